Background: an optimization exercise with open tools, aiming at small area. Do not read the settings as production practice.
In this exercise RTL edits were held to simulation tests only and were not proved equivalent to the original.
Order is by start time. A run may have started before the one above it ended, and the first run may already hold edits.
The series may have gaps, and a smaller design here may also do less where the tests do not look.
No activity file was given, so power comes from the tool's default toggle rates.

`config.mk`:
```
export PLATFORM = sky130hd
export DESIGN_NAME = LCD_WATCH
export DESIGN_NICKNAME = LCD_WATCH
export VERILOG_FILES = /design/flow/design.v
export SDC_FILE = /design/flow/constraint.sdc
export NUM_CORES = 4
export LEC_CHECK = 0
export CAP_MARGIN = 20
export CORE_MARGIN = 2
export CORE_UTILIZATION = 40
export SLEW_MARGIN = 20
```
`constraint.sdc`:
```
create_clock -name core_clock -period 10.0 [get_ports {CLK}]
set_input_delay 2.0000 -clock core_clock [delete_from_list [all_inputs] [get_ports {CLK}]]
set_output_delay 2.0000 -clock core_clock [all_outputs]
set_load 0.01 [all_outputs]
```
`design.v`:
```
module ARALM (RESETN,CLK,
HOUR,MIN,U,D,COUNT,SW_A,M_A10,M_A1,H_A10,H_A1,ALR_ONOFF,s,OPTION);
input [3:0]OPTION;
input RESETN,CLK;
input SW_A,U,D;
input [3:0]COUNT;
input [6:0]HOUR,MIN;
output [3:0]M_A10,M_A1,H_A10,H_A1;
output ALR_ONOFF;
output s;
wire RESETN,CLK;
wire [6:0]HOUR_A,MIN_A;
wire U,D;
wire [3:0]COUNT;
wire [3:0]OPTION;
reg SW_A_EN,SW_A_LAST,ALR_ONOFF;
reg s;
parameter ON = 1 , OFF = 0;
always @(posedge CLK) 
begin
	SW_A_LAST <= SW_A;
	SW_A_EN <= SW_A & ~SW_A_LAST;
end
always @(negedge RESETN or posedge CLK)
begin
	if(RESETN==1'b0)
		begin
			ALR_ONOFF <= OFF;
		end
	else
		begin
			if(ALR_ONOFF == OFF)  
				begin
					if(SW_A_EN == 1)   
						begin 
							ALR_ONOFF <= ON;  
 						end
					else
						ALR_ONOFF <= OFF; 
				end
			else                   
				begin
					if(SW_A_EN == 1)    
						ALR_ONOFF <= OFF;     
					else
						ALR_ONOFF <= ON;     
				end
		end
end
always @(negedge RESETN or posedge CLK)
begin
	if(RESETN==1'b0)
		 s<=0;
	else
		begin
			if (ALR_ONOFF == ON)        
				begin
					if( (HOUR_A	== HOUR) && (MIN_A == MIN) )    
						begin
							s<=1;                    
						end
					else  
						 s<=0;                    
				end
			else                             
				begin
					s<=0;                     
				end
		end
end
ALARM_SET ALR_SET(RESETN,CLK,HOUR_A,MIN_A,U,D,COUNT,OPTION);
WT_SEP_SM M_A_SEP(MIN_A,M_A10,M_A1);  
WT_SEP_H H_A_SEP(HOUR_A,H_A10,H_A1);  
endmodule
module ALARM_SET (RESETN,CLK,HOUR_A,MIN_A,U,D,COUNT,OPTION);
input RESETN,CLK;
input U,D;
input [3:0]COUNT;
input [3:0]OPTION;
output [6:0]HOUR_A,MIN_A;
reg U_EN ,D_EN,U_LAST,D_LAST;
reg[6:0] HOUR_A,MIN_A;
always @(posedge CLK) 
begin
	U_LAST <= U;
	U_EN <= U & ~U_LAST;
	D_LAST <= D;
	D_EN <= D & ~D_LAST;
end
always @(negedge RESETN or posedge CLK )
begin
   if(RESETN==1'b0)
		begin
			HOUR_A <= 0;
			MIN_A <= 0;
		end
   else
		begin		
				if( (U_EN&&COUNT==4'b0010)&&OPTION==4'b0001 ) 
						begin
							if(HOUR_A >= 24) 
								HOUR_A<=0;
							else
								HOUR_A <= HOUR_A + 1; 			
							end
				else if( (D_EN&&COUNT==4'b0010)&&OPTION==4'b0001 )
						begin
							if(HOUR_A == 0)
								HOUR_A <= 23;
							else
								HOUR_A <= HOUR_A - 1;   
						end
				else if( (U_EN&&COUNT==4'b0001)&&OPTION==4'b0001 ) 
						begin
							if(MIN_A >= 59) 
								MIN_A<=0;
							else
								MIN_A <= MIN_A + 1; 			
							end
				else if((D_EN&&COUNT==4'b0001)&&OPTION==4'b0001)
						begin
							if(MIN_A == 0)
								MIN_A <= 59;
							else
								MIN_A <= MIN_A - 1;  
						end
				else
					begin
						HOUR_A <= HOUR_A;
						MIN_A <= MIN_A;
					end
		end				
end
endmodule
module LCD_WATCH_ampm(HOUR,HOUR_AMPM10,HOUR_AMPM1);
input [6:0]HOUR;
output [3:0]HOUR_AMPM10,HOUR_AMPM1;
reg[3:0] HOUR_AMPM10,HOUR_AMPM1;
wire[3:0] H10,H1;
always @(*)
begin
			if( ( (H10==1)&&(H1>=3) ) || ( (H10==2)&&(H1>=2) )  )   
				begin
					HOUR_AMPM10 = H10-1;
					HOUR_AMPM1 = H1-2; 
				end
			else if( (H10==2)&& (H1==0) )   
				begin
					HOUR_AMPM10 = 0;
					HOUR_AMPM1 = 8; 				
				end
			else if( (H10==2)&& (H1==1) )    
				begin
					HOUR_AMPM10 = 0;
					HOUR_AMPM1 = 9; 				
				end			
			else        
				begin
					HOUR_AMPM10 = H10;
					HOUR_AMPM1 = H1; 				
				end
end	
 WT_SEP_H H_SEP(HOUR,H10,H1);  
endmodule
module calender(
RESETN,CLK,HOUR,MIN,SEC,CNT1,U,D,COUNT,y10,y1,m10,m1,d10,d1,OPTION);
input [3:0]OPTION;
input RESETN,CLK;
input [6:0]HOUR,MIN,SEC;
input U,D;
input [3:0]COUNT;
input [9:0]CNT1;
output [3:0]y10,y1,m10,m1,d10,d1;
reg U_EN ,D_EN,U_LAST,D_LAST ;
reg[6:0] YEAR,MONTH,DAY;
wire[3:0]d1,d10,m1,m10,y1,y10;
always @(posedge CLK) 
begin
	U_LAST <= U;
	U_EN <= U & ~U_LAST;
	D_LAST <= D;
	D_EN <= D & ~D_LAST;
end
always @(negedge RESETN or posedge CLK)
begin
   if(RESETN==1'b0)
      DAY <= 15;
   else
      begin
           if( ((CNT1 == 999) && (SEC == 59)&& (MIN==59)&&(HOUR == 23)) || ((U_EN&&COUNT==4'b0001)&&OPTION==4'b0011) )  
              begin
							if(MONTH == 2)
								begin
									if(DAY==28)
											DAY<=1;
										else
											DAY <= DAY + 1;  
								end
							else if(MONTH == 4 || MONTH == 6 || MONTH == 9 || MONTH == 11 )
								begin		
										if(DAY==30)
											DAY<=1;
										else
											DAY <= DAY + 1;  
								end
							else
								begin		
										if(DAY==31)
											DAY<=1;
										else
											DAY <= DAY + 1;  
								end
					end
			  else if( (D_EN&&COUNT==4'b0001)&&OPTION==4'b0011 )
				  begin
							if(MONTH == 3)
								begin
									if(DAY==1)
											DAY<=28;
										else
											DAY <= DAY - 1;  
								end
							else if(MONTH == 5 || MONTH == 7 || MONTH == 10 || MONTH == 12 )
								begin		
										if(DAY==1)
											DAY<=30;
										else
											DAY <= DAY - 1;  
								end
							else
								begin		
										if(DAY==1)
											DAY<=31;
										else
											DAY <= DAY - 1;  
								end
				  end
			  else
					DAY <=DAY;
      end
end
always @(negedge RESETN or posedge CLK)
begin
   if(RESETN==1'b0)
      MONTH <= 12;
   else
      begin
           if( ( (CNT1 == 999) && (SEC == 59)&& (MIN==59)&&(HOUR == 23) && DAY == 31) ||  ( (U_EN&&COUNT==4'b0010)&&OPTION==4'b0011)  )  
              begin    
						if(MONTH==12)
							MONTH<=1;
						else
							MONTH <= MONTH + 1; 
					end
			  else if((D_EN&&COUNT==4'b0010)&&OPTION==4'b0011)
				  begin
						if(MONTH == 1)
							MONTH <=12;
						else
							MONTH <= MONTH -1;
				  end
				else
					MONTH <=MONTH;
      end
end
always @(negedge RESETN or posedge CLK )
begin
   if(RESETN==1'b0)
      YEAR <= 20;
   else
      begin
           if( ((CNT1 == 999) && (SEC == 59)&& (MIN==59)&&(HOUR == 23)&& DAY == 31 && MONTH==12) || ((U_EN&&COUNT==4'b0011)&&OPTION==4'b0011) )  
              begin    
						if(YEAR==99)
							YEAR<=1;
						else
							YEAR <= YEAR + 1; 
					end
				else if((D_EN&&COUNT==4'b0011)&&OPTION==4'b0011)
					begin
						if(YEAR==1)
							YEAR <= 99;
						else
							YEAR <= YEAR - 1;
					end
				else
					YEAR <= YEAR;
      end
end
WT_SEP_Y Y_SEP(YEAR,y10,y1); 
WT_SEP_M M_SEP(MONTH,m10,m1);
WT_SEP_D D_SEP(DAY,d10,d1);
endmodule
module WT_SEP_D(
NUMBER,A,B);
input [6:0] NUMBER;
output [3:0]A,B;
reg [3:0]A,B;
always @(NUMBER)
begin
	if(NUMBER <=9)
		begin
			A=0;
			B=NUMBER[3:0];
		end
	else if(NUMBER <=19)
		begin
			A=1;
			B=NUMBER -10;
		end
	else if(NUMBER <=29)
		begin
			A=2;
			B=NUMBER -20;
		end
	else if(NUMBER <=39)
		begin
			A=3;
			B=NUMBER -30;
		end
	else 
		begin
			A=0;
			B=0;
		end
end
endmodule
module WT_SEP_M(
NUMBER,A,B);
input [6:0] NUMBER;
output [3:0]A,B;
reg [3:0]A,B;
always @(NUMBER)
begin
	if(NUMBER <=9)
		begin
			A=0;
			B=NUMBER[3:0];
		end
	else if(NUMBER <=19)
		begin
			A=1;
			B=NUMBER -10;
		end
	else 
		begin
			A=0;
			B=0;
		end
end
endmodule
module WT_SEP_Y(
NUMBER,A,B);
input [6:0] NUMBER;
output [3:0]A,B;
reg [3:0]A,B;
always @(NUMBER)
begin
	if(NUMBER <=9)
		begin
			A=0;
			B=NUMBER[3:0];
		end
	else if(NUMBER <=19)
		begin
			A=1;
			B=NUMBER -10;
		end
	else if(NUMBER <=29)
		begin
			A=2;
			B=NUMBER -20;
		end
	else if(NUMBER <=39)
		begin
			A=3;
			B=NUMBER -30;
		end		
	else if(NUMBER <=49)
		begin
			A=4;
			B=NUMBER -40;
		end		
	else if(NUMBER <=59)
		begin
			A=5;
			B=NUMBER -50;
		end		
	else if(NUMBER <=69)
		begin
			A=6;
			B=NUMBER -60;
		end		
	else if(NUMBER <=79)
		begin
			A=7;
			B=NUMBER -70;
		end		
	else if(NUMBER <=89)
		begin
			A=8;
			B=NUMBER -80;
		end		
	else if(NUMBER <=99)
		begin
			A=9;
			B=NUMBER -90;
		end		
	else 
		begin
			A=0;
			B=0;
		end
end
endmodule
module COUNTDOWN(COUNT1,COUNT_DOWN,CLK,RESETN);
input CLK,RESETN;
input [31:0]COUNT1;
output [2:0]COUNT_DOWN;
reg [2:0]COUNT_DOWN;
always @(negedge RESETN or posedge CLK)
begin 
	if(RESETN ==1'b0)
		COUNT_DOWN <= 0;
	else
		 begin
						if( COUNT1>0 && COUNT1 <999)  
									COUNT_DOWN <= 3'b101; 		 
						else if( COUNT1>=1000 && COUNT1 <1999)  
									COUNT_DOWN <= 3'b100; 	 
						else if( COUNT1>=2000 && COUNT1 <2999)  
										COUNT_DOWN <= 3'b011;  
						else if( COUNT1>=3000 && COUNT1 <3999)  
										COUNT_DOWN <= 3'b010; 			 
						else if( COUNT1>=4000 && COUNT1 <4999)  
										COUNT_DOWN <= 3'b001;		 
						else 
									COUNT_DOWN <= 0;
		end
end
endmodule
module COUNTDOWN_game2(COUNT1,COUNT_DOWN,CLK,RESETN);
input CLK,RESETN;
input [31:0]COUNT1;
output [2:0]COUNT_DOWN;
reg [2:0]COUNT_DOWN;
always @(negedge RESETN or posedge CLK)
begin 
	if(RESETN ==1'b0)
		COUNT_DOWN <= 0;
	else
		 begin
						if( COUNT1>0 && COUNT1 <999)  
									COUNT_DOWN <= 3'b011; 		 
						else if( COUNT1>=1000 && COUNT1 <1999)  
									COUNT_DOWN <= 3'b010; 	 
						else if( COUNT1>=2000 && COUNT1 <2999)  
										COUNT_DOWN <= 3'b001;  
						else 
									COUNT_DOWN <= 0;
		end
end
endmodule
module game_2player(RESETN,CLK,P_1,P_2,
COUNT,COUNT_DOWN,P1_100,P1_10,P1_1,P2_100,P2_10,P2_1,
LOCATION,OPTION,SCREEN,P_1_2); 
input RESETN,CLK;
input [1:0]P_1,P_2,P_1_2;
input [3:0]COUNT;
input [3:0]OPTION;
output [2:0]COUNT_DOWN;
output [3:0] P1_100,P1_10,P1_1,P2_100,P2_10,P2_1;
output [2:0]LOCATION;
output [2:0]SCREEN;
reg [6:0]P_1_COUNT,P_2_COUNT;
reg [2:0]LOCATION;
reg [2:0] SCREEN ;
reg [31:0]COUNT1,COUNT2;
wire [1:0]P_1,P_2;
wire [1:0]P_1_EN,P_2_EN  ;
wire [3:0] P1_100,P1_10,P1_1,P2_100,P2_10,P2_1;
wire [7:0]SUB_COUNT ;
wire CLK,RESETN;
wire [2:0]COUNT_DOWN; 
assign SUB_COUNT = P_1_COUNT - P_2_COUNT + 127;
always @(negedge RESETN or posedge CLK)
begin
	if(RESETN == 1'b0) 
		P_1_COUNT <= 0;
	else
		begin
			if( COUNT1 == 0)
				P_1_COUNT <= 0;
			else if( P_1_EN[0] || P_1_EN[1] )
				P_1_COUNT <= P_1_COUNT + 1 ;
			else   
				P_1_COUNT <= P_1_COUNT;
		end
end
always @(negedge RESETN or posedge CLK)
begin
	if(RESETN == 1'b0) 
		P_2_COUNT <= 0;
	else
		begin
			if( COUNT1 == 0)
				P_2_COUNT <= 0;
			else if( P_2_EN[0] || P_2_EN[1] )
				P_2_COUNT <= P_2_COUNT + 1 ;
			else   
				P_2_COUNT <= P_2_COUNT;
		end
end
always @(negedge RESETN or posedge CLK)
begin	
	if(RESETN==1'b0)
		begin			
			COUNT1 <= 0;
			COUNT2 <= 0;
			SCREEN <= 3'b001;
			LOCATION <= 3'b011;
		end
	else if(OPTION != 4'b0111)	     
		begin			
			COUNT1 <= 0;
			SCREEN <= 3'b001;
			LOCATION <= 3'b011;
		end
	else 
		begin
			if(SCREEN == 3'b100)  
				begin
					if( P_1[1] && P_1[0] && P_1_2[1] && P_1_2[0] )  
					begin
						COUNT1 <= 0;     
						SCREEN <= 3'b001;  
						LOCATION <= 3'b011;  
					end
				end
			else if( SCREEN == 3'b001 )  
				begin
						if(COUNT2 <= 3000)   
							COUNT2 <= COUNT2 +1 ;
						else  
							begin
								COUNT2 <= 0;  
								SCREEN <= 3'b010; 
								LOCATION <= 3'b011;   
							end								
				end
			else if( SCREEN == 3'b010 )         
				begin
					COUNT1 <= 1;
					if(P_1_COUNT == 7'b0111111 || P_2_COUNT == 7'b0111111 )   
						begin
							LOCATION <= 3'b011;     
							SCREEN <= 3'b100;		  
							COUNT1<= 0;
						end
					else
						begin
							if( SUB_COUNT < 120 || SUB_COUNT > 134  )    
 								begin
									LOCATION <= 3'b011;                    
									SCREEN <= 3'b100;       
								end
							else if( SUB_COUNT == 120)
									LOCATION <= 3'b000;		
							else if( SUB_COUNT == 122 || SUB_COUNT == 121)
									LOCATION <= 3'b000;					
							else if( SUB_COUNT == 124 || SUB_COUNT == 123)
									LOCATION <= 3'b001;					
							else if( SUB_COUNT == 126 || SUB_COUNT == 125)
									LOCATION <= 3'b010;					
							else if( SUB_COUNT == 0 )	
									LOCATION <= 3'b011;					
							else if( SUB_COUNT == 128 || SUB_COUNT == 129)
									LOCATION <= 3'b100;					
							else if( SUB_COUNT == 130 || SUB_COUNT == 131)
									LOCATION <= 3'b101;					
							else if( SUB_COUNT == 132 || SUB_COUNT == 133)
									LOCATION <= 3'b110;	
							else if( SUB_COUNT == 134)
								LOCATION <= 3'b110;
							else 
									LOCATION <= 3'b011;
					end
				end
			else  
				begin
					COUNT1 <= 0;
					SCREEN <= 3'b001;
					LOCATION <= 3'b011;
				end
		end
end
COUNTDOWN_game2 COUNTDOWN(COUNT2,COUNT_DOWN,CLK,RESETN);
oneshot p_1_0_ENABLE(CLK,P_1[0],P_1_EN[0]);
oneshot p_1_1_ENABLE(CLK,P_1[1],P_1_EN[1]);
oneshot p_2_0_ENABLE(CLK,P_2[0],P_2_EN[0]);
oneshot p_2_1_ENABLE(CLK,P_2[1],P_2_EN[1]);
WT_SEP_PLAYER P1(P_1_COUNT,P1_100,P1_10,P1_1);
WT_SEP_PLAYER P2(P_2_COUNT,P2_100,P2_10,P2_1);
endmodule
module game1_1player(RESETN,CLK,
P_1,STATE_GAME,STATE3,G10,G1,P10,P1,LEVEL,COUNT1,COUNT2,COUNT_DOWN,P_1_2);  
input RESETN,CLK;
input [1:0]P_1,P_1_2;
input [3:0]STATE_GAME;  
output [3:0] G10,G1,P10,P1;
output [2:0]STATE3;
output [3:0] LEVEL; 
output [31:0]COUNT1,COUNT2;
output [3:0]COUNT_DOWN;
wire [3:0]COUNT_DOWN;
wire [2:0]STATE3 ; 
wire[3:0] G10,G1,P10,P1;
wire [7:0] DATA;
wire CLK,RESETN;
reg [6:0] LEVEL_COUNT;
reg LEVEL_CLEAR;
reg ALL_CLEAR;
reg LEVEL_FAIL;
reg [1:0]P_1_EN ,P_1_LAST;
reg [6:0]P_1_COUNT;
reg [3:0] LEVEL;
reg [31:0]COUNT1;
reg [31:0]COUNT2;
assign STATE3 = {ALL_CLEAR,LEVEL_FAIL,LEVEL_CLEAR};        
always @(*)
begin
	if(LEVEL <= 5)
	LEVEL_COUNT = 10*LEVEL;
	else
	LEVEL_COUNT = 0;
end
always @(posedge CLK) 
begin
	P_1_LAST[1] <= P_1[1];
	P_1_EN[1] <= P_1[1] & ~P_1_LAST[1];
	P_1_LAST[0] <= P_1[0];
	P_1_EN[0] <= P_1[0] & ~P_1_LAST[0];
end
always @(negedge RESETN or posedge CLK)
begin
	if(RESETN == 1'b0) 
		P_1_COUNT <= 0;
	else
		begin
			if( COUNT1 == 0)
				P_1_COUNT <= 0;
			else if( P_1_EN[0] || P_1_EN[1] ) 
				P_1_COUNT <= P_1_COUNT + 1 ;
			else   
				P_1_COUNT <= P_1_COUNT;
		end
end
always @(negedge RESETN or posedge CLK)
begin	
	if(RESETN==1'b0)
		begin			
			LEVEL_CLEAR <= 1;      
			LEVEL_FAIL <= 0;             
			COUNT1 <= 0;
			COUNT2 <= 0;
			LEVEL <= 1;	          
			ALL_CLEAR <= 0;
		end
	else if(STATE_GAME != 4'b0110)	   
		begin			 
			LEVEL_CLEAR <= 1;             
			LEVEL_FAIL <= 0;
			COUNT1 <= 0;
			LEVEL <= 1;	
			ALL_CLEAR <= 0;
		end
	else                           
		begin
			if(ALL_CLEAR ==1)         
				begin
					if(P_1[1] && P_1[0]&&P_1_2[0]&&P_1_2[1])	 
					begin
						ALL_CLEAR  <= 0; 
						LEVEL_CLEAR <= 1;          
					end
					else 
						begin
							ALL_CLEAR  <= 1; 
							LEVEL_CLEAR <= 0;
							LEVEL_FAIL <= 0;
						end
				end
			else 
			begin
				if(LEVEL_FAIL == 1)             
					begin
						if(P_1[1] && P_1[0]&&P_1_2[0]&&P_1_2[1])             
							begin
								LEVEL_FAIL <= 0;					
								LEVEL_CLEAR <= 1;         	  
							end
					end
				else   
					begin
						if( (LEVEL_CLEAR==1) && (COUNT2 <= 3000) )  
								COUNT2 <= COUNT2 +1 ;
						else if( (LEVEL_CLEAR==1) && (COUNT2 > 3000)  )  
											begin
												COUNT2 <= 0;
												LEVEL_CLEAR <= 0;
											end
						else	   
							begin
										if(LEVEL <=5)    
										begin
														if( (COUNT1 <= 5000) && ( LEVEL_COUNT >  P_1_COUNT ) )   
															begin
																LEVEL_CLEAR <= 0;  
																LEVEL_FAIL <= 0;
																LEVEL <= LEVEL;                               
 																COUNT1 <= COUNT1 + 1;   
															end
														else if( (COUNT1 <= 5000)  && ( LEVEL_COUNT  <=  P_1_COUNT ) )      
															begin
																if(LEVEL == 5)
																	LEVEL_CLEAR <= 0;     
																else
																	LEVEL_CLEAR <= 1; 
																LEVEL_FAIL <= 0;
																LEVEL <= LEVEL + 1;      
																COUNT1 <= 0;   
															end
														else 
															begin  
																LEVEL_CLEAR <= 0;
																LEVEL_FAIL <= 1;          
																LEVEL <= 1 ; 
																COUNT1 <= 0;    
															end
										end
										else    
											begin
												LEVEL <= 1;
												LEVEL_CLEAR <= 0;
												LEVEL_FAIL <= 0;
												COUNT1 <= 0;
												ALL_CLEAR <= 1;
											end
							end	
			end
		end
	end
end
COUNTDOWN count_down(COUNT1,COUNT_DOWN[2:0],CLK,RESETN);
assign COUNT_DOWN[3] = 1'b0;
WT_SEP_Y count_G_SEP(LEVEL_COUNT,G10,G1); 
WT_SEP_Y count_p_SEP(P_1_COUNT,P10,P1);
endmodule
module WT_SEP_PLAYER(
NUMBER,C,A,B);
input [6:0] NUMBER;
output [3:0]A,B,C;
reg [3:0]A,B,C;
always @(NUMBER)
begin
	if(NUMBER <=9)
		begin
			C=0;
			A=0;
			B=NUMBER[3:0];		
		end
	else if(NUMBER <=19)
		begin
			C=0;
			A=1;
			B=NUMBER -10;
		end
	else if(NUMBER <=29)
		begin
			C=0;
			A=2;
			B=NUMBER -20;
		end	
	else if(NUMBER <=39)
		begin
			C=0;
			A=3;
			B=NUMBER -30;
		end
	else if(NUMBER <=49)
		begin
			C=0;
			A=4;
			B=NUMBER -40;
		end
	else if(NUMBER <=59)
		begin
			C=0;
			A=5;
			B=NUMBER -50;
		end
	else if(NUMBER <=69)
		begin
			C=0;
			A=6;
			B=NUMBER -60;
		end
	else if(NUMBER <=79)
		begin
			C=0;
			A=7;
			B=NUMBER -70;
		end
	else if(NUMBER <=89)
		begin
			C=0;
			A=8;
			B=NUMBER -80;
		end
	else if(NUMBER <=99)
		begin
			C=0;
			A=9;
			B=NUMBER -90;
		end
	else if(NUMBER <=109)
		begin
			C=1;
			A=0;
			B=NUMBER -100;
		end
	else if(NUMBER <=119)
		begin
			C=1;
			A=1;
			B=NUMBER -110;
		end
	else if(NUMBER <=129)
		begin
			C=1;
			A=2;
			B=NUMBER -120;
		end
	else 
		begin
			C=0;
			A=0;
			B=0;
		end
end
endmodule
module WT_SEP_H(
NUMBER,A,B);
input [6:0] NUMBER;
output [3:0]A,B;
reg [3:0]A,B;
always @(NUMBER)
begin
	if(NUMBER <=9)
		begin
			A=0;
			B=NUMBER[3:0];
		end
	else if(NUMBER <=19)
		begin
			A=1;
			B=NUMBER -10;
		end
	else if(NUMBER <=23)
		begin
			A=2;
			B=NUMBER -20;
		end
	else 
		begin
			A=0;
			B=0;
		end
end
endmodule
module STOP_WATCH(RESETN,CLK,MIN_S10,MIN_S1,SEC_S10,SEC_S1,SW_S);
input RESETN,CLK;
input SW_S;
output [3:0]MIN_S10,MIN_S1,SEC_S10,SEC_S1;
reg [6:0]MIN_S,SEC_S;
reg [1:0]S;
wire [3:0]MIN_S10,MIN_S1,SEC_S10,SEC_S1;
wire SW_S;
wire [1:0]SW_S_MODE;
wire RESETN,CLK;
integer CNT;
always @(negedge RESETN or posedge CLK)
begin
   if(~RESETN)
      CNT <= 0;
   else
      begin
			if(SW_S_MODE == 2'b00)     
				CNT <= 0;
			else if(SW_S_MODE == 2'b01) 
				begin
					if(CNT>=999)  
						CNT <= 0;
					else
						CNT <= CNT+1;
				end
			else if(SW_S_MODE == 2'b10) 
				CNT <= CNT ;    
			else 
				CNT <= 0;       
      end
end
always @ (negedge RESETN or posedge CLK)
begin
	if(~RESETN)
		begin
			SEC_S <= 0;
		end
	else
		begin
			if(SW_S_MODE == 2'b00)        
					SEC_S <= 0;							
			else if(SW_S_MODE == 2'b01)    
				begin
					if( CNT==999 )  
					begin
						if(SEC_S >= 59)  
							SEC_S<=0;
					else
						SEC_S <= SEC_S + 1;  
					end
				end
			else if(SW_S_MODE == 2'b10)     
					SEC_S <= SEC_S;     
			else
				SEC_S <= 0; 
		end
end
always @(negedge RESETN or posedge CLK)
begin
   if(~RESETN)
      MIN_S<=0;
   else
		begin
			if(SW_S_MODE == 2'b00)        
					MIN_S <= 0;							
			else if(SW_S_MODE == 2'b01)    
				begin
					if( (CNT == 999) && (SEC_S == 59) )  
					begin
						if(MIN_S >= 59)  
							MIN_S<=0;
					else
						MIN_S <= MIN_S + 1;  
					end
				end				
			else if(SW_S_MODE == 2'b10)     
				begin
					MIN_S <= MIN_S;     
				end
			else
				MIN_S  <= 0; 
		end
end
SW_TRANSFER sw(RESETN,CLK,SW_S,SW_S_MODE);
WT_SEP_SM S_S_SEP(SEC_S,SEC_S10,SEC_S1); 
WT_SEP_SM S_M_SEP(MIN_S,MIN_S10,MIN_S1); 
endmodule
module oneshot(CLK,SW,SW_EN);
input SW,CLK;
output SW_EN;
reg SW_LAST,SW_EN;
always @(posedge CLK)
begin
	SW_LAST <= SW;
	SW_EN <= SW & ~SW_LAST;
end
endmodule
module SW_TRANSFER(RESETN,CLK,SW_S,SW_S_MODE);
input RESETN,CLK;
input SW_S;
output [1:0]SW_S_MODE;
reg [1:0]SW_S_MODE;
integer CLK_COUNT;
always @(negedge RESETN or posedge CLK)
begin
	if(~RESETN)
		begin
			SW_S_MODE <= 0;
		end
	else
		begin
			if(CLK_COUNT >= 1500)   
				begin
					SW_S_MODE <=2'b00;        
				end
			else if ( (CLK_COUNT > 0) && (CLK_COUNT<1500) )	 
				begin
					if(SW_S_MODE == 2'b00)    
							SW_S_MODE <= 2'b01;       
					else if(SW_S_MODE == 2'b01)    
							SW_S_MODE <= 2'b10;        
					else if (SW_S_MODE == 2'b10)    
						   SW_S_MODE <= 2'b01;       
					else 
						SW_S_MODE <= 2'b00;
				end
			else
				SW_S_MODE <= SW_S_MODE;       
		end
end	
always @(negedge RESETN or posedge CLK)
begin
		if(~RESETN)
			begin
				CLK_COUNT <=  0; 
			end
		else 
			begin
				if(SW_S == 1)
					CLK_COUNT <= CLK_COUNT + 1;      
				else
					CLK_COUNT <= 0;                   
			end	
end
endmodule
module TIEMR( 
RESETN,CLK,U,D,COUNT,SW_T,S_T10,S_T1,M_T10,M_T1,S,OPTION);
input [3:0]OPTION;
input RESETN,CLK;
input SW_T,U,D;
input [3:0]COUNT;
output [3:0]S_T10,S_T1,M_T10,M_T1;
output S;
wire U,D,SW_T;
wire [3:0]COUNT;
wire SW_T_EN,U_EN ,D_EN;
wire RESETN,CLK;
wire TIMER_ONOFF;
reg [6:0]MIN_A,SEC_A;
reg S;
integer CNT1;
parameter ON =1 , OFF = 0;
always @(negedge RESETN or posedge CLK)
begin
	if(RESETN==1'b0)
		 S<=0;
	else
		begin
			if (TIMER_ONOFF == ON)        
				begin
					if( (MIN_A	== 0) && (SEC_A == 0) )     
						begin
							S<=1;                    
						end
					else  
						 S<=0;                    
				end
			else                             
				begin
					S<=0;                     
				end
		end
end
always @(negedge RESETN or posedge CLK )
begin
   if(RESETN==1'b0)
		begin
			SEC_A <= 0;
			MIN_A <= 0;
			CNT1 <= 0;
		end
   else
		begin		
				if(TIMER_ONOFF == OFF)
					begin
						if( (U_EN&&COUNT==4'b0001)&&OPTION==4'b0010 ) 
								begin
									if(SEC_A >= 60 ) 
										SEC_A<=0;
									else
										SEC_A <= SEC_A + 1; 			
									end
						else if( (D_EN&&COUNT==4'b0001)&&OPTION==4'b0010 )
								begin
									if(SEC_A == 0)
										SEC_A <= 59;
									else
										SEC_A <= SEC_A - 1;   
								end
						else if( (U_EN&&COUNT==4'b0010)&&OPTION==4'b0010 )  
								begin
									if(MIN_A >= 59) 
										MIN_A<=0;
									else
										MIN_A <= MIN_A + 1; 			
									end
						else if((D_EN&&COUNT==4'b0010)&&OPTION==4'b0010)
								begin
									if(MIN_A == 0)
										MIN_A <= 59;
									else
										MIN_A <= MIN_A - 1;  
								end
						else
							begin
								SEC_A <= SEC_A;
								MIN_A <= MIN_A;
							end
				end
			else             
				begin
						if(CNT1 < 999)       
							CNT1 <= CNT1 + 1;     
						else                   
							begin
								if(MIN_A != 0 )        
									begin
										if(SEC_A != 0)          
												begin
													SEC_A <= SEC_A -1; 	 
													MIN_A <= MIN_A ; 		
													CNT1 <= 0;            
												end
											else                  
												begin   
													SEC_A <=59;         
													MIN_A <=MIN_A -1;   
													CNT1 <= 0;      
												end
									end
								else       
									begin
											if(SEC_A != 0)          
													begin
														SEC_A <= SEC_A -1; 	 
														MIN_A <= MIN_A ; 		
														CNT1 <= 0;            
													end
												else                  
													begin   
														SEC_A <=0;         
														MIN_A <=0;   
														CNT1 <= 0;      
													end
									end
							end				
				end			
		end				
end
oneshot U_ENABLE(CLK,U,U_EN);
oneshot D_ENABLE(CLK,D,D_EN);
oneshot SW_T_ENABLE(CLK,SW_T,SW_T_EN);
TIMER_ONOFF ONOFF(RESETN,CLK,TIMER_ONOFF,SW_T_EN);
WT_SEP_SM T_S_SEP(SEC_A,S_T10,S_T1);  
WT_SEP_SM T_M_SEP(MIN_A,M_T10,M_T1);  
endmodule
module TIMER_ONOFF(RESETN,CLK,TIMER_ONOFF,SW_T_EN);
input RESETN,CLK,SW_T_EN;
output TIMER_ONOFF;
reg TIMER_ONOFF;
parameter ON =1 , OFF = 0;
always @(negedge RESETN or posedge CLK)
begin
	if(RESETN==1'b0)
		begin
			TIMER_ONOFF <= OFF;
		end
	else
		begin
			if(TIMER_ONOFF == OFF)
				begin
					if(SW_T_EN == 1)
						begin
							TIMER_ONOFF <= ON;
						end
					else
						TIMER_ONOFF <= OFF;
				end
			else 
				begin
					if(SW_T_EN == 1)
						TIMER_ONOFF <= OFF;
					else
						TIMER_ONOFF <= ON;
				end
		end
end
endmodule
module WORLD_TIME(
RESETN,CLK,HOUR,HOUR_W10,HOUR_W1,W_SELECT,W_COUNT);
input RESETN,CLK;
input [6:0]HOUR;
input W_SELECT;
output [3:0]HOUR_W10,HOUR_W1;
output [2:0]W_COUNT;
wire W_SELECT;
wire [3:0]HOUR_W10,HOUR_W1;
wire CLK;
wire [6:0]HOUR_W;
wire [6:0]HOUR;
wire W_EN ;
reg [2:0]W_COUNT;
always @(negedge RESETN or posedge CLK)
begin
	if (RESETN==1'b0)
			W_COUNT <= 0;
	else
		begin
			if(W_EN==1)
				begin	
					if(W_COUNT >= 3'b011)  
						W_COUNT <= 0;
					else
						W_COUNT <= W_COUNT + 1;
				end
			else
				W_COUNT <= W_COUNT ;
		end 
end
HOUR_W_TRANSFER W_HOUR(HOUR_W,HOUR,W_COUNT);
oneshot W_ENABLE(CLK,W_SELECT,W_EN);
WT_SEP_H H_SEP(HOUR_W,HOUR_W10,HOUR_W1);  
endmodule
module up_down (RESETN,CLK,COUNT_U,COUNT_D, COUNT);
input RESETN,CLK,COUNT_U,COUNT_D; 
output [3:0]COUNT;
reg [3:0]COUNT;
wire U_EN,D_EN;
oneshot COUNT_U_ENABLE(CLK,COUNT_U,U_EN);
oneshot COUNT_D_ENABLE(CLK,COUNT_D,D_EN);
always @(negedge RESETN or posedge CLK)
begin
	if(RESETN==1'b0)
		COUNT <= 4'b0000;
	else
	if(U_EN && ~D_EN)  
		begin
			if(COUNT == 4'b0011) 
					COUNT<= 4'b0000;
			else
				COUNT <= COUNT + 1;
		end
	else if(~U_EN && D_EN) 
		begin
			if(COUNT == 4'b0000) 
					COUNT<= 4'b0011;
			else
				COUNT <= COUNT - 1;
		end
	else
		COUNT <= COUNT ;
end
endmodule
module HOUR_W_TRANSFER(HOUR_W,HOUR,W_COUNT);
input [6:0]HOUR;
input [2:0]W_COUNT;
output [6:0]HOUR_W ;
reg [6:0]HOUR_W ;
always @(*)
begin
	if(W_COUNT == 0)  
		begin
			if(HOUR < 22)          
				HOUR_W = HOUR + 2;     
			else if(HOUR == 23)       
				HOUR_W = 1;
			else                   
				HOUR_W =0;
		end	
	else if(W_COUNT == 3'b001) 
		begin
			if(HOUR >= 1 )   
				HOUR_W = HOUR - 1;
			else     
				HOUR_W = 23;
		end
	else if(W_COUNT == 3'b010) 
		begin
			if(HOUR >= 14 )   
				HOUR_W = HOUR - 14;
			else                  
				HOUR_W = HOUR + 10;
		end
	else  
		begin		
				if(HOUR >= 9 )   
				HOUR_W = HOUR - 9;
			else                  
			HOUR_W = HOUR + 15;
		end
end
endmodule
module WT_DECODER(BCD,BUFF);
input [3:0]BCD;
output [7:0]BUFF;
reg[7:0]BUFF;
always @(BCD)
begin 
	 case(BCD)
		4'b0000: BUFF =8'b00110000;
		4'b0001: BUFF =8'b00110001;
		4'b0010: BUFF =8'b00110010;
		4'b0011: BUFF =8'b00110011;
		4'b0100: BUFF =8'b00110100;
		4'b0101: BUFF =8'b00110101;
		4'b0110: BUFF =8'b00110110;
		4'b0111: BUFF =8'b00110111;
		4'b1000: BUFF =8'b00111000;
		4'b1001: BUFF =8'b00111001;
		4'b1011: BUFF =8'b01000111;          
		4'b1100: BUFF =8'b01001111;        
		4'b1101: BUFF =8'b00111010;        
		4'b1110: BUFF =8'b00100000;        
		default: BUFF =8'b00100000;		 
		endcase
	end
endmodule
module WT_SEP_SM(
NUMBER,A,B);
input [6:0] NUMBER;
output [3:0]A,B;
reg [3:0]A,B;
always @(NUMBER)
begin
	if(NUMBER <=9)
		begin
			A=0;
			B=NUMBER[3:0];
		end
	else if(NUMBER <=19)
		begin
			A=1;
			B=NUMBER -10;
		end
	else if(NUMBER <=29)
		begin
			A=2;
			B=NUMBER -20;
		end
	else if(NUMBER <=39)
		begin
			A=3;
			B=NUMBER -30;
		end		
	else if(NUMBER <=49)
		begin
			A=4;
			B=NUMBER -40;
		end		
	else if(NUMBER <=59)
		begin
			A=5;
			B=NUMBER -50;
		end		
	else 
		begin
			A=0;
			B=0;
		end
end
endmodule
module LCD_WATCH(
RESETN,CLK,LCD_E,LCD_RS,LCD_RW,LCD_DATA,
COUNT_U,COUNT_D,COUNT,U,D,
OPTION,SW_A,ALARM,TIMER_END,ALR_ONOFF,SW_T,W_SELECT,P_1,P_1_2,P_2,SW_S);
input RESETN,CLK;
input COUNT_U,COUNT_D,U,D;
input [3:0]OPTION;
input SW_A,SW_T,SW_S;
input W_SELECT;
input [1:0]P_1;
input [1:0]P_1_2,P_2;
output LCD_E,LCD_RS,LCD_RW;
output [7:0] LCD_DATA;
output [3:0] COUNT;
output ALARM,TIMER_END;
output ALR_ONOFF;
wire CLK_100HZ_EN;
wire LCD_E;
wire [7:0]DATA;
wire [7:0]DATAG;
wire[3:0] H10,H1,M10,M1,S10,S1; 
wire[3:0] H_A10,H_A1,M_A10,M_A1;      
wire[3:0] M_T10,M_T1,S_T10,S_T1;      
wire[3:0] HOUR_W10,HOUR_W1;          
wire[3:0] MIN_S10,MIN_S1,SEC_S10,SEC_S1;   
wire [3:0]y10,y1,m10,m1,d10,d1; 
wire RESETN,CLK;
wire COUNT_U,COUNT_D,U,D;
wire [3:0] COUNT;
wire s;
assign s = 1'b0;
wire [6:0] HOUR_A,MIN_A;
wire [6:0] MIN_T,SEC_T;
wire W_SELECT;
wire [2:0]W_COUNT;
wire [3:0] HOUR_AMPM10,HOUR_AMPM1;
wire [1:0]P_1;
wire [1:0]P_1_2,P_2;
wire [3:0]OPTION;
wire [2:0]STATE3;
wire [3:0]G10,G1,P10,P1;
wire [3:0]LEVEL;
wire [31:0]COUNT1,COUNT2;
wire [3:0]COUNT_DOWN;
wire A,T;
wire [2:0]COUNT_DOWN_2;
wire [3:0]P1_100,P1_10,P1_1,P2_100,P2_10,P2_1;
wire [2:0]LOCATION;
wire [2:0]SCREEN;
wire SW_A,SW_T,SW_S;
reg [9:0] CNT1;
reg LCD_RS,LCD_RW;
reg [7:0] LCD_DATA;
reg [2:0] STATE;
reg CLK_100HZ;
reg [6:0] HOUR,MIN,SEC;
reg [3:0] NUM;
reg [3:0] NUMG;
reg U_EN ,D_EN,U_LAST,D_LAST;
reg [7:0] DATA1;
parameter DELAY =3'b000,
          FUNCTION_SET =3'b001,
          ENTRY_MODE =3'b010,
          DISP_ONOFF =3'b011,
          LINE1 =3'b100,
          LINE2 =3'b101;
integer CNT2;
integer CNT_100HZ;
always @(posedge CLK) 
begin
	U_LAST <= U;
	U_EN <= U & ~U_LAST;
	D_LAST <= D;
	D_EN <= D & ~D_LAST;
end
always @(negedge RESETN or posedge CLK)
begin
   if(~RESETN)
      CNT1 <= 0;
   else
      begin
         if(CNT1>=999)  
            CNT1 <= 0;
         else
            CNT1 <= CNT1+1;
      end
end
always @(negedge RESETN or posedge CLK)
begin
   if(~RESETN)
      SEC <= 0;
   else
      begin
         if( CNT1==999 || ( (U_EN&&COUNT==4'b0001)&&OPTION==4'b0000)   )  
            begin
               if(SEC >= 59)  
                  SEC<=0;
               else
                  SEC <= SEC + 1;  
            end
			else if( (D_EN&&COUNT==4'b0001)&&OPTION==4'b0000 ) 
					begin
						if(SEC == 0)
							SEC <= 59;
						else
							SEC <= SEC - 1;    
					end
			else
				SEC <= SEC;
      end
end
always @(negedge RESETN or posedge CLK)
begin
   if(~RESETN)
      MIN<=0;
   else 
      begin
         if( ((CNT1 == 999) && (SEC == 59))||((U_EN&&COUNT==4'b0010)&&OPTION==4'b0000 )) 
            begin
               if(MIN >=59)  
                  MIN <=0;
               else
                  MIN <=MIN + 1;  
            end
			else if(  (D_EN && COUNT==4'b0010)&&OPTION==4'b0000 ) 
				begin
					if(MIN == 0)
							MIN <= 59;
					else						
							MIN<=MIN- 1;    
				end	
			else
				MIN <=MIN;
      end
end
always @(negedge RESETN or posedge CLK)
begin
   if(~RESETN)
      HOUR<=0;
   else 
      begin
         if( ((CNT1 == 999) && (SEC == 59)&& (MIN==59)) || ((U_EN&&COUNT==4'b0011)&&OPTION==4'b0000)    )  
            begin
               if(HOUR >=24)  
                  HOUR <=0;
               else
                  HOUR <=HOUR + 1;  
            end
			else if( (D_EN&&COUNT==4'b0011)&&OPTION==4'b0000 ) 
				begin
					if(HOUR == 0)
							HOUR <= 23;
					else						
							HOUR <= HOUR- 1;    
				end	
			else	
				HOUR <= HOUR;
      end
end
always @ (negedge RESETN or posedge CLK)
begin
   if (RESETN == 1'b0)
   begin
      CNT_100HZ<=0;
      CLK_100HZ<=1'b0;
   end
   else if( CNT_100HZ >=4)
   begin
      CNT_100HZ<=0;
      CLK_100HZ<= ~CLK_100HZ;
   end
   else
      CNT_100HZ <= CNT_100HZ+1;
end
always @(negedge RESETN or posedge CLK)
begin
   if(RESETN ==1'b0)
         STATE <= DELAY;
   else if(CLK_100HZ_EN)
      begin
         case(STATE)
            DELAY:
               if(CNT2==70) STATE <= FUNCTION_SET;   
            FUNCTION_SET:
               if(CNT2==30) STATE <= DISP_ONOFF;
            DISP_ONOFF:
               if(CNT2==30) STATE <= ENTRY_MODE;
            ENTRY_MODE:
               if(CNT2==30) STATE <= LINE1;    
            LINE1:      
               if(CNT2==20) STATE <= LINE2;     
            LINE2:       
               if(CNT2==20) STATE <= LINE1;
            default : STATE <= DELAY;
         endcase
      end
end
always @(negedge RESETN or posedge CLK)
begin
   if(RESETN ==1'b0)
      CNT2 <= 0;
   else if(CLK_100HZ_EN)
      begin
         case(STATE)
         DELAY :
            if(CNT2 >=70) CNT2 <=0;
            else CNT2 <= CNT2 +1;
         FUNCTION_SET:
            if(CNT2 >=30) CNT2 <=0;
            else CNT2 <= CNT2 +1;
         DISP_ONOFF:
            if(CNT2 >=30) CNT2 <=0;
            else CNT2 <= CNT2 +1;
         ENTRY_MODE:
            if(CNT2 >=30) CNT2 <=0;
            else CNT2 <= CNT2 +1;               
         LINE1:
            if(CNT2 >=20) CNT2 <=0;
            else CNT2 <= CNT2 +1;   
         LINE2:
            if(CNT2 >=20) CNT2 <=0;
            else CNT2 <= CNT2 +1;   
         default : CNT2 <= 0;
         endcase
      end
   end
always @(*)
begin
	DATA1 = 8'b00100000;
	NUM = 10;
	if(OPTION ==4'b0000)
		begin
			if(STATE == LINE1)
				case(CNT2)
					2:	DATA1 = 8'b01001100;  
					3: DATA1 = 8'b01000011;  
					4: DATA1 = 8'b01000100;  
					5: DATA1 = 8'b01011111;  
					6: DATA1 = 8'b01010111;  
					7: DATA1 = 8'b01000001;  
					8: DATA1 = 8'b01010100;  
					9: DATA1 = 8'b01000011; 
					10:DATA1 = 8'b01001000; 
					default: DATA1 = 8'b00100000;
				endcase
			else if(STATE == LINE2)
				case(CNT2)
					4: NUM =H10;
					5: NUM =H1;
					6: NUM = 13;
					7: NUM =M10;
					8: NUM =M1;
					9: NUM = 13;
					10: NUM =S10;
					11: NUM =S1;
					16: if(A==1)
							NUM =1;
						 else
							NUM = 0;
					default NUM=10;
				endcase
			else
				begin
					NUM =0;
					DATA1 = 8'b00100000;
				end
		end
	else if(OPTION ==4'b0001)
		begin
			if(STATE == LINE1)
					case(CNT2)
						2:	DATA1 = 8'b01001100;  
                  3: DATA1 = 8'b01000011;  
                  4: DATA1 = 8'b01000100;  
                  5: DATA1 = 8'b01011111;  
                  6: DATA1 = 8'b01000001;  
                  7: DATA1 = 8'b01001100;  
                  8: DATA1 = 8'b01000001;  
                  9: DATA1 = 8'b01010010; 
                  10:DATA1 = 8'b01001101; 
                  default: DATA1 = 8'b00100000;
					endcase
			else if(STATE == LINE2)
					case(CNT2)
						4: NUM =H_A10;
						5: NUM =H_A1;
						6: NUM = 13;
						7: NUM =M_A10;
						8: NUM =M_A1;
						default NUM=10;
					endcase
				else
					begin
						NUM =0;
						DATA1 = 8'b00100000;
					end		
		end
	else if(OPTION ==4'b0010)
		begin
			if(STATE == LINE1)
					case(CNT2)
						2:	DATA1 = 8'b01001100;  
                  3: DATA1 = 8'b01000011;  
                  4: DATA1 = 8'b01000100;  
                  5: DATA1 = 8'b01011111;  
                  6: DATA1 = 8'b01010100;  
                  7: DATA1 = 8'b01001001;   
                  8: DATA1 = 8'b01001101;  
                  9: DATA1 = 8'b01000101; 
                  10:DATA1 = 8'b01010010; 
                  default: DATA1 = 8'b00100000;
					endcase
			else if(STATE == LINE2)
					case(CNT2)
						4: NUM =M_T10;
						5: NUM =M_T1;	
						6: NUM = 13;	
						7: NUM =S_T10;
						8: NUM =S_T1;
						default NUM=10;
					endcase		
				else
					begin
						NUM =0;
						DATA1 = 8'b00100000;
					end		
		end
	else if(OPTION ==4'b0011)
		begin
			if(STATE == LINE1)
					case(CNT2)
						2:	DATA1 = 8'b01001100;  
                  3: DATA1 = 8'b01000011;  
                  4: DATA1 = 8'b01000100;  
                  5: DATA1 = 8'b01011111;  
                  6: DATA1 = 8'b01000011;  
                  7: DATA1 = 8'b01000001;  
                  8: DATA1 = 8'b01001100;  
                  9: DATA1 = 8'b01000101; 
                  10:DATA1 = 8'b01001110; 
                  11:DATA1 = 8'b01000100; 
                  12:DATA1 = 8'b01000101; 
                  13:DATA1 = 8'b01010010; 
                  default: DATA1 = 8'b00100000;
					endcase
			else if(STATE == LINE2)
					case(CNT2)
						2: NUM =2;
						3: NUM =0;
						4: NUM =y10;
						5: NUM =y1;
						7: NUM =m10;
						8: NUM =m1;
						10: NUM =d10;
						11: NUM =d1;
						default NUM=10;
					endcase		
				else
					begin
						NUM =0;
						DATA1 = 8'b00100000;
					end		
		end
	else if(OPTION ==4'b0100)
		begin
			if(STATE == LINE1)
					case(CNT2)
                  2:
                     begin
								if(W_COUNT == 0)
									DATA1 = 8'b01010011;            
								else if(W_COUNT == 1)
									DATA1 = 8'b01000010;            
								else if(W_COUNT == 2)
									DATA1 = 8'b01001110;             
								else 
									DATA1 = 8'b01001100;             
                     end
                  3:
                     begin
								if(W_COUNT == 0)
									DATA1 = 8'b01011001;            
								else if(W_COUNT == 1)
									DATA1 = 8'b01000101;            
								else if(W_COUNT == 2)
									DATA1 = 8'b01000101;            
								else 
									DATA1 = 8'b01001111;            
                     end
                  4:
                     begin
								if(W_COUNT == 0)
									DATA1 = 8'b01000100;            
								else if(W_COUNT == 1)
									DATA1 = 8'b01001001;            
								else if(W_COUNT == 2)
									DATA1 = 8'b01010111;            
								else 
									DATA1 = 8'b01001110;             
                     end
                  5:
                     begin
								if(W_COUNT == 0)
									DATA1 = 8'b01001110;      		  
								else if(W_COUNT == 1)
									DATA1 = 8'b01001010;            
								else if(W_COUNT == 2)
									DATA1 = 8'b01011001;            
								else 
									DATA1 = 8'b01000100;      		  
                     end
                  6:
                     begin
								if(W_COUNT == 0)
									DATA1 = 8'b01000101;           
								else if(W_COUNT == 1)
									DATA1 = 8'b01001001;        	 
								else if(W_COUNT == 2)
									DATA1 = 8'b01001111;         	 
								else
									DATA1 = 8'b01001111;            
                     end
                  7:
                     begin
								if(W_COUNT == 0)
									DATA1 = 8'b01011001;				  
								else if(W_COUNT == 1)
									DATA1 = 8'b01001110;             
								else if(W_COUNT == 2)
									DATA1 = 8'b01010010;         	 
								else 
									DATA1 = 8'b01001110;               
                     end
                  8:
                     begin    
								if(W_COUNT == 0)								
									DATA1 = 8'b00100000;           
								else if(W_COUNT == 1)
									DATA1 = 8'b01000111;     		  
								else if(W_COUNT == 2)
									DATA1 = 8'b01001011;            
								else 
									DATA1 = 8'b00100000;             
                     end
                  default: DATA1 = 8'b00100000;
					endcase
			else if(STATE == LINE2)
					case(CNT2)
						4: NUM =HOUR_W10;
						5: NUM =HOUR_W1;
						6: NUM = 13;
						7: NUM =M10;
						8: NUM =M1;
						9: NUM = 13;
						10: NUM =S10;
						11: NUM =S1;
						default NUM=10;
					endcase		
				else
					begin
						NUM =0;
						DATA1 = 8'b00100000;
					end		
		end
		else if(OPTION ==4'b0101)
		begin
				if(STATE == LINE1)
					case(CNT2)
						2:	DATA1 = 8'b01001100;  
                  3: DATA1 = 8'b01000011;  
                  4: DATA1 = 8'b01000100;  
                  5: DATA1 = 8'b01011111;  
                  6: DATA1 = 8'b01010111;  
                  7: DATA1 = 8'b01000001;  
                  8: DATA1 = 8'b01010100;  
                  9: DATA1 = 8'b01000011; 
                  10:DATA1 = 8'b01001000; 
                  12:	if(HOUR >=12)
									DATA1 = 8'b01010000;  
								else
									DATA1 = 8'b01000001;  
                  13:DATA1 = 8'b01001101;  
                  default: DATA1 = 8'b00100000;
					endcase
				else if(STATE == LINE2)
					case(CNT2)
						4: NUM =HOUR_AMPM10;
						5: NUM =HOUR_AMPM1;
						6: NUM = 13;
						7: NUM =M10;
						8: NUM =M1;
						9: NUM = 13;
						10: NUM =S10;
						11: NUM =S1;
						16: if(s==1)
								NUM =1;
							 else
								NUM = 0;
						default NUM=10;
					endcase
				else
					begin
						NUM =0;
						DATA1 = 8'b00100000;
					end
		end
		else if(OPTION ==4'b0110)
		begin
				if(STATE == LINE1)
					case(CNT2)
						2:	if(STATE3 == 3'b000)
							DATA1 = 8'b01001100;          
							else if(STATE3 == 3'b001)
							DATA1 = 8'b01010010;			   
							else 
							DATA1 = 8'b00100000;
						3: if(STATE3 == 3'b000)
							DATA1 = 8'b01000101;          
							else if(STATE3 == 3'b001)
							DATA1 = 8'b01000101;			   
							else if(STATE3 == 3'b100)
							DATA1 = 8'b01000011;		 
							else 
							DATA1 = 8'b00100000;
                  4: 
							if(STATE3 == 3'b000)
							DATA1 = 8'b01010110;          
							else if(STATE3 == 3'b001)		   
							DATA1 = 8'b01000001;
							else if(STATE3 == 3'b100)  
							DATA1 = 8'b01001100;
							else 
							DATA1 = 8'b00100000;
				    	5: if(STATE3 == 3'b000)
							DATA1 = 8'b01000101;          
							else if(STATE3 == 3'b001)        
							DATA1 = 8'b01000100;
							else if(STATE3 == 3'b100)
							DATA1 = 8'b01000101;   
							else 
							DATA1 = 8'b00100000;
					   6: if(STATE3 == 3'b000)
							DATA1 = 8'b01001100;          
							else if(STATE3 == 3'b001)		   
							DATA1 = 8'b01011001;
							else if(STATE3 == 3'b100)
							DATA1 = 8'b01000001;   
							else 
							DATA1 = 8'b00100000;
                  7: 	if(STATE3 == 3'b010)
								DATA1 = 8'b01000110;       
								else if(STATE3 == 3'b100)
								DATA1 = 8'b01010010;  
								else 
								DATA1 = 8'b00100000;     
                  8: 	if(STATE3 == 3'b000)
                        DATA1 = DATAG ;       
								else if(STATE3 == 3'b001)
								DATA1 = DATAG;      
								else if(STATE3 == 3'b010)
								DATA1 = 8'b01000001;      
								else 
								DATA1 = 8'b00100000;
                  9:    if(STATE3 == 3'b010)
								DATA1 = 8'b01001001;     
								else if(STATE3 == 3'b100)
								DATA1 = 8'b01010010;  
								else 
								DATA1 = 8'b00100000;     
                  10:	if(STATE3 == 3'b000)
                        DATA1 = 8'b01010100;     
								else if(STATE3 == 3'b010)
								DATA1 = 8'b01001100;     
								else if(STATE3 == 3'b100)
								DATA1 = 8'b01000101;  
								else 
								DATA1 = 8'b00100000;
						11:	
								if(STATE3 == 3'b000)
                        DATA1 = 8'b01001001;    
								else if(STATE3 == 3'b100)
								DATA1 = 8'b01010000;     
								else 
								DATA1 = 8'b00100000;
						12:	if(STATE3 == 3'b000)
                        DATA1 = 8'b01001101;          
								else if(STATE3 == 3'b100)
								DATA1 = 8'b01001100;     
								else 
								DATA1 = 8'b00100000;
						13:	if(STATE3 == 3'b000)
                        DATA1 = 8'b01000101;       
								else if(STATE3 == 3'b100)
								DATA1 = 8'b01000001;     
								else 
								DATA1 = 8'b00100000; 
						14:	if(STATE3 == 3'b000)
								DATA1 = DATAG;	
								else if(STATE3 == 3'b100)
								DATA1 = 8'b01011001;     
								else 
								DATA1 = 8'b00100000;
						15:	if(STATE3 == 3'b100)
								DATA1 = 8'b00111111;  
								else 
								DATA1 = 8'b00100000;
                  default: DATA1 = 8'b00100000;
					endcase
				else if(STATE == LINE2)
					case(CNT2)
                  1:		if(STATE3 == 3'b000)
                        NUM=11;   
								else 
								NUM=10; 
						2:
								if(STATE3 == 3'b000)
								NUM = 12;        
								else 
								NUM=10; 
						4:		if(STATE3 == 3'b000)
                        NUM = G10;
								else 
								NUM = 10;
						5:		if(STATE3 == 3'b000)
                        NUM = G1;
								else 
								NUM = 10;
						10:	if(STATE3 == 3'b000)
                        NUM = P10;         
								else 
								NUM=10;
						11:	if(STATE3 == 3'b000)
                        NUM = P1;         
								else 
								NUM=10;							
						default NUM=10;
					endcase
				else
					begin
						NUM =0;
						DATA1 = 8'b00100000;
					end					
			end
	else if(OPTION ==4'b0111)
		begin
				if(STATE == LINE1)
					case(CNT2)
						2:	if(SCREEN == 3'b010)
							DATA1 = 8'b00110001;         
							else 
							DATA1 = 8'b00100000;
						3: if(SCREEN == 3'b001)
                     DATA1 = 8'b01010010;			   
							else if(SCREEN == 3'b010)
							DATA1 = 8'b01010000;			   
							else if(SCREEN == 3'b100)
							DATA1 = 8'b01000111;         
							else 
							DATA1 = 8'b00100000;
                  4: if(SCREEN == 3'b001)
                     DATA1 = 8'b01000101;			   
							else if(SCREEN == 3'b100)
							DATA1 = 8'b01000001;          
							else 
							DATA1 = 8'b00100000;
				    	5: if(SCREEN == 3'b001)
                     DATA1 = 8'b01000001;		   
							else if(SCREEN == 3'b010)
							DATA1 = 8'b01111100;        
							else if(SCREEN == 3'b100)
							DATA1 = 8'b01001101;          
							else 
							DATA1 = 8'b00100000;
					   6: if(SCREEN == 3'b001)
                     DATA1 = 8'b01000100;         
							else if(SCREEN == 3'b010)
							begin
								if(LOCATION == 3'b000)
										DATA1 = 8'b10111011;       
								else
										DATA1 = 8'b00100000;
							end
							else if(SCREEN == 3'b100)
							DATA1 = 8'b01000101;          
							else  
							DATA1 = 8'b00100000;
                  7: 	if(SCREEN == 3'b001)
                        DATA1 = 8'b01011001;          
								else if(SCREEN == 3'b010)
							   begin
									if(LOCATION == 3'b001)
											DATA1 = 8'b10111011;       
									else
											DATA1 = 8'b00100000;
								end
								else if(SCREEN == 3'b100)
								DATA1 = 8'b00100000;
								else 
								DATA1 = 8'b00100000;     
                  8: 	if(SCREEN == 3'b010)
								begin
									if(LOCATION == 3'b010)
											DATA1 = 8'b10111011;       
									else
											DATA1 = 8'b00100000;
								end
								else if(SCREEN == 3'b100)
								DATA1 = 8'b01001111;          
								else 
								DATA1 = 8'b00100000;
                  9:  	if(SCREEN == 3'b001)
									begin
										if(COUNT_DOWN_2==3'b011)
										DATA1 = 8'b00110011;         
										else if(COUNT_DOWN_2==3'b010)
										DATA1 = 8'b00110010;			 
										else if(COUNT_DOWN_2==3'b001)	
										DATA1 = 8'b00110001;		    
										else 
										DATA1 = 8'b00100000;
									end						
								else if(SCREEN == 3'b010)
								begin
									if(LOCATION == 3'b011)
											DATA1 = 8'b01111100;       
									else
											DATA1 = 8'b00100000;
								end
								else if(SCREEN == 3'b100)
								DATA1 = 8'b01010110;             
								else 
								DATA1 = 8'b00100000;     
                  10:	if(SCREEN == 3'b010)
								begin
									if(LOCATION == 3'b100)
											DATA1 = 8'b10111100;       
									else
											DATA1 = 8'b00100000;
								end
								else if(SCREEN == 3'b100)
								DATA1 = 8'b01000101;           
								else 
								DATA1 = 8'b00100000;
						11:	if(SCREEN == 3'b010)
								begin
									if(LOCATION == 3'b101)
											DATA1 = 8'b10111100;       
									else
											DATA1 = 8'b00100000;
								end
								else if(SCREEN == 3'b100)
								DATA1 = 8'b01010010;           
								else 
								DATA1 = 8'b00100000;
						12:	if(SCREEN == 3'b010)
								begin
									if(LOCATION == 3'b110)
											DATA1 = 8'b10111100;       
									else
											DATA1 = 8'b00100000;
								end
								else 
								DATA1 = 8'b00100000;
						13:	if(SCREEN == 3'b010)
								DATA1 = 8'b01111100;         
								else 
								DATA1 = 8'b00100000;
						15: 	if(SCREEN == 3'b010)
								DATA1 = 8'b00110010;         
								else
								DATA1 = 8'b00100000;
						16: 	if(SCREEN == 3'b010)
								DATA1 = 8'b01010000;			   
								else
								DATA1 = 8'b00100000;
                  default: DATA1 = 8'b00100000;
					endcase
				else if(STATE == LINE2)
					case(CNT2) 
						2:		if(SCREEN == 3'b010)
								NUM = P1_100; 
								else
								NUM = 10;
						3:   if(SCREEN == 3'b010)
								NUM = P1_10; 
								else
								NUM = 10; 
						4:		if(SCREEN == 3'b010)
								NUM = P1_1; 
								else
								NUM = 10;
						14:	if(SCREEN == 3'b010)
								NUM = P2_100; 
								else
								NUM = 10;
						15:	if(SCREEN == 3'b010)
								NUM = P2_10; 
								else
								NUM = 10;
						16:	if(SCREEN == 3'b010)
								NUM = P2_1; 
								else
								NUM = 10;
						default NUM=10;
					endcase
				else
					begin
						NUM =0;
						DATA1 = 8'b00100000;
					end				
		end	
		else if(OPTION ==4'b1000)
		begin
			if(STATE == LINE1)
					case(CNT2)
						1: DATA1 = 8'b01010011;	 
						2:	DATA1 = 8'b01010100;  
                  3: DATA1 = 8'b01001111;  
                  4: DATA1 = 8'b01010000;  
                  5: DATA1 = 8'b01011111;  
                  6: DATA1 = 8'b01010111;  
                  7: DATA1 = 8'b01000001;  
                  8: DATA1 = 8'b01010100;  
                  9: DATA1 = 8'b01000011; 
                  10:DATA1 = 8'b01001000; 
                  default: DATA1 = 8'b00100000;
					endcase
			else if(STATE == LINE2)
					case(CNT2)
						4: NUM =MIN_S10;
						5: NUM =MIN_S1;
						6: NUM =13;
						7: NUM =SEC_S10;
						8: NUM =SEC_S1;
						default NUM=10;
					endcase
				else
					begin
						NUM =0;
						DATA1 = 8'b00100000;
					end		
		end	
end
always @(*)
begin
	NUMG = 0;
	if (STATE == LINE1)  
		case(CNT2)
			8: 
				if(STATE3 == 3'b000)
					NUMG =LEVEL;
				else if(STATE3 == 3'b001)
					begin
						if( COUNT2 && COUNT2 <999)  
									NUMG = 3; 		 
						else if( COUNT2>=1000 && COUNT2 <1999)  
									NUMG = 2; 	 
						else if( COUNT2>=2000 && COUNT2 <2999)  
									NUMG = 1;  
						else
							NUMG = 0;
					end  
			14: if(STATE3 == 3'b000)
					NUMG =COUNT_DOWN;
			default NUMG=0;
		endcase	
end
always @(negedge RESETN or posedge CLK)
begin
   if(RESETN ==1'b0)
      begin
         LCD_RS <=1'b1;
         LCD_RW <=1'b1;
         LCD_DATA <=8'b00000000;
      end
   else if(CLK_100HZ_EN)
      begin
         case(STATE)
            FUNCTION_SET :
               begin
                  LCD_RS <= 1'b0;
                  LCD_RW <= 1'b0;
                  LCD_DATA <= 8'b00111100;
               end   
            DISP_ONOFF :
               begin
                  LCD_RS <= 1'b0;
                  LCD_RW <= 1'b0;
                  LCD_DATA <= 8'b00001100;
               end      
            ENTRY_MODE :
               begin
                  LCD_RS <= 1'b0;
                  LCD_RW <= 1'b0;
                  LCD_DATA <= 8'b00000110;
               end
            LINE1 :   
               begin
                  LCD_RW <= 1'b0;
                  case(CNT2)
                  0:
                     begin
                        LCD_RS <= 1'b0;
                        LCD_DATA <= 8'b10000000;
                     end
                  1:
                     begin
                        LCD_RS <= 1'b1;
                        LCD_DATA <= DATA1;
                     end
                  2:
                     begin
                        LCD_RS <= 1'b1;
                        LCD_DATA <= DATA1;
                     end
                  3:
                     begin
                        LCD_RS <= 1'b1;
                        LCD_DATA <= DATA1;
                     end
                  4:
                     begin
                        LCD_RS <= 1'b1;
                        LCD_DATA <= DATA1;
                     end
                  5:
                     begin
                        LCD_RS <= 1'b1;
                        LCD_DATA <= DATA1;
                     end
                  6:
                     begin
                        LCD_RS <= 1'b1;
                        LCD_DATA <= DATA1;
                     end
                  7:
                     begin
                        LCD_RS <= 1'b1;
                        LCD_DATA <= DATA1;
                     end
                  8:
                     begin
                        LCD_RS <= 1'b1;
                        LCD_DATA <= DATA1;
                     end
                  9:
                     begin
                        LCD_RS <= 1'b1;
                        LCD_DATA <= DATA1;
                     end
                  10:
                     begin
                        LCD_RS <= 1'b1;
                        LCD_DATA <= DATA1;
                     end
                  11:
                     begin
                        LCD_RS <= 1'b1;
                        LCD_DATA <= DATA1;
                     end
                  12:
                     begin
                        LCD_RS <= 1'b1;
                        LCD_DATA <= DATA1;
                     end
                  13:
                     begin
                        LCD_RS <= 1'b1;
                        LCD_DATA <= DATA1;
                     end
                  14:
                     begin
                        LCD_RS <= 1'b1;
                        LCD_DATA <= DATA1;
                     end
                  15:
                     begin
                        LCD_RS <= 1'b1;
                        LCD_DATA <= DATA1;
                     end
                  16:
                     begin
                        LCD_RS <= 1'b1;
                        LCD_DATA <= DATA1;
                     end
                  default:
                     begin
                        LCD_RS <=1'b1;
                        LCD_DATA <=8'b00100000;
                     end
                  endcase
               end
               LINE2 :   
               begin
                  LCD_RW <= 1'b0;
                  case(CNT2)
                  0:
                     begin
                        LCD_RS <= 1'b0;
                        LCD_DATA <= 8'b11000000;
                     end
                  1:
                     begin
                        LCD_RS <= 1'b1;
                        LCD_DATA <= DATA;
                     end
                  2:
                     begin
                        LCD_RS <= 1'b1;
                        LCD_DATA <= DATA;                    
                        end
                  3:
                     begin
                        LCD_RS <= 1'b1;
                        LCD_DATA <= DATA;
                     end
                  4:
                     begin
                        LCD_RS <= 1'b1;                  
                        LCD_DATA <= DATA;
                     end
                  5:
                     begin
                        LCD_RS <= 1'b1;   
                        LCD_DATA <= DATA;
                     end
                  6:
                     begin
                        LCD_RS <= 1'b1;
                        LCD_DATA <= DATA;  
                     end
                  7:
                     begin
                        LCD_RS <= 1'b1;                 
                        LCD_DATA <= DATA;
                     end
                  8:
                     begin
                        LCD_RS <= 1'b1;                  
                        LCD_DATA <= DATA;
                     end
                  9:
                     begin
                        LCD_RS <= 1'b1;
                        LCD_DATA <= 8'b00100000; 
                     end
                  10:
                     begin
                        LCD_RS <= 1'b1;                
                        LCD_DATA <= DATA;
                     end
                  11:
                     begin
                        LCD_RS <= 1'b1;                 
                        LCD_DATA <= DATA;
                     end
                  12:
                     begin
                        LCD_RS <= 1'b1;
                        LCD_DATA <= DATA;
                     end
                  13:
                     begin
                        LCD_RS <= 1'b1;
                        LCD_DATA <= DATA;
                     end
                  14:
                     begin
                        LCD_RS <= 1'b1;
                        LCD_DATA <= DATA;
                     end
                  15:
                     begin
                        LCD_RS <= 1'b1;
                        LCD_DATA <= DATA;
                     end
                  16:
                     begin
                        LCD_RS <= 1'b1;
                        LCD_DATA <= DATA;
                     end
                  default:
                     begin
                        LCD_RS <=1'b1;
                        LCD_DATA <=8'b00100000;
                     end
                  endcase
            end
         default :
            begin   
               LCD_RS <=1'b1;
               LCD_RW <=1'b1;
               LCD_DATA <=8'b00000000;
            end      
         endcase
      end
end
assign LCD_E = CLK_100HZ;
assign CLK_100HZ_EN = (CNT_100HZ >= 4) && (CLK_100HZ == 1'b0);
assign ALARM = A;
assign TIMER_END = T;
WT_SEP_SM S_SEP(SEC,S10,S1);  
WT_SEP_SM M_SEP(MIN,M10,M1);  
WT_SEP_H H_SEP(HOUR,H10,H1);  
up_down option(RESETN,CLK,COUNT_U,COUNT_D, COUNT);
WT_DECODER S_DECODE(NUM,DATA);
WT_DECODER S_1_DECODE(NUMG,DATAG);
ARALM option1(RESETN,CLK,HOUR,MIN,U,D,COUNT,SW_A,M_A10,M_A1,H_A10,H_A1,ALR_ONOFF,A,OPTION);
TIEMR option2(RESETN,CLK,U,D,COUNT,SW_T,S_T10,S_T1,M_T10,M_T1,T,OPTION);
calender option3(RESETN,CLK,HOUR,MIN,SEC,CNT1,U,D,COUNT,y10,y1,m10,m1,d10,d1,OPTION);
WORLD_TIME option4(RESETN,CLK,HOUR,HOUR_W10,HOUR_W1,W_SELECT,W_COUNT);
LCD_WATCH_ampm option5(HOUR,HOUR_AMPM10,HOUR_AMPM1);
game1_1player option6(RESETN,CLK,P_1,OPTION,STATE3,G10,G1,P10,P1,LEVEL,COUNT1,COUNT2,COUNT_DOWN,P_1_2);
game_2player option7(RESETN,CLK,P_1_2,P_2,COUNT,COUNT_DOWN_2,P1_100,P1_10,P1_1,P2_100,P2_10,P2_1,LOCATION,OPTION,SCREEN,P_1); 
STOP_WATCH option8(RESETN,CLK,MIN_S10,MIN_S1,SEC_S10,SEC_S1,SW_S);
endmodule
```
`run.sh`:
```
#!/bin/bash
# synth_recipe.tcl (not shown) runs the flow's synth.tcl, then flattens the netlist and writes it again
# the make line also repeats each setting of config.mk as NAME=value (left out here)
make -C /OpenROAD-flow-scripts/flow DESIGN_CONFIG=/design/flow/config.mk WORK_HOME=/design/flow/orfs CLKGATE_MAP_FILE= SYNTH_SCRIPT=/design/flow/synth_recipe.tcl finish
```
==> metrics.yaml, run 1 <==
global_route:
  grt_max_degree: 125
  antenna_found_initial: 6
  grt_remaining_overflow: 0
  grt_usage_pct: 27.2
  grt_pass1_wl_mm: 215
  grt_pass1_vias: 36300
routing:
  dr.pass1.iters: 7
  num_vias: 39400
  drtAntennaViolNets: 0
  initialDrtViolationCount: 4254
  viasPerCell: 6.35
  avgRoutedWirePerCell_um: 22.2
  drc_errors: 0
  wl_mm: 138
timing:
  fin_crit_sh_pct: 60.3
  fmax_mhz: 166
  rsz0062_at_grt: "no"
  fin_crit_ns: 6.03
  hold_violations: 0
  timing.setup.tns_ns: 0
  relSlewSlack_pct: 20.3
  fin_skew_ns: 0.0248
  slew_viol_final: 0
  worstMarginPinSlew_ns: 1.16
  whs_ns: 0.378
  finalSetupViolCount: 0
power:
  p_leak_nw: 17.1
  peakVddDrop_mv: 0.151
  powerDensity_mw_per_mm2: 163
final_layout:
  drive_gt1_share_pct: 5.91
  instances_no_fill: 6203
  design_area_mm2: 0.0419
  multi_input_area_mm2: 0.0259
  fin_nets: 5147
  layout_commonest_cell: "nand2_1"
  seq_area_mm2: 0.0110
  final_cell_mix: "nand2_1, nor2_1, dfrtp_1, o21ai_0, a21oi_1"
  syn2layout_area_growth_pct: 8.67
  fillers: 9727
placed_design:
  place_area_mm2: 0.0400
  hpwl_mm: 101
  placed_cells: 6101
  io_buffers: 37
  gp_congestion: 1.11
critical_path:
  r2r_end: "LCD_DATA[2]$_DFFE_PN0P_"
  cp_max_fo: 12
  crit_family: "simple AND/OR/NAND/NOR gates"
  r2r_slack_ns: 3.97
  cp_cell_sequence: "nor4_1 > nand3_1 > nor2_1 > buf_4 > o221ai_1 > a2111oi_0 > a21oi_1 > o41ai_2 > nor2_1 > mux2_4 > o21a_1"
  r2r_start: "CNT2[8]$_DFFE_PN0P_"
  cp_common_cell: "nor2_1"
  crit_buf_inv: 1
  reg2regPathDepth: 11
  arrival_ns: 6.58
  crit_path_end_kind: "flop"
  critPathRequiredTime_ns: 10.55
  worstSetupPathType: "reg2reg"
  critPathLaunchType: "flop"
  slowest_stage: "a2111oi_0"
  critical-path-max-stage-delay_ns: 1.02
synthesis:
  synth-compound-area-share_pct: 27.0
  ys_seq_area_share_pct: 28.5
  synth-edff-count: 0
  muxShareOfSynthArea_pct: 0.659
  yosys.area_share.simple_pct: 26.8
  ys.flop_type: "dfrtp_1"
  synth_area_per_cell_um2: 7.68
  synth_fa_ha_area_share_pct: 7.66
  synthXorXnorAreaFrac_pct: 4.88
  syn_inst: 5021
  synth-seq-cells: 443
  yosys.cell_types.count: 104
  ys_async_sr_fraction_pct: 94.1
  synth_top_family_by_area: "compound AO/OA/AOI/OAI gates"
  syn-cell-area_mm2: 0.0386
  yosysWarnings: 24
floorplan:
  rows: 113
  core-area_mm2: 0.0953
  die-area_mm2: 0.0989
  die_y_um: 314
  fp.dieW_um: 314
  boundaryPins: 38
  initial_core_util_pct: 40.5
status:
  outcome: "timing/DRC/antenna clean"
clock_tree:
  root_buffer: "clkbuf_16"
  cts_setup_buffers: 0
  clk_pin_slew_worst_paths_ns: 0.07
  clk_latency_ns: 0.66
  htreeDepth: 2
  clk_path_buf_depth: 3
  cts_hold_buf: 0
  cts_sinks: 443
  post_cts_resized: 0
  cts_inserted_buffers: 54
  cts_tree: "done"
min_path:
  min-delay-start: "option3.D_LAST$_DFF_P_"
  min_to: "option3.D_EN$_DFF_P_"
  hold_path_depth: 1
  hp-class: "reg2reg"
job:
  max_cap_violations: 0
==> state kept, by name, summed over array words and instances (netlist names), 8 cells and up <==
signal and cells:
CNT1 10, CNT2 32, CNT_100HZ 32, LCD_DATA 8, option2.CNT1 32, option6.COUNT1 32, option6.COUNT2 32, option7.COUNT2 32
option8.CNT 32, option8.sw.CLK_COUNT 32
==> worst max path at each step <==
stage | from | endpoint | slack (ns) | depth (start not counted)
after floorplan | OPTION[0] | LCD_DATA[2]$_DFFE_PN0P_ | 5.32 | 12
after global placement | OPTION[0] | LCD_DATA[2]$_DFFE_PN0P_ | 4.22 | 11
after detailed placement | OPTION[0] | LCD_DATA[2]$_DFFE_PN0P_ | 4.09 | 11
after CTS | HOUR[3]$_DFFE_PN0P_ | LCD_DATA[2]$_DFFE_PN0P_ | 4.32 | 18
after global routing | HOUR[3]$_DFFE_PN0P_ | LCD_DATA[2]$_DFFE_PN0P_ | 3.93 | 18
final | CNT2[8]$_DFFE_PN0P_ | LCD_DATA[2]$_DFFE_PN0P_ | 3.97 | 11
==> layout make-up <==
cell class / instances / area share, %
Clock buffer: 74 / 3.72
Antenna cell: 1 / 0.00597
Timing Repair Buffer: 100 / 2.05
Inverter: 173 / 1.55
Tap cell: 1265 / 3.78
Sequential cell: 443 / 26.2
Multi-Input combinational cell: 4121 / 61.9
Clock inverter: 26 / 0.851
==> stage by stage <==
stage          worst slack (ns)  total power (W)  util, %
2_1_floorplan              5.32          0.00396        -
3_3_place_gp               4.22          0.00466     41.9
3_5_place_dp               4.09          0.00466     41.9
4_1_cts                    4.32          0.00684     43.9
5_1_grt                    3.93          0.00726     44.0
6_report                   3.97          0.00684     44.0
==> synth_stat cells (51+ instances only) <==
cell type | n | share of area [%]
dfrtp_1 | 402 | 26
nor4_1 | 76 | 1.2
nand3_1 | 225 | 2.9
o21ai_0 | 388 | 5.0
a21o_1 | 51 | 0.99
nor2_1 | 504 | 4.9
a21oi_1 | 299 | 3.9
ha_1 | 232 | 7.5
and3_1 | 94 | 1.5
o31ai_1 | 70 | 1.4
nor2b_1 | 54 | 0.88
nand4_1 | 97 | 1.6
a31oi_1 | 120 | 1.9
xnor2_1 | 110 | 2.5
and2_1 | 90 | 1.5
or3_1 | 59 | 0.96
nand2_1 | 513 | 5.0
inv_1 | 169 | 1.6
clkbuf_1 | 252 | 2.5
a211oi_1 | 59 | 1.1
nor3_1 | 166 | 2.2
xor2_1 | 105 | 2.4
nand2b_1 | 55 | 0.89
==> per-layer routing <==
| metal | routed length, um | part of all wire [%] | global-route usage (%) |
|---|---|---|---|
| met1 | 60700 | 44 | 38.2 |
| met5 | 59 | 0.043 | 0 |
| met3 | 11400 | 8.3 | 4.58 |
| met4 | 6270 | 4.6 | 11.4 |
| met2 | 59300 | 43 | 41.1 |
==> logic make-up (layout without fill, tap and decap cells) <==
logic type      Yosys count  after routing
simple gates           2095           2095
xor+xnor                215            215
mux                      23             23
fa+ha+maj               235            235
compound gates         1553           1553
flops                   443            443
other cells               0              1
buf+inv                 457            373
==> power breakdown <==
group | internal [W] | switching (W) | leakage, nW
Combinational | 0.000916 | 0.00152 | 10.4
Clock | 0.00127 | 0.000853 | 0.936
Sequential | 0.00192 | 0.000346 | 5.80
Total | 0.00412 | 0.00272 | 17.1
==> run 2: changes to the inputs <==
==> design.v (replaced) <==
module LCD_WATCH(
RESETN,CLK,LCD_E,LCD_RS,LCD_RW,LCD_DATA,
COUNT_U,COUNT_D,COUNT,U,D,
OPTION,SW_A,ALARM,TIMER_END,ALR_ONOFF,SW_T,W_SELECT,P_1,P_1_2,P_2,SW_S);
input RESETN,CLK;
input COUNT_U,COUNT_D,U,D;
input [3:0]OPTION;
input SW_A,SW_T,SW_S;
input W_SELECT;
input [1:0]P_1;
input [1:0]P_1_2,P_2;
output LCD_E,LCD_RS,LCD_RW;
output [7:0] LCD_DATA;
output [3:0] COUNT;
output ALARM,TIMER_END;
output ALR_ONOFF;
reg LCD_RS,LCD_RW;
reg [7:0] LCD_DATA;
reg u_l, u_e, d_l, d_e, cu_l, cu_e, cd_l, cd_e;
reg a_l, a_e, t_l, t_e, w_l, w_e;
reg [1:0] p1_l, p12_l, p2_l;
reg g1_inc, g2a_inc, g2b_inc;
always @(posedge CLK)
begin
	u_l <= U;        u_e <= U & ~u_l;
	d_l <= D;        d_e <= D & ~d_l;
	cu_l <= COUNT_U; cu_e <= COUNT_U & ~cu_l;
	cd_l <= COUNT_D; cd_e <= COUNT_D & ~cd_l;
	a_l <= SW_A;     a_e <= SW_A & ~a_l;
	t_l <= SW_T;     t_e <= SW_T & ~t_l;
	w_l <= W_SELECT; w_e <= W_SELECT & ~w_l;
	p1_l <= P_1;     g1_inc  <= |(P_1 & ~p1_l);
	p12_l <= P_1_2;  g2a_inc <= |(P_1_2 & ~p12_l);
	p2_l <= P_2;     g2b_inc <= |(P_2 & ~p2_l);
end
wire o0 = (OPTION == 4'd0);
wire o1 = (OPTION == 4'd1);
wire o2 = (OPTION == 4'd2);
wire o3 = (OPTION == 4'd3);
wire o6 = (OPTION == 4'd6);
wire o7 = (OPTION == 4'd7);
reg [1:0] cnt;
assign COUNT = {2'b00, cnt};
always @(negedge RESETN or posedge CLK)
	if (!RESETN) cnt <= 2'd0;
	else if (cu_e & ~cd_e) cnt <= cnt + 2'd1;
	else if (~cu_e & cd_e) cnt <= cnt - 2'd1;
wire cs1 = (cnt == 2'd1);
wire cs2 = (cnt == 2'd2);
wire cs3 = (cnt == 2'd3);
reg [9:0] ms;
reg [5:0] sec, min;
reg [4:0] hour;
wire tick = (ms == 10'd999);
wire sec59 = (sec == 6'd59);
wire min59 = (min == 6'd59);
always @(negedge RESETN or posedge CLK)
	if (!RESETN) ms <= 10'd0;
	else if (tick) ms <= 10'd0;
	else ms <= ms + 10'd1;
wire s_up = tick | (u_e & cs1 & o0);
wire s_dn = d_e & cs1 & o0;
wire m_up = (tick & sec59) | (u_e & cs2 & o0);
wire m_dn = d_e & cs2 & o0;
wire h_up = (tick & sec59 & min59) | (u_e & cs3 & o0);
wire h_dn = d_e & cs3 & o0;
always @(negedge RESETN or posedge CLK)
	if (!RESETN) begin sec <= 0; min <= 0; hour <= 0; end
	else begin
		if (s_up) sec <= sec59 ? 6'd0 : sec + 6'd1;
		else if (s_dn) sec <= (sec == 0) ? 6'd59 : sec - 6'd1;
		if (m_up) min <= min59 ? 6'd0 : min + 6'd1;
		else if (m_dn) min <= (min == 0) ? 6'd59 : min - 6'd1;
		if (h_up) hour <= (hour == 5'd24) ? 5'd0 : hour + 5'd1;
		else if (h_dn) hour <= (hour == 0) ? 5'd23 : hour - 5'd1;
	end
reg alr_on, alr_s;
reg [4:0] hour_a;
reg [5:0] min_a;
assign ALR_ONOFF = alr_on;
assign ALARM = alr_s;
always @(negedge RESETN or posedge CLK)
	if (!RESETN) begin alr_on <= 0; alr_s <= 0; hour_a <= 0; min_a <= 0; end
	else begin
		alr_on <= alr_on ^ a_e;
		alr_s <= alr_on & (hour_a == hour) & (min_a == min);
		if (o1) begin
			if (u_e & cs2) hour_a <= (hour_a == 5'd24) ? 5'd0 : hour_a + 5'd1;
			else if (d_e & cs2) hour_a <= (hour_a == 0) ? 5'd23 : hour_a - 5'd1;
			else if (u_e & cs1) min_a <= (min_a == 6'd59) ? 6'd0 : min_a + 6'd1;
			else if (d_e & cs1) min_a <= (min_a == 0) ? 6'd59 : min_a - 6'd1;
		end
	end
reg t_on, t_s;
reg [5:0] t_sec, t_min;
reg [9:0] t_ms;
assign TIMER_END = t_s;
always @(negedge RESETN or posedge CLK)
	if (!RESETN) begin t_on <= 0; t_s <= 0; t_sec <= 0; t_min <= 0; t_ms <= 0; end
	else begin
		t_on <= t_on ^ t_e;
		t_s <= t_on & (t_min == 0) & (t_sec == 0);
		if (!t_on) begin
			if (o2) begin
				if (u_e & cs1) t_sec <= (t_sec == 6'd60) ? 6'd0 : t_sec + 6'd1;
				else if (d_e & cs1) t_sec <= (t_sec == 0) ? 6'd59 : t_sec - 6'd1;
				else if (u_e & cs2) t_min <= (t_min == 6'd59) ? 6'd0 : t_min + 6'd1;
				else if (d_e & cs2) t_min <= (t_min == 0) ? 6'd59 : t_min - 6'd1;
			end
		end else begin
			if (t_ms != 10'd999) t_ms <= t_ms + 10'd1;
			else begin
				t_ms <= 0;
				if (t_sec != 0) t_sec <= t_sec - 6'd1;
				else if (t_min != 0) begin t_sec <= 6'd59; t_min <= t_min - 6'd1; end
			end
		end
	end
reg [6:0] day, year;
reg [3:0] month;
wire midnight = tick & sec59 & min59 & (hour == 5'd23);
wire d_up = midnight | (u_e & cs1 & o3);
wire d_dn = d_e & cs1 & o3;
wire mo_up = (midnight & (day == 7'd31)) | (u_e & cs2 & o3);
wire mo_dn = d_e & cs2 & o3;
wire y_up = (midnight & (day == 7'd31) & (month == 4'd12)) | (u_e & cs3 & o3);
wire y_dn = d_e & cs3 & o3;
wire m30 = (month == 4) | (month == 6) | (month == 9) | (month == 11);
wire p30 = (month == 5) | (month == 7) | (month == 10) | (month == 12);
wire [6:0] dlast_up = (month == 2) ? 7'd28 : m30 ? 7'd30 : 7'd31;
wire [6:0] dlast_dn = (month == 3) ? 7'd28 : p30 ? 7'd30 : 7'd31;
always @(negedge RESETN or posedge CLK)
	if (!RESETN) begin day <= 7'd15; month <= 4'd12; year <= 7'd20; end
	else begin
		if (d_up) day <= (day == dlast_up) ? 7'd1 : day + 7'd1;
		else if (d_dn) day <= (day == 7'd1) ? dlast_dn : day - 7'd1;
		if (mo_up) month <= (month == 4'd12) ? 4'd1 : month + 4'd1;
		else if (mo_dn) month <= (month == 4'd1) ? 4'd12 : month - 4'd1;
		if (y_up) year <= (year == 7'd99) ? 7'd1 : year + 7'd1;
		else if (y_dn) year <= (year == 7'd1) ? 7'd99 : year - 7'd1;
	end
reg [1:0] wc;
always @(negedge RESETN or posedge CLK)
	if (!RESETN) wc <= 0;
	else wc <= wc + {1'b0, w_e};
reg [4:0] hour_w;
always @(*)
begin
	case (wc)
	2'd0: hour_w = (hour < 5'd22) ? hour + 5'd2 : (hour == 5'd23) ? 5'd1 : 5'd0;
	2'd1: hour_w = (hour >= 5'd1) ? hour - 5'd1 : 5'd23;
	2'd2: hour_w = (hour >= 5'd14) ? hour - 5'd14 : hour + 5'd10;
	default: hour_w = (hour >= 5'd9) ? hour - 5'd9 : hour + 5'd15;
	endcase
end
wire [4:0] hour_ap = (hour > 5'd12 && hour < 5'd24) ? hour - 5'd12 : hour;
reg [10:0] sw_cc;   
reg [1:0] sw_mode;
reg [9:0] sw_ms;
reg [5:0] sw_sec, sw_min;
always @(posedge CLK)
	if (!SW_S) sw_cc <= 0;
	else if (sw_cc != 11'd1500) sw_cc <= sw_cc + 11'd1;
wire sw_long = (sw_cc == 11'd1500);
wire sw_short = (sw_cc != 0) & ~sw_long;
always @(negedge RESETN or posedge CLK)
	if (!RESETN) sw_mode <= 0;
	else if (sw_long) sw_mode <= 0;
	else if (sw_short) sw_mode <= (sw_mode == 2'd1) ? 2'd2 : (sw_mode == 2'd3) ? 2'd0 : 2'd1;
always @(negedge RESETN or posedge CLK)
	if (!RESETN) begin sw_ms <= 0; sw_sec <= 0; sw_min <= 0; end
	else if (sw_mode == 2'd1) begin
		if (sw_ms == 10'd999) begin
			sw_ms <= 0;
			sw_sec <= (sw_sec == 6'd59) ? 6'd0 : sw_sec + 6'd1;
			if (sw_sec == 6'd59) sw_min <= (sw_min == 6'd59) ? 6'd0 : sw_min + 6'd1;
		end else sw_ms <= sw_ms + 10'd1;
	end else if (sw_mode != 2'd2) begin
		sw_ms <= 0; sw_sec <= 0; sw_min <= 0;
	end
wire restart = P_1[1] & P_1[0] & P_1_2[1] & P_1_2[0];
reg [1:0] g1s;
reg [2:0] lvl;
reg [2:0] g1_s;      
reg [9:0] g1_ms;     
reg [5:0] g1_p;
reg [2:0] g1_cd;     
wire g1_ms0 = (g1_ms == 10'd0);
wire g1_ms999 = (g1_ms == 10'd999);
wire g1_zero = (g1_s == 3'd0) & g1_ms0;
wire g1_le3000 = (g1_s < 3'd3) | ((g1_s == 3'd3) & g1_ms0);
wire g1_le5000 = (g1_s < 3'd5) | ((g1_s == 3'd5) & g1_ms0);
wire [5:0] lvl_cnt = {lvl, 3'b000} + {2'b00, lvl, 1'b0};   
wire g1_more = (lvl_cnt > g1_p);
wire [2:0] g1_s_inc = g1_ms999 ? g1_s + 3'd1 : g1_s;
wire [9:0] g1_ms_inc = g1_ms999 ? 10'd0 : g1_ms + 10'd1;
wire g1_c1_zero = (g1s == 2'd1) | g1_zero;    
always @(negedge RESETN or posedge CLK)
	if (!RESETN) begin g1s <= 2'd1; lvl <= 3'd1; g1_s <= 0; g1_ms <= 0; end
	else if (!o6) begin
		g1s <= 2'd1; lvl <= 3'd1;
		if (g1s != 2'd1) begin g1_s <= 0; g1_ms <= 0; end
	end else begin
		case (g1s)
		2'd3: if (restart) g1s <= 2'd1;
		2'd2: if (restart) g1s <= 2'd1;
		2'd1: if (g1_le3000) begin g1_s <= g1_s_inc; g1_ms <= g1_ms_inc; end
		      else begin g1_s <= 0; g1_ms <= 0; g1s <= 2'd0; end
		default:
			if (lvl <= 3'd5) begin
				if (g1_le5000 & g1_more) begin g1_s <= g1_s_inc; g1_ms <= g1_ms_inc; end
				else if (g1_le5000) begin
					g1s <= (lvl == 3'd5) ? 2'd0 : 2'd1;
					lvl <= lvl + 3'd1;
					g1_s <= 0; g1_ms <= 0;
				end else begin
					g1s <= 2'd2; lvl <= 3'd1; g1_s <= 0; g1_ms <= 0;
				end
			end else begin
				lvl <= 3'd1; g1_s <= 0; g1_ms <= 0; g1s <= 2'd3;
			end
		endcase
	end
always @(negedge RESETN or posedge CLK)
	if (!RESETN) g1_p <= 0;
	else if (g1_c1_zero) g1_p <= 0;
	else if (g1_inc) g1_p <= g1_p + 6'd1;
always @(negedge RESETN or posedge CLK)
	if (!RESETN) g1_cd <= 0;
	else if (g1s == 2'd1 || g1_ms999 || g1_zero || g1_s >= 3'd5) g1_cd <= 0;
	else g1_cd <= 3'd5 - g1_s;
wire [1:0] g1_c2d = (g1_ms999 || g1_zero || g1_s >= 3'd3) ? 2'd0 : 2'd3 - g1_s[1:0];
reg [1:0] g2s;
reg g2_c1;
reg [1:0] g2_s;
reg [9:0] g2_ms;
reg [5:0] g2_p1, g2_p2;
reg [2:0] g2_loc;
reg [1:0] g2_cd;
wire g2_ms0 = (g2_ms == 10'd0);
wire g2_ms999 = (g2_ms == 10'd999);
wire g2_le3000 = (g2_s != 2'd3) | g2_ms0;
wire [3:0] g2_d = g2_p1[3:0] - g2_p2[3:0];
wire g2_out = (g2_d == 4'b1000);
wire g2_end = (g2_p1 == 6'd63) | (g2_p2 == 6'd63);
reg [2:0] g2_map;
always @(*)
begin
	case (g2_d)
	4'd9, 4'd10, 4'd11: g2_map = 3'd0;    
	4'd12, 4'd13:       g2_map = 3'd1;    
	4'd14, 4'd15:       g2_map = 3'd2;    
	4'd0:               g2_map = 3'd3;
	4'd1, 4'd2:         g2_map = 3'd4;
	4'd3, 4'd4:         g2_map = 3'd5;
	default:            g2_map = 3'd6;    
	endcase
end
always @(negedge RESETN or posedge CLK)
	if (!RESETN) begin g2s <= 0; g2_c1 <= 0; g2_s <= 0; g2_ms <= 0; g2_loc <= 3'd3; end
	else if (!o7) begin
		g2s <= 0; g2_c1 <= 0; g2_loc <= 3'd3;
	end else begin
		case (g2s)
		2'd2: if (restart) begin g2_c1 <= 0; g2s <= 0; g2_loc <= 3'd3; end
		2'd0: if (g2_le3000) begin
		          g2_s <= g2_ms999 ? g2_s + 2'd1 : g2_s;
		          g2_ms <= g2_ms999 ? 10'd0 : g2_ms + 10'd1;
		      end else begin
		          g2_s <= 0; g2_ms <= 0; g2s <= 2'd1; g2_loc <= 3'd3;
		      end
		2'd1: begin
		          g2_c1 <= 1'b1;
		          if (g2_end) begin g2_loc <= 3'd3; g2s <= 2'd2; g2_c1 <= 1'b0; end
		          else if (g2_out) begin g2_loc <= 3'd3; g2s <= 2'd2; end
		          else g2_loc <= g2_map;
		      end
		default: begin g2_c1 <= 0; g2s <= 0; g2_loc <= 3'd3; end
		endcase
	end
always @(negedge RESETN or posedge CLK)
	if (!RESETN) begin g2_p1 <= 0; g2_p2 <= 0; end
	else if (!g2_c1) begin g2_p1 <= 0; g2_p2 <= 0; end
	else begin
		if (g2a_inc) g2_p1 <= g2_p1 + 6'd1;
		if (g2b_inc) g2_p2 <= g2_p2 + 6'd1;
	end
always @(negedge RESETN or posedge CLK)
	if (!RESETN) g2_cd <= 0;
	else if (g2_ms999 || (g2_s == 2'd0 && g2_ms0) || g2_s == 2'd3) g2_cd <= 0;
	else g2_cd <= 2'd3 - g2_s;
reg [2:0] c100;
reg e100;
assign LCD_E = e100;
wire en = (c100 == 3'd4) & ~e100;
always @(negedge RESETN or posedge CLK)
	if (!RESETN) begin c100 <= 0; e100 <= 0; end
	else if (c100 == 3'd4) begin c100 <= 0; e100 <= ~e100; end
	else c100 <= c100 + 3'd1;
parameter DELAY = 3'd0, FUNCTION_SET = 3'd1, ENTRY_MODE = 3'd2, DISP_ONOFF = 3'd3, LINE1 = 3'd4, LINE2 = 3'd5;
reg [2:0] st;
reg [6:0] lc2;
wire [6:0] c2lim = (st == DELAY) ? 7'd70 : (st == LINE1 || st == LINE2) ? 7'd20 : 7'd30;
wire c2end = (lc2 == c2lim);
always @(negedge RESETN or posedge CLK)
	if (!RESETN) begin st <= DELAY; lc2 <= 0; end
	else if (en) begin
		lc2 <= c2end ? 7'd0 : lc2 + 7'd1;
		if (c2end)
			case (st)
			DELAY: st <= FUNCTION_SET;
			FUNCTION_SET: st <= DISP_ONOFF;
			DISP_ONOFF: st <= ENTRY_MODE;
			ENTRY_MODE: st <= LINE1;
			LINE1: st <= LINE2;
			default: st <= LINE1;
			endcase
	end
wire [4:0] pos = lc2[4:0];
reg [6:0] cv;        
reg cz;              
reg [1:0] ck;        
reg [3:0] kc;        
always @(*)
begin
	cv = 7'd0; cz = 1'b0; ck = 2'd0; kc = 4'd10;
	case (OPTION)
	4'd0: case (pos)
		5'd4, 5'd5: begin cv = {2'b0, hour}; cz = (hour == 5'd24); ck = (pos == 5'd4) ? 2'd1 : 2'd2; end
		5'd6: kc = 4'd13;
		5'd7, 5'd8: begin cv = {1'b0, min}; ck = (pos == 5'd7) ? 2'd1 : 2'd2; end
		5'd10, 5'd11: begin cv = {1'b0, sec}; ck = (pos == 5'd10) ? 2'd1 : 2'd2; end
		5'd16: kc = {3'b000, alr_s};
		default: ;
		endcase
	4'd1: case (pos)
		5'd4, 5'd5: begin cv = {2'b0, hour_a}; cz = (hour_a == 5'd24); ck = (pos == 5'd4) ? 2'd1 : 2'd2; end
		5'd6: kc = 4'd13;
		5'd7, 5'd8: begin cv = {1'b0, min_a}; ck = (pos == 5'd7) ? 2'd1 : 2'd2; end
		default: ;
		endcase
	4'd2: case (pos)
		5'd4, 5'd5: begin cv = {1'b0, t_min}; ck = (pos == 5'd4) ? 2'd1 : 2'd2; end
		5'd6: kc = 4'd13;
		5'd7, 5'd8: begin cv = {1'b0, t_sec}; cz = (t_sec == 6'd60); ck = (pos == 5'd7) ? 2'd1 : 2'd2; end
		default: ;
		endcase
	4'd3: case (pos)
		5'd2: kc = 4'd2;
		5'd3: kc = 4'd0;
		5'd4, 5'd5: begin cv = year; ck = (pos == 5'd4) ? 2'd1 : 2'd2; end
		5'd7, 5'd8: begin cv = {3'b0, month}; ck = (pos == 5'd7) ? 2'd1 : 2'd2; end
		5'd10, 5'd11: begin cv = day; cz = (day > 7'd39); ck = (pos == 5'd10) ? 2'd1 : 2'd2; end
		default: ;
		endcase
	4'd4: case (pos)
		5'd4, 5'd5: begin cv = {2'b0, hour_w}; ck = (pos == 5'd4) ? 2'd1 : 2'd2; end
		5'd6: kc = 4'd13;
		5'd7, 5'd8: begin cv = {1'b0, min}; ck = (pos == 5'd7) ? 2'd1 : 2'd2; end
		5'd10, 5'd11: begin cv = {1'b0, sec}; ck = (pos == 5'd10) ? 2'd1 : 2'd2; end
		default: ;
		endcase
	4'd5: case (pos)
		5'd4, 5'd5: begin cv = {2'b0, hour_ap}; cz = (hour == 5'd24); ck = (pos == 5'd4) ? 2'd1 : 2'd2; end
		5'd6: kc = 4'd13;
		5'd7, 5'd8: begin cv = {1'b0, min}; ck = (pos == 5'd7) ? 2'd1 : 2'd2; end
		5'd10, 5'd11: begin cv = {1'b0, sec}; ck = (pos == 5'd10) ? 2'd1 : 2'd2; end
		5'd16: kc = 4'd0;
		default: ;
		endcase
	4'd6: if (g1s == 2'd0) case (pos)
		5'd1: kc = 4'd11;
		5'd2: kc = 4'd12;
		5'd4: kc = (lvl <= 3'd5) ? {1'b0, lvl} : 4'd0;
		5'd5: kc = 4'd0;
		5'd10, 5'd11: begin cv = {1'b0, g1_p}; ck = (pos == 5'd10) ? 2'd1 : 2'd2; end
		default: ;
		endcase
	4'd7: if (g2s == 2'd1) case (pos)
		5'd2, 5'd14: kc = 4'd0;
		5'd3, 5'd4: begin cv = {1'b0, g2_p1}; ck = (pos == 5'd3) ? 2'd1 : 2'd2; end
		5'd15, 5'd16: begin cv = {1'b0, g2_p2}; ck = (pos == 5'd15) ? 2'd1 : 2'd2; end
		default: ;
		endcase
	4'd8: case (pos)
		5'd4, 5'd5: begin cv = {1'b0, sw_min}; ck = (pos == 5'd4) ? 2'd1 : 2'd2; end
		5'd6: kc = 4'd13;
		5'd7, 5'd8: begin cv = {1'b0, sw_sec}; ck = (pos == 5'd7) ? 2'd1 : 2'd2; end
		default: ;
		endcase
	default: ;
	endcase
end
reg [7:0] bcd;
integer bi;
always @(*)
begin
	bcd = 8'd0;
	for (bi = 6; bi >= 0; bi = bi - 1) begin
		if (bcd[3:0] >= 4'd5) bcd[3:0] = bcd[3:0] + 4'd3;
		if (bcd[7:4] >= 4'd5) bcd[7:4] = bcd[7:4] + 4'd3;
		bcd = {bcd[6:0], cv[bi]};
	end
end
wire [3:0] num = (ck == 2'd0) ? kc : cz ? 4'd0 : (ck == 2'd1) ? bcd[7:4] : bcd[3:0];
function [7:0] dec;
	input [3:0] n;
	begin
		case (n)
		4'd0, 4'd1, 4'd2, 4'd3, 4'd4, 4'd5, 4'd6, 4'd7, 4'd8, 4'd9: dec = {4'b0011, n};
		4'd11: dec = 8'h47;
		4'd12: dec = 8'h4F;
		4'd13: dec = 8'h3A;
		default: dec = 8'h20;
		endcase
	end
endfunction
wire [7:0] data2 = dec(num);
reg [7:0] data1;
always @(*)
begin
	data1 = 8'h20;
	case (OPTION)
	4'd0: case (pos)
		2: data1 = "L"; 3: data1 = "C"; 4: data1 = "D"; 5: data1 = "_"; 6: data1 = "W";
		7: data1 = "A"; 8: data1 = "T"; 9: data1 = "C"; 10: data1 = "H";
		default: ;
		endcase
	4'd1: case (pos)
		2: data1 = "L"; 3: data1 = "C"; 4: data1 = "D"; 5: data1 = "_"; 6: data1 = "A";
		7: data1 = "L"; 8: data1 = "A"; 9: data1 = "R"; 10: data1 = "M";
		default: ;
		endcase
	4'd2: case (pos)
		2: data1 = "L"; 3: data1 = "C"; 4: data1 = "D"; 5: data1 = "_"; 6: data1 = "T";
		7: data1 = "I"; 8: data1 = "M"; 9: data1 = "E"; 10: data1 = "R";
		default: ;
		endcase
	4'd3: case (pos)
		2: data1 = "L"; 3: data1 = "C"; 4: data1 = "D"; 5: data1 = "_"; 6: data1 = "C";
		7: data1 = "A"; 8: data1 = "L"; 9: data1 = "E"; 10: data1 = "N"; 11: data1 = "D";
		12: data1 = "E"; 13: data1 = "R";
		default: ;
		endcase
	4'd4: case (wc)
		2'd0: case (pos) 2: data1 = "S"; 3: data1 = "Y"; 4: data1 = "D"; 5: data1 = "N"; 6: data1 = "E"; 7: data1 = "Y"; default: ; endcase
		2'd1: case (pos) 2: data1 = "B"; 3: data1 = "E"; 4: data1 = "I"; 5: data1 = "J"; 6: data1 = "I"; 7: data1 = "N"; 8: data1 = "G"; default: ; endcase
		2'd2: case (pos) 2: data1 = "N"; 3: data1 = "E"; 4: data1 = "W"; 5: data1 = "Y"; 6: data1 = "O"; 7: data1 = "R"; 8: data1 = "K"; default: ; endcase
		default: case (pos) 2: data1 = "L"; 3: data1 = "O"; 4: data1 = "N"; 5: data1 = "D"; 6: data1 = "O"; 7: data1 = "N"; default: ; endcase
		endcase
	4'd5: case (pos)
		2: data1 = "L"; 3: data1 = "C"; 4: data1 = "D"; 5: data1 = "_"; 6: data1 = "W";
		7: data1 = "A"; 8: data1 = "T"; 9: data1 = "C"; 10: data1 = "H";
		12: data1 = (hour >= 5'd12) ? "P" : "A";
		13: data1 = "M";
		default: ;
		endcase
	4'd6: case (g1s)
		2'd0: case (pos)   
			2: data1 = "L"; 3: data1 = "E"; 4: data1 = "V"; 5: data1 = "E"; 6: data1 = "L";
			8: data1 = {5'b00110, lvl};
			10: data1 = "T"; 11: data1 = "I"; 12: data1 = "M"; 13: data1 = "E";
			14: data1 = {5'b00110, g1_cd};
			default: ;
			endcase
		2'd1: case (pos)   
			2: data1 = "R"; 3: data1 = "E"; 4: data1 = "A"; 5: data1 = "D"; 6: data1 = "Y";
			8: data1 = {6'b001100, g1_c2d};
			default: ;
			endcase
		2'd2: case (pos)   
			7: data1 = "F"; 8: data1 = "A"; 9: data1 = "I"; 10: data1 = "L";
			default: ;
			endcase
		default: case (pos)   
			3: data1 = "C"; 4: data1 = "L"; 5: data1 = "E"; 6: data1 = "A"; 7: data1 = "R";
			9: data1 = "R"; 10: data1 = "E"; 11: data1 = "P"; 12: data1 = "L"; 13: data1 = "A";
			14: data1 = "Y"; 15: data1 = "?";
			default: ;
			endcase
		endcase
	4'd7: case (g2s)
		2'd0: case (pos)   
			3: data1 = "R"; 4: data1 = "E"; 5: data1 = "A"; 6: data1 = "D"; 7: data1 = "Y";
			9: data1 = (g2_cd == 2'd0) ? 8'h20 : {6'b001100, g2_cd};
			default: ;
			endcase
		2'd1: case (pos)
			2: data1 = "1"; 3: data1 = "P"; 5: data1 = 8'h7C;
			6: data1 = (g2_loc == 3'd0) ? 8'hBB : 8'h20;
			7: data1 = (g2_loc == 3'd1) ? 8'hBB : 8'h20;
			8: data1 = (g2_loc == 3'd2) ? 8'hBB : 8'h20;
			9: data1 = (g2_loc == 3'd3) ? 8'h7C : 8'h20;
			10: data1 = (g2_loc == 3'd4) ? 8'hBC : 8'h20;
			11: data1 = (g2_loc == 3'd5) ? 8'hBC : 8'h20;
			12: data1 = (g2_loc == 3'd6) ? 8'hBC : 8'h20;
			13: data1 = 8'h7C; 15: data1 = "2"; 16: data1 = "P";
			default: ;
			endcase
		2'd2: case (pos)   
			3: data1 = "G"; 4: data1 = "A"; 5: data1 = "M"; 6: data1 = "E";
			8: data1 = "O"; 9: data1 = "V"; 10: data1 = "E"; 11: data1 = "R";
			default: ;
			endcase
		default: ;
		endcase
	4'd8: case (pos)
		1: data1 = "S"; 2: data1 = "T"; 3: data1 = "O"; 4: data1 = "P"; 5: data1 = "_";
		6: data1 = "W"; 7: data1 = "A"; 8: data1 = "T"; 9: data1 = "C"; 10: data1 = "H";
		default: ;
		endcase
	default: ;
	endcase
end
always @(negedge RESETN or posedge CLK)
	if (!RESETN) begin LCD_RS <= 1'b1; LCD_RW <= 1'b1; LCD_DATA <= 8'h00; end
	else if (en) begin
		case (st)
		FUNCTION_SET: begin LCD_RS <= 0; LCD_RW <= 0; LCD_DATA <= 8'h3C; end
		DISP_ONOFF:   begin LCD_RS <= 0; LCD_RW <= 0; LCD_DATA <= 8'h0C; end
		ENTRY_MODE:   begin LCD_RS <= 0; LCD_RW <= 0; LCD_DATA <= 8'h06; end
		LINE1: begin
			LCD_RW <= 0;
			if (lc2 == 0) begin LCD_RS <= 0; LCD_DATA <= 8'h80; end
			else begin LCD_RS <= 1; LCD_DATA <= data1; end
		end
		LINE2: begin
			LCD_RW <= 0;
			if (lc2 == 0) begin LCD_RS <= 0; LCD_DATA <= 8'hC0; end
			else begin LCD_RS <= 1; LCD_DATA <= data2; end
		end
		default: begin LCD_RS <= 1; LCD_RW <= 1; LCD_DATA <= 8'h00; end
		endcase
	end
endmodule
==> run 2 against run 1 <==
Sequential cell count fell by 216. Highest routed layer is now met4. Critical path depth is 18 higher. Count of clock-buffer cells in the layout down 31. Critical path type is now in2reg. Still clean on timing, DRC and antenna. Synthesized area fell by 53%. Final cell count fell by 53%. Combinational power shrank 56%. Via count is 54% lower.
==> metrics.yaml, run 2 <==
status:
  outcome: "timing/DRC/antenna clean"
timing:
  rsz0062_at_grt: "no"
  slew_viol_final: 0
  hold_violations: 0
  fmax_mhz: 115
  relSlewSlack_pct: 23.7
  finalSetupViolCount: 0
  fin_crit_ns: 8.71
  worstMarginPinSlew_ns: 1.13
  fin_skew_ns: 0.0299
  fin_crit_sh_pct: 87.1
  timing.setup.tns_ns: 0
  setup_ws_ns: 1.29
global_route:
  grt_remaining_overflow: 0
  grt_max_degree: 84
  grt_pass1_wl_mm: 95.7
  grt_usage_pct: 25.4
  antenna_found_initial: 3
  grt_pass1_vias: 16800
final_layout:
  design_area_mm2: 0.0199
  final_cell_mix: "o21ai_0, nand2_1, nor2_1, dfrtp_1, a21oi_1"
  largest_reg_flops: 11
  syn2layout_area_growth_pct: 10.6
  drive_gt1_share_pct: 5.98
  layout_commonest_cell: "o21ai_0"
  top_register: "sw_cc"
  fin_nets: 2421
  instances_no_fill: 2919
clock_tree:
  cts_tree: "done"
  cts_hold_buf: 0
  clk_latency_ns: 0.60
  htreeDepth: 1
  clk_path_buf_depth: 3
  cts_inserted_buffers: 30
  cts_sinks: 227
  post_cts_resized: 0
  clk_pin_slew_worst_paths_ns: 0.06
  cts_setup_buffers: 0
  root_buffer: "clkbuf_16"
synthesis:
  yosysWarnings: 1
  ys.flop_type: "dfrtp_1"
  ys_top_cells_by_area: "dfrtp_1, ha_1, o21ai_0, nand2_1, nor2_1"
  yosys.cell_types.count: 93
  synth-seq-cells: 227
  yosysTopAreaCellShare_pct: 25.0
  synth_area_leader_cell: "dfrtp_1"
  synth_area_per_cell_um2: 7.68
  yosysMostFrequentCell: "o21ai_0"
  ys_seq_area_share_pct: 30.8
  netlist_top_cells_count: "o21ai_0, nand2_1, nor2_1"
  syn_inst: 2336
  ys_async_sr_fraction_pct: 85.0
  syn-cell-area_mm2: 0.0179
  synth-edff-count: 0
critical_path:
  crit_path_end_kind: "flop"
  critPathRequiredTime_ns: 10.47
  arrival_ns: 9.17
  slowest_stage: "clkdlybuf4s50_1"
  cp_common_cell: "ha_1"
  worstSetupPathType: "in2reg"
  critical-path-max-stage-delay_ns: 0.84
  cp_max_fo: 21
  critPathLaunchType: "input port"
routing:
  drtAntennaViolNets: 0
  drc_errors: 0
  initialDrtViolationCount: 1988
  wl_mm: 60.6
  num_vias: 18000
  viasPerCell: 6.15
  dr.pass1.iters: 6
  avgRoutedWirePerCell_um: 20.8
min_path:
  hp-class: "reg2reg"
power:
  power.internal_w: 0.00220
  p_leak_nw: 7.97
  clkPwrFrac_pct: 32.5
  seqPwrFrac_pct: 37.3
  p_switching_w: 0.00134
  powerDensity_mw_per_mm2: 178
  swShare_pct: 37.9
  peakVddDrop_mv: 0.134
  combPwrFrac_pct: 30.2
placed_design:
  io_buffers: 35
  place_area_mm2: 0.0188
  placed_cells: 2860
  gp_congestion: 1.02
  hpwl_mm: 44.5
  pre_cts_slack_ns: 0.914
floorplan:
  boundaryPins: 38
  die_y_um: 216
  die-area_mm2: 0.0466
  core-area_mm2: 0.0442
  rows: 77
  fp.dieW_um: 216
  initial_core_util_pct: 40.6
job:
  max_cap_violations: 0
[run 2: changes by cell type after synthesis, sizes merged, moves of 140 or more]
cell / before / now
nand2: 513 / 234
clkbuf: 252 / 107
a21oi: 301 / 161
o21ai: 390 / 240
nor2: 505 / 218
dfrtp: 402 / 179
[run 2: worst max-delay path, delay by kind of cell]
kind | cells | cell delay (ns)
compound gates | 11 | 3.00
simple gates | 5 | 1.35
buf+inv | 5 | 1.11
fa+ha+maj | 5 | 0.92
xor+xnor | 3 | 0.79
[run 2: power by group through the flow]
stage | clock, W | combinational [W] | sequential, W
6_report | 0.00115 | 0.00107 | 0.00132
5_1_grt | 0.00122 | 0.00121 | 0.00135
4_1_cts | 0.00118 | 0.00106 | 0.00132
3_5_place_dp | 0 | 0.00105 | 0.00133
3_3_place_gp | 0 | 0.00103 | 0.00133
2_1_floorplan | 0 | 0.000909 | 0.00116
[run 2: layout make-up]
type                       instances  area, um2
multi-input combinational       1867      11500
fill                            4324      24400
antenna                            3       7.51
clock inverter                    13        205
sequential                       227       5530
inverter                         104        390
clock buffer                      43        860
timing repair buffer              70        617
tap                              592        741
[run 2: path summary, 6_finish.rpt]
kind,from,endpoint,slack (ns),depth (start not counted)
min in group asynchronous,RESETN,ms[4]$_DFF_PN0_,1.44,1
worst max register to register,lc2[1]$_DFFE_PN0P_,LCD_DATA[5]$_DFFE_PN0P_,1.63,30
worst max-delay path,OPTION[2],LCD_DATA[5]$_DFFE_PN0P_,1.29,29
worst min-delay path,cd_l$_DFF_P_,cd_e$_DFF_P_,0.38,1
worst min register to register,cd_l$_DFF_P_,cd_e$_DFF_P_,0.38,1
max in group asynchronous,RESETN,g1s[1]$_DFFE_PN0P_,7.16,2
[run 2: layer usage]
layer,wire [um],vias to the layer above,GRT usage (%),part of all wire (%)
met4,2110,0,8.25,3.5
met3,4470,158,4.82,7.4
met2,27000,684,39.9,44
li1,-,8463,-,-
met5,0,-,0,0
met1,27100,8646,35.1,45
[run 2: cells by family after synthesis]
family / count (synthesis) / synth area share, %
AND/OR/NAND/NOR: 923 / 25.5
flip-flops: 227 / 30.8
other: 1 / 0.0209
adder cells (fa/ha/maj): 101 / 7.08
XOR/XNOR: 85 / 4.27
buffers and inverters: 243 / 5.27
AO/OA/AOI/OAI: 735 / 25.8
multiplexers: 21 / 1.20
[run 2: stage by stage]
step                      util (%)  total power (W)  hold WS [ns]
after floorplan                  -          0.00207         0.367
after global placement        42.5          0.00236         0.372
after detailed placement      42.5          0.00238         0.376
after CTS                     44.9          0.00356         0.384
after global routing          44.9          0.00377         0.391
final                         44.9          0.00354         0.379
==> run 3: changes to the inputs <==
==> flow/run.sh (new file) <==
#!/bin/bash
# Layout flow: the standard flow (standard.sh) unchanged, except that Yosys's
# full/half-adder extraction is turned off (ADDER_MAP_FILE empty), so ABC maps the
# counters' arithmetic together with the logic around it. All tool output goes to
# flow.log in this folder (ORFS also keeps its per-step logs under orfs/logs).
set -euo pipefail
bash standard.sh ADDER_MAP_FILE= finish > flow.log 2>&1
==> standard.sh (new file) <==
#!/bin/bash
# synth_recipe.tcl (not shown) runs the flow's synth.tcl, then flattens the netlist and writes it again
# the make line also repeats each setting of config.mk as NAME=value (left out here)
make -C /OpenROAD-flow-scripts/flow DESIGN_CONFIG=/design/flow/config.mk WORK_HOME=/design/flow/orfs CLKGATE_MAP_FILE= SYNTH_SCRIPT=/design/flow/synth_recipe.tcl "${@:-finish}"
--- a/config.mk
+++ b/config.mk
@@ -6,4 +6,5 @@
 export NUM_CORES = 4
 export LEC_CHECK = 0
+export ABC_AREA = 1
 export CAP_MARGIN = 20
 export CORE_MARGIN = 2
removed: run.sh
==> run 3 against run 2 <==
Still clean on timing, DRC and antenna. Routed wire length shrank 13%. Final cell count grew 2.7%. Worst setup slack gained 3.2 ns. Sequential cell count is the same. Worst hold slack is essentially flat. Die area shrank 12%. Core utilization grew 0.84 points. Critical endpoint is now LCD_DATA[6]$_DFFE_PN0P_.
==> metrics.yaml, run 3 <==
synthesis:
  synth-compound-area-share_pct: 19.0
  synth-edff-count: 0
  ys_async_sr_fraction_pct: 85.0
  synth-seq-cells: 227
  muxShareOfSynthArea_pct: 0
  ys.flop_type: "dfrtp_1"
  yosysMostFrequentCell: "nand2_1"
  synth_area_per_cell_um2: 6.56
  syn_inst: 2417
  ys_top_cells_by_area: "dfrtp_1, nand2_1, inv_1, nor2_1, o21ai_0"
  synthXorXnorAreaFrac_pct: 2.27
  yosysWarnings: 1
  synth_fa_ha_area_share_pct: 0
  syn-cell-area_mm2: 0.0158
  synth_top_family_by_area: "simple AND/OR/NAND/NOR gates"
  netlist_top_cells_count: "nand2_1, inv_1, nor2_1"
  synth_area_leader_cell: "dfrtp_1"
  yosysTopAreaCellShare_pct: 28.3
  yosys.area_share.simple_pct: 32.5
  ys_seq_area_share_pct: 34.9
  yosys.cell_types.count: 67
final_layout:
  drive_gt1_share_pct: 6.01
  seq_area_mm2: 0.00553
  multi_input_area_mm2: 0.00853
  layout_commonest_cell: "nand2_1"
  fillers: 4072
  final_cell_mix: "nand2_1, inv_1, nor2_1, o21ai_0, dfrtp_1"
  top_register: "sw_cc"
  syn2layout_area_growth_pct: 12.4
  fin_nets: 2478
  largest_reg_flops: 11
critical_path:
  cp_common_cell: "nand2_1"
  critPathRequiredTime_ns: 10.50
  crit_path_end_kind: "flop"
  crit_family: "simple AND/OR/NAND/NOR gates"
  critical-path-max-stage-delay_ns: 0.59
  slowest_stage: "nor3_2"
  arrival_ns: 5.99
  crit_buf_inv: 4
  critPathLaunchType: "input port"
  cp_max_fo: 8
  worstSetupPathType: "in2reg"
timing:
  finalSetupViolCount: 0
  relSlewSlack_pct: 36.8
  fin_crit_ns: 5.49
  fin_skew_ns: 0.0145
  hold_violations: 0
  worstMarginPinSlew_ns: 0.944
  slew_viol_final: 0
  timing.setup.tns_ns: 0
  fmax_mhz: 182
  rsz0062_at_grt: "no"
  fin_crit_sh_pct: 54.9
  whs_ns: 0.379
routing:
  num_vias: 16500
  dr.pass1.iters: 6
  wl_mm: 52.9
  initialDrtViolationCount: 1536
  drc_errors: 0
  viasPerCell: 5.51
  avgRoutedWirePerCell_um: 17.6
  drtAntennaViolNets: 0
power:
  peakVddDrop_mv: 0.126
  p_leak_nw: 8.42
  powerDensity_mw_per_mm2: 201
placed_design:
  io_buffers: 35
  gp_congestion: 0.984
  hpwl_mm: 41.2
floorplan:
  initial_core_util_pct: 40.7
  die_y_um: 203
  core-area_mm2: 0.0389
  rows: 72
  die-area_mm2: 0.0412
  boundaryPins: 38
  fp.dieW_um: 203
clock_tree:
  clk_path_buf_depth: 3
  post_cts_resized: 0
  cts_inserted_buffers: 28
  root_buffer: "clkbuf_16"
  cts_hold_buf: 0
  clk_pin_slew_worst_paths_ns: 0.06
  cts_setup_buffers: 0
  cts_sinks: 227
  clk_latency_ns: 0.58
  htreeDepth: 1
  cts_tree: "done"
job:
  max_cap_violations: 0
global_route:
  grt_remaining_overflow: 0
  grt_max_degree: 79
  grt_pass1_vias: 15700
  grt_pass1_wl_mm: 84.4
  grt_usage_pct: 25.5
  antenna_found_initial: 1
status:
  outcome: "timing/DRC/antenna clean"
min_path:
  hp-class: "reg2reg"
run 3: path summary, 6_finish.rpt:
check                              startpoint                      end  slack [ns]  cells past startpoint
setup / recovery                    OPTION[1]  LCD_DATA[6]$_DFFE_PN0P_        4.51                     34
hold / removal                   cu_l$_DFF_P_             cu_e$_DFF_P_        0.38                      1
setup reg to reg           lc2[4]$_DFFE_PN0P_  LCD_DATA[6]$_DFFE_PN0P_        5.04                     31
hold reg to reg                  cu_l$_DFF_P_             cu_e$_DFF_P_        0.38                      1
max in group asynchronous              RESETN  LCD_DATA[2]$_DFFE_PN0P_        7.32                      2
min in group asynchronous              RESETN       cnt[0]$_DFFE_PN0P_        1.43                      1
run 3: power by group:
part           internal, W  switching (W)
registers          0.00108       0.000219
logic             0.000378       0.000725
clock network     0.000743       0.000427
run 3: kinds of logic after synthesis:
| group | after synthesis |
|---|---|
| flops | 227 |
| compound gates | 508 |
| simple gates | 1185 |
| buf+inv | 455 |
| other cells | 1 |
| xor+xnor | 41 |
run 3: worst reg2reg max path, delay by kind of cell, from the launching register on:
family	cells	cell delay, ns
AOI/OAI and AO/OA	2	0.26
buffers and inverters	3	0.76
DFF	1	0.96
and+or+nand+nor	26	2.85
run 3: layer usage:
layer  track usage [%]  up-vias  share of wire [%]  routed length [um]
li1                  -     8037                  -                   -
met1              34.9     7782                 46               24200
met2              40.8      571                 44               23400
met3              3.74      132                5.9                3140
met4              9.57        2                3.9                2080
met5                 0        -              0.030                  16
run 3: layout make-up:
class | count | share of cell area, %
clock inverters | 19 | 1.74
multi-input cells | 1736 | 47.9
clock buffers | 33 | 4.38
inverters | 423 | 8.97
well taps | 518 | 3.64
flip-flops and latches | 227 | 31.0
diodes | 1 | 0.0141
repair buffers | 42 | 2.28
run 3: metrics by stage:
stage          cells  total power, W  setup slack, ns  cell area, um2  utilization, %
6_report        2999         0.00357             4.51           17800            45.8
4_1_cts         2998         0.00358             4.60           17800            45.7
2_1_floorplan   2418         0.00206             5.34           15800               -
3_5_place_dp    2946         0.00239             4.01           16700            42.9
3_3_place_gp    2946         0.00237             4.17           16700            42.9
5_1_grt         2998         0.00381             4.11           17800            45.7
==> run 4: changes to the inputs <==
--- a/design.v
+++ b/design.v
@@ -15,5 +15,5 @@
 output ALARM,TIMER_END;
 output ALR_ONOFF;
-reg LCD_RS,LCD_RW;
+reg LCD_RS;
 reg [7:0] LCD_DATA;
 reg u_l, u_e, d_l, d_e, cu_l, cu_e, cd_l, cd_e;
@@ -49,14 +49,18 @@
 wire cs2 = (cnt == 2'd2);
 wire cs3 = (cnt == 2'd3);
-reg [9:0] ms;
+reg [4:0] u10;
+reg [6:0] q100;
 reg [5:0] sec, min;
 reg [4:0] hour;
-wire tick = (ms == 10'd999);
+wire u_is9 = u10[4] & ~u10[3];
+wire tick = u_is9 & (q100 == 7'h4B);
 wire sec59 = (sec == 6'd59);
 wire min59 = (min == 6'd59);
 always @(negedge RESETN or posedge CLK)
-	if (!RESETN) ms <= 10'd0;
-	else if (tick) ms <= 10'd0;
-	else ms <= ms + 10'd1;
+	if (!RESETN) begin u10 <= 5'd0; q100 <= 7'd0; end
+	else begin
+		u10 <= {u10[3:0], ~u10[4]};
+		if (u_is9) q100 <= (q100 == 7'h4B) ? 7'd0 : {q100[5:0], q100[6] ~^ q100[5]};
+	end
 wire s_up = tick | (u_e & cs1 & o0);
 wire s_dn = d_e & cs1 & o0;
@@ -109,5 +113,5 @@
 			end
 		end else begin
-			if (t_ms != 10'd999) t_ms <= t_ms + 10'd1;
+			if (t_ms != 10'h2B2) t_ms <= {t_ms[8:0], t_ms[9] ~^ t_ms[6]};
 			else begin
 				t_ms <= 0;
@@ -161,6 +165,6 @@
 always @(posedge CLK)
 	if (!SW_S) sw_cc <= 0;
-	else if (sw_cc != 11'd1500) sw_cc <= sw_cc + 11'd1;
-wire sw_long = (sw_cc == 11'd1500);
+	else if (sw_cc != 11'h02F) sw_cc <= {sw_cc[9:0], sw_cc[10] ~^ sw_cc[8]};
+wire sw_long = (sw_cc == 11'h02F);
 wire sw_short = (sw_cc != 0) & ~sw_long;
 always @(negedge RESETN or posedge CLK)
@@ -171,9 +175,9 @@
 	if (!RESETN) begin sw_ms <= 0; sw_sec <= 0; sw_min <= 0; end
 	else if (sw_mode == 2'd1) begin
-		if (sw_ms == 10'd999) begin
+		if (sw_ms == 10'h2B2) begin
 			sw_ms <= 0;
 			sw_sec <= (sw_sec == 6'd59) ? 6'd0 : sw_sec + 6'd1;
 			if (sw_sec == 6'd59) sw_min <= (sw_min == 6'd59) ? 6'd0 : sw_min + 6'd1;
-		end else sw_ms <= sw_ms + 10'd1;
+		end else sw_ms <= {sw_ms[8:0], sw_ms[9] ~^ sw_ms[6]};
 	end else if (sw_mode != 2'd2) begin
 		sw_ms <= 0; sw_sec <= 0; sw_min <= 0;
@@ -187,5 +191,5 @@
 reg [2:0] g1_cd;     
 wire g1_ms0 = (g1_ms == 10'd0);
-wire g1_ms999 = (g1_ms == 10'd999);
+wire g1_ms999 = (g1_ms == 10'h2B2);
 wire g1_zero = (g1_s == 3'd0) & g1_ms0;
 wire g1_le3000 = (g1_s < 3'd3) | ((g1_s == 3'd3) & g1_ms0);
@@ -194,5 +198,5 @@
 wire g1_more = (lvl_cnt > g1_p);
 wire [2:0] g1_s_inc = g1_ms999 ? g1_s + 3'd1 : g1_s;
-wire [9:0] g1_ms_inc = g1_ms999 ? 10'd0 : g1_ms + 10'd1;
+wire [9:0] g1_ms_inc = g1_ms999 ? 10'd0 : {g1_ms[8:0], g1_ms[9] ~^ g1_ms[6]};
 wire g1_c1_zero = (g1s == 2'd1) | g1_zero;    
 always @(negedge RESETN or posedge CLK)
@@ -239,5 +243,5 @@
 reg [1:0] g2_cd;
 wire g2_ms0 = (g2_ms == 10'd0);
-wire g2_ms999 = (g2_ms == 10'd999);
+wire g2_ms999 = (g2_ms == 10'h2B2);
 wire g2_le3000 = (g2_s != 2'd3) | g2_ms0;
 wire [3:0] g2_d = g2_p1[3:0] - g2_p2[3:0];
@@ -266,5 +270,5 @@
 		2'd0: if (g2_le3000) begin
 		          g2_s <= g2_ms999 ? g2_s + 2'd1 : g2_s;
-		          g2_ms <= g2_ms999 ? 10'd0 : g2_ms + 10'd1;
+		          g2_ms <= g2_ms999 ? 10'd0 : {g2_ms[8:0], g2_ms[9] ~^ g2_ms[6]};
 		      end else begin
 		          g2_s <= 0; g2_ms <= 0; g2s <= 2'd1; g2_loc <= 3'd3;
@@ -290,12 +294,6 @@
 	else if (g2_ms999 || (g2_s == 2'd0 && g2_ms0) || g2_s == 2'd3) g2_cd <= 0;
 	else g2_cd <= 2'd3 - g2_s;
-reg [2:0] c100;
-reg e100;
-assign LCD_E = e100;
-wire en = (c100 == 3'd4) & ~e100;
-always @(negedge RESETN or posedge CLK)
-	if (!RESETN) begin c100 <= 0; e100 <= 0; end
-	else if (c100 == 3'd4) begin c100 <= 0; e100 <= ~e100; end
-	else c100 <= c100 + 3'd1;
+assign LCD_E = u10[4];
+wire en = ~u10[4] & u10[3];
 parameter DELAY = 3'd0, FUNCTION_SET = 3'd1, ENTRY_MODE = 3'd2, DISP_ONOFF = 3'd3, LINE1 = 3'd4, LINE2 = 3'd5;
 reg [2:0] st;
@@ -513,22 +511,21 @@
 	endcase
 end
+assign LCD_RW = (st == DELAY) | ((st == FUNCTION_SET) & (lc2 == 7'd0));
 always @(negedge RESETN or posedge CLK)
-	if (!RESETN) begin LCD_RS <= 1'b1; LCD_RW <= 1'b1; LCD_DATA <= 8'h00; end
+	if (!RESETN) begin LCD_RS <= 1'b1; LCD_DATA <= 8'h00; end
 	else if (en) begin
 		case (st)
-		FUNCTION_SET: begin LCD_RS <= 0; LCD_RW <= 0; LCD_DATA <= 8'h3C; end
-		DISP_ONOFF:   begin LCD_RS <= 0; LCD_RW <= 0; LCD_DATA <= 8'h0C; end
-		ENTRY_MODE:   begin LCD_RS <= 0; LCD_RW <= 0; LCD_DATA <= 8'h06; end
+		FUNCTION_SET: begin LCD_RS <= 0; LCD_DATA <= 8'h3C; end
+		DISP_ONOFF:   begin LCD_RS <= 0; LCD_DATA <= 8'h0C; end
+		ENTRY_MODE:   begin LCD_RS <= 0; LCD_DATA <= 8'h06; end
 		LINE1: begin
-			LCD_RW <= 0;
 			if (lc2 == 0) begin LCD_RS <= 0; LCD_DATA <= 8'h80; end
 			else begin LCD_RS <= 1; LCD_DATA <= data1; end
 		end
 		LINE2: begin
-			LCD_RW <= 0;
 			if (lc2 == 0) begin LCD_RS <= 0; LCD_DATA <= 8'hC0; end
 			else begin LCD_RS <= 1; LCD_DATA <= data2; end
 		end
-		default: begin LCD_RS <= 1; LCD_RW <= 1; LCD_DATA <= 8'h00; end
+		default: begin LCD_RS <= 1; LCD_DATA <= 8'h00; end
 		endcase
 	end
==> flow/run.sh (replaced) <==
#!/bin/bash
# Layout flow. 1) the standard synthesis (standard.sh synth), with Yosys's adder
# extraction off (ADDER_MAP_FILE empty). 2) The combinational logic of that netlist is
# re-mapped with a stronger ABC script (flow/remap.ys, flow/deep.abc); every register
# keeps its cell and name. 3) the standard layout (standard.sh) on that netlist,
# with clock-tree synthesis told not to add dummy loads.
# Each tool's full output goes to its own log file in this folder.
set -euo pipefail
W=$PWD
LIB=$FLOW_HOME/platforms/sky130hd/lib/sky130_fd_sc_hd__tt_025C_1v80.lib
bash standard.sh ADDER_MAP_FILE= synth > synth_std.log 2>&1
cp orfs/results/sky130hd/LCD_WATCH/base/1_2_yosys.v synth_std.v
sed "s|LIBFILE|$LIB|g" flow/remap.ys > remap_run.ys
yosys -s remap_run.ys > remap.log 2>&1
mv orfs orfs_std
bash standard.sh ADDER_MAP_FILE= SYNTH_NETLIST_FILES=$W/synth_remap.v \
  "CTS_ARGS=-sink_clustering_enable -repair_clock_nets -dont_use_dummy_load" finish > layout.log 2>&1
==> flow/deep.abc (new file) <==
strash
ifraig
scorr
dc2
strash
&get -n
&deepsyn -T 120
&dch -f
&nf
&put
==> flow/remap.ys (new file) <==
# Re-map the combinational logic of the standard synthesis netlist (synth_std.v) with a
# stronger ABC script. Registers and their output nets keep their cells and names.
read_liberty -ignore_miss_func LIBFILE
blackbox sky130_fd_sc_hd__df*
blackbox sky130_fd_sc_hd__conb_1
read_verilog synth_std.v
hierarchy -top LCD_WATCH
flatten
rename -hide w:_*_.*
opt
abc -script flow/deep.abc -liberty LIBFILE -dont_use sky130_fd_sc_hd__lpflow_bleeder_1 -dont_use sky130_fd_sc_hd__lpflow_clkbufkapwr_1 -dont_use sky130_fd_sc_hd__lpflow_clkbufkapwr_16 -dont_use sky130_fd_sc_hd__lpflow_clkbufkapwr_2 -dont_use sky130_fd_sc_hd__lpflow_clkbufkapwr_4 -dont_use sky130_fd_sc_hd__lpflow_clkbufkapwr_8 -dont_use sky130_fd_sc_hd__lpflow_clkinvkapwr_1 -dont_use sky130_fd_sc_hd__lpflow_clkinvkapwr_16 -dont_use sky130_fd_sc_hd__lpflow_clkinvkapwr_2 -dont_use sky130_fd_sc_hd__lpflow_clkinvkapwr_4 -dont_use sky130_fd_sc_hd__lpflow_clkinvkapwr_8 -dont_use sky130_fd_sc_hd__lpflow_decapkapwr_12 -dont_use sky130_fd_sc_hd__lpflow_decapkapwr_3 -dont_use sky130_fd_sc_hd__lpflow_decapkapwr_4 -dont_use sky130_fd_sc_hd__lpflow_decapkapwr_6 -dont_use sky130_fd_sc_hd__lpflow_decapkapwr_8 -dont_use sky130_fd_sc_hd__lpflow_inputiso0n_1 -dont_use sky130_fd_sc_hd__lpflow_inputiso0p_1 -dont_use sky130_fd_sc_hd__lpflow_inputiso1n_1 -dont_use sky130_fd_sc_hd__lpflow_inputiso1p_1 -dont_use sky130_fd_sc_hd__lpflow_inputisolatch_1 -dont_use sky130_fd_sc_hd__lpflow_isobufsrc_1 -dont_use sky130_fd_sc_hd__lpflow_isobufsrc_16 -dont_use sky130_fd_sc_hd__lpflow_isobufsrc_2 -dont_use sky130_fd_sc_hd__lpflow_isobufsrc_4 -dont_use sky130_fd_sc_hd__lpflow_isobufsrc_8 -dont_use sky130_fd_sc_hd__lpflow_isobufsrckapwr_16 -dont_use sky130_fd_sc_hd__lpflow_lsbuf_lh_hl_isowell_tap_1 -dont_use sky130_fd_sc_hd__lpflow_lsbuf_lh_hl_isowell_tap_2 -dont_use sky130_fd_sc_hd__lpflow_lsbuf_lh_hl_isowell_tap_4 -dont_use sky130_fd_sc_hd__lpflow_lsbuf_lh_isowell_4 -dont_use sky130_fd_sc_hd__lpflow_lsbuf_lh_isowell_tap_1 -dont_use sky130_fd_sc_hd__lpflow_lsbuf_lh_isowell_tap_2 -dont_use sky130_fd_sc_hd__lpflow_lsbuf_lh_isowell_tap_4 -dont_use sky130_fd_sc_hd__probe_p_8 -dont_use sky130_fd_sc_hd__probec_p_8 
opt_clean
hilomap -singleton -hicell sky130_fd_sc_hd__conb_1 HI -locell sky130_fd_sc_hd__conb_1 LO
insbuf -buf sky130_fd_sc_hd__buf_4 A X
opt_clean
tee -o synth_remap_stat.txt stat -liberty LIBFILE
write_verilog -noattr -nohex -nodec synth_remap.v
==> run 4 against run 3 <==
Still clean. Count of clock-buffer cells in the layout decreased by 7. Maximum frequency decreased by 21%. Die area decreased by 20%. Sequential cell count decreased by 3. Critical path depth decreased by 18. Final cell count decreased by 35%. Worst hold slack got worse by 0.028 ns. Core utilization decreased by 0.085 points. Largest cell class unchanged.
==> metrics.yaml, run 4 <==
job:
  max_cap_violations: 0
routing:
  viasPerCell: 6.19
  num_vias: 12100
  drc_errors: 0
  initialDrtViolationCount: 1182
  avgRoutedWirePerCell_um: 21.9
  wl_mm: 43.0
  drtAntennaViolNets: 0
  dr.pass1.iters: 9
final_layout:
  layout_commonest_cell: "dfrtp_1"
  top_register: "sw_cc"
  diodes: 0
  fin_nets: 1579
  final_cell_mix: "dfrtp_1, nor2_1, nand2_1, a21oi_1, o21ai_0"
  largest_reg_flops: 11
  syn2layout_area_growth_pct: 13.0
  design_area_mm2: 0.0143
  postLayoutCoreUtil_pct: 45.7
  drive_gt1_share_pct: 3.85
timing:
  slew_viol_final: 0
  hold_violations: 0
  fin_skew_ns: 0.0185
  worstMarginPinSlew_ns: 0.963
  relSlewSlack_pct: 35.7
  timing.setup.tns_ns: 0
  fin_crit_sh_pct: 69.5
  fmax_mhz: 144
  fin_crit_ns: 6.95
  finalSetupViolCount: 0
  rsz0062_at_grt: "no"
floorplan:
  die-area_mm2: 0.0332
  boundaryPins: 38
  fp.dieW_um: 182
  rows: 65
  core-area_mm2: 0.0314
  initial_core_util_pct: 40.4
  die_y_um: 182
global_route:
  grt_remaining_overflow: 0
  grt_usage_pct: 25.6
  antenna_found_initial: 0
  grt_max_degree: 80
  grt_pass1_wl_mm: 67.0
  grt_pass1_vias: 11400
power:
  swShare_pct: 34.6
  clkPwrFrac_pct: 28.9
  combPwrFrac_pct: 22.2
  p_leak_nw: 5.66
  seqPwrFrac_pct: 48.8
  powerDensity_mw_per_mm2: 192
  power.internal_w: 0.00180
  peakVddDrop_mv: 0.153
  p_switching_w: 0.000952
clock_tree:
  htreeDepth: 1
  clk_latency_ns: 0.54
  cts_hold_buf: 0
  cts_sinks: 224
  cts_setup_buffers: 0
  clk_pin_slew_worst_paths_ns: 0.05
  clk_path_buf_depth: 3
  cts_tree: "done"
  post_cts_resized: 0
  cts_inserted_buffers: 26
  root_buffer: "clkbuf_16"
critical_path:
  r2r_end: "LCD_DATA[1]$_DFFE_PN0P_"
  startpoint: "OPTION[1]"
  critPathRequiredTime_ns: 10.41
  arrival_ns: 7.37
  critPathLaunchType: "input port"
  reg2regPathDepth: 17
  r2r_slack_ns: 4.66
  r2r_start: "lc2[3]$_DFFE_PN0P_"
  worstSetupPathType: "in2reg"
  cp_max_fo: 12
  crit_path_end: "LCD_DATA[1]$_DFFE_PN0P_"
  crit_path_end_kind: "flop"
synthesis:
  syn-cell-area_mm2: 0.0127
  synth_area_per_cell_um2: 8.59
  syn_inst: 1477
  yosysWarnings: 0
placed_design:
  io_buffers: 35
  gp_congestion: 1.01
  place_area_mm2: 0.0137
  hpwl_mm: 31.8
min_path:
  min-delay-start: "u10[0]$_DFF_PN0_"
  hp-class: "reg2reg"
status:
  outcome: "timing/DRC/antenna clean"
==> run 4: cell types whose count changed in the layout (fill, tap and decap cells not counted), moves of 40 or more <==
cell	change
clkinv_1	+40
inv_1	-402
nand2_1	-346
nand3_1	-69
nor2_1	-203
o21ai_0	-98
xnor2_1	+49
==> run 4: worst min path at each step <==
stage	end	cells past startpoint
after CTS	u10[3]$_DFF_PN0_	0
after global placement	u10[3]$_DFF_PN0_	0
after floorplan	u10[1]$_DFF_PN0_	0
after global routing	u10[3]$_DFF_PN0_	0
final	u10[1]$_DFF_PN0_	0
after detailed placement	u10[1]$_DFF_PN0_	0
==> run 4: layout make-up <==
class,instances,area (um2)
sequential,224,5450
timing repair buffer,55,504
inverter,42,158
tap,402,503
multi-input combinational,1210,7070
clock buffer,26,651
fill,3132,17100
==> run 4: power groups by stage <==
| stage | combinational [W] | sequential, W | clock (W) |
|---|---|---|---|
| 6_report | 0.000612 | 0.00134 | 0.000797 |
| 3_3_place_gp | 0.000602 | 0.00135 | 0 |
| 2_1_floorplan | 0.000465 | 0.00125 | 0 |
| 5_1_grt | 0.000686 | 0.00137 | 0.000855 |
| 3_5_place_dp | 0.000608 | 0.00135 | 0 |
| 4_1_cts | 0.000611 | 0.00134 | 0.000821 |
==> run 4: critical path, stage by stage <==
cell and delay [ns]:
clkdlybuf4s50_1 0.78, nand2_1 0.25, nor2_1 0.26, nand4b_1 0.46
nor3_1 0.75, a222oi_1 0.21, and4_1 0.32, a211oi_1 0.41
nor2_1 0.14, xnor2_1 0.31, a21oi_1 0.09, a211o_1 0.35
a211oi_1 0.41, o21a_1 0.18, o21ai_0 0.09, a221o_1 0.31
==> run 4: routing by layer <==
layer	part of all wire, %	track usage, %	up-vias
met3	8.4	5.51	98
met5	0	0	-
met2	43	38.3	526
met1	46	37.0	5841
li1	-	-	5664
met4	3.2	8.29	0
==> run 4: metrics by stage <==
stage                     hold slack (ns)  power (W)  instances  setup WS (ns)
after global routing                0.358    0.00291       1959           2.79
after global placement              0.333    0.00195       1933           2.99
after detailed placement            0.339    0.00196       1933           2.74
after CTS                           0.353    0.00277       1959           3.29
final                               0.352    0.00275       1959           3.05
after floorplan                     0.331    0.00172       1478           4.48
==> run 5: changes to the inputs <==
--- a/design.v
+++ b/design.v
@@ -226,8 +226,12 @@
 		endcase
 	end
+reg g2_c1;           
+wire g1_act = ~g1_c1_zero & o6;
+wire g2_act = g2_c1 & o7;
 always @(negedge RESETN or posedge CLK)
 	if (!RESETN) g1_p <= 0;
-	else if (g1_c1_zero) g1_p <= 0;
-	else if (g1_inc) g1_p <= g1_p + 6'd1;
+	else if (g1_act) begin if (g1_inc) g1_p <= g1_p + 6'd1; end
+	else if (g2_act) begin if (g2a_inc) g1_p <= g1_p + 6'd1; end
+	else g1_p <= 0;
 always @(negedge RESETN or posedge CLK)
 	if (!RESETN) g1_cd <= 0;
@@ -236,8 +240,8 @@
 wire [1:0] g1_c2d = (g1_ms999 || g1_zero || g1_s >= 3'd3) ? 2'd0 : 2'd3 - g1_s[1:0];
 reg [1:0] g2s;
-reg g2_c1;
 reg [1:0] g2_s;
 reg [9:0] g2_ms;
-reg [5:0] g2_p1, g2_p2;
+reg [5:0] g2_p2;
+wire [5:0] g2_p1 = g1_p;
 reg [2:0] g2_loc;
 reg [1:0] g2_cd;
@@ -284,10 +288,7 @@
 	end
 always @(negedge RESETN or posedge CLK)
-	if (!RESETN) begin g2_p1 <= 0; g2_p2 <= 0; end
-	else if (!g2_c1) begin g2_p1 <= 0; g2_p2 <= 0; end
-	else begin
-		if (g2a_inc) g2_p1 <= g2_p1 + 6'd1;
-		if (g2b_inc) g2_p2 <= g2_p2 + 6'd1;
-	end
+	if (!RESETN) g2_p2 <= 0;
+	else if (!g2_c1) g2_p2 <= 0;
+	else if (g2b_inc) g2_p2 <= g2_p2 + 6'd1;
 always @(negedge RESETN or posedge CLK)
 	if (!RESETN) g2_cd <= 0;
==> run 5 against run 4 <==
Sequential cell count down 6. Synthesized cell count down 4.3%. Die area down 2.1%. Routed wire length down 8.7%. Synthesized area down 2.2%. Sequential share of layout area down 0.39 points. Combinational power up 3.6%. Via count down 2.8%. Critical path type unchanged. Highest routed layer unchanged.
==> metrics.yaml, run 5 <==
status:
  outcome: "timing/DRC/antenna clean"
global_route:
  grt_remaining_overflow: 0
  grt_max_degree: 114
  busiest_layer: "met2"
  gr-usage-met2_pct: 35.3
  use_met1_pct: 34.2
  grt_usage_pct: 23.7
  grt_pass1_vias: 11100
  met3_usage_pct: 4.20
  antenna_found_initial: 0
  grt_pass1_wl_mm: 62.6
min_path:
  hp-class: "reg2reg"
  min-delay-start: "u10[1]$_DFF_PN0_"
synthesis:
  synth_area_per_cell_um2: 8.78
  syn-cell-area_mm2: 0.0124
  syn_inst: 1413
  yosysWarnings: 0
final_layout:
  top_register: "sw_cc"
  largest_reg_flops: 11
  final_cell_mix: "dfrtp_1, nand2_1, nor2_1, a21oi_1, o21ai_0"
  fin_nets: 1515
  drive_gt1_share_pct: 4.42
  layout_commonest_cell: "dfrtp_1"
  seq_area_mm2: 0.00530
  multi_input_area_mm2: 0.00696
  diodes: 0
  fillers: 2992
  syn2layout_area_growth_pct: 13.5
clock_tree:
  clk_path_buf_depth: 3
  clk_latency_ns: 0.52
  cts_tree: "done"
  root_buffer: "clkbuf_16"
  clk_pin_slew_worst_paths_ns: 0.05
  cts_setup_buffers: 0
  cts_hold_buf: 0
  htreeDepth: 1
  cts_sinks: 218
  cts_inserted_buffers: 26
  post_cts_resized: 0
timing:
  timing.setup.tns_ns: 0
  hold_violations: 0
  rsz0062_at_grt: "no"
  fmax_mhz: 143
  fin_crit_ns: 6.98
  relSlewSlack_pct: 30.2
  finalSetupViolCount: 0
  slew_viol_final: 0
  fin_crit_sh_pct: 69.8
  whs_ns: 0.349
  fin_skew_ns: 0.0160
  worstMarginPinSlew_ns: 1.05
critical_path:
  cp_cell_sequence: "clkdlybuf4s50_1 > and4b_1 > nand3_1 > nand2b_1 > o21ai_0 > a221o_1 > or4_1 > xnor2_1 > or3_1 > a21oi_1 > o21ai_0 > o31ai_1 > o211ai_1 > o21ai_0 > a31oi_1 > a31o_1"
  slowest_stage: "clkdlybuf4s50_1"
  worstSetupPathType: "in2reg"
  critical-path-max-stage-delay_ns: 0.88
  critPathLaunchType: "input port"
  r2r_start: "lc2[3]$_DFFE_PN0P_"
  startpoint: "OPTION[0]"
  cp_common_cell: "o21ai_0"
  crit_path_end_kind: "flop"
  cp_max_fo: 20
  critPathRequiredTime_ns: 10.40
  arrival_ns: 7.38
floorplan:
  core-area_mm2: 0.0306
  die_y_um: 180
  die-area_mm2: 0.0325
  initial_core_util_pct: 40.6
  boundaryPins: 38
  rows: 64
  fp.dieW_um: 180
power:
  peakVddDrop_mv: 0.124
  p_total_w: 0.00278
  powerDensity_mw_per_mm2: 197
  p_leak_nw: 5.56
routing:
  num_vias: 11800
  initialDrtViolationCount: 1266
  dr.pass1.iters: 8
  wl_mm: 39.2
  drtAntennaViolNets: 0
  drc_errors: 0
  viasPerCell: 6.24
  avgRoutedWirePerCell_um: 20.8
placed_design:
  gp_congestion: 1.00
  io_buffers: 35
  hpwl_mm: 28.6
job:
  max_cap_violations: 0
## run 5: cell types whose count changed in the layout (fill, tap and decap cells not counted), sizes merged, moves of 7 or more
cell	delta
nor2	-32
nand3	-18
nor2b	-15
o22ai	-9
a22oi	+8
nand2b	-8
and2	-7
nor4b	+7
o21ai	-7
o31ai	+7
## run 5: cell type report
type | count | share of cell area [%]
clock buffer | 26 | 4.62
inverter | 46 | 1.23
multi-input combinational | 1148 | 49.4
sequential | 218 | 37.6
tap | 396 | 3.52
timing repair buffer | 55 | 3.58
## run 5: final timing paths
path / end / slack (ns) / cells past startpoint
min: u10[2]$_DFF_PN0_ / 0.35 / 0
max reg2reg: LCD_DATA[6]$_DFFE_PN0P_ / 4.42 / 16
max: LCD_DATA[6]$_DFFE_PN0P_ / 3.02 / 16
min in group asynchronous: sw_sec[3]$_DFFE_PN0P_ / 1.59 / 1
max in group asynchronous: g2_loc[2]$_DFFE_PN0P_ / 6.99 / 2
min reg2reg: u10[2]$_DFF_PN0_ / 0.35 / 0
## run 5: metal layers
layer	vias up	wire, um
met5	-	0
met4	0	1640
met3	135	3190
met2	547	16700
met1	5627	17700
li1	5475	-
## run 5: report_power, final
group          switching, W  internal, W
registers          0.000310      0.00105
clock network      0.000327     0.000452
logic              0.000326     0.000308
total              0.000962      0.00181
## run 5: stage by stage
| step | worst slack, ns | utilization (%) | cell area, um2 | cells |
|---|---|---|---|---|
| after global placement | 2.80 | 43.9 | 13400 | 1863 |
| after floorplan | 3.81 | - | 12400 | 1414 |
| final | 3.02 | 46.1 | 14100 | 1889 |
| after CTS | 3.15 | 46.0 | 14100 | 1889 |
| after detailed placement | 2.60 | 43.9 | 13400 | 1863 |
| after global routing | 2.69 | 46.1 | 14100 | 1889 |
## run 5: critical path: cells and delay by family
family,cells,cell delay [ns]
compound gates,9,2.21
simple gates,5,2.07
buf+inv,1,0.88
xor+xnor,1,0.20
==> run 6: changes to the inputs <==
--- a/design.v
+++ b/design.v
@@ -189,5 +189,4 @@
 reg [9:0] g1_ms;     
 reg [5:0] g1_p;
-reg [2:0] g1_cd;     
 wire g1_ms0 = (g1_ms == 10'd0);
 wire g1_ms999 = (g1_ms == 10'h2B2);
@@ -199,5 +198,5 @@
 wire [2:0] g1_s_inc = g1_ms999 ? g1_s + 3'd1 : g1_s;
 wire [9:0] g1_ms_inc = g1_ms999 ? 10'd0 : {g1_ms[8:0], g1_ms[9] ~^ g1_ms[6]};
-wire g1_c1_zero = (g1s == 2'd1) | g1_zero;    
+wire g1_c1_zero = (g1s == 2'd1) | g1_zero | (lvl[2] & lvl[1]);    
 always @(negedge RESETN or posedge CLK)
 	if (!RESETN) begin g1s <= 2'd1; lvl <= 3'd1; g1_s <= 0; g1_ms <= 0; end
@@ -217,5 +216,6 @@
 					g1s <= (lvl == 3'd5) ? 2'd0 : 2'd1;
 					lvl <= lvl + 3'd1;
-					g1_s <= 0; g1_ms <= 0;
+					g1_s <= (lvl == 3'd5) ? g1_s_inc : 3'd0;
+					g1_ms <= (lvl == 3'd5) ? g1_ms_inc : 10'd0;
 				end else begin
 					g1s <= 2'd2; lvl <= 3'd1; g1_s <= 0; g1_ms <= 0;
@@ -234,8 +234,6 @@
 	else if (g2_act) begin if (g2a_inc) g1_p <= g1_p + 6'd1; end
 	else g1_p <= 0;
-always @(negedge RESETN or posedge CLK)
-	if (!RESETN) g1_cd <= 0;
-	else if (g1s == 2'd1 || g1_ms999 || g1_zero || g1_s >= 3'd5) g1_cd <= 0;
-	else g1_cd <= 3'd5 - g1_s;
+wire g1_ms1 = (g1_ms == 10'd1);
+wire [2:0] g1_cd = (g1_ms0 || (g1_s == 3'd0 && g1_ms1) || g1_s >= 3'd5) ? 3'd0 : 3'd5 - g1_s;
 wire [1:0] g1_c2d = (g1_ms999 || g1_zero || g1_s >= 3'd3) ? 2'd0 : 2'd3 - g1_s[1:0];
 reg [1:0] g2s;
--- a/flow/run.sh
+++ b/flow/run.sh
@@ -4,5 +4,5 @@
 # re-mapped with a stronger ABC script (flow/remap.ys, flow/deep.abc); every register
 # keeps its cell and name. 3) the standard layout (standard.sh) on that netlist,
-# with clock-tree synthesis told not to add dummy loads.
+# with clock-tree synthesis told not to add dummy loads and to use clkbuf_4 buffers.
 # Each tool's full output goes to its own log file in this folder.
 set -euo pipefail
@@ -15,3 +15,3 @@
 mv orfs orfs_std
 bash standard.sh ADDER_MAP_FILE= SYNTH_NETLIST_FILES=$W/synth_remap.v \
-  "CTS_ARGS=-sink_clustering_enable -repair_clock_nets -dont_use_dummy_load" finish > layout.log 2>&1
+  "CTS_ARGS=-sink_clustering_enable -repair_clock_nets -dont_use_dummy_load -buf_list sky130_fd_sc_hd__clkbuf_4" finish > layout.log 2>&1
==> run 6 against run 5 <==
Final cell count grew 4.4%. Critical endpoint is now LCD_DATA[1]$_DFFE_PN0P_. Highest routed layer unchanged. Maximum frequency is 0.77% lower. Sequential share of layout area decreased by 0.47 points. Clock power down 24%. Sequential cell count decreased by 3.
==> metrics.yaml, run 6 <==
clock_tree:
  clk_pin_slew_worst_paths_ns: 0.06
  cts_inserted_buffers: 60
  clk_path_buf_depth: 3
  htreeDepth: 2
  root_buffer: "clkbuf_4"
  clk_latency_ns: 0.74
  post_cts_resized: 0
  cts_tree: "done"
  cts_hold_buf: 0
  cts_sinks: 215
  cts_setup_buffers: 0
timing:
  fin_skew_ns: 0.113
  worstMarginPinSlew_ns: 1.11
  rsz0062_at_grt: "no"
  whs_ns: 0.337
  slew_viol_final: 0
  relSlewSlack_pct: 25.3
  fmax_mhz: 142
  setup_ws_ns: 2.96
  fin_crit_sh_pct: 70.4
  timing.setup.tns_ns: 0
  fin_crit_ns: 7.04
  hold_violations: 0
  finalSetupViolCount: 0
synthesis:
  yosysWarnings: 0
  synth_area_per_cell_um2: 8.61
  syn-cell-area_mm2: 0.0126
  syn_inst: 1459
power:
  powerDensity_mw_per_mm2: 189
  p_leak_nw: 5.50
  peakVddDrop_mv: 0.103
critical_path:
  slowest_stage: "clkdlybuf4s50_1"
  cp_common_cell: "o21ai_0"
  cp_cell_sequence: "clkdlybuf4s50_1 > nand3_1 > or3_1 > o21ai_0 > a221o_1 > or4_1 > or3_1 > mux2i_1 > o221ai_1 > a31oi_1 > o221ai_1 > a22oi_1 > clkinv_1 > o21ai_0 > o21ai_0 > o31ai_1 > o22a_1"
  critPathRequiredTime_ns: 10.56
  arrival_ns: 7.60
  worstSetupPathType: "in2reg"
  cp_max_fo: 21
  critPathLaunchType: "input port"
  critical-path-max-stage-delay_ns: 0.81
  crit_path_end_kind: "flop"
routing:
  wl_mm: 43.1
  drtAntennaViolNets: 0
  num_vias: 12300
  viasPerCell: 6.24
  dr.pass1.iters: 6
  drc_errors: 0
  initialDrtViolationCount: 1272
  avgRoutedWirePerCell_um: 21.8
final_layout:
  top_register: "sw_cc"
  final_cell_mix: "dfrtp_1, nand2_1, nor2_1, o21ai_0, a21oi_1"
  largest_reg_flops: 11
  instances_no_fill: 1973
  syn2layout_area_growth_pct: 12.0
  layout_commonest_cell: "dfrtp_1"
  drive_gt1_share_pct: 6.54
  fin_nets: 1598
global_route:
  grt_pass1_wl_mm: 68.4
  grt_remaining_overflow: 0
  grt_pass1_vias: 11800
  antenna_found_initial: 1
  grt_usage_pct: 26.5
  grt_max_degree: 111
floorplan:
  rows: 64
  die_y_um: 181
  boundaryPins: 38
  die-area_mm2: 0.0328
  core-area_mm2: 0.0307
  initial_core_util_pct: 40.8
  fp.dieW_um: 181
status:
  outcome: "timing/DRC/antenna clean"
job:
  max_cap_violations: 0
placed_design:
  placed_cells: 1912
  hpwl_mm: 32.0
  gp_congestion: 1.03
  io_buffers: 35
  pre_cts_slack_ns: 2.38
min_path:
  hp-class: "reg2reg"
[run 6: final cells by class]
type | count | area, um2
Tap cell | 396 | 495
Timing Repair Buffer | 58 | 527
Antenna cell | 1 | 2.50
Fill cell | 3111 | 16700
Sequential cell | 215 | 5230
Inverter | 39 | 146
Multi-Input combinational cell | 1204 | 7220
Clock buffer | 60 | 450
[run 6: per-stage QoR]
step	total power [W]	area (um2)	util [%]
after floorplan	0.00177	12600	-
after global placement	0.00205	13600	44.2
after detailed placement	0.00206	13600	44.2
after CTS	0.00267	14100	45.7
after global routing	0.00284	14100	45.7
final	0.00266	14100	45.7
[run 6: report_power, final]
group	internal (W)	total [W]	leakage, nW	switching [W]
clock	0.000268	0.000588	0.276	0.000320
combinational	0.000327	0.000704	2.65	0.000377
sequential	0.00104	0.00136	2.57	0.000319
[run 6: path summary, 6_finish.rpt]
kind	startpoint	to	slack, ns	cells after the start
worst min register to register	u10[1]$_DFF_PN0_	u10[2]$_DFF_PN0_	0.34	0
worst max register to register	lc2[0]$_DFFE_PN0P_	LCD_DATA[1]$_DFFE_PN0P_	4.44	16
worst max-delay path	OPTION[2]	LCD_DATA[1]$_DFFE_PN0P_	2.96	17
min in group asynchronous	RESETN	t_ms[0]$_DFFE_PN0P_	1.39	1
worst min-delay path	u10[1]$_DFF_PN0_	u10[2]$_DFF_PN0_	0.34	0
max in group asynchronous	RESETN	LCD_DATA[4]$_DFFE_PN0P_	7.05	2
[run 6: metal layers]
metal,wire length (um),global-route usage (%),vias up
met5,0,0,-
met2,18000,38.5,539
met3,3750,5.83,117
li1,-,-,5746
met4,1580,10.3,0
met1,19700,38.2,5903
[run 6: critical path: cells and delay by family]
family	cells	cell delay [ns]
multiplexers	1	0.26
AND/OR/NAND/NOR	4	1.83
buffers and inverters	2	0.91
AO/OA/AOI/OAI	10	2.60
==> run 7: changes to the inputs <==
--- a/flow/run.sh
+++ b/flow/run.sh
@@ -4,5 +4,6 @@
 # re-mapped with a stronger ABC script (flow/remap.ys, flow/deep.abc); every register
 # keeps its cell and name. 3) the standard layout (standard.sh) on that netlist,
-# with clock-tree synthesis told not to add dummy loads and to use clkbuf_4 buffers.
+# with clock-tree synthesis told to add no dummy loads and to use clkbuf_2 buffers, and
+# the ports buffered with buf_1 cells.
 # Each tool's full output goes to its own log file in this folder.
 set -euo pipefail
@@ -15,3 +16,4 @@
 mv orfs orfs_std
 bash standard.sh ADDER_MAP_FILE= SYNTH_NETLIST_FILES=$W/synth_remap.v \
-  "CTS_ARGS=-sink_clustering_enable -repair_clock_nets -dont_use_dummy_load -buf_list sky130_fd_sc_hd__clkbuf_4" finish > layout.log 2>&1
+  "CTS_ARGS=-sink_clustering_enable -repair_clock_nets -dont_use_dummy_load -buf_list sky130_fd_sc_hd__clkbuf_2" \
+  "BUFFER_PORTS_ARGS=-buffer_cell sky130_fd_sc_hd__buf_1" finish > layout.log 2>&1
==> flow/deep.abc (replaced) <==
strash
ifraig
scorr
dc2
strash
&get -n
&deepsyn -T 300
&dch -f
&nf
&put
==> run 7 against run 6 <==
Synthesized cell count fell by 1.1%. Register-to-register slack improved by 0.56 ns. Maximum frequency increased by 25%. Die area down 1.4%. Sequential share of layout area is 1.5 points higher. Sequential power shrank 4%. Via count decreased by 1.4%. Worst hold slack gained 0.019 ns. Clock skew fell by 0.044 ns. Worst setup slack gained 1.4 ns. Final cell count decreased by 0.81%. Non-clock buffer count rose by 1.
==> metrics.yaml, run 7 <==
floorplan:
  initial_core_util_pct: 40.6
  fp.dieW_um: 180
  die_y_um: 180
  rows: 64
  boundaryPins: 38
  die-area_mm2: 0.0324
  core-area_mm2: 0.0305
final_layout:
  fin_nets: 1580
  layout_commonest_cell: "dfrtp_1"
  design_area_mm2: 0.0135
  top_register: "sw_cc"
  syn2layout_area_growth_pct: 9.19
  largest_reg_flops: 11
  final_cell_mix: "dfrtp_1, nand2_1, nor2_1, a21oi_1, o21ai_0"
  drive_gt1_share_pct: 6.48
job:
  max_cap_violations: 0
timing:
  relSlewSlack_pct: 11.1
  timing.setup.tns_ns: 0
  rsz0062_at_grt: "no"
  worstMarginPinSlew_ns: 1.30
  whs_ns: 0.356
  fin_crit_sh_pct: 56.3
  fin_crit_ns: 5.63
  slew_viol_final: 0
  fin_skew_ns: 0.0693
  hold_violations: 0
  finalSetupViolCount: 0
  fmax_mhz: 178
global_route:
  grt_usage_pct: 26.2
  grt_remaining_overflow: 0
  grt_pass1_vias: 11400
  antenna_found_initial: 2
  grt_pass1_wl_mm: 66.8
  grt_max_degree: 70
critical_path:
  crit_path_end_kind: "flop"
  r2r_slack_ns: 5.00
  cp_max_fo: 21
  critPathRequiredTime_ns: 10.85
  arrival_ns: 6.48
  critPathLaunchType: "input port"
  worstSetupPathType: "in2reg"
routing:
  initialDrtViolationCount: 1272
  num_vias: 12100
  drtAntennaViolNets: 0
  drc_errors: 0
  dr_wl_met3_mm: 3.87
  top_layer_used: "met4"
  dr.pass1.iters: 5
  avgRoutedWirePerCell_um: 21.7
  wl_met2_mm: 18.2
  viasPerCell: 6.20
  wl_mm: 42.5
  m1WireLength_mm: 19.3
clock_tree:
  cts_tree: "done"
  post_cts_resized: 0
  clk_path_buf_depth: 3
  clk_latency_ns: 0.96
  cts_hold_buf: 0
  root_buffer: "clkbuf_2"
  cts_inserted_buffers: 57
  cts_setup_buffers: 0
  clk_pin_slew_worst_paths_ns: 0.09
  htreeDepth: 2
  cts_sinks: 215
power:
  powerDensity_mw_per_mm2: 180
  peakVddDrop_mv: 0.136
  p_leak_nw: 5.36
synthesis:
  syn-cell-area_mm2: 0.0124
  synth_area_per_cell_um2: 8.58
  yosysWarnings: 0
  syn_inst: 1443
placed_design:
  hpwl_mm: 31.1
  place_area_mm2: 0.0132
  io_buffers: 35
  gp_congestion: 1.02
status:
  outcome: "timing/DRC/antenna clean"
min_path:
  hp-class: "reg2reg"
==> run 7: changes by cell type in the layout (fill, tap and decap cells not counted), moves of 9 or more <==
cell	change
clkbuf_4	-59
clkbuf_2	+57
buf_1	+34
clkdlybuf4s50_1	-34
nand2b_1	-14
a21oi_1	+13
nor4_1	-12
clkinv_1	+10
a31oi_1	+9
o21ai_0	-9
o31ai_1	+9
==> run 7: through the flow <==
step	worst slack, ns	total power (W)	utilization (%)	cells
2_1_floorplan	3.47	0.00171	-	1444
3_3_place_gp	3.22	0.00194	43.3	1897
3_5_place_dp	3.12	0.00195	43.3	1897
4_1_cts	4.16	0.00245	44.3	1954
5_1_grt	4.12	0.00261	44.3	1957
6_report	4.37	0.00243	44.3	1957
==> run 7: cell type report <==
type,instances,area (um2)
antenna,3,7.51
multi-input combinational,1178,7000
sequential,215,5230
fill,3100,17000
clock buffer,57,285
tap,396,495
timing repair buffer,59,315
inverter,49,184
==> run 7: power by group <==
group / switching, W / internal [W] / total [W]
registers: 0.000288 / 0.00102 / 0.00131
logic: 0.000352 / 0.000287 / 0.000639
clock network: 0.000330 / 0.000148 / 0.000477
total: 0.000970 / 0.00146 / 0.00243
==> run 7: final timing paths <==
kind,startpoint,to,cells past startpoint
hold reg to reg,u10[0]$_DFF_PN0_,u10[1]$_DFF_PN0_,0
min in group asynchronous,RESETN,lc2[3]$_DFFE_PN0P_,1
max in group asynchronous,RESETN,g2_p2[5]$_DFFE_PN0P_,2
setup reg to reg,lc2[2]$_DFFE_PN0P_,LCD_DATA[1]$_DFFE_PN0P_,16
hold / removal,u10[0]$_DFF_PN0_,u10[1]$_DFF_PN0_,0
setup / recovery,OPTION[2],LCD_DATA[1]$_DFFE_PN0P_,17
==> run 7: worst max-delay path, cell delays in order <==
cell and delay (ns):
buf_1 0.07, buf_4 0.26, nor4b_2 0.63, nand3b_1 0.23, a21oi_1 0.28, or3_1 0.15
a31oi_1 0.14, nor4_1 0.62, nor2_1 0.17, mux2i_1 0.31, xor2_1 0.22, o21ai_0 0.14
or3_1 0.38, a221o_1 0.35, or3_1 0.31, nand3_1 0.08, o2bb2ai_1 0.11
==> run 7: routing by layer <==
metal,GRT usage (%),up-vias
met5,0,-
met2,38.5,536
met1,37.7,5872
met3,6.62,83
li1,-,5641
met4,8.62,0
==> run 8: changes to the inputs <==
--- a/design.v
+++ b/design.v
@@ -295,24 +295,17 @@
 assign LCD_E = u10[4];
 wire en = ~u10[4] & u10[3];
-parameter DELAY = 3'd0, FUNCTION_SET = 3'd1, ENTRY_MODE = 3'd2, DISP_ONOFF = 3'd3, LINE1 = 3'd4, LINE2 = 3'd5;
+parameter DELAY1 = 3'd0, DELAY2 = 3'd1, DELAY3 = 3'd2, FUNCTION_SET = 3'd3, DISP_ONOFF = 3'd4,
+          ENTRY_MODE = 3'd5, LINE1 = 3'd6, LINE2 = 3'd7;
 reg [2:0] st;
-reg [6:0] lc2;
-wire [6:0] c2lim = (st == DELAY) ? 7'd70 : (st == LINE1 || st == LINE2) ? 7'd20 : 7'd30;
+reg [4:0] lc2;
+wire [4:0] c2lim = (st == DELAY3) ? 5'd8 : (st[2] & st[1]) ? 5'd20 : 5'd30;
 wire c2end = (lc2 == c2lim);
 always @(negedge RESETN or posedge CLK)
-	if (!RESETN) begin st <= DELAY; lc2 <= 0; end
+	if (!RESETN) begin st <= DELAY1; lc2 <= 0; end
 	else if (en) begin
-		lc2 <= c2end ? 7'd0 : lc2 + 7'd1;
-		if (c2end)
-			case (st)
-			DELAY: st <= FUNCTION_SET;
-			FUNCTION_SET: st <= DISP_ONOFF;
-			DISP_ONOFF: st <= ENTRY_MODE;
-			ENTRY_MODE: st <= LINE1;
-			LINE1: st <= LINE2;
-			default: st <= LINE1;
-			endcase
+		lc2 <= c2end ? 5'd0 : lc2 + 5'd1;
+		if (c2end) st <= (st == LINE2) ? LINE1 : st + 3'd1;
 	end
-wire [4:0] pos = lc2[4:0];
+wire [4:0] pos = lc2;
 reg [6:0] cv;        
 reg cz;              
@@ -510,5 +503,5 @@
 	endcase
 end
-assign LCD_RW = (st == DELAY) | ((st == FUNCTION_SET) & (lc2 == 7'd0));
+assign LCD_RW = (st < FUNCTION_SET) | ((st == FUNCTION_SET) & (lc2 == 5'd0));
 always @(negedge RESETN or posedge CLK)
 	if (!RESETN) begin LCD_RS <= 1'b1; LCD_DATA <= 8'h00; end
==> flow/deep.abc (replaced) <==
strash
ifraig
scorr
dc2
strash
&get -n
&deepsyn -T 300
&dch -f
&nf -R 1000
&put
==> run 8 against run 7 <==
Still clean. Cell area shrank 2.4%. Die area shrank 1.6%. Global-route usage down 0.39 points. Clock power decreased by 3%. Largest cell class unchanged. Largest power group unchanged.
==> metrics.yaml, run 8 <==
routing:
  drc_errors: 0
  viasPerCell: 6.11
  initialDrtViolationCount: 1029
  drtAntennaViolNets: 0
  avgRoutedWirePerCell_um: 21.0
  num_vias: 11700
  wl_mm: 40.4
  dr.pass1.iters: 8
critical_path:
  worstSetupPathType: "in2reg"
  r2r_slack_ns: 4.65
  critical-path-max-stage-delay_ns: 0.54
  slowest_stage: "or4_1"
  cp_common_cell: "nand2_1"
  cp_max_fo: 13
  critPathLaunchType: "input port"
  reg2regPathDepth: 20
  worst-path-stages: 20
  cp_cell_sequence: "buf_1 > nand2_1 > nor2_1 > nand2_1 > or2_0 > or4_1 > a21oi_1 > a211oi_1 > nand3_1 > nor2b_1 > nand2_1 > a21oi_1 > xor2_1 > nand2_1 > xor2_1 > nand3_1 > o311ai_0 > xnor2_1 > nand3_1 > a32o_1"
  crit_buf_inv: 1
  critPathRequiredTime_ns: 10.65
  arrival_ns: 6.85
  crit_family: "simple AND/OR/NAND/NOR gates"
  crit_path_end_kind: "flop"
clock_tree:
  root_buffer: "clkbuf_2"
  clk_latency_ns: 0.88
  clk_path_buf_depth: 3
  cts_inserted_buffers: 57
  cts_setup_buffers: 0
  htreeDepth: 2
  cts_tree: "done"
  cts_hold_buf: 0
  clk_pin_slew_worst_paths_ns: 0.09
  post_cts_resized: 0
  cts_sinks: 213
timing:
  finalSetupViolCount: 0
  worstMarginPinSlew_ns: 0.951
  rsz0062_at_grt: "no"
  fmax_mhz: 161
  timing.setup.tns_ns: 0
  slew_viol_final: 0
  fin_crit_ns: 6.20
  fin_skew_ns: 0.131
  relSlewSlack_pct: 36.3
  hold_violations: 0
  fin_crit_sh_pct: 62.0
final_layout:
  fillers: 3016
  drive_gt1_share_pct: 5.68
  multi_input_area_mm2: 0.00684
  seq_area_mm2: 0.00518
  design_area_mm2: 0.0132
  postLayoutCoreUtil_pct: 44.3
  final_cell_mix: "nor2_1, nand2_1, dfrtp_1, a21oi_1, o21ai_0"
  syn2layout_area_growth_pct: 8.36
  top_register: "sw_cc"
  fin_nets: 1553
  largest_reg_flops: 11
placed_design:
  io_buffers: 35
  gp_congestion: 0.972
  hpwl_mm: 29.8
  place_area_mm2: 0.0129
floorplan:
  fp.dieW_um: 178
  initial_core_util_pct: 40.8
  core-area_mm2: 0.0298
  rows: 63
  die-area_mm2: 0.0318
  boundaryPins: 38
  die_y_um: 178
min_path:
  hp-class: "reg2reg"
  hold_path_depth: 0
synthesis:
  yosysWarnings: 0
  syn_inst: 1425
  synth_area_per_cell_um2: 8.54
  syn-cell-area_mm2: 0.0122
job:
  max_cap_violations: 0
power:
  powerDensity_mw_per_mm2: 182
  p_leak_nw: 5.29
  peakVddDrop_mv: 0.0790
status:
  outcome: "timing/DRC/antenna clean"
global_route:
  grt_pass1_wl_mm: 63.5
  grt_pass1_vias: 11000
  grt_max_degree: 66
  grt_remaining_overflow: 0
  antenna_found_initial: 2
  grt_usage_pct: 25.8
-- run 8: changes by cell type in the layout (fill, tap and decap cells not counted), sizes merged, moves of 11 or more --
cell / previous run / this run
a21oi: 112 / 86
nor2: 153 / 172
nor2b: 27 / 38
nand2: 161 / 172
nand2b: 27 / 39
-- run 8: final cells by class --
cell class,instances,share of cell area [%]
Clock buffer,57,2.16
Sequential cell,213,39.2
Inverter,40,1.14
Antenna cell,1,0.0190
Tap cell,390,3.70
Timing Repair Buffer,50,1.88
Multi-Input combinational cell,1171,51.9
-- run 8: worst register-to-register path, stage by stage, from the launching register on --
cell and delay (ns):
dfrtp_1 0.36, buf_4 0.21, nand2b_1 0.28, nor2_1 0.51, nand2_1 0.53, and2_0 0.60
a21oi_1 0.30, o211ai_1 0.13, nand2_1 0.13, o211ai_1 0.14, nor2b_1 0.36, nand2_1 0.09
a21oi_1 0.26, xor2_1 0.17, nand2_1 0.14, xor2_1 0.18, nand3_1 0.12, o311ai_0 0.20
xnor2_1 0.19, nand3_1 0.09, a32o_1 0.25
-- run 8: report_power, final --
| part | internal [W] | switching, W | total [W] |
|---|---|---|---|
| Sequential | 0.00102 | 0.000284 | 0.00131 |
| Clock | 0.000148 | 0.000315 | 0.000462 |
| Combinational | 0.000279 | 0.000345 | 0.000624 |
-- run 8: through the flow --
| stage | worst slack (ns) | hold slack, ns | total power, W | cells |
|---|---|---|---|---|
| final | 3.80 | 0.354 | 0.00240 | 1922 |
| after global routing | 3.37 | 0.368 | 0.00257 | 1922 |
| after CTS | 3.98 | 0.360 | 0.00241 | 1921 |
| after detailed placement | 3.17 | 0.338 | 0.00193 | 1864 |
| after global placement | 3.34 | 0.334 | 0.00193 | 1864 |
| after floorplan | 4.38 | 0.331 | 0.00171 | 1426 |
-- run 8: worst paths after layout --
| path | end | start |
|---|---|---|
| min reg2reg | u10[2]$_DFF_PN0_ | u10[1]$_DFF_PN0_ |
| max reg2reg | LCD_DATA[1]$_DFFE_PN0P_ | lc2[4]$_DFFE_PN0P_ |
| max in group asynchronous | g1_ms[8]$_DFFE_PN0P_ | RESETN |
| min in group asynchronous | sw_mode[1]$_DFFE_PN0P_ | RESETN |
| min | u10[2]$_DFF_PN0_ | u10[1]$_DFF_PN0_ |
| max | LCD_DATA[1]$_DFFE_PN0P_ | OPTION[1] |
-- run 8: per-layer routing --
| layer | share of wire [%] | vias up | global-route usage, % |
|---|---|---|---|
| met5 | 0.027 | - | 0 |
| met3 | 8.5 | 91 | 5.67 |
| met1 | 47 | 5658 | 38.5 |
| met4 | 3.0 | 2 | 9.01 |
| li1 | - | 5468 | - |
| met2 | 41 | 528 | 36.5 |
==> run 9: changes to the inputs <==
--- a/design.v
+++ b/design.v
@@ -84,9 +84,9 @@
 assign ALR_ONOFF = alr_on;
 assign ALARM = alr_s;
+always @(posedge CLK) alr_s <= alr_on & (hour_a == hour) & (min_a == min);
 always @(negedge RESETN or posedge CLK)
-	if (!RESETN) begin alr_on <= 0; alr_s <= 0; hour_a <= 0; min_a <= 0; end
+	if (!RESETN) begin alr_on <= 0; hour_a <= 0; min_a <= 0; end
 	else begin
 		alr_on <= alr_on ^ a_e;
-		alr_s <= alr_on & (hour_a == hour) & (min_a == min);
 		if (o1) begin
 			if (u_e & cs2) hour_a <= (hour_a == 5'd24) ? 5'd0 : hour_a + 5'd1;
@@ -100,9 +100,9 @@
 reg [9:0] t_ms;
 assign TIMER_END = t_s;
+always @(posedge CLK) t_s <= t_on & (t_min == 0) & (t_sec == 0);
 always @(negedge RESETN or posedge CLK)
-	if (!RESETN) begin t_on <= 0; t_s <= 0; t_sec <= 0; t_min <= 0; t_ms <= 0; end
+	if (!RESETN) begin t_on <= 0; t_sec <= 0; t_min <= 0; t_ms <= 0; end
 	else begin
 		t_on <= t_on ^ t_e;
-		t_s <= t_on & (t_min == 0) & (t_sec == 0);
 		if (!t_on) begin
 			if (o2) begin
@@ -229,7 +229,6 @@
 wire g1_act = ~g1_c1_zero & o6;
 wire g2_act = g2_c1 & o7;
-always @(negedge RESETN or posedge CLK)
-	if (!RESETN) g1_p <= 0;
-	else if (g1_act) begin if (g1_inc) g1_p <= g1_p + 6'd1; end
+always @(posedge CLK)
+	if (g1_act) begin if (g1_inc) g1_p <= g1_p + 6'd1; end
 	else if (g2_act) begin if (g2a_inc) g1_p <= g1_p + 6'd1; end
 	else g1_p <= 0;
@@ -264,32 +263,32 @@
 end
 always @(negedge RESETN or posedge CLK)
-	if (!RESETN) begin g2s <= 0; g2_c1 <= 0; g2_s <= 0; g2_ms <= 0; g2_loc <= 3'd3; end
+	if (!RESETN) begin g2s <= 0; g2_c1 <= 0; g2_s <= 0; g2_ms <= 0; end
 	else if (!o7) begin
-		g2s <= 0; g2_c1 <= 0; g2_loc <= 3'd3;
+		g2s <= 0; g2_c1 <= 0;
 	end else begin
 		case (g2s)
-		2'd2: if (restart) begin g2_c1 <= 0; g2s <= 0; g2_loc <= 3'd3; end
+		2'd2: if (restart) begin g2_c1 <= 0; g2s <= 0; end
 		2'd0: if (g2_le3000) begin
 		          g2_s <= g2_ms999 ? g2_s + 2'd1 : g2_s;
 		          g2_ms <= g2_ms999 ? 10'd0 : {g2_ms[8:0], g2_ms[9] ~^ g2_ms[6]};
 		      end else begin
-		          g2_s <= 0; g2_ms <= 0; g2s <= 2'd1; g2_loc <= 3'd3;
+		          g2_s <= 0; g2_ms <= 0; g2s <= 2'd1;
 		      end
 		2'd1: begin
 		          g2_c1 <= 1'b1;
-		          if (g2_end) begin g2_loc <= 3'd3; g2s <= 2'd2; g2_c1 <= 1'b0; end
-		          else if (g2_out) begin g2_loc <= 3'd3; g2s <= 2'd2; end
-		          else g2_loc <= g2_map;
+		          if (g2_end) begin g2s <= 2'd2; g2_c1 <= 1'b0; end
+		          else if (g2_out) g2s <= 2'd2;
 		      end
-		default: begin g2_c1 <= 0; g2s <= 0; g2_loc <= 3'd3; end
+		default: begin g2_c1 <= 0; g2s <= 0; end
 		endcase
 	end
-always @(negedge RESETN or posedge CLK)
-	if (!RESETN) g2_p2 <= 0;
-	else if (!g2_c1) g2_p2 <= 0;
+always @(posedge CLK)
+	if (o7 & (g2s == 2'd0) & ~g2_le3000) g2_loc <= 3'd3;
+	else if (o7 & (g2s == 2'd1) & ~g2_end & ~g2_out) g2_loc <= g2_map;
+always @(posedge CLK)
+	if (!g2_c1) g2_p2 <= 0;
 	else if (g2b_inc) g2_p2 <= g2_p2 + 6'd1;
-always @(negedge RESETN or posedge CLK)
-	if (!RESETN) g2_cd <= 0;
-	else if (g2_ms999 || (g2_s == 2'd0 && g2_ms0) || g2_s == 2'd3) g2_cd <= 0;
+always @(posedge CLK)
+	if (g2_ms999 || (g2_s == 2'd0 && g2_ms0) || g2_s == 2'd3) g2_cd <= 0;
 	else g2_cd <= 2'd3 - g2_s;
 assign LCD_E = u10[4];
==> run 9 against run 8 <==
The flow now stops in netlist read-in after synthesis (1_synth).
==> metrics.yaml, run 9 <==
status:
  outcome: "stopped before the end"
  haltStage: "netlist read-in after synthesis (1_synth)"
  error: "[ERROR STA-0171] /design/flow/orfs/results/sky130hd/LCD_WATCH/base/1_2_yosys.v line 1270, syntax error"
synthesis:
  yosysWarnings: 0
==> run 10: changes to the inputs <==
--- a/flow/run.sh
+++ b/flow/run.sh
@@ -13,5 +13,9 @@
 cp orfs/results/sky130hd/LCD_WATCH/base/1_2_yosys.v synth_std.v
 sed "s|LIBFILE|$LIB|g" flow/remap.ys > remap_run.ys
-yosys -s remap_run.ys > remap.log 2>&1
+# fall back to the standard netlist if the re-mapping fails or leaves any behavioural register
+if ! yosys -s remap_run.ys > remap.log 2>&1 || grep -q '^ *reg ' synth_remap.v; then
+  echo "remap failed; using the standard netlist" >> remap.log
+  cp synth_std.v synth_remap.v
+fi
 mv orfs orfs_std
 bash standard.sh ADDER_MAP_FILE= SYNTH_NETLIST_FILES=$W/synth_remap.v \
--- a/flow/remap.ys
+++ b/flow/remap.ys
@@ -3,4 +3,7 @@
 read_liberty -ignore_miss_func LIBFILE
 blackbox sky130_fd_sc_hd__df*
+blackbox sky130_fd_sc_hd__edf*
+blackbox sky130_fd_sc_hd__sdf*
+blackbox sky130_fd_sc_hd__dl*
 blackbox sky130_fd_sc_hd__conb_1
 read_verilog synth_std.v
==> run 10 against run 9 <==
The run now finishes clean.
==> metrics.yaml, run 10 <==
placed_design:
  io_buffers: 35
  place_area_mm2: 0.0128
  hpwl_mm: 30.0
  gp_congestion: 0.992
global_route:
  grt_remaining_overflow: 0
  antenna_found_initial: 1
  grt_pass1_vias: 11100
  grt_pass1_wl_mm: 63.5
  grt_max_degree: 74
  grt_usage_pct: 25.8
min_path:
  hold_path_depth: 0
  hp-class: "reg2reg"
floorplan:
  boundaryPins: 38
  core-area_mm2: 0.0296
  die_y_um: 178
  rows: 63
  die-area_mm2: 0.0316
  initial_core_util_pct: 40.7
  fp.dieW_um: 178
clock_tree:
  clk_pin_slew_worst_paths_ns: 0.09
  cts_setup_buffers: 0
  cts_inserted_buffers: 58
  htreeDepth: 2
  cts_hold_buf: 0
  clk_latency_ns: 0.89
  clk_path_buf_depth: 3
  root_buffer: "clkbuf_2"
  cts_tree: "done"
  post_cts_resized: 0
  cts_sinks: 213
power:
  p_leak_nw: 5.27
  powerDensity_mw_per_mm2: 184
  peakVddDrop_mv: 0.118
critical_path:
  arrival_ns: 7.44
  cp_max_fo: 14
  critPathLaunchType: "input port"
  worstSetupPathType: "in2reg"
  critPathRequiredTime_ns: 10.72
  crit_path_end_kind: "flop"
  reg2regPathDepth: 21
timing:
  slew_viol_final: 0
  fmax_mhz: 149
  relSlewSlack_pct: 31.9
  timing.setup.tns_ns: 0
  hold_violations: 0
  finalSetupViolCount: 0
  fin_crit_sh_pct: 67.2
  rsz0062_at_grt: "no"
  fin_crit_ns: 6.72
  worstMarginPinSlew_ns: 1.02
  fin_skew_ns: 0.0691
routing:
  drc_errors: 0
  initialDrtViolationCount: 1282
  avgRoutedWirePerCell_um: 21.0
  num_vias: 11700
  dr.pass1.iters: 10
  wl_mm: 40.4
  drtAntennaViolNets: 0
  viasPerCell: 6.11
final_layout:
  syn2layout_area_growth_pct: 8.60
  final_cell_mix: "nor2_1, nand2_1, dfrtp_1, o21ai_0, a21oi_1"
  fillers: 3053
  drive_gt1_share_pct: 5.74
  layout_commonest_cell: "nor2_1"
  fin_nets: 1554
  top_register: "sw_cc"
  largest_reg_flops: 11
  design_area_mm2: 0.0131
synthesis:
  syn_inst: 1423
  synth_area_per_cell_um2: 8.48
  syn-cell-area_mm2: 0.0121
  yosysWarnings: 0
job:
  max_cap_violations: 0
status:
  outcome: "timing/DRC/antenna clean"
## run 10: layer usage
layer  vias to the layer above  track usage [%]  routed length (um)  part of all wire, %
met5                         -                0                   0                    0
met4                         0             10.9                1550                  3.8
met3                        98             4.76                3160                  7.8
met2                       551             41.0               18600                   46
met1                      5605             34.3               17100                   42
li1                       5489                -                   -                    -
## run 10: where the power goes
| part | switching, W | internal (W) |
|---|---|---|
| clock network | 0.000323 | 0.000150 |
| logic | 0.000334 | 0.000283 |
| registers | 0.000297 | 0.00103 |
| total | 0.000954 | 0.00146 |
## run 10: critical path, stage by stage
cell	delay, ns
buf_1	0.47
nand2b_1	0.27
and2_0	0.37
nand2_1	0.37
nor2_1	0.14
o21ai_0	0.19
a21oi_1	0.13
a2111oi_0	0.78
nand3_1	0.25
o21ai_0	0.41
o221ai_1	0.31
xnor2_1	0.37
a211oi_1	0.12
a21oi_1	0.24
nor2_1	0.10
and3_1	0.17
o22ai_1	0.19
and2_0	0.22
o21ai_0	0.10
a31oi_1	0.16
nor2_1	0.05
## run 10: area by class of cell
| type | count | area (um2) | area share (%) |
|---|---|---|---|
| tap | 390 | 488 | 3.72 |
| sequential | 213 | 5140 | 39.2 |
| timing repair buffer | 52 | 263 | 2.01 |
| clock buffer | 58 | 290 | 2.22 |
| inverter | 48 | 180 | 1.37 |
| multi-input combinational | 1161 | 6740 | 51.4 |
| antenna | 1 | 2.50 | 0.0191 |
## run 10: worst paths after layout
kind / to / from / slack (ns)
setup / recovery: LCD_DATA[6]$_DFFE_PN0P_ / OPTION[0] / 3.28
hold / removal: u10[2]$_DFF_PN0_ / u10[1]$_DFF_PN0_ / 0.35
setup reg to reg: LCD_DATA[6]$_DFFE_PN0P_ / lc2[2]$_DFFE_PN0P_ / 3.89
hold reg to reg: u10[2]$_DFF_PN0_ / u10[1]$_DFF_PN0_ / 0.35
max in group asynchronous: min_a[1]$_DFFE_PN0P_ / RESETN / 7.52
min in group asynchronous: st[0]$_DFFE_PN0P_ / RESETN / 1.14
## run 10: per-stage QoR
stage	hold slack [ns]	util (%)	cells	worst slack, ns	total power [W]
after floorplan	0.331	-	1424	3.95	0.00171
after global placement	0.334	43.2	1864	2.74	0.00195
after detailed placement	0.335	43.2	1864	2.61	0.00195
after CTS	0.357	44.2	1922	3.50	0.00244
after global routing	0.358	44.2	1923	2.68	0.00260
final	0.355	44.2	1923	3.28	0.00242
==> run 11: changes to the inputs <==
==> flow/run.sh (replaced) <==
#!/bin/bash
# Layout flow. 1) the standard synthesis (standard.sh synth), with Yosys's adder
# extraction off (ADDER_MAP_FILE empty). 2) The combinational logic of that netlist is
# re-mapped with a stronger ABC script (flow/remap.ys, flow/deep.abc, three seeds, the
# smallest kept); every register
# keeps its cell and name. 3) the standard layout (standard.sh) on that netlist,
# with clock-tree synthesis told to add no dummy loads and to use clkbuf_2 buffers, and
# the ports buffered with buf_1 cells.
# Each tool's full output goes to its own log file in this folder.
set -euo pipefail
W=$PWD
LIB=$FLOW_HOME/platforms/sky130hd/lib/sky130_fd_sc_hd__tt_025C_1v80.lib
bash standard.sh ADDER_MAP_FILE= synth > synth_std.log 2>&1
cp orfs/results/sky130hd/LCD_WATCH/base/1_2_yosys.v synth_std.v
# three re-mappings with different ABC seeds, run side by side; the smallest valid one is kept
for S in 0 1 2; do
  mkdir -p remap$S
  sed "s|SEED|$S|" flow/deep.abc > remap$S/deep.abc
  sed "s|LIBFILE|$LIB|g; s|OUTDIR|remap$S|g" flow/remap.ys > remap$S/remap.ys
  ( yosys -s remap$S/remap.ys > remap$S/remap.log 2>&1 || true ) &
done
wait
cp synth_std.v synth_remap.v
BEST=""
BESTA=""
for S in 0 1 2; do
  if [[ -s remap$S/net.v && -s remap$S/stat.txt ]] && ! grep -q '^ *reg ' remap$S/net.v; then
    A=$(grep 'Chip area' remap$S/stat.txt | awk '{print $NF}')
    if [[ -z "$BESTA" ]] || awk -v a="$A" -v b="$BESTA" 'BEGIN{exit !(a<b)}'; then BEST=$S; BESTA=$A; fi
  fi
done
echo "chosen re-mapping: ${BEST:-none (standard netlist)} area ${BESTA:-}" > remap_choice.log
if [[ -n "$BEST" ]]; then cp remap$BEST/net.v synth_remap.v; fi
mv orfs orfs_std
bash standard.sh ADDER_MAP_FILE= SYNTH_NETLIST_FILES=$W/synth_remap.v \
  "CTS_ARGS=-sink_clustering_enable -repair_clock_nets -dont_use_dummy_load -buf_list sky130_fd_sc_hd__clkbuf_2" \
  "BUFFER_PORTS_ARGS=-buffer_cell sky130_fd_sc_hd__buf_1" finish > layout.log 2>&1
==> flow/deep.abc (replaced) <==
strash
ifraig
scorr
dc2
strash
&get -n
&deepsyn -T 300 -S SEED
&dch -f
&nf -R 1000
&put
==> flow/remap.ys (replaced) <==
# Re-map the combinational logic of the standard synthesis netlist (synth_std.v) with a
# stronger ABC script. Registers and their output nets keep their cells and names.
read_liberty -ignore_miss_func LIBFILE
blackbox sky130_fd_sc_hd__df*
blackbox sky130_fd_sc_hd__edf*
blackbox sky130_fd_sc_hd__sdf*
blackbox sky130_fd_sc_hd__dl*
blackbox sky130_fd_sc_hd__conb_1
read_verilog synth_std.v
hierarchy -top LCD_WATCH
flatten
rename -hide w:_*_.*
opt
abc -script OUTDIR/deep.abc -liberty LIBFILE -dont_use sky130_fd_sc_hd__lpflow_bleeder_1 -dont_use sky130_fd_sc_hd__lpflow_clkbufkapwr_1 -dont_use sky130_fd_sc_hd__lpflow_clkbufkapwr_16 -dont_use sky130_fd_sc_hd__lpflow_clkbufkapwr_2 -dont_use sky130_fd_sc_hd__lpflow_clkbufkapwr_4 -dont_use sky130_fd_sc_hd__lpflow_clkbufkapwr_8 -dont_use sky130_fd_sc_hd__lpflow_clkinvkapwr_1 -dont_use sky130_fd_sc_hd__lpflow_clkinvkapwr_16 -dont_use sky130_fd_sc_hd__lpflow_clkinvkapwr_2 -dont_use sky130_fd_sc_hd__lpflow_clkinvkapwr_4 -dont_use sky130_fd_sc_hd__lpflow_clkinvkapwr_8 -dont_use sky130_fd_sc_hd__lpflow_decapkapwr_12 -dont_use sky130_fd_sc_hd__lpflow_decapkapwr_3 -dont_use sky130_fd_sc_hd__lpflow_decapkapwr_4 -dont_use sky130_fd_sc_hd__lpflow_decapkapwr_6 -dont_use sky130_fd_sc_hd__lpflow_decapkapwr_8 -dont_use sky130_fd_sc_hd__lpflow_inputiso0n_1 -dont_use sky130_fd_sc_hd__lpflow_inputiso0p_1 -dont_use sky130_fd_sc_hd__lpflow_inputiso1n_1 -dont_use sky130_fd_sc_hd__lpflow_inputiso1p_1 -dont_use sky130_fd_sc_hd__lpflow_inputisolatch_1 -dont_use sky130_fd_sc_hd__lpflow_isobufsrc_1 -dont_use sky130_fd_sc_hd__lpflow_isobufsrc_16 -dont_use sky130_fd_sc_hd__lpflow_isobufsrc_2 -dont_use sky130_fd_sc_hd__lpflow_isobufsrc_4 -dont_use sky130_fd_sc_hd__lpflow_isobufsrc_8 -dont_use sky130_fd_sc_hd__lpflow_isobufsrckapwr_16 -dont_use sky130_fd_sc_hd__lpflow_lsbuf_lh_hl_isowell_tap_1 -dont_use sky130_fd_sc_hd__lpflow_lsbuf_lh_hl_isowell_tap_2 -dont_use sky130_fd_sc_hd__lpflow_lsbuf_lh_hl_isowell_tap_4 -dont_use sky130_fd_sc_hd__lpflow_lsbuf_lh_isowell_4 -dont_use sky130_fd_sc_hd__lpflow_lsbuf_lh_isowell_tap_1 -dont_use sky130_fd_sc_hd__lpflow_lsbuf_lh_isowell_tap_2 -dont_use sky130_fd_sc_hd__lpflow_lsbuf_lh_isowell_tap_4 -dont_use sky130_fd_sc_hd__probe_p_8 -dont_use sky130_fd_sc_hd__probec_p_8 
opt_clean
hilomap -hicell sky130_fd_sc_hd__conb_1 HI -locell sky130_fd_sc_hd__conb_1 LO
insbuf -buf sky130_fd_sc_hd__buf_4 A X
opt_clean
tee -o OUTDIR/stat.txt stat -liberty LIBFILE
write_verilog -noattr -nohex -nodec OUTDIR/net.v
==> run 11 against run 10 <==
Cell area unchanged. First-iteration DRC count unchanged. Final cell count unchanged. Synthesized cell count is the same. Routed wire length is the same. Synthesized area unchanged. Critical path depth is the same. Combinational power about the same. Worst hold slack unchanged. Power stayed put. Largest cell class unchanged. Highest routed layer unchanged.
==> metrics.yaml, run 11 <==
final_layout:
  largest_reg_flops: 11
  syn2layout_area_growth_pct: 8.60
  drive_gt1_share_pct: 5.74
  final_cell_mix: "nor2_1, nand2_1, dfrtp_1, o21ai_0, a21oi_1"
  top_register: "sw_cc"
  fin_nets: 1554
  layout_commonest_cell: "nor2_1"
floorplan:
  die-area_mm2: 0.0316
  core-area_mm2: 0.0296
  die_y_um: 178
  rows: 63
  initial_core_util_pct: 40.7
  boundaryPins: 38
  fp.dieW_um: 178
clock_tree:
  clk_path_buf_depth: 3
  clk_latency_ns: 0.89
  cts_setup_buffers: 0
  cts_hold_buf: 0
  cts_inserted_buffers: 58
  post_cts_resized: 0
  root_buffer: "clkbuf_2"
  cts_tree: "done"
  clk_pin_slew_worst_paths_ns: 0.09
  htreeDepth: 2
  cts_sinks: 213
power:
  powerDensity_mw_per_mm2: 184
  p_leak_nw: 5.27
  combPwrFrac_pct: 25.5
  seqPwrFrac_pct: 54.9
  swShare_pct: 39.5
  clkPwrFrac_pct: 19.6
  peakVddDrop_mv: 0.118
  power.internal_w: 0.00146
  p_switching_w: 0.000954
critical_path:
  critical-path-max-stage-delay_ns: 0.78
  cp_max_fo: 14
  r2r_slack_ns: 3.89
  worstSetupPathType: "in2reg"
  slowest_stage: "a2111oi_0"
  critPathRequiredTime_ns: 10.72
  cp_cell_sequence: "buf_1 > nand2b_1 > and2_0 > nand2_1 > nor2_1 > o21ai_0 > a21oi_1 > a2111oi_0 > nand3_1 > o21ai_0 > o221ai_1 > xnor2_1 > a211oi_1 > a21oi_1 > nor2_1 > and3_1 > o22ai_1 > and2_0 > o21ai_0 > a31oi_1 > nor2_1"
  crit_path_end_kind: "flop"
  critPathLaunchType: "input port"
  arrival_ns: 7.44
global_route:
  grt_pass1_vias: 11100
  grt_max_degree: 74
  grt_remaining_overflow: 0
  grt_usage_pct: 25.8
  antenna_found_initial: 1
  grt_pass1_wl_mm: 63.5
routing:
  avgRoutedWirePerCell_um: 21.0
  dr.pass1.iters: 10
  initialDrtViolationCount: 1282
  viasPerCell: 6.11
  drtAntennaViolNets: 0
  drc_errors: 0
  wl_mm: 40.4
  num_vias: 11700
placed_design:
  hpwl_mm: 30.0
  gp_congestion: 0.992
  io_buffers: 35
job:
  max_cap_violations: 0
timing:
  whs_ns: 0.355
  slew_viol_final: 0
  hold_violations: 0
  fin_skew_ns: 0.0691
  rsz0062_at_grt: "no"
  worstMarginPinSlew_ns: 1.02
  finalSetupViolCount: 0
  fin_crit_sh_pct: 67.2
  fin_crit_ns: 6.72
  fmax_mhz: 149
  timing.setup.tns_ns: 0
  relSlewSlack_pct: 31.9
synthesis:
  yosysWarnings: 0
  syn-cell-area_mm2: 0.0121
  synth_area_per_cell_um2: 8.48
  syn_inst: 1423
status:
  outcome: "timing/DRC/antenna clean"
min_path:
  hp-class: "reg2reg"
[run 11: worst paths after layout]
path                                    start                      end  cells past startpoint
setup / recovery                    OPTION[0]  LCD_DATA[6]$_DFFE_PN0P_                     21
hold / removal               u10[1]$_DFF_PN0_         u10[2]$_DFF_PN0_                      0
setup reg to reg           lc2[2]$_DFFE_PN0P_  LCD_DATA[6]$_DFFE_PN0P_                     21
hold reg to reg              u10[1]$_DFF_PN0_         u10[2]$_DFF_PN0_                      0
max in group asynchronous              RESETN     min_a[1]$_DFFE_PN0P_                      2
min in group asynchronous              RESETN        st[0]$_DFFE_PN0P_                      1
[run 11: power groups by stage]
stage | registers [W] | logic (W) | clock network (W)
floorplan | 0.00123 | 0.000475 | 0
detailed placement | 0.00134 | 0.000614 | 0
global route | 0.00136 | 0.000701 | 0.000539
finish | 0.00133 | 0.000617 | 0.000473
global placement | 0.00134 | 0.000605 | 0
CTS | 0.00132 | 0.000619 | 0.000501
[run 11: metal layers]
layer | vias to the layer above | share of wire, % | track usage (%)
li1 | 5489 | - | -
met5 | - | 0 | 0
met1 | 5605 | 42 | 34.3
met3 | 98 | 7.8 | 4.76
met2 | 551 | 46 | 41.0
met4 | 0 | 3.8 | 10.9
[run 11: area by class of cell]
| cell class | instances | area (um2) |
|---|---|---|
| flip-flops and latches | 213 | 5140 |
| multi-input cells | 1161 | 6740 |
| clock buffers | 58 | 290 |
| well taps | 390 | 488 |
| repair buffers | 52 | 263 |
| inverters | 48 | 180 |
| diodes | 1 | 2.50 |
| fillers | 3053 | 16500 |
[run 11: worst max-delay path: cells and delay by family]
family	cells	cell delay, ns
compound gates	10	2.63
xor+xnor	1	0.37
buf+inv	1	0.47
simple gates	9	1.94
[run 11: per-stage QoR]
stage | cell area (um2) | instances | total power (W) | utilization [%] | setup WS [ns]
after CTS | 13100 | 1922 | 0.00244 | 44.2 | 3.50
after global placement | 12800 | 1864 | 0.00195 | 43.2 | 2.74
after floorplan | 12100 | 1424 | 0.00171 | - | 3.95
after detailed placement | 12800 | 1864 | 0.00195 | 43.2 | 2.61
final | 13100 | 1923 | 0.00242 | 44.2 | 3.28
after global routing | 13100 | 1923 | 0.00260 | 44.2 | 2.68
==> run 12: changes to the inputs <==
--- a/design.v
+++ b/design.v
@@ -15,5 +15,4 @@
 output ALARM,TIMER_END;
 output ALR_ONOFF;
-reg LCD_RS;
 reg [7:0] LCD_DATA;
 reg u_l, u_e, d_l, d_e, cu_l, cu_e, cd_l, cd_e;
@@ -49,4 +48,9 @@
 wire cs2 = (cnt == 2'd2);
 wire cs3 = (cnt == 2'd3);
+function [6:0] pm1;
+	input [6:0] x;
+	input dn;
+	pm1 = x + {dn, dn, dn, dn, dn, dn, 1'b1};
+endfunction
 reg [4:0] u10;
 reg [6:0] q100;
@@ -72,10 +76,7 @@
 	if (!RESETN) begin sec <= 0; min <= 0; hour <= 0; end
 	else begin
-		if (s_up) sec <= sec59 ? 6'd0 : sec + 6'd1;
-		else if (s_dn) sec <= (sec == 0) ? 6'd59 : sec - 6'd1;
-		if (m_up) min <= min59 ? 6'd0 : min + 6'd1;
-		else if (m_dn) min <= (min == 0) ? 6'd59 : min - 6'd1;
-		if (h_up) hour <= (hour == 5'd24) ? 5'd0 : hour + 5'd1;
-		else if (h_dn) hour <= (hour == 0) ? 5'd23 : hour - 5'd1;
+		if (s_up | s_dn) sec <= (s_up & sec59) ? 6'd0 : (~s_up & (sec == 0)) ? 6'd59 : pm1({1'b0, sec}, ~s_up);
+		if (m_up | m_dn) min <= (m_up & min59) ? 6'd0 : (~m_up & (min == 0)) ? 6'd59 : pm1({1'b0, min}, ~m_up);
+		if (h_up | h_dn) hour <= (h_up & (hour == 5'd24)) ? 5'd0 : (~h_up & (hour == 0)) ? 5'd23 : pm1({2'b0, hour}, ~h_up);
 	end
 reg alr_on, alr_s;
@@ -137,10 +138,7 @@
 	if (!RESETN) begin day <= 7'd15; month <= 4'd12; year <= 7'd20; end
 	else begin
-		if (d_up) day <= (day == dlast_up) ? 7'd1 : day + 7'd1;
-		else if (d_dn) day <= (day == 7'd1) ? dlast_dn : day - 7'd1;
-		if (mo_up) month <= (month == 4'd12) ? 4'd1 : month + 4'd1;
-		else if (mo_dn) month <= (month == 4'd1) ? 4'd12 : month - 4'd1;
-		if (y_up) year <= (year == 7'd99) ? 7'd1 : year + 7'd1;
-		else if (y_dn) year <= (year == 7'd1) ? 7'd99 : year - 7'd1;
+		if (d_up | d_dn) day <= (d_up & (day == dlast_up)) ? 7'd1 : (~d_up & (day == 7'd1)) ? dlast_dn : pm1(day, ~d_up);
+		if (mo_up | mo_dn) month <= (mo_up & (month == 4'd12)) ? 4'd1 : (~mo_up & (month == 4'd1)) ? 4'd12 : pm1({3'b0, month}, ~mo_up);
+		if (y_up | y_dn) year <= (y_up & (year == 7'd99)) ? 7'd1 : (~y_up & (year == 7'd1)) ? 7'd99 : pm1(year, ~y_up);
 	end
 reg [1:0] wc;
@@ -148,14 +146,7 @@
 	if (!RESETN) wc <= 0;
 	else wc <= wc + {1'b0, w_e};
-reg [4:0] hour_w;
-always @(*)
-begin
-	case (wc)
-	2'd0: hour_w = (hour < 5'd22) ? hour + 5'd2 : (hour == 5'd23) ? 5'd1 : 5'd0;
-	2'd1: hour_w = (hour >= 5'd1) ? hour - 5'd1 : 5'd23;
-	2'd2: hour_w = (hour >= 5'd14) ? hour - 5'd14 : hour + 5'd10;
-	default: hour_w = (hour >= 5'd9) ? hour - 5'd9 : hour + 5'd15;
-	endcase
-end
+wire [4:0] w_off = (wc == 2'd0) ? 5'd2 : (wc == 2'd1) ? 5'd23 : (wc == 2'd2) ? 5'd10 : 5'd15;
+wire [5:0] w_sum = {1'b0, hour} + {1'b0, w_off};
+wire [4:0] hour_w = ((wc == 2'd0) && (hour == 5'd24)) ? 5'd0 : (w_sum >= 6'd24) ? w_sum[4:0] - 5'd24 : w_sum[4:0];
 wire [4:0] hour_ap = (hour > 5'd12 && hour < 5'd24) ? hour - 5'd12 : hour;
 reg [10:0] sw_cc;   
@@ -502,21 +493,23 @@
 	endcase
 end
+assign LCD_RS = ~((LCD_DATA == 8'h3C) | (LCD_DATA == 8'h0C) | (LCD_DATA == 8'h06) |
+                  (LCD_DATA == 8'h80) | (LCD_DATA == 8'hC0));
 assign LCD_RW = (st < FUNCTION_SET) | ((st == FUNCTION_SET) & (lc2 == 5'd0));
 always @(negedge RESETN or posedge CLK)
-	if (!RESETN) begin LCD_RS <= 1'b1; LCD_DATA <= 8'h00; end
+	if (!RESETN) LCD_DATA <= 8'h00;
 	else if (en) begin
 		case (st)
-		FUNCTION_SET: begin LCD_RS <= 0; LCD_DATA <= 8'h3C; end
-		DISP_ONOFF:   begin LCD_RS <= 0; LCD_DATA <= 8'h0C; end
-		ENTRY_MODE:   begin LCD_RS <= 0; LCD_DATA <= 8'h06; end
+		FUNCTION_SET: LCD_DATA <= 8'h3C;
+		DISP_ONOFF:   LCD_DATA <= 8'h0C;
+		ENTRY_MODE:   LCD_DATA <= 8'h06;
 		LINE1: begin
-			if (lc2 == 0) begin LCD_RS <= 0; LCD_DATA <= 8'h80; end
-			else begin LCD_RS <= 1; LCD_DATA <= data1; end
+			if (lc2 == 0) LCD_DATA <= 8'h80;
+			else LCD_DATA <= data1;
 		end
 		LINE2: begin
-			if (lc2 == 0) begin LCD_RS <= 0; LCD_DATA <= 8'hC0; end
-			else begin LCD_RS <= 1; LCD_DATA <= data2; end
+			if (lc2 == 0) LCD_DATA <= 8'hC0;
+			else LCD_DATA <= data2;
 		end
-		default: begin LCD_RS <= 1; LCD_DATA <= 8'h00; end
+		default: LCD_DATA <= 8'h00;
 		endcase
 	end
==> run 12 against run 11 <==
Power fell by 5.2%. Die area is 0.16% lower. Clock power is 3% lower. First-iteration DRC count is 3.3% higher. Via count down 1.3%. Non-clock buffer count grew 1. Worst setup slack improved by 0.046 ns.
==> metrics.yaml, run 12 <==
timing:
  timing.setup.tns_ns: 0
  worstMarginPinSlew_ns: 0.997
  fmax_mhz: 150
  hold_violations: 0
  rsz0062_at_grt: "no"
  slew_viol_final: 0
  finalSetupViolCount: 0
  fin_skew_ns: 0.124
  relSlewSlack_pct: 32.9
  fin_crit_ns: 6.67
  fin_crit_sh_pct: 66.7
critical_path:
  critical-path-max-stage-delay_ns: 0.97
  slowest_stage: "a2111oi_1"
  startpoint: "OPTION[0]"
  cp_cell_sequence: "buf_1 > clkinv_1 > nand2_1 > nor2_1 > nand2_1 > nor2_1 > a31oi_1 > nand2_1 > a2111oi_1 > and4_1 > nand2b_1 > nand2_1 > o21ai_0 > o21ai_0 > mux2i_1 > o21a_1 > a21oi_1 > nor2_1 > nor2_1 > xor2_1 > o221a_1 > xnor2_1 > a21oi_1"
  cp_max_fo: 15
  r2r_slack_ns: 4.31
  crit_path_end: "LCD_DATA[1]$_DFFE_PN0P_"
  critPathRequiredTime_ns: 10.65
  reg2regPathDepth: 23
  crit_path_end_kind: "flop"
  r2r_start: "lc2[3]$_DFFE_PN0P_"
  critPathLaunchType: "input port"
  r2r_end: "LCD_DATA[1]$_DFFE_PN0P_"
  worstSetupPathType: "in2reg"
  arrival_ns: 7.32
routing:
  wl_mm: 39.3
  dr.pass1.iters: 8
  drc_errors: 0
  num_vias: 11600
  avgRoutedWirePerCell_um: 20.5
  initialDrtViolationCount: 1324
  viasPerCell: 6.04
  drtAntennaViolNets: 0
clock_tree:
  clk_pin_slew_worst_paths_ns: 0.10
  cts_tree: "done"
  cts_setup_buffers: 0
  htreeDepth: 2
  root_buffer: "clkbuf_2"
  clk_path_buf_depth: 3
  post_cts_resized: 0
  cts_hold_buf: 0
  cts_sinks: 212
  cts_inserted_buffers: 58
  clk_latency_ns: 0.85
final_layout:
  postLayoutCoreUtil_pct: 44.2
  fin_nets: 1551
  design_area_mm2: 0.0131
  top_register: "sw_cc"
  largest_reg_flops: 11
  final_cell_mix: "nor2_1, nand2_1, dfrtp_1, a21oi_1, o21ai_0"
  layout_commonest_cell: "nor2_1"
  syn2layout_area_growth_pct: 8.64
  drive_gt1_share_pct: 5.69
global_route:
  grt_usage_pct: 25.4
  grt_pass1_wl_mm: 62.8
  antenna_found_initial: 1
  grt_max_degree: 78
  grt_pass1_vias: 11000
  grt_remaining_overflow: 0
power:
  powerDensity_mw_per_mm2: 175
  peakVddDrop_mv: 0.129
  p_leak_nw: 5.19
floorplan:
  die_y_um: 178
  fp.dieW_um: 178
  boundaryPins: 38
  rows: 63
  die-area_mm2: 0.0315
  initial_core_util_pct: 40.6
  core-area_mm2: 0.0296
synthesis:
  synth_area_per_cell_um2: 8.49
  yosysWarnings: 0
  syn_inst: 1419
  syn-cell-area_mm2: 0.0120
placed_design:
  place_area_mm2: 0.0128
  gp_congestion: 1.02
  hpwl_mm: 29.4
  io_buffers: 35
min_path:
  hp-class: "reg2reg"
status:
  outcome: "timing/DRC/antenna clean"
job:
  max_cap_violations: 0
[run 12: changes by cell type in the layout (fill, tap and decap cells not counted), sizes merged, moves of 5 or more]
cell,previous run,this run
a21o,11,4
a21oi,94,110
a222oi,11,6
nor2b,31,37
o2111ai,2,7
o21a,5,15
o21ai,104,88
o22ai,17,12
xnor2,50,56
[run 12: layer usage]
| metal | GRT usage [%] | share of wire, % | up-vias |
|---|---|---|---|
| met2 | 39.7 | 45 | 502 |
| met4 | 11.2 | 4.1 | 0 |
| li1 | - | - | 5462 |
| met5 | 0 | 0 | - |
| met1 | 34.1 | 43 | 5506 |
| met3 | 4.97 | 8.0 | 118 |
[run 12: layout make-up]
class                      instances  area, um2
fill                            3073      16600
multi-input combinational       1161       6760
sequential                       212       5110
tap                              390        488
clock buffer                      58        290
timing repair buffer              53        270
inverter                          45        169
antenna                            1       2.50
[run 12: worst min path at each step]
| stage | start | endpoint | slack [ns] | cells past startpoint |
|---|---|---|---|---|
| after CTS | u10[0]$_DFF_PN0_ | u10[1]$_DFF_PN0_ | 0.37 | 0 |
| after floorplan | u10[0]$_DFF_PN0_ | u10[1]$_DFF_PN0_ | 0.33 | 0 |
| final | u10[0]$_DFF_PN0_ | u10[1]$_DFF_PN0_ | 0.35 | 0 |
| after global routing | u10[0]$_DFF_PN0_ | u10[1]$_DFF_PN0_ | 0.38 | 0 |
| after detailed placement | u10[1]$_DFF_PN0_ | u10[2]$_DFF_PN0_ | 0.35 | 0 |
| after global placement | u10[1]$_DFF_PN0_ | u10[2]$_DFF_PN0_ | 0.33 | 0 |
[run 12: power breakdown]
group          internal [W]  leakage [nW]  switching, W
clock network      0.000150         0.241      0.000309
logic              0.000255          2.47      0.000306
registers           0.00101          2.48      0.000262
[run 12: critical path: cells and delay by family]
kind	cells	cell delay [ns]
and+or+nand+nor	10	1.65
xor gates and xnor gates	2	0.27
buffers and inverters	2	0.83
muxes	1	0.19
AOI/OAI and AO/OA	8	2.38
[run 12: per-stage QoR]
step | total power [W] | hold WS [ns] | instances | setup WS (ns)
6_report | 0.00229 | 0.351 | 1920 | 3.33
5_1_grt | 0.00247 | 0.381 | 1920 | 2.92
4_1_cts | 0.00231 | 0.367 | 1919 | 3.57
3_5_place_dp | 0.00184 | 0.345 | 1861 | 2.75
3_3_place_gp | 0.00183 | 0.334 | 1861 | 2.67
2_1_floorplan | 0.00163 | 0.331 | 1420 | 4.14
==> run 13: changes to the inputs <==
--- a/design.v
+++ b/design.v
@@ -15,4 +15,5 @@
 output ALARM,TIMER_END;
 output ALR_ONOFF;
+reg LCD_RS;
 reg [7:0] LCD_DATA;
 reg u_l, u_e, d_l, d_e, cu_l, cu_e, cd_l, cd_e;
@@ -48,9 +49,4 @@
 wire cs2 = (cnt == 2'd2);
 wire cs3 = (cnt == 2'd3);
-function [6:0] pm1;
-	input [6:0] x;
-	input dn;
-	pm1 = x + {dn, dn, dn, dn, dn, dn, 1'b1};
-endfunction
 reg [4:0] u10;
 reg [6:0] q100;
@@ -76,7 +72,10 @@
 	if (!RESETN) begin sec <= 0; min <= 0; hour <= 0; end
 	else begin
-		if (s_up | s_dn) sec <= (s_up & sec59) ? 6'd0 : (~s_up & (sec == 0)) ? 6'd59 : pm1({1'b0, sec}, ~s_up);
-		if (m_up | m_dn) min <= (m_up & min59) ? 6'd0 : (~m_up & (min == 0)) ? 6'd59 : pm1({1'b0, min}, ~m_up);
-		if (h_up | h_dn) hour <= (h_up & (hour == 5'd24)) ? 5'd0 : (~h_up & (hour == 0)) ? 5'd23 : pm1({2'b0, hour}, ~h_up);
+		if (s_up) sec <= sec59 ? 6'd0 : sec + 6'd1;
+		else if (s_dn) sec <= (sec == 0) ? 6'd59 : sec - 6'd1;
+		if (m_up) min <= min59 ? 6'd0 : min + 6'd1;
+		else if (m_dn) min <= (min == 0) ? 6'd59 : min - 6'd1;
+		if (h_up) hour <= (hour == 5'd24) ? 5'd0 : hour + 5'd1;
+		else if (h_dn) hour <= (hour == 0) ? 5'd23 : hour - 5'd1;
 	end
 reg alr_on, alr_s;
@@ -138,7 +137,10 @@
 	if (!RESETN) begin day <= 7'd15; month <= 4'd12; year <= 7'd20; end
 	else begin
-		if (d_up | d_dn) day <= (d_up & (day == dlast_up)) ? 7'd1 : (~d_up & (day == 7'd1)) ? dlast_dn : pm1(day, ~d_up);
-		if (mo_up | mo_dn) month <= (mo_up & (month == 4'd12)) ? 4'd1 : (~mo_up & (month == 4'd1)) ? 4'd12 : pm1({3'b0, month}, ~mo_up);
-		if (y_up | y_dn) year <= (y_up & (year == 7'd99)) ? 7'd1 : (~y_up & (year == 7'd1)) ? 7'd99 : pm1(year, ~y_up);
+		if (d_up) day <= (day == dlast_up) ? 7'd1 : day + 7'd1;
+		else if (d_dn) day <= (day == 7'd1) ? dlast_dn : day - 7'd1;
+		if (mo_up) month <= (month == 4'd12) ? 4'd1 : month + 4'd1;
+		else if (mo_dn) month <= (month == 4'd1) ? 4'd12 : month - 4'd1;
+		if (y_up) year <= (year == 7'd99) ? 7'd1 : year + 7'd1;
+		else if (y_dn) year <= (year == 7'd1) ? 7'd99 : year - 7'd1;
 	end
 reg [1:0] wc;
@@ -493,23 +495,21 @@
 	endcase
 end
-assign LCD_RS = ~((LCD_DATA == 8'h3C) | (LCD_DATA == 8'h0C) | (LCD_DATA == 8'h06) |
-                  (LCD_DATA == 8'h80) | (LCD_DATA == 8'hC0));
 assign LCD_RW = (st < FUNCTION_SET) | ((st == FUNCTION_SET) & (lc2 == 5'd0));
 always @(negedge RESETN or posedge CLK)
-	if (!RESETN) LCD_DATA <= 8'h00;
+	if (!RESETN) begin LCD_RS <= 1'b1; LCD_DATA <= 8'h00; end
 	else if (en) begin
 		case (st)
-		FUNCTION_SET: LCD_DATA <= 8'h3C;
-		DISP_ONOFF:   LCD_DATA <= 8'h0C;
-		ENTRY_MODE:   LCD_DATA <= 8'h06;
+		FUNCTION_SET: begin LCD_RS <= 0; LCD_DATA <= 8'h3C; end
+		DISP_ONOFF:   begin LCD_RS <= 0; LCD_DATA <= 8'h0C; end
+		ENTRY_MODE:   begin LCD_RS <= 0; LCD_DATA <= 8'h06; end
 		LINE1: begin
-			if (lc2 == 0) LCD_DATA <= 8'h80;
-			else LCD_DATA <= data1;
+			if (lc2 == 0) begin LCD_RS <= 0; LCD_DATA <= 8'h80; end
+			else begin LCD_RS <= 1; LCD_DATA <= data1; end
 		end
 		LINE2: begin
-			if (lc2 == 0) LCD_DATA <= 8'hC0;
-			else LCD_DATA <= data2;
+			if (lc2 == 0) begin LCD_RS <= 0; LCD_DATA <= 8'hC0; end
+			else begin LCD_RS <= 1; LCD_DATA <= data2; end
 		end
-		default: LCD_DATA <= 8'h00;
+		default: begin LCD_RS <= 1; LCD_DATA <= 8'h00; end
 		endcase
 	end
--- a/flow/run.sh
+++ b/flow/run.sh
@@ -6,5 +6,5 @@
 # keeps its cell and name. 3) the standard layout (standard.sh) on that netlist,
 # with clock-tree synthesis told to add no dummy loads and to use clkbuf_2 buffers, and
-# the ports buffered with buf_1 cells.
+# the ports buffered with buf_1 cells (clkbuf_4 instead if the clock-pin slew is high).
 # Each tool's full output goes to its own log file in this folder.
 set -euo pipefail
@@ -36,2 +36,11 @@
   "CTS_ARGS=-sink_clustering_enable -repair_clock_nets -dont_use_dummy_load -buf_list sky130_fd_sc_hd__clkbuf_2" \
   "BUFFER_PORTS_ARGS=-buffer_cell sky130_fd_sc_hd__buf_1" finish > layout.log 2>&1
+RES=$W/orfs/results/sky130hd/LCD_WATCH/base LIB=$LIB openroad -no_init -exit flow/slew.tcl > slew.log 2>&1 || true
+SL=$(grep MAXCLKSLEW slew.log | awk '{print $2}')
+if [[ -z "$SL" ]] || awk -v s="$SL" 'BEGIN{exit !(s > 0.112)}'; then
+  mv orfs orfs_clkbuf2
+  rm -f out/final.def
+  bash standard.sh ADDER_MAP_FILE= SYNTH_NETLIST_FILES=$W/synth_remap.v \
+    "CTS_ARGS=-sink_clustering_enable -repair_clock_nets -dont_use_dummy_load -buf_list sky130_fd_sc_hd__clkbuf_4" \
+    "BUFFER_PORTS_ARGS=-buffer_cell sky130_fd_sc_hd__buf_1" finish > layout_clkbuf4.log 2>&1
+fi
==> flow/slew.tcl (new file) <==
# largest slew at a flip-flop clock pin of the final layout (ns), printed as MAXCLKSLEW
set R $::env(RES)
read_liberty $::env(LIB)
read_db $R/6_final.odb
read_sdc $R/6_final.sdc
read_spef $R/6_final.spef
set_propagated_clock [all_clocks]
set mx 0
foreach p [get_pins -hierarchical */CLK] {
  set s [get_property $p slew_max]
  if {$s > $mx} { set mx $s }
}
puts "MAXCLKSLEW $mx"
==> run 13 against run 12 <==
Clock skew decreased by 0.037 ns. Core utilization increased by 0.34 points. Sequential cell count increased by 1. Power increased by 15%. Clock power increased by 24%. Highest routed layer unchanged. Count of clock-buffer cells in the layout decreased by 1. Maximum frequency decreased by 0.33%. Sequential share of layout area decreased by 0.10 points. First-iteration DRC count decreased by 14%. Die area decreased by 0.28%. Routed wire length increased by 0.33%. Sequential power increased by 8%.
==> metrics.yaml, run 13 <==
status:
  outcome: "timing/DRC/antenna clean"
synthesis:
  yosysWarnings: 0
  syn-cell-area_mm2: 0.0120
  synth_area_per_cell_um2: 8.50
  syn_inst: 1413
timing:
  fin_crit_ns: 6.70
  rsz0062_at_grt: "no"
  hold_violations: 0
  worstMarginPinSlew_ns: 1.12
  fin_crit_sh_pct: 67.0
  timing.setup.tns_ns: 0
  finalSetupViolCount: 0
  relSlewSlack_pct: 24.8
  slew_viol_final: 0
  fmax_mhz: 149
  fin_skew_ns: 0.0873
  setup_ws_ns: 3.30
critical_path:
  crit_buf_inv: 1
  slowest_stage: "nor2_1"
  critPathLaunchType: "input port"
  arrival_ns: 7.26
  critPathRequiredTime_ns: 10.57
  r2r_start: "lc2[1]$_DFFE_PN0P_"
  cp_cell_sequence: "buf_1 > nand2b_1 > or2_0 > nor2_1 > a22oi_1 > a21oi_1 > nor2_1 > o21ai_0 > nor2_1 > or2_0 > nor3_1 > nor2_1 > nand2_1 > nand2b_1 > a21oi_1 > a211oi_1 > o21ai_0 > and2_0 > or2_0 > nor2_1 > o311ai_0 > a21oi_1 > o211ai_1"
  crit_path_end_kind: "flop"
  reg2regPathDepth: 23
  critical-path-max-stage-delay_ns: 0.71
  crit_family: "simple AND/OR/NAND/NOR gates"
  worstSetupPathType: "in2reg"
  worst-path-stages: 23
  cp_common_cell: "nor2_1"
  cp_max_fo: 16
  startpoint: "OPTION[1]"
clock_tree:
  root_buffer: "clkbuf_4"
  htreeDepth: 2
  cts_hold_buf: 0
  clk_path_buf_depth: 3
  cts_tree: "done"
  cts_setup_buffers: 0
  post_cts_resized: 0
  clk_pin_slew_worst_paths_ns: 0.06
  cts_inserted_buffers: 57
  cts_sinks: 213
  clk_latency_ns: 0.73
min_path:
  min-delay-start: "u10[2]$_DFF_PN0_"
  hold_path_depth: 0
  hp-class: "reg2reg"
final_layout:
  syn2layout_area_growth_pct: 9.80
  top_register: "sw_cc"
  postLayoutCoreUtil_pct: 44.5
  final_cell_mix: "nand2_1, nor2_1, dfrtp_1, o21ai_0, a21oi_1"
  drive_gt1_share_pct: 5.72
  fin_nets: 1544
  largest_reg_flops: 11
  fillers: 3042
  instances_no_fill: 1913
  layout_commonest_cell: "nand2_1"
routing:
  num_vias: 11700
  drtAntennaViolNets: 0
  wl_mm: 39.5
  drc_errors: 0
  viasPerCell: 6.12
  dr.pass1.iters: 6
  initialDrtViolationCount: 1136
  avgRoutedWirePerCell_um: 20.6
placed_design:
  gp_congestion: 1.02
  hpwl_mm: 29.2
  placed_cells: 1855
  pre_cts_slack_ns: 2.80
  io_buffers: 35
floorplan:
  die_y_um: 177
  initial_core_util_pct: 40.5
  core-area_mm2: 0.0296
  fp.dieW_um: 177
  die-area_mm2: 0.0314
  rows: 63
  boundaryPins: 38
global_route:
  antenna_found_initial: 1
  grt_pass1_wl_mm: 62.9
  grt_remaining_overflow: 0
  grt_usage_pct: 25.6
  grt_pass1_vias: 11100
  grt_max_degree: 75
power:
  peakVddDrop_mv: 0.139
  powerDensity_mw_per_mm2: 200
  p_leak_nw: 5.23
  p_total_w: 0.00264
job:
  max_cap_violations: 0
run 13: cell types whose count changed in the layout (fill, tap and decap cells not counted), moves of 9 or more:
| cell | before | now |
|---|---|---|
| a21oi_1 | 110 | 87 |
| clkbuf_2 | 58 | 0 |
| nand2_1 | 160 | 190 |
| nor2_1 | 178 | 161 |
| a221oi_1 | 4 | 16 |
| clkbuf_4 | 1 | 58 |
| o22ai_1 | 12 | 21 |
run 13: layout make-up:
| cell class | instances | area [um2] | share of cell area [%] |
|---|---|---|---|
| Timing Repair Buffer | 53 | 270 | 2.05 |
| Clock buffer | 57 | 428 | 3.24 |
| Inverter | 46 | 173 | 1.31 |
| Multi-Input combinational cell | 1153 | 6690 | 50.7 |
| Antenna cell | 1 | 2.50 | 0.0190 |
| Tap cell | 390 | 488 | 3.70 |
| Sequential cell | 213 | 5140 | 39.0 |
run 13: power by group:
group	switching, W	internal (W)	total, W
logic	0.000376	0.000317	0.000693
registers	0.000332	0.00104	0.00137
clock network	0.000315	0.000256	0.000571
total	0.00102	0.00161	0.00264
run 13: metrics by stage:
stage,instance area (um2),hold WS [ns]
2_1_floorplan,12000,0.331
3_3_place_gp,12800,0.333
3_5_place_dp,12800,0.340
4_1_cts,13200,0.349
5_1_grt,13200,0.362
6_report,13200,0.347
run 13: path summary, 6_finish.rpt:
path                                            to  slack (ns)
setup / recovery           LCD_DATA[0]$_DFFE_PN0P_        3.30
hold / removal                    u10[3]$_DFF_PN0_        0.35
setup reg to reg           LCD_DATA[0]$_DFFE_PN0P_        4.75
hold reg to reg                   u10[3]$_DFF_PN0_        0.35
max in group asynchronous     min_a[3]$_DFFE_PN0P_        7.42
min in group asynchronous      q100[2]$_DFFE_PN0P_        1.26
run 13: metal layers:
| metal | wire length, um | track usage [%] |
|---|---|---|
| met1 | 17000 | 34.2 |
| met2 | 17900 | 40.5 |
| met4 | 1970 | 12.2 |
| met5 | 0 | 0 |
| met3 | 2650 | 4.41 |
==> run 14: changes to the inputs <==
--- a/flow/run.sh
+++ b/flow/run.sh
@@ -5,6 +5,7 @@
 # smallest kept); every register
 # keeps its cell and name. 3) the standard layout (standard.sh) on that netlist,
-# with clock-tree synthesis told to add no dummy loads and to use clkbuf_2 buffers, and
-# the ports buffered with buf_1 cells (clkbuf_4 instead if the clock-pin slew is high).
+# with clock-tree synthesis told to add no dummy loads and to use clkbuf_2 buffers in
+# clusters at most 50 um across, and
+# the ports buffered with buf_1 cells (clkbuf_2/clkbuf_4 if the clock-pin slew is high).
 # Each tool's full output goes to its own log file in this folder.
 set -euo pipefail
@@ -34,5 +35,5 @@
 mv orfs orfs_std
 bash standard.sh ADDER_MAP_FILE= SYNTH_NETLIST_FILES=$W/synth_remap.v \
-  "CTS_ARGS=-sink_clustering_enable -repair_clock_nets -dont_use_dummy_load -buf_list sky130_fd_sc_hd__clkbuf_2" \
+  "CTS_ARGS=-sink_clustering_enable -repair_clock_nets -dont_use_dummy_load -buf_list sky130_fd_sc_hd__clkbuf_2 -sink_clustering_max_diameter 50" \
   "BUFFER_PORTS_ARGS=-buffer_cell sky130_fd_sc_hd__buf_1" finish > layout.log 2>&1
 RES=$W/orfs/results/sky130hd/LCD_WATCH/base LIB=$LIB openroad -no_init -exit flow/slew.tcl > slew.log 2>&1 || true
@@ -42,5 +43,5 @@
   rm -f out/final.def
   bash standard.sh ADDER_MAP_FILE= SYNTH_NETLIST_FILES=$W/synth_remap.v \
-    "CTS_ARGS=-sink_clustering_enable -repair_clock_nets -dont_use_dummy_load -buf_list sky130_fd_sc_hd__clkbuf_4" \
+    "CTS_ARGS=-sink_clustering_enable -repair_clock_nets -dont_use_dummy_load -buf_list sky130_fd_sc_hd__clkbuf_2 sky130_fd_sc_hd__clkbuf_4" \
     "BUFFER_PORTS_ARGS=-buffer_cell sky130_fd_sc_hd__buf_1" finish > layout_clkbuf4.log 2>&1
 fi
==> run 14 against run 13 <==
Still clean on timing, DRC and antenna. Clock skew is 0.066 ns higher. Global-route usage is 1.1 points higher. Combinational power fell by 19%. Clock power is 18% lower. First-iteration DRC count rose by 17%. Worst setup slack better by 0.26 ns. Die area is essentially flat. Sequential cell count stayed put. Register-to-register slack worse by 0.19 ns.
==> metrics.yaml, run 14 <==
placed_design:
  gp_congestion: 0.993
  placed_cells: 1861
  hpwl_mm: 30.6
  io_buffers: 35
final_layout:
  largest_reg_flops: 11
  layout_commonest_cell: "nor2_1"
  final_cell_mix: "nor2_1, nand2_1, dfrtp_1, a21oi_1, o21ai_0"
  top_register: "sw_cc"
  fin_nets: 1550
  instances_no_fill: 1919
  drive_gt1_share_pct: 5.96
  syn2layout_area_growth_pct: 8.84
min_path:
  hold_path_depth: 1
  min-delay-start: "w_l$_DFF_P_"
  hp-class: "reg2reg"
  min_to: "w_e$_DFF_P_"
routing:
  viasPerCell: 6.16
  avgRoutedWirePerCell_um: 21.5
  num_vias: 11800
  drc_errors: 0
  dr.pass1.iters: 6
  initialDrtViolationCount: 1325
  drtAntennaViolNets: 0
  wl_mm: 41.2
floorplan:
  die-area_mm2: 0.0314
  die_y_um: 177
  core-area_mm2: 0.0296
  fp.dieW_um: 177
  initial_core_util_pct: 40.5
  rows: 63
  boundaryPins: 38
status:
  outcome: "timing/DRC/antenna clean"
power:
  swShare_pct: 39.0
  clkPwrFrac_pct: 20.0
  p_total_w: 0.00234
  power.internal_w: 0.00143
  peakVddDrop_mv: 0.0948
  seqPwrFrac_pct: 56.0
  p_leak_nw: 5.21
  powerDensity_mw_per_mm2: 179
  p_switching_w: 0.000912
  combPwrFrac_pct: 24.0
timing:
  fin_crit_ns: 6.44
  slew_viol_final: 0
  fin_crit_sh_pct: 64.4
  relSlewSlack_pct: 27.4
  finalSetupViolCount: 0
  fmax_mhz: 155
  fin_skew_ns: 0.153
  rsz0062_at_grt: "no"
  timing.setup.tns_ns: 0
  worstMarginPinSlew_ns: 1.08
  hold_violations: 0
  whs_ns: 0.344
clock_tree:
  cts_sinks: 213
  post_cts_resized: 0
  htreeDepth: 2
  clk_path_buf_depth: 3
  cts_hold_buf: 0
  clk_latency_ns: 0.88
  cts_tree: "done"
  cts_inserted_buffers: 57
  clk_pin_slew_worst_paths_ns: 0.09
  cts_setup_buffers: 0
  root_buffer: "clkbuf_2"
global_route:
  grt_remaining_overflow: 0
  antenna_found_initial: 2
  grt_pass1_vias: 11300
  grt_usage_pct: 26.7
  grt_pass1_wl_mm: 64.6
  grt_max_degree: 65
critical_path:
  r2r_slack_ns: 4.56
  critPathRequiredTime_ns: 10.65
  cp_max_fo: 16
  worstSetupPathType: "in2reg"
  critPathLaunchType: "input port"
  r2r_end: "LCD_DATA[5]$_DFFE_PN0P_"
  arrival_ns: 7.09
  r2r_start: "lc2[3]$_DFFE_PN0P_"
  crit_path_end_kind: "flop"
  reg2regPathDepth: 21
job:
  max_cap_violations: 0
synthesis:
  syn-cell-area_mm2: 0.0120
  syn_inst: 1416
  synth_area_per_cell_um2: 8.49
  yosysWarnings: 0
==> run 14: cell types whose count changed in the layout (fill, tap and decap cells not counted), sizes merged, moves of 7 or more <==
cell   change
a21oi     +30
a32oi      -7
nand2     -37
nand3     +10
nor2      +14
nor3       +8
nor4       -9
==> run 14: through the flow <==
step	worst slack (ns)	util (%)	cell area, um2
floorplan	4.33	-	12000
global placement	3.22	43.2	12800
detailed placement	3.02	43.2	12800
CTS	3.86	44.1	13100
global route	3.28	44.1	13100
finish	3.56	44.1	13100
==> run 14: how the worst max path moves through the flow <==
| stage | from | end | slack, ns | cells after the start |
|---|---|---|---|---|
| after floorplan | OPTION[3] | LCD_DATA[5]$_DFFE_PN0P_ | 4.33 | 18 |
| after global placement | OPTION[2] | LCD_DATA[1]$_DFFE_PN0P_ | 3.22 | 22 |
| after detailed placement | OPTION[2] | LCD_DATA[5]$_DFFE_PN0P_ | 3.02 | 22 |
| after CTS | OPTION[2] | LCD_DATA[5]$_DFFE_PN0P_ | 3.86 | 22 |
| after global routing | OPTION[2] | LCD_DATA[5]$_DFFE_PN0P_ | 3.28 | 22 |
| final | OPTION[2] | LCD_DATA[5]$_DFFE_PN0P_ | 3.56 | 22 |
==> run 14: routing by layer <==
metal | track usage (%) | vias up | share of wire (%)
li1 | - | 5514 | -
met3 | 6.60 | 105 | 8.7
met5 | 0 | - | 0.029
met4 | 10.9 | 2 | 3.5
met2 | 40.4 | 484 | 44
met1 | 36.5 | 5708 | 44
==> run 14: final cells by class <==
cell class | count | area, um2
flip-flops and latches | 213 | 5140
multi-input cells | 1160 | 6710
well taps | 390 | 488
diodes | 1 | 2.50
repair buffers | 56 | 293
inverters | 42 | 158
fillers | 3060 | 16600
clock buffers | 57 | 285
==> run 14: worst max-delay path, stage by stage <==
cell and delay, ns:
buf_1 0.45, nand2b_1 0.41, nor2_1 0.62, nand2_1 0.32, o21ai_0 0.16, buf_4 0.18, a222oi_1 0.13, o211ai_1 0.13
a31oi_1 0.06, o21ai_0 0.21, nor2_1 0.15, or2_0 0.22, a22oi_1 0.31, nor3_1 0.11, a21o_1 0.21, or2_0 0.24
o21ai_0 0.25, a21oi_1 0.10, nor4_1 0.39, nand2_1 0.09, nand3_1 0.11, a21boi_0 0.20
==> run 14: power groups by stage <==
| stage | Combinational, W | Sequential (W) | Clock (W) |
|---|---|---|---|
| 2_1_floorplan | 0.000435 | 0.00122 | 0 |
| 3_3_place_gp | 0.000547 | 0.00132 | 0 |
| 3_5_place_dp | 0.000558 | 0.00132 | 0 |
| 4_1_cts | 0.000561 | 0.00130 | 0.000497 |
| 5_1_grt | 0.000630 | 0.00134 | 0.000541 |
| 6_report | 0.000561 | 0.00131 | 0.000468 |

## what the ideal ports hide
Ports are ideal in the flow. The routed layouts listed here were re-timed in OpenROAD.
Step 1 assumes that a clkbuf_16 drives the clock port and a buf_2 every other input.
Step 2 also shifts input and output timing later by t, the mid clock arrival at the registers, as if the neighbouring blocks saw the same clock.
a / b / c = ideal ports / drivers / drivers and shift; a / b = the first two.
| run | t, ns | setup WS [ns] | worst hold slack (ns) | cell pins on the clock port's net |
|---|---|---|---|---|
| run 1 | 0.717 | 3.973 / 3.973 / 3.698 | 0.378 / 0.378 / 0.378 | 1 |
| run 2 | 0.644 | 1.293 / 1.260 / 0.616 | 0.379 / 0.379 / 0.379 | 1 |
| run 3 | 0.627 | 4.511 / 4.547 / 3.919 | 0.379 / 0.379 / 0.379 | 1 |
| run 4 | 0.580 | 3.046 / 3.058 / 2.478 | 0.352 / 0.352 / 0.352 | 1 |
| run 5 | 0.564 | 3.019 / 3.043 / 2.480 | 0.349 / 0.349 / 0.349 | 1 |
| run 6 | 0.720 | 2.964 / 2.975 / 2.255 | 0.337 / 0.337 / 0.337 | 1 |
| run 7 | 0.976 | 4.371 / 4.388 / 3.411 | 0.356 / 0.356 / 0.356 | 1 |
| run 8 | 0.858 | 3.797 / 3.759 / 2.902 | 0.354 / 0.354 / 0.354 | 1 |
| run 10 | 0.895 | 3.280 / 3.290 / 2.396 | 0.355 / 0.355 / 0.355 | 1 |
| run 11 | 0.895 | 3.280 / 3.290 / 2.396 | 0.355 / 0.355 / 0.355 | 1 |
| run 12 | 0.827 | 3.326 / 3.317 / 2.490 | 0.351 / 0.351 / 0.351 | 1 |
| run 13 | 0.731 | 3.304 / 3.313 / 2.582 | 0.347 / 0.347 / 0.347 | 1 |
| run 14 | 0.846 | 3.562 / 3.544 / 2.698 | 0.344 / 0.344 / 0.344 | 1 |
After both steps setup and hold are still met in every run listed. For run 7, which loses most, drivers alone change the setup slack by +0.017 ns; drivers and shift together by -0.960 ns.
